This is an optimization exercise on Yosys and OpenROAD, whose aim is small area, not a production implementation.
At most, simulation tests tie the RTL to the original design; equivalence was not proved.
Order is by start time. A run may have started before the one above it ended, and the first run may already hold edits.
Not every run is shown, and edits may drop behaviour that the tests do not exercise.
Function not checked in run 2: the RTL went through the layout flow alone.

**config.mk**
```make
export PLATFORM = sky130hd
export DESIGN_NAME = main
export DESIGN_NICKNAME = main
export VERILOG_FILES = /design/flow/design.v
export SDC_FILE = /design/flow/constraint.sdc
export NUM_CORES = 4
export LEC_CHECK = 0
export CAP_MARGIN = 20
export CORE_MARGIN = 2
export CORE_UTILIZATION = 45
export PLACE_DENSITY = 0.6
export SLEW_MARGIN = 20
```
**constraint.sdc**
```tcl
create_clock -name core_clock -period 5.0 [get_ports {clk}]
set_input_delay 1.0000 -clock core_clock [delete_from_list [all_inputs] [get_ports {clk}]]
set_output_delay 1.0000 -clock core_clock [all_outputs]
set_load 0.01 [all_outputs]
```
**design.v**
```verilog
`timescale 1ns/1ps
`default_nettype none
module adder_1(a, b, c_in, sum, c_out);
input wire a, b, c_in;
output logic sum, c_out;
logic sum0;
logic sum1;
logic carry0;
logic carry1;
always_comb begin
  sum0 = a ^ b;
  sum = sum0 ^ c_in;
  carry0 = a & b;
  carry1 = sum0 & c_in;
  c_out = carry1 | carry0; 
end
endmodule
`timescale 1ns/1ps
`default_nettype none
module eight_input_adder(neighbors, sum);
input  wire [7:0] neighbors;
output logic [3:0] sum;
logic s1, c1, s2, c2, s3, c3, c4, s4, c5, c6;
adder_1 FA1 (.a(neighbors[0]), .b(neighbors[1]), .c_in(neighbors[2]), .sum(s1), .c_out(c1));
adder_1 FA2 (.a(neighbors[3]), .b(neighbors[4]), .c_in(neighbors[5]), .sum(s2), .c_out(c2));
adder_1 FA3 (.a(s1), .b(s2), .c_in(neighbors[6]), .sum(s3), .c_out(c3));
adder_1 HA1 (.a(s3), .b(neighbors[7]), .c_in(1'b0), .sum(sum[0]), .c_out(c4));
adder_1 FA4 (.a(c1), .b(c2), .c_in(c3), .sum(s4), .c_out(c5));
adder_1 HA2 (.a(s4), .b(c4), .c_in(1'b0), .sum(sum[1]), .c_out(c6));
adder_1 HA3 (.a(c5), .b(c6), .c_in(1'b0), .sum(sum[2]), .c_out(sum[3]));
endmodule
module equality_comparator(a, b, out);
input wire [3:0] a;
input wire [3:0] b;
output logic out;
logic [3:0] xor_out;
always_comb begin
    xor_out = a ^ b;
    out = ~xor_out[0] & ~xor_out[1] & ~xor_out[2] & ~xor_out[3];
end
endmodule
`default_nettype none
`timescale 1ns/1ps
module conway_cell(clk, rst, ena, state_0, state_d, state_q, neighbors);
input wire clk;
input wire rst;
input wire ena;
input wire state_0;
output logic state_d;
output logic state_q;
input wire [7:0] neighbors;
logic [3:0] sum;
eight_input_adder eight_input_adder_inst (.neighbors(neighbors), .sum(sum));
logic three_neighbors;
logic two_neighbors;
logic two_or_three_neighbors;
equality_comparator two_neighbors_comparator (.a(sum), .b(4'b0010), .out(two_neighbors));
equality_comparator three_neighbors_comparator (.a(sum), .b(4'b0011), .out(three_neighbors));
always_comb begin
	two_or_three_neighbors = three_neighbors | two_neighbors;
	state_d = (~ state_q & three_neighbors) | (state_q & two_or_three_neighbors);
end
always_ff @(posedge clk) begin : delay
	state_q <= rst ? state_0 : (ena ? state_d : state_q);
end 
endmodule
`default_nettype none  
module main(clk, rst, ena, state_0, cells);
parameter N = 16;  
parameter M = N + 2;  
input wire clk;
input wire rst;
input wire ena;
input wire [N*N-1:0] state_0;
output logic [N*N-1:0] cells;
wire [M*M-1:0] bordered_cells_q;  
wire [M*M-1:0] bordered_cells_d;
logic [M*M-1:0] bordered_cells_0;  
function int cell_index(int i, int j);
  cell_index = M*j + i;
endfunction
generate
  genvar i;
  genvar j;
  for (i = 0; i < M; i = i + 1) begin : cells_x
    for (j = 0; j < M; j = j + 1) begin : cells_y
      if ( (i > 0) && (i < (M-1)) && (j > 0) && (j < (M-1)) ) begin
        assign bordered_cells_0[cell_index(i, j)] = state_0[N*(j-1) + (i-1)];
        conway_cell CELL(
          .clk(clk), .rst(rst), .ena(ena),
          .neighbors({
            bordered_cells_q[cell_index(i-1, j-1)],
            bordered_cells_q[cell_index(i-1, j  )],
            bordered_cells_q[cell_index(i-1, j+1)],
            bordered_cells_q[cell_index(i  , j+1)],
            bordered_cells_q[cell_index(i+1, j+1)],
            bordered_cells_q[cell_index(i+1, j  )],
            bordered_cells_q[cell_index(i+1, j-1)],
            bordered_cells_q[cell_index(i  , j-1)]
          }),
          .state_0(bordered_cells_0[cell_index(i, j)]),
          .state_d(bordered_cells_d[cell_index(i, j)]),
          .state_q(bordered_cells_q[cell_index(i, j)])
        );
      end else begin  
        assign bordered_cells_0[cell_index(i,j)] = 1'b0;
        assign bordered_cells_q[cell_index(i,j)] = bordered_cells_0[cell_index(i,j)];
        assign bordered_cells_d[cell_index(i,j)] = 0;
      end
    end
  end
  for (i = 0; i < N; i = i + 1) begin : unborder
    always_comb begin
        cells[N*(i+1)-1:N*i] = bordered_cells_q[M*(i+2)-2:M*(i+1)+1];
    end
  end
endgenerate
endmodule
`default_nettype wire  
```
**run.sh**
```bash
#!/bin/bash
# synth_recipe.tcl (not shown) runs the flow's synth.tcl, then flattens the netlist and writes it again
# the make line also repeats each setting of config.mk as NAME=value (left out here)
make -C /OpenROAD-flow-scripts/flow DESIGN_CONFIG=/design/flow/config.mk WORK_HOME=/design/flow/orfs CLKGATE_MAP_FILE= SYNTH_SCRIPT=/design/flow/synth_recipe.tcl finish
```
==> results.yml, run 1 <==
cells_and_area:
  final_layout_size_suffix_gt1_share_pct: 1.39
  largest_reg_flops: 256
  num-nets-final: 7174
  nFillCells: 10246
  reg.largest.list: "cells_x.cells_y.genblk1.CELL.state_q (256)"
  fin_area_um2: 56100
  syn2layout_area_growth_pct: 12.3
  largest-register: "cells_x.cells_y.genblk1.CELL.state_q"
setup_path:
  rr_worst_depth: 9
  crit_required_ns: 5.47
  path_class: "flip-flop to flip-flop"
  critPathLaunchType: "flip-flop"
  cp_slowest_stage_delay_ns: 0.64
  r2r_end: "cells_x[7].cells_y[10].genblk1.CELL.state_q"
  path_cells: "inv_1 > fa_1 > fa_1 > fa_1 > inv_1 > ha_1 > ha_1 > or4b_1 > o21ai_1"
  crit_path_frequent_cell: "fa_1"
  timing.rr.start: "cells_x[8].cells_y[10].genblk1.CELL.state_q"
  cp-end-kind: "flip-flop"
  r2r_slack_ns: 1.38
  arrival_ns: 4.09
  path_max_fanout: 8
  critPathSlowestCell: "edfxtp_1"
job:
  cap_viol_max_count: 0
clock_tree:
  clock_sinks: 256
  tritoncts: "done"
  clk_path_buf_depth: 3
  cts_htree_levels: 2
  cts-hold-fix-buffers: 0
  root_buffer: "clkbuf_16"
  cts_setup_buffers: 0
  ctsResizeCount: 0
  cts_buffers: 44
  clk_pin_slew_ns: 0.06
  clkLatencyLatePin_ns: 0.63
timing:
  max-slew-margin-rel_pct: 41.5
  grt_setup_unrepaired: "no"
  slew_violations: 0
  final-hold-violation-count: 0
  finClkSkew_ns: 0.0288
  tightestPinTransition_ns: 0.878
  period_minus_slack_ns: 3.62
  holdWs_ns: 0.714
  setup_violations: 0
  fin_ws_ns: 1.38
  period_share_pct: 72.4
  setup_tns_ns: 0
  fmax_mhz: 276
drt:
  dr.pass1.iters: 5
  wl_per_cell_um: 17.7
  vias: 32257
  drtIter0Drc: 1184
  vias_per_cell: 4.77
  antenna_left: 0
  wirelength_um: 120000
  drc: 0
synthesis:
  synth_top_cell_by_area: "fa_1"
  ys_ff_latch: 256
  netlist_top_cells_count: "inv_1, fa_1, ha_1, buf_4, edfxtp_1"
  syn_avg_cell_area_um2: 10.0
  async_flop_share_pct: 0
  seq_area_frac_synth_pct: 15.4
  syn_area_um2: 49900
  yosysMostFrequentCell: "inv_1"
  ys.flop_type: "edfxtp_1"
  synth_cells: 4978
  netlist.area_leader.share_pct: 36.1
  synth.area.top_cells: "fa_1, ha_1, edfxtp_1"
  yosysWarnings: 4
  synth_edf_count: 256
  synth_cell_type_count: 22
  synth_fp_nets: 6916
die:
  core_area_um2: 110000
  start_util_pct: 45.2
  die_h_um: 337
  rows: 122
  die_x_um: 337
  num_io_pins: 515
  die-area_um2: 114000
global_routing:
  grt_usage_pct: 22.1
  first_global_vias: 33991
  antenna_found_initial: 35
  grt_max_degree: 176
  grt_overflow: 0
  grt_pass1_wl_um: 192000
worst_hold_path:
  hold_end: "cells_x[16].cells_y[1].genblk1.CELL.state_q"
  hold_class: "flip-flop to flip-flop"
  min_path_cells: 2
  min_from: "cells_x[16].cells_y[1].genblk1.CELL.state_q"
placed_design:
  numPortBuffers: 514
  place_area_um2: 54800
  dp_hpwl_um: 94600
  gp_congestion: 0.845
  dp_slack_ns: 1.34
run_status:
  status: "timing/DRC/antenna clean"
stage by stage:
stage	utilization, %	cells
final	50.8	6763
after global routing	50.8	6757
after CTS	50.8	6752
after detailed placement	49.6	6678
after global placement	49.6	6678
after floorplan	-	4978
how the worst max path moves through the flow:
stage	slack [ns]	cells past startpoint	end	startpoint
final	1.38	9	cells_x[7].cells_y[10].genblk1.CELL.state_q	cells_x[8].cells_y[10].genblk1.CELL.state_q
after global routing	1.16	9	cells_x[10].cells_y[7].genblk1.CELL.state_q	cells_x[10].cells_y[6].genblk1.CELL.state_q
after CTS	1.33	9	cells_x[7].cells_y[10].genblk1.CELL.state_q	cells_x[8].cells_y[10].genblk1.CELL.state_q
after detailed placement	1.34	9	cells_x[7].cells_y[10].genblk1.CELL.state_q	cells_x[8].cells_y[10].genblk1.CELL.state_q
after global placement	1.37	9	cells_x[12].cells_y[12].genblk1.CELL.state_q	cells_x[13].cells_y[12].genblk1.CELL.state_q
after floorplan	1.23	4	cells_x[10].cells_y[10].genblk1.CELL.state_q	rst
kinds of logic (layout without fill, tap and decap cells):
| family | Yosys count | in the layout | synth area share, % |
|---|---|---|---|
| AO/OA/AOI/OAI | 260 | 260 | 2.90 |
| adder cells (fa/ha/maj) | 1679 | 1679 | 55.6 |
| buffers and inverters | 2050 | 2336 | 17.7 |
| flip-flops | 256 | 256 | 15.4 |
| other | 0 | 11 | 0 |
| AND/OR/NAND/NOR | 733 | 733 | 8.40 |
layout make-up:
class | count | area (um^2) | share of cell area, %
Inverter | 1738 | 6520 | 11.6
Timing Repair Buffer | 524 | 5310 | 9.47
Tap cell | 1488 | 1860 | 3.32
Clock buffer | 58 | 1170 | 2.10
Sequential cell | 256 | 7690 | 13.7
Clock inverter | 16 | 77.6 | 0.138
Multi-Input combinational cell | 2672 | 33400 | 59.6
Antenna cell | 11 | 27.5 | 0.0491
layout by cell type (no fill, tap or decap), drive strengths merged, types with 14 or more instances in the layout:
cell           count
inv             1740
ha               779
clkbuf            58
fa               900
clkdlybuf4s50    513
clkinv            14
or4b             224
edfxtp           256
o41ai             23
o21ai            226
nand2            248
nor2             251
worst max-delay path: cells and delay by family, from the launching register on:
kind                     cells  cell delay [ns]
AO/OA/AOI/OAI                1             0.12
buffers and inverters        2             0.28
AND/OR/NAND/NOR              1             0.51
flip-flops                   1             0.64
adder cells (fa/ha/maj)      5             1.93
routing by layer:
metal	track usage [%]	part of all wire, %
met5	0	0.23
met4	5.94	2.7
met3	5.50	6.6
met2	37.3	49
met1	28.3	42
Power of run 1 is left out: the tool's default activity adds up to more than one toggle a clock period on the data nets, which glitch-free logic cannot reach.
==> run 2, diff against run 1 <==
==> design.v (replaced) <==
`default_nettype none
module adder_1(a, b, c_in, sum, c_out);
input wire a, b, c_in;
output logic sum, c_out;
assign sum = a ^ b ^ c_in;
assign c_out = (a & b) | (a & c_in) | (b & c_in);
endmodule
`default_nettype wire
`default_nettype none
module conway_cell(rst, ena, state_0, state_q, s0, k, v0, v1, state_d);
input wire rst, ena, state_0, state_q;
input wire s0, k, v0, v1;
output logic state_d;
logic nxt;
assign nxt = s0 ? ((v0 ^ k) & ~v1) : (state_q & (v1 ? ~(v0 | k) : (v0 & k)));
assign state_d = rst ? state_0 : (ena ? nxt : state_q);
endmodule
`default_nettype wire
`default_nettype none
module main(clk, rst, ena, state_0, cells);
parameter N = 16;
input wire clk;
input wire rst;
input wire ena;
input wire [N*N-1:0] state_0;
output logic [N*N-1:0] cells;
logic [(N+2)*N-1:0] t0, t1;
logic [N*N-1:0] s0, k, v0, v1, nxt;
genvar x, y;
generate
  for (y = 0; y < N; y = y + 1) begin : g_row
    assign t0[(N+2)*y] = 1'b0;
    assign t1[(N+2)*y] = 1'b0;
    assign t0[(N+2)*y + N+1] = 1'b0;
    assign t1[(N+2)*y + N+1] = 1'b0;
    for (x = 0; x < N; x = x + 1) begin : g_col
      if (y == 0) begin : g_top
        assign t0[(N+2)*y + x+1] = cells[N*y + x] ^ cells[N*(y+1) + x];
        assign t1[(N+2)*y + x+1] = cells[N*y + x] & cells[N*(y+1) + x];
      end else if (y == N-1) begin : g_bot
        assign t0[(N+2)*y + x+1] = cells[N*(y-1) + x] ^ cells[N*y + x];
        assign t1[(N+2)*y + x+1] = cells[N*(y-1) + x] & cells[N*y + x];
      end else begin : g_mid
        adder_1 vsum (.a(cells[N*(y-1) + x]), .b(cells[N*y + x]), .c_in(cells[N*(y+1) + x]),
                      .sum(t0[(N+2)*y + x+1]), .c_out(t1[(N+2)*y + x+1]));
      end
    end
  end
  for (y = 0; y < N; y = y + 1) begin : g_cy
    for (x = 0; x < N; x = x + 1) begin : g_cx
      localparam int L = (N+2)*y + x;
      localparam int I = N*y + x;
      if (x == 0) begin : g_left
        assign s0[I] = t0[L+1] ^ t0[L+2];
        assign k[I] = t0[L+1] & t0[L+2];
        assign v0[I] = t1[L+1] ^ t1[L+2];
        assign v1[I] = t1[L+1] & t1[L+2];
      end else if (x == N-1) begin : g_right
        assign s0[I] = t0[L] ^ t0[L+1];
        assign k[I] = t0[L] & t0[L+1];
        assign v0[I] = t1[L] ^ t1[L+1];
        assign v1[I] = t1[L] & t1[L+1];
      end else begin : g_mid
        adder_1 hsum0 (.a(t0[L]), .b(t0[L+1]), .c_in(t0[L+2]), .sum(s0[I]), .c_out(k[I]));
        adder_1 hsum1 (.a(t1[L]), .b(t1[L+1]), .c_in(t1[L+2]), .sum(v0[I]), .c_out(v1[I]));
      end
      conway_cell rule (.rst(rst), .ena(ena), .state_0(state_0[I]), .state_q(cells[I]),
                        .s0(s0[I]), .k(k[I]), .v0(v0[I]), .v1(v1[I]), .state_d(nxt[I]));
    end
  end
endgenerate
always_ff @(posedge clk)
  cells <= nxt;
endmodule
`default_nettype wire
--- a/config.mk
+++ b/config.mk
@@ -10,3 +10,4 @@
 export CORE_UTILIZATION = 45
 export PLACE_DENSITY = 0.6
 export SLEW_MARGIN = 20
+export SYNTH_HIERARCHICAL = 1
==> results.yml, run 2 <==
timing:
  fmax_mhz: 337
  max-slew-margin-rel_pct: 37.5
  finClkSkew_ns: 0.0240
  slew_violations: 0
  tightestPinTransition_ns: 0.938
  period_minus_slack_ns: 2.97
  period_share_pct: 59.4
  setup_tns_ns: 0
  final-hold-violation-count: 0
  grt_setup_unrepaired: "no"
  setup_violations: 0
synthesis:
  synth_top_family_by_area: "adder cells"
  synth_simple_gate_area_share_pct: 10.3
  synth_fa_ha_area_share_pct: 51.9
  synth-compound-area-share_pct: 8.68
  netlist_top_cells_count: "inv_1, fa_1, ha_1"
  yosysMostFrequentCell: "inv_1"
  netlist.area_leader.share_pct: 33.1
  seq_area_frac_synth_pct: 12.6
  synth_xor_area_share_pct: 0
  synth_mux_area_share_pct: 7.10
  yosysWarnings: 7
  synth_edf_count: 0
  synth.area.top_cells: "fa_1, ha_1, dfxtp_1"
  async_flop_share_pct: 0
  ys_ff_latch: 256
  synth_cells: 3840
  synth_cell_type_count: 9
  syn_avg_cell_area_um2: 10.6
  synth_fp_nets: 5379
  ys.flop_type: "dfxtp_1"
  synth_top_cell_by_area: "fa_1"
  syn_area_um2: 40600
cells_and_area:
  final_cell_mix: "inv_1, fa_1, ha_1"
  largest_reg_flops: 256
  final_layout_size_suffix_gt1_share_pct: 1.58
  mostFrequentLayoutCell: "inv_1"
  reg.largest.list: "cells (256)"
  syn2layout_area_growth_pct: 19.9
  largest-register: "cells"
  num-nets-final: 5948
die:
  core_area_um2: 89700
  die_x_um: 304
  rows: 110
  die_h_um: 304
  num_io_pins: 515
  die-area_um2: 92600
  start_util_pct: 45.2
setup_path:
  critPathTopFamily: "buffers and inverters"
  cp_slowest_stage_delay_ns: 0.76
  rr_worst_depth: 6
  timing.rr.start: "cells[135]"
  path_class: "flip-flop to output port"
  path_max_fanout: 6
  timing.critical_path.buf_inv: 1
  path_cells: "clkdlybuf4s50_1"
  crit_required_ns: 4.00
  critPathLaunchType: "flip-flop"
  critPathSlowestCell: "clkdlybuf4s50_1"
  arrival_ns: 1.97
  r2r_end: "cells[120]"
  cp-end-kind: "output port"
  r2r_slack_ns: 2.41
global_routing:
  grt_pass1_wl_um: 179000
  grt_max_degree: 127
  grt_usage_pct: 24.6
  antenna_found_initial: 38
  first_global_vias: 31570
  grt_overflow: 0
drt:
  vias: 29800
  antenna_left: 0
  vias_per_cell: 5.30
  drc: 0
  wirelength_um: 111000
  drtIter0Drc: 1544
  wl_per_cell_um: 19.7
  dr.pass1.iters: 7
clock_tree:
  ctsResizeCount: 0
  cts_htree_levels: 2
  clkLatencyLatePin_ns: 0.58
  cts-hold-fix-buffers: 0
  tritoncts: "done"
  cts_setup_buffers: 0
  clock_sinks: 256
  root_buffer: "clkbuf_16"
  cts_buffers: 41
  clk_pin_slew_ns: 0.05
  clk_path_buf_depth: 3
placed_design:
  dp_hpwl_um: 91000
  numPortBuffers: 514
  gp_congestion: 0.845
worst_hold_path:
  min_path_cells: 2
  min_from: "cells[244]"
  hold_class: "flip-flop to flip-flop"
  hold_end: "cells[244]"
run_status:
  status: "timing/DRC/antenna clean"
job:
  cap_viol_max_count: 0
-- run 2: cell type report --
type	count	area, um^2
Tap cell	1176	1470
Clock inverter	4	27.5
Sequential cell	256	5120
Fill cell	7986	41000
Timing Repair Buffer	526	5330
Inverter	1024	3840
Antenna cell	14	35.0
Clock buffer	66	1230
Multi-Input combinational cell	2560	31600
-- run 2: kinds of logic after synthesis --
group	after synthesis
adder cells (fa/ha/maj)	1280
AO/OA/AOI/OAI	512
flip-flops	256
multiplexers	256
buffers and inverters	1024
AND/OR/NAND/NOR	512
-- run 2: worst max path at each step --
stage                     cells after the start  slack, ns          to        from
after floorplan                               7       2.75  cells[100]   cells[83]
after global placement                        4       2.37  cells[251]         rst
after detailed placement                      4       2.34  cells[205]         rst
after CTS                                     1       1.98  cells[164]  cells[164]
after global routing                          1       1.97  cells[165]  cells[165]
final                                         1       2.03  cells[164]  cells[164]
-- run 2: per-stage QoR --
step           worst slack, ns  instance area, um^2  utilization (%)  hold WS (ns)  std cells
3_3_place_gp              2.37                47400             52.8         0.571       5542
5_1_grt                   1.97                48700             54.2         0.617       5620
3_5_place_dp              2.34                47400             52.8         0.574       5542
2_1_floorplan             2.75                40600                -         0.577       3840
6_report                  2.03                48700             54.3         0.591       5626
4_1_cts                   1.98                48700             54.2         0.585       5612
-- run 2: modules after synthesis, one instance, submodules excluded --
module	cell area, um^2	flip-flops and latches
adder_1	20.0	0
conway_cell	81.3	0
main	6330	256
-- run 2: worst reg2reg max path, cell delays in order (launching register included) --
cell and delay [ns]:
dfxtp_1 0.65, fa_1 0.63, fa_1 0.49, ha_1 0.21
mux2_1 0.28, nand3b_1 0.08, a32oi_1 0.09
-- run 2: per-layer routing --
metal / share of wire, % / vias to the layer above / GRT usage [%]
met4: 2.3 / 48 / 6.16
met5: 0.27 / - / 0
met1: 43 / 14804 / 31.5
met3: 6.1 / 151 / 5.67
met2: 49 / 537 / 41.7
li1: - / 14260 / -
Power of run 2 is left out for the same reason.
==> run 3, diff against run 2 <==
--- a/design.v
+++ b/design.v
@@ -7,13 +7,13 @@
 endmodule
 `default_nettype wire
 `default_nettype none
-module conway_cell(rst, ena, state_0, state_q, s0, k, v0, v1, state_d);
-input wire rst, ena, state_0, state_q;
+module conway_cell(ld, st, hd, state_0, state_q, s0, k, v0, v1, state_d);
+input wire ld, st, hd, state_0, state_q;
 input wire s0, k, v0, v1;
 output logic state_d;
 logic nxt;
 assign nxt = s0 ? ((v0 ^ k) & ~v1) : (state_q & (v1 ? ~(v0 | k) : (v0 & k)));
-assign state_d = rst ? state_0 : (ena ? nxt : state_q);
+assign state_d = (ld & state_0) | (st & nxt) | (hd & state_q);
 endmodule
 `default_nettype wire
 `default_nettype none
@@ -26,6 +26,10 @@
 output logic [N*N-1:0] cells;
 logic [(N+2)*N-1:0] t0, t1;
 logic [N*N-1:0] s0, k, v0, v1, nxt;
+logic ld, st, hd;
+assign ld = rst;
+assign st = ~rst & ena;
+assign hd = ~rst & ~ena;
 genvar x, y;
 generate
   for (y = 0; y < N; y = y + 1) begin : g_row
@@ -64,7 +68,7 @@
         adder_1 hsum0 (.a(t0[L]), .b(t0[L+1]), .c_in(t0[L+2]), .sum(s0[I]), .c_out(k[I]));
         adder_1 hsum1 (.a(t1[L]), .b(t1[L+1]), .c_in(t1[L+2]), .sum(v0[I]), .c_out(v1[I]));
       end
-      conway_cell rule (.rst(rst), .ena(ena), .state_0(state_0[I]), .state_q(cells[I]),
+      conway_cell rule (.ld(ld), .st(st), .hd(hd), .state_0(state_0[I]), .state_q(cells[I]),
                         .s0(s0[I]), .k(k[I]), .v0(v0[I]), .v1(v1[I]), .state_d(nxt[I]));
     end
   end
==> results.yml, run 3 <==
setup_path:
  path_max_fanout: 6
  path_cells: "clkdlybuf4s50_1"
  rr_worst_depth: 7
  timing.rr.start: "cells[147]"
  r2r_slack_ns: 2.36
  crit_required_ns: 4.00
  cp-end-kind: "output port"
  timing.critical_path.buf_inv: 1
  critPathLaunchType: "flip-flop"
  critPathTopFamily: "buffers and inverters"
  path_class: "flip-flop to output port"
  arrival_ns: 2.03
  cp_slowest_stage_delay_ns: 0.76
  r2r_end: "cells[132]"
  critPathSlowestCell: "clkdlybuf4s50_1"
clock_tree:
  cts-hold-fix-buffers: 0
  cts_htree_levels: 2
  clkLatencyLatePin_ns: 0.59
  cts_buffers: 40
  clk_path_buf_depth: 3
  cts_setup_buffers: 0
  clock_sinks: 256
  tritoncts: "done"
  root_buffer: "clkbuf_16"
  clk_pin_slew_ns: 0.05
  ctsResizeCount: 0
placed_design:
  numPortBuffers: 514
  dp_hpwl_um: 89600
  gp_congestion: 0.851
timing:
  slew_violations: 0
  setup_violations: 0
  fmax_mhz: 330
  grt_setup_unrepaired: "no"
  period_minus_slack_ns: 3.03
  tightestPinTransition_ns: 1.08
  period_share_pct: 60.6
  finClkSkew_ns: 0.0362
  final-hold-violation-count: 0
  max-slew-margin-rel_pct: 27.9
  setup_tns_ns: 0
global_routing:
  grt_pass1_wl_um: 178000
  antenna_found_initial: 37
  grt_overflow: 0
  grt_usage_pct: 25.1
  first_global_vias: 31332
  grt_max_degree: 155
die:
  start_util_pct: 45.3
  die-area_um2: 91200
  core_area_um2: 88200
  num_io_pins: 515
  die_x_um: 302
  die_h_um: 302
  rows: 109
drt:
  wirelength_um: 111000
  dr.pass1.iters: 5
  drc: 0
  drtIter0Drc: 1045
  vias_per_cell: 5.31
  antenna_left: 0
  vias: 29809
  wl_per_cell_um: 19.8
cells_and_area:
  num-nets-final: 5944
  largest_reg_flops: 256
  final_layout_size_suffix_gt1_share_pct: 1.56
  syn2layout_area_growth_pct: 20.2
  largest-register: "cells"
  nFillCells: 7905
  reg.largest.list: "cells (256)"
  mostFrequentLayoutCell: "inv_1"
  final_cell_mix: "inv_1, fa_1, ha_1"
synthesis:
  yosysWarnings: 7
  synth_cells: 3842
  synth_edf_count: 0
  ys.flop_type: "dfxtp_1"
  seq_area_frac_synth_pct: 12.8
  synth.area.top_cells: "fa_1, ha_1, dfxtp_1"
  synth_cell_type_count: 12
  ys_ff_latch: 256
  yosysMostFrequentCell: "inv_1"
  syn_avg_cell_area_um2: 10.4
  synth_top_cell_by_area: "fa_1"
  netlist_top_cells_count: "inv_1, fa_1, ha_1"
  async_flop_share_pct: 0
  netlist.area_leader.share_pct: 33.7
  syn_area_um2: 40000
  synth_fp_nets: 5381
worst_hold_path:
  hold_class: "flip-flop to flip-flop"
  min_from: "cells[241]"
  min_path_cells: 2
  hold_end: "cells[241]"
job:
  cap_viol_max_count: 0
run_status:
  status: "timing/DRC/antenna clean"
run 3: worst max path at each step:
stage | from | cells past startpoint | end
finish | cells[147] | 1 | cells[147]
global route | cells[111] | 1 | cells[111]
CTS | cells[147] | 1 | cells[147]
detailed placement | ena | 4 | cells[98]
global placement | ena | 4 | cells[132]
floorplan | ena | 3 | cells[0]
run 3: kinds of logic after synthesis:
kind of cell | count (synthesis) | share of synthesized area, %
AO/OA/AOI/OAI | 1024 | 18.4
flip-flops | 256 | 12.8
buffers and inverters | 768 | 7.21
AND/OR/NAND/NOR | 514 | 8.86
adder cells (fa/ha/maj) | 1280 | 52.7
run 3: through the flow:
stage / instance area [um^2] / hold WS (ns) / cells / util [%] / worst slack (ns)
after floorplan: 40000 / 0.671 / 3842 / - / 0.777
after global placement: 46700 / 0.674 / 5528 / 52.9 / 2.21
after detailed placement: 46700 / 0.663 / 5528 / 52.9 / 2.18
after CTS: 48000 / 0.684 / 5599 / 54.4 / 1.96
after global routing: 48000 / 0.728 / 5613 / 54.4 / 1.91
final: 48000 / 0.695 / 5617 / 54.4 / 1.97
run 3: metal layers:
layer	track usage [%]	vias to the layer above	share of wire, %
met4	7.57	40	2.9
met3	6.02	179	6.0
met5	0	-	0.23
li1	-	14265	-
met1	31.6	14817	42
met2	42.9	508	49
run 3: area by class of cell:
cell class                 instances  area, um^2  area share, %
sequential                       256        5120           10.7
multi-input combinational       2818       32000           66.6
clock buffer                      64        1230           2.57
tap                             1165        1460           3.03
timing repair buffer             521        5270           11.0
inverter                         768        2880           6.00
clock inverter                     7        48.8          0.102
antenna                           18        45.0         0.0938
run 3: worst reg2reg max path, cell delays in order, from the launching register on:
cell and delay (ns):
dfxtp_1 0.69, fa_1 0.62, fa_1 0.48, inv_1 0.07, ha_1 0.22, and2b_1 0.18, o22ai_1 0.07, a31o_1 0.20
run 3: Yosys stat by module, one instance, submodules excluded:
module       cells  area (um^2)
main           354         6340
adder_1          1         20.0
conway_cell     11         78.8
Power of run 3 is left out for the same reason.
==> run 4, diff against run 3 <==
--- a/design.v
+++ b/design.v
@@ -7,13 +7,53 @@
 endmodule
 `default_nettype wire
 `default_nettype none
+module gate_a21oi(a1, a2, b1, y);
+input wire a1, a2, b1;
+output logic y;
+assign y = ~((a1 & a2) | b1);
+endmodule
+module gate_o21ai(a1, a2, b1, y);
+input wire a1, a2, b1;
+output logic y;
+assign y = ~((a1 | a2) & b1);
+endmodule
+module gate_nand4b(a_n, b, c, d, y);
+input wire a_n, b, c, d;
+output logic y;
+assign y = ~(~a_n & b & c & d);
+endmodule
+module gate_o2111ai(a1, a2, b1, c1, d1, y);
+input wire a1, a2, b1, c1, d1;
+output logic y;
+assign y = ~((a1 | a2) & b1 & c1 & d1);
+endmodule
+module gate_o211ai(a1, a2, b1, c1, y);
+input wire a1, a2, b1, c1;
+output logic y;
+assign y = ~((a1 | a2) & b1 & c1);
+endmodule
+module gate_a22oi(a1, a2, b1, b2, y);
+input wire a1, a2, b1, b2;
+output logic y;
+assign y = ~((a1 & a2) | (b1 & b2));
+endmodule
+`default_nettype wire
+`default_nettype none
 module conway_cell(ld, st, hd, state_0, state_q, s0, k, v0, v1, state_d);
 input wire ld, st, hd, state_0, state_q;
 input wire s0, k, v0, v1;
 output logic state_d;
-logic nxt;
-assign nxt = s0 ? ((v0 ^ k) & ~v1) : (state_q & (v1 ? ~(v0 | k) : (v0 & k)));
-assign state_d = (ld & state_0) | (st & nxt) | (hd & state_q);
+logic n_kv_or_v1;    
+logic n_kv_and_v1;   
+logic n_four;        
+logic n_three;       
+logic n_hold_load;   
+gate_a21oi  g1 (.a1(k), .a2(v0), .b1(v1), .y(n_kv_or_v1));
+gate_o21ai  g2 (.a1(k), .a2(v0), .b1(v1), .y(n_kv_and_v1));
+gate_nand4b g3 (.a_n(s0), .b(n_kv_and_v1), .c(state_q), .d(st), .y(n_four));
+gate_o2111ai g4 (.a1(k), .a2(v0), .b1(s0), .c1(n_kv_or_v1), .d1(st), .y(n_three));
+gate_a22oi  g5 (.a1(hd), .a2(state_q), .b1(ld), .b2(state_0), .y(n_hold_load));
+gate_o211ai g6 (.a1(n_kv_or_v1), .a2(n_four), .b1(n_three), .c1(n_hold_load), .y(state_d));
 endmodule
 `default_nettype wire
 `default_nettype none
==> results.yml, run 4 <==
die:
  start_util_pct: 45.4
  num_io_pins: 515
  rows: 103
  die_h_um: 286
  core_area_um2: 78900
  die_x_um: 286
  die-area_um2: 81900
drt:
  dr.pass1.iters: 5
  drc: 0
  drtIter0Drc: 1310
  wirelength_um: 115000
  vias: 27203
  antenna_left: 0
  vias_per_cell: 6.45
  wl_per_cell_um: 27.2
synthesis:
  synth_top_family_by_area: "adder cells"
  async_flop_share_pct: 0
  yosysMostFrequentCell: "fa_1"
  synth_simple_gate_area_share_pct: 6.31
  ys_ff_latch: 256
  synth.area.top_cells: "fa_1, dfxtp_1, o2111ai_2"
  synth_cells: 2562
  netlist.area_leader.share_pct: 37.6
  synth_edf_count: 0
  synth_top_cell_by_area: "fa_1"
  yosysWarnings: 7
  syn_area_um2: 35800
  synth_xor_area_share_pct: 0
  ys.flop_type: "dfxtp_1"
  synth_fp_nets: 3589
  seq_area_frac_synth_pct: 14.3
  synth_cell_type_count: 11
  synth_mux_area_share_pct: 0
  synth-compound-area-share_pct: 38.5
  syn_avg_cell_area_um2: 14.0
  synth_fa_ha_area_share_pct: 40.9
timing:
  period_share_pct: 59.9
  tightestPinTransition_ns: 1.04
  period_minus_slack_ns: 2.99
  setup_violations: 0
  slew_violations: 0
  grt_setup_unrepaired: "no"
  final-hold-violation-count: 0
  finClkSkew_ns: 0.0240
  fmax_mhz: 334
  max-slew-margin-rel_pct: 30.4
global_routing:
  first_global_vias: 30322
  grt_pass1_wl_um: 180000
  grt_usage_pct: 28.2
  grt_max_degree: 141
  antenna_found_initial: 26
  grt_overflow: 0
clock_tree:
  cts_htree_levels: 2
  cts_setup_buffers: 0
  clk_pin_slew_ns: 0.06
  tritoncts: "done"
  clk_path_buf_depth: 3
  root_buffer: "clkbuf_16"
  clock_sinks: 256
  clkLatencyLatePin_ns: 0.58
  ctsResizeCount: 0
  cts_buffers: 41
  cts-hold-fix-buffers: 0
run_status:
  status: "timing/DRC/antenna clean"
setup_path:
  path_max_fanout: 6
  critPathTopFamily: "flip-flops"
  critPathSlowestCell: "dfxtp_1"
  arrival_ns: 1.99
  path_class: "flip-flop to output port"
  timing.critical_path.buf_inv: 1
  path_cells: "clkdlybuf4s50_1"
  critPathLaunchType: "flip-flop"
  crit_required_ns: 4.00
  cp-end-kind: "output port"
  cp_slowest_stage_delay_ns: 0.73
placed_design:
  gp_congestion: 0.849
  numPortBuffers: 514
  dp_hpwl_um: 91000
cells_and_area:
  mostFrequentLayoutCell: "fa_1"
  fin_util_pct: 55.6
  reg.largest.list: "cells (256)"
  num-nets-final: 4161
  syn2layout_area_growth_pct: 22.4
  final_cell_mix: "fa_1, clkdlybuf4s50_1"
  nFillCells: 6475
  largest_reg_flops: 256
  final_layout_size_suffix_gt1_share_pct: 34.7
  largest-register: "cells"
job:
  cap_viol_max_count: 0
worst_hold_path:
  hold_class: "flip-flop to flip-flop"
-- run 4: per-layer routing --
| metal | wire (um) | global-route usage [%] | vias up |
|---|---|---|---|
| met3 | 6860 | 6.27 | 198 |
| met4 | 3730 | 9.16 | 40 |
| met2 | 56700 | 47.3 | 627 |
| li1 | - | - | 11957 |
| met1 | 46900 | 36.3 | 14381 |
| met5 | 245 | 0 | - |
-- run 4: per-module statistics from Yosys, one instance, submodules excluded, excerpt --
| module | flip-flops and latches | copies in the design | area, um^2 | cells |
|---|---|---|---|---|
| main | 256 | 1 | 6340 | 354 |
| gate_a21oi | 0 | 256 | 8.76 | 1 |
| gate_o21ai | 0 | 256 | 5.00 | 1 |
| gate_nand4b | 0 | 256 | 8.76 | 1 |
| gate_a22oi | 0 | 256 | 12.5 | 1 |
| gate_o211ai | 0 | 256 | 12.5 | 1 |
| adder_1 | 0 | 672 | 20.0 | 1 |
| gate_o2111ai | 0 | 256 | 15.0 | 1 |
-- run 4: worst register-to-register path, stage by stage, from the launching register on --
cell and delay (ns):
dfxtp_1 0.72, fa_1 0.63, fa_1 0.53, a21oi_2 0.24, o2111ai_2 0.16, o211ai_2 0.10
-- run 4: path summary, 6_finish.rpt --
| check | start | slack, ns | end | cells past startpoint |
|---|---|---|---|---|
| worst max-delay path | cells[144] | 2.01 | cells[144] | 1 |
| worst min-delay path | cells[3] | 0.64 | cells[3] | 2 |
| worst max register to register | cells[145] | 2.56 | cells[130] | 5 |
| worst min register to register | cells[3] | 0.64 | cells[3] | 2 |
-- run 4: per-stage QoR --
step | setup TNS [ns] | instance area [um^2] | hold WS [ns] | std cells | worst slack, ns
floorplan | -1093.07 | 35800 | 0.623 | 2562 | -4.27
global placement | 0 | 42500 | 0.614 | 4141 | 1.87
detailed placement | 0 | 42500 | 0.632 | 4141 | 1.78
CTS | 0 | 43800 | 0.639 | 4211 | 1.92
global route | 0 | 43800 | 0.660 | 4217 | 1.89
finish | 0 | 43800 | 0.638 | 4217 | 2.01
-- run 4: area by class of cell --
cell class	count	area (um^2)	area share, %
multi-input combinational	2306	30700	70.0
tap	1050	1310	3.00
timing repair buffer	529	5380	12.3
clock inverter	4	48.8	0.111
sequential	256	5120	11.7
antenna	6	15.0	0.0343
clock buffer	66	1250	2.86
-- run 4: cell families (layout without fill, tap and decap cells) --
group,Yosys count,in the layout
AOI/OAI and AO/OA,1280,1280
adders and majority gates,768,768
buffers and inverters,0,599
DFF,256,256
other,0,6
and+or+nand+nor,258,258
Power of run 4 is left out for the same reason.
==> run 5, diff against run 4 <==
==> flow/run.sh (new file) <==
#!/bin/bash
# Own flow: the standard layout, with three changes:
#  - after synthesis, every combinational cell gets its smallest drive strength
#    (flow/downsize.tcl); the resizer repairs slew, capacitance and timing later;
#  - the port buffers are sky130_fd_sc_hd__buf_1;
#  - clock tree synthesis without dummy loads.
set -euo pipefail
here=$(pwd)
bash standard.sh \
  "POST_SYNTH_TCL=$here/flow/downsize.tcl" \
  "BUFFER_PORTS_ARGS=-buffer_cell sky130_fd_sc_hd__buf_1" \
  "CTS_ARGS=-sink_clustering_enable -repair_clock_nets -dont_use_dummy_load" \
  finish > "$here/standard_flow.log" 2>&1
==> flow/downsize.tcl (new file) <==
# Post-synthesis hook: give every combinational cell the smallest drive
# strength of its function (the resizer repairs slew and timing later).
# Sequential cells keep the cell the standard synthesis gave them.
set db [ord::get_db]
set block [ord::get_db_block]
set n 0
foreach inst [$block getInsts] {
  set m [$inst getMaster]
  set name [$m getName]
  if { ![regexp {^(sky130_fd_sc_hd__[a-z0-9]+)_([0-9]+)$} $name -> base drive] } { continue }
  if { [regexp {^sky130_fd_sc_hd__(df|edf|sdf|sedf|dl|clkbuf|conb|tap|fill|decap)} $base] } { continue }
  set best $m
  set best_area [expr { [$m getWidth] * [$m getHeight] }]
  foreach d {0 1 2} {
    set cand [$db findMaster "${base}_$d"]
    if { $cand eq "NULL" || $cand eq "" } { continue }
    set a [expr { [$cand getWidth] * [$cand getHeight] }]
    if { $a < $best_area } { set best $cand; set best_area $a }
  }
  if { $best ne $m } {
    $inst swapMaster $best
    incr n
  }
}
puts "downsize: $n cells given a smaller drive strength"
==> standard.sh (new file) <==
#!/bin/bash
# synth_recipe.tcl (not shown) runs the flow's synth.tcl, then flattens the netlist and writes it again
# the make line also repeats each setting of config.mk as NAME=value (left out here)
make -C /OpenROAD-flow-scripts/flow DESIGN_CONFIG=/design/flow/config.mk WORK_HOME=/design/flow/orfs CLKGATE_MAP_FILE= SYNTH_SCRIPT=/design/flow/synth_recipe.tcl "${@:-finish}"
removed: run.sh
==> results.yml, run 5 <==
clock_tree:
  cts-hold-fix-buffers: 0
  tritoncts: "done"
  root_buffer: "clkbuf_16"
  cts_htree_levels: 2
  clock_sinks: 256
  clkLatencyLatePin_ns: 0.57
  clk_pin_slew_ns: 0.05
  cts_buffers: 38
  cts_setup_buffers: 0
  clk_path_buf_depth: 3
  ctsResizeCount: 0
timing:
  setup_violations: 0
  fin_ws_ns: 2.44
  final-hold-violation-count: 0
  tightestPinTransition_ns: 0.774
  max-slew-margin-rel_pct: 48.4
  period_share_pct: 51.2
  period_minus_slack_ns: 2.56
  finClkSkew_ns: 0.0397
  slew_violations: 0
  fmax_mhz: 391
  grt_setup_unrepaired: "no"
  holdWs_ns: 0.611
cells_and_area:
  syn2layout_area_growth_pct: 13.9
  largest_reg_flops: 256
  reg.largest.list: "cells (256)"
  num-nets-final: 4156
  mostFrequentLayoutCell: "fa_1"
  fin_area_um2: 34900
  final_layout_size_suffix_gt1_share_pct: 1.73
  largest-register: "cells"
  final_cell_mix: "fa_1, buf_1"
  nFillCells: 6059
drt:
  vias: 27240
  antenna_left: 0
  wirelength_um: 104000
  dr.pass1.iters: 5
  drtIter0Drc: 1980
  drc: 0
  vias_per_cell: 6.77
  wl_per_cell_um: 25.7
run_status:
  status: "timing/DRC/antenna clean"
synthesis:
  yosysWarnings: 7
  syn_area_um2: 30700
  synth_fp_nets: 3589
  syn_avg_cell_area_um2: 12.0
  synth_cells: 2562
placed_design:
  dp_slack_ns: 2.02
  dp_hpwl_um: 81800
  place_area_um2: 33900
  numPortBuffers: 514
  gp_congestion: 0.915
global_routing:
  grt_usage_pct: 29.8
  grt_pass1_wl_um: 165000
  grt_max_degree: 130
  antenna_found_initial: 40
  first_global_vias: 28871
  grt_overflow: 0
setup_path:
  path_cells: "buf_1"
  cp-startpoint: "cells[110]"
  critPathLaunchType: "flip-flop"
  critPathSlowestCell: "dfxtp_1"
  timing.critical_path.buf_inv: 1
  cp_slowest_stage_delay_ns: 0.73
  timing.rr.start: "cells[109]"
  critPathTopFamily: "flip-flops"
  path_class: "flip-flop to output port"
  arrival_ns: 1.56
  path_max_fanout: 6
  cp-end-kind: "output port"
  crit_required_ns: 4.00
die:
  rows: 95
  core_area_um2: 67300
  die_h_um: 265
  num_io_pins: 515
  die-area_um2: 70300
  die_x_um: 265
  start_util_pct: 45.6
job:
  cap_viol_max_count: 0
worst_hold_path:
  min_from: "cells[240]"
  hold_class: "flip-flop to flip-flop"
## run 5: changes by cell type in the layout (fill, tap and decap cells not counted), sizes merged, moves of 2 or more
cell	previous run	this run
diode	6	26
clkdlybuf4s50	513	0
clkinv	2	0
clkbuf	66	39
buf	16	526
## run 5: path summary, 6_finish.rpt
path,end,slack [ns],depth (start not counted)
worst max register to register,cells[94],2.63,5
worst max-delay path,cells[110],2.44,1
worst min register to register,cells[240],0.61,2
worst min-delay path,cells[240],0.61,2
## run 5: routing by layer
layer	track usage, %	up-vias	part of all wire [%]
met5	0	-	0.22
met4	12.7	36	4.4
met3	6.03	248	6.8
met2	47.6	978	47
met1	39.6	14007	41
li1	-	11971	-
## run 5: layout make-up
cell class                 instances  area (um^2)  share of cell area (%)
multi-input combinational       2306        25600                    73.2
sequential                       256         5120                    14.7
timing repair buffer             527         2140                    6.13
tap                              873         1090                    3.13
clock buffer                      38          951                    2.72
antenna                           26         65.1                   0.186
## run 5: per-stage QoR
step / cells / TNS [ns] / util [%]
final: 4026 / 0 / 51.9
after detailed placement: 3962 / 0 / 50.4
after global placement: 3962 / 0 / 50.4
after floorplan: 2562 / -532.57 / -
after global routing: 4022 / 0 / 51.9
after CTS: 4000 / 0 / 51.8
Power of run 5 is left out for the same reason.
==> run 6, diff against run 5 <==
==> design.v (replaced) <==
`default_nettype none
module adder_1(a, b, c_in, sum, c_out);
input wire a, b, c_in;
output logic sum, c_out;
assign sum = a ^ b ^ c_in;
assign c_out = (a & b) | (a & c_in) | (b & c_in);
endmodule
module half_adder(a, b, sum, c_out);
input wire a, b;
output logic sum, c_out;
assign sum = a ^ b;
assign c_out = a & b;
endmodule
module gate_xor2(a, b, y);
input wire a, b;
output logic y;
assign y = a ^ b;
endmodule
module gate_xnor2(a, b, y);
input wire a, b;
output logic y;
assign y = ~(a ^ b);
endmodule
module gate_a21o(a1, a2, b1, y);
input wire a1, a2, b1;
output logic y;
assign y = (a1 & a2) | b1;
endmodule
module gate_nor2(a, b, y);
input wire a, b;
output logic y;
assign y = ~(a | b);
endmodule
module gate_nor3(a, b, c, y);
input wire a, b, c;
output logic y;
assign y = ~(a | b | c);
endmodule
module gate_nand2(a, b, y);
input wire a, b;
output logic y;
assign y = ~(a & b);
endmodule
module gate_o21ai(a1, a2, b1, y);
input wire a1, a2, b1;
output logic y;
assign y = ~((a1 | a2) & b1);
endmodule
module gate_a22oi(a1, a2, b1, b2, y);
input wire a1, a2, b1, b2;
output logic y;
assign y = ~((a1 & a2) | (b1 & b2));
endmodule
`default_nettype wire
`default_nettype none
module conway_cell(ld, n_st, hd, state_0, state_q, n0, kk, w0, w1, state_d);
parameter bit has_w1 = 1'b1;
input wire ld, n_st, hd, state_0, state_q;
input wire n0, kk, w0, w1;
output logic state_d;
logic same;          
logic one_st;        
logic n_step;        
logic n_hold_load;   
gate_xnor2 g1 (.a(kk), .b(w0), .y(same));
if (has_w1) begin : g_w1
  gate_nor3 g2 (.a(same), .b(w1), .c(n_st), .y(one_st));
end else begin : g_no_w1
  gate_nor2 g2 (.a(same), .b(n_st), .y(one_st));
end
gate_o21ai g3 (.a1(n0), .a2(state_q), .b1(one_st), .y(n_step));
gate_a22oi g4 (.a1(hd), .a2(state_q), .b1(ld), .b2(state_0), .y(n_hold_load));
gate_nand2 g5 (.a(n_step), .b(n_hold_load), .y(state_d));
endmodule
`default_nettype wire
`default_nettype none
module main(clk, rst, ena, state_0, cells);
parameter N = 16;
input wire clk;
input wire rst;
input wire ena;
input wire [N*N-1:0] state_0;
output logic [N*N-1:0] cells;
logic [N*N-1:0] p0, p1, t0, t1;
logic [N*N-1:0] n0, kk, w0, w1;
logic [N*N-1:0] nxt;
logic ld, n_st, hd;
assign ld = rst;
assign n_st = rst | ~ena;
assign hd = ~rst & ~ena;
genvar x, y;
generate
  for (y = 0; y < N; y = y + 1) begin : g_row
    for (x = 0; x < N; x = x + 1) begin : g_col
      localparam int I = N*y + x;
      if (y == 0) begin : g_top
        assign p0[I] = cells[I+N];
        assign p1[I] = 1'b0;
        half_adder vt (.a(cells[I+N]), .b(cells[I]), .sum(t0[I]), .c_out(t1[I]));
      end else if (y == N-1) begin : g_bot
        assign p0[I] = cells[I-N];
        assign p1[I] = 1'b0;
        half_adder vt (.a(cells[I-N]), .b(cells[I]), .sum(t0[I]), .c_out(t1[I]));
      end else begin : g_mid
        half_adder vp (.a(cells[I-N]), .b(cells[I+N]), .sum(p0[I]), .c_out(p1[I]));
        gate_xor2 vt0 (.a(p0[I]), .b(cells[I]), .y(t0[I]));
        gate_a21o vt1 (.a1(p0[I]), .a2(cells[I]), .b1(p1[I]), .y(t1[I]));
      end
      if (x == 0) begin : g_left
        half_adder h0 (.a(t0[I+1]), .b(p0[I]), .sum(n0[I]), .c_out(kk[I]));
        if (y == 0 || y == N-1) begin : g_corner
          assign w0[I] = t1[I+1];
          assign w1[I] = 1'b0;
        end else begin : g_edge
          half_adder h1 (.a(t1[I+1]), .b(p1[I]), .sum(w0[I]), .c_out(w1[I]));
        end
      end else if (x == N-1) begin : g_right
        half_adder h0 (.a(t0[I-1]), .b(p0[I]), .sum(n0[I]), .c_out(kk[I]));
        if (y == 0 || y == N-1) begin : g_corner
          assign w0[I] = t1[I-1];
          assign w1[I] = 1'b0;
        end else begin : g_edge
          half_adder h1 (.a(t1[I-1]), .b(p1[I]), .sum(w0[I]), .c_out(w1[I]));
        end
      end else begin : g_inner
        adder_1 h0 (.a(t0[I-1]), .b(p0[I]), .c_in(t0[I+1]), .sum(n0[I]), .c_out(kk[I]));
        if (y == 0 || y == N-1) begin : g_edge
          half_adder h1 (.a(t1[I-1]), .b(t1[I+1]), .sum(w0[I]), .c_out(w1[I]));
        end else begin : g_mid
          adder_1 h1 (.a(t1[I-1]), .b(p1[I]), .c_in(t1[I+1]), .sum(w0[I]), .c_out(w1[I]));
        end
      end
      conway_cell #(.has_w1((x > 0 && x < N-1) || (y > 0 && y < N-1)))
        rule (.ld(ld), .n_st(n_st), .hd(hd), .state_0(state_0[I]), .state_q(cells[I]),
              .n0(n0[I]), .kk(kk[I]), .w0(w0[I]), .w1(w1[I]), .state_d(nxt[I]));
    end
  end
endgenerate
always_ff @(posedge clk)
  cells <= nxt;
endmodule
`default_nettype wire
==> results.yml, run 6 <==
synthesis:
  syn_avg_cell_area_um2: 10.5
  yosysWarnings: 7
  synth_fp_nets: 3805
  synth_cells: 2782
  syn_area_um2: 29300
setup_path:
  path_max_fanout: 56
  crit_required_ns: 5.42
  cp-end-kind: "flip-flop"
  timing.critical_path.buf_inv: 2
  path_cells: "clkbuf_4 > nand2b_4 > buf_4 > nor3_1 > o21ai_1 > nand2_1"
  r2r_slack_ns: 2.70
  rr_worst_depth: 7
  critPathSlowestCell: "nand2b_4"
  critPathLaunchType: "input port"
  cp-startpoint: "rst"
  critPathTopFamily: "simple AND/OR/NAND/NOR gates"
  path_class: "input port to flip-flop"
  r2r_end: "cells[35]"
  cp_slowest_stage_delay_ns: 0.78
  crit_cells: 6
  arrival_ns: 2.97
  timing.rr.start: "cells[18]"
  crit_end: "cells[189]"
clock_tree:
  cts_buffers: 38
  clkLatencyLatePin_ns: 0.56
  clk_path_buf_depth: 3
  cts-hold-fix-buffers: 0
  clock_sinks: 256
  cts_htree_levels: 2
  ctsResizeCount: 0
  clk_pin_slew_ns: 0.05
  cts_setup_buffers: 0
  root_buffer: "clkbuf_16"
  tritoncts: "done"
drt:
  dr.pass1.iters: 5
  vias_per_cell: 5.68
  drtIter0Drc: 1384
  wl_per_cell_um: 21.2
  antenna_left: 0
  vias: 23703
  routed.top_layer: "met5"
  wl_met3_um: 6250
  wl_met1_um: 33600
  drc: 0
  route.met2.wl_um: 45400
  wirelength_um: 88500
timing:
  fmax_mhz: 393
  finClkSkew_ns: 0.0277
  setup_violations: 0
  grt_setup_unrepaired: "no"
  slew_violations: 0
  period_share_pct: 50.9
  max-slew-margin-rel_pct: 24.9
  setup_tns_ns: 0
  period_minus_slack_ns: 2.55
  tightestPinTransition_ns: 1.13
  final-hold-violation-count: 0
die:
  die_x_um: 259
  core_area_um2: 64500
  num_io_pins: 515
  die-area_um2: 67200
  start_util_pct: 45.4
  rows: 93
  die_h_um: 259
worst_hold_path:
  hold_class: "flip-flop to flip-flop"
global_routing:
  grt_usage_pct: 26.2
  grt_overflow: 0
  grt_pass1_wl_um: 139000
  antenna_found_initial: 21
  first_global_vias: 25696
  grt_max_degree: 186
cells_and_area:
  reg.largest.list: "cells (256)"
  syn2layout_area_growth_pct: 13.6
  nFillCells: 5999
  largest-register: "cells"
  final_layout_size_suffix_gt1_share_pct: 1.54
  mostFrequentLayoutCell: "buf_1"
  final_cell_mix: "buf_1, fa_1, ha_1"
  num-nets-final: 4337
  largest_reg_flops: 256
job:
  cap_viol_max_count: 0
placed_design:
  dp_hpwl_um: 69200
  gp_congestion: 0.887
  numPortBuffers: 514
run_status:
  status: "timing/DRC/antenna clean"
-- run 6: worst min-delay path by stage --
stage	startpoint	to	slack [ns]	cells past startpoint
floorplan	cells[240]	cells[240]	0.57	2
global placement	cells[249]	cells[249]	0.54	2
detailed placement	cells[11]	cells[11]	0.56	2
CTS	cells[11]	cells[11]	0.57	2
global route	cells[240]	cells[240]	0.61	2
finish	cells[245]	cells[245]	0.57	2
-- run 6: worst min-delay path, cell delays in order, from the launching register on --
cell,delay (ns)
dfxtp_1,0.40
o21ai_1,0.09
nand2_1,0.05
-- run 6: cell type report --
class | instances | area (um^2) | area share (%)
multi-input cells | 2494 | 24100 | 72.3
flip-flops and latches | 256 | 5120 | 15.4
well taps | 855 | 1070 | 3.22
repair buffers | 524 | 2050 | 6.15
diodes | 7 | 17.5 | 0.0526
clock buffers | 38 | 951 | 2.86
-- run 6: layer usage --
layer	track usage, %	up-vias
met5	0	-
met3	6.80	181
li1	-	11131
met4	9.12	32
met1	29.8	11729
met2	47.2	630
-- run 6: stage by stage --
step | setup WS, ns | instances | hold slack (ns) | util, % | cell area [um^2]
floorplan | 0.765 | 2782 | 0.572 | - | 29300
global placement | 1.96 | 4129 | 0.540 | 50.1 | 32300
detailed placement | 1.90 | 4129 | 0.559 | 50.1 | 32300
CTS | 2.48 | 4167 | 0.570 | 51.6 | 33300
global route | 2.34 | 4169 | 0.606 | 51.6 | 33300
finish | 2.45 | 4174 | 0.568 | 51.6 | 33300
Power of run 6 is left out for the same reason.
==> run 7, diff against run 6 <==
--- a/flow/run.sh
+++ b/flow/run.sh
@@ -9,5 +9,5 @@
 bash standard.sh \
   "POST_SYNTH_TCL=$here/flow/downsize.tcl" \
   "BUFFER_PORTS_ARGS=-buffer_cell sky130_fd_sc_hd__buf_1" \
-  "CTS_ARGS=-sink_clustering_enable -repair_clock_nets -dont_use_dummy_load" \
+  "CTS_ARGS=-sink_clustering_enable -repair_clock_nets -dont_use_dummy_load -buf_list sky130_fd_sc_hd__clkbuf_8 -sink_clustering_size 12 -sink_clustering_max_diameter 50" \
   finish > "$here/standard_flow.log" 2>&1
==> results.yml, run 7 <==
run_status:
  status: "timing/DRC/antenna clean"
drt:
  vias: 23712
  antenna_left: 0
  wl_per_cell_um: 21.2
  wirelength_um: 88700
  drc: 0
  dr.pass1.iters: 5
  drtIter0Drc: 1420
  vias_per_cell: 5.66
setup_path:
  critPathTopFamily: "flip-flops"
  crit_required_ns: 4.00
  rr_worst_depth: 7
  critPathLaunchType: "flip-flop"
  r2r_slack_ns: 2.72
  cp-end-kind: "output port"
  timing.critical_path.buf_inv: 1
  r2r_end: "cells[108]"
  crit_cells: 1
  path_max_fanout: 7
  critPathSlowestCell: "dfxtp_1"
  path_cells: "buf_1"
  path_class: "flip-flop to output port"
  timing.rr.start: "cells[123]"
  arrival_ns: 1.48
  cp_slowest_stage_delay_ns: 0.52
clock_tree:
  clkLatencyLatePin_ns: 0.67
  cts_htree_levels: 2
  clk_pin_slew_ns: 0.07
  ctsResizeCount: 0
  root_buffer: "clkbuf_8"
  cts_buffers: 56
  clock_sinks: 256
  clk_path_buf_depth: 3
  cts_setup_buffers: 0
  cts-hold-fix-buffers: 0
  tritoncts: "done"
global_routing:
  grt_usage_pct: 26.2
  first_global_vias: 25795
  grt_pass1_wl_um: 139000
  grt_max_degree: 186
  grt_overflow: 0
  antenna_found_initial: 22
synthesis:
  synth_fp_nets: 3805
  synth_cells: 2782
  syn_area_um2: 29300
  syn_avg_cell_area_um2: 10.5
  yosysWarnings: 7
die:
  die_x_um: 259
  die-area_um2: 67200
  num_io_pins: 515
  core_area_um2: 64500
  rows: 93
  start_util_pct: 45.4
  die_h_um: 259
timing:
  fin_ws_ns: 2.52
  period_minus_slack_ns: 2.48
  setup_tns_ns: 0
  slew_violations: 0
  finClkSkew_ns: 0.0664
  tightestPinTransition_ns: 1.20
  max-slew-margin-rel_pct: 19.8
  fmax_mhz: 403
  setup_violations: 0
  final-hold-violation-count: 0
  period_share_pct: 49.6
  grt_setup_unrepaired: "no"
cells_and_area:
  syn2layout_area_growth_pct: 13.0
  final_cell_mix: "buf_1, fa_1, ha_1"
  num-nets-final: 4355
  largest_reg_flops: 256
  mostFrequentLayoutCell: "buf_1"
  largest-register: "cells"
  reg.largest.list: "cells (256)"
  final_layout_size_suffix_gt1_share_pct: 2.07
  final_cell_count_no_fill: 4191
  fin_area_um2: 33100
worst_hold_path:
  min_path_cells: 3
  min_from: "state_0[151]"
  hold_class: "input port to flip-flop"
  hold_end: "cells[151]"
placed_design:
  numPortBuffers: 514
  gp_congestion: 0.887
  dp_slack_ns: 1.90
  dp.cells: 4129
  place_area_um2: 32300
  dp_hpwl_um: 69200
job:
  cap_viol_max_count: 0
run 7: area by class of cell:
cell class | count | area, um^2
antenna | 6 | 15.0
clock buffer | 56 | 771
fill | 6005 | 31400
multi-input combinational | 2494 | 24100
sequential | 256 | 5120
tap | 855 | 1070
timing repair buffer | 524 | 2050
run 7: layer usage:
| layer | routed length, um | up-vias | part of all wire, % | global-route usage (%) |
|---|---|---|---|---|
| met5 | 226 | - | 0.25 | 0 |
| met2 | 45500 | 635 | 51 | 47.3 |
| met3 | 6250 | 200 | 7.0 | 7.11 |
| met1 | 33700 | 11700 | 38 | 29.6 |
| met4 | 3040 | 32 | 3.4 | 8.97 |
| li1 | - | 11145 | - | - |
run 7: through the flow:
step	util, %	hold slack (ns)
2_1_floorplan	-	0.572
3_3_place_gp	50.1	0.540
3_5_place_dp	50.1	0.559
4_1_cts	51.3	0.462
5_1_grt	51.3	0.500
6_report	51.3	0.531
run 7: how the worst max path moves through the flow:
stage,endpoint,slack [ns],start
after detailed placement,cells[147],1.90,rst
after global routing,cells[136],2.41,cells[136]
after global placement,cells[114],1.96,rst
final,cells[152],2.52,cells[152]
after floorplan,cells[0],0.76,ena
after CTS,cells[135],2.46,cells[135]
run 7: tightest hold or removal path, cell delays in order:
cell and delay [ns]:
buf_1 0.07, a22oi_1 0.06, nand2_1 0.05
Power of run 7 is left out for the same reason.
==> run 8, diff against run 7 <==
--- a/flow/run.sh
+++ b/flow/run.sh
@@ -9,5 +9,5 @@
 bash standard.sh \
   "POST_SYNTH_TCL=$here/flow/downsize.tcl" \
   "BUFFER_PORTS_ARGS=-buffer_cell sky130_fd_sc_hd__buf_1" \
-  "CTS_ARGS=-sink_clustering_enable -repair_clock_nets -dont_use_dummy_load -buf_list sky130_fd_sc_hd__clkbuf_8 -sink_clustering_size 12 -sink_clustering_max_diameter 50" \
+  "CTS_ARGS=-sink_clustering_enable -repair_clock_nets -dont_use_dummy_load -buf_list sky130_fd_sc_hd__clkbuf_8 -sink_clustering_size 16 -sink_clustering_max_diameter 50" \
   finish > "$here/standard_flow.log" 2>&1
==> results.yml, run 8 <==
timing:
  setup_tns_ns: 0
  fin_ws_ns: 2.52
  max-slew-margin-rel_pct: 19.8
  tightestPinTransition_ns: 1.20
  setup_violations: 0
  final-hold-violation-count: 0
  period_share_pct: 49.6
  grt_setup_unrepaired: "no"
  period_minus_slack_ns: 2.48
  fmax_mhz: 403
  slew_violations: 0
  finClkSkew_ns: 0.0664
placed_design:
  place_area_um2: 32300
  gp_congestion: 0.887
  dp_hpwl_um: 69200
  dp_slack_ns: 1.90
  numPortBuffers: 514
drt:
  vias_per_cell: 5.66
  dr.pass1.iters: 5
  drtIter0Drc: 1420
  wirelength_um: 88700
  antenna_left: 0
  vias: 23712
  wl_per_cell_um: 21.2
  drc: 0
cells_and_area:
  syn2layout_area_growth_pct: 13.0
  mostFrequentLayoutCell: "buf_1"
  final_layout_size_suffix_gt1_share_pct: 2.07
  fin_area_um2: 33100
  num-nets-final: 4355
  nFillCells: 6005
  largest_reg_flops: 256
  final_cell_mix: "buf_1, fa_1, ha_1"
  reg.largest.list: "cells (256)"
  largest-register: "cells"
setup_path:
  crit_required_ns: 4.00
  arrival_ns: 1.48
  cp_slowest_stage_delay_ns: 0.52
  critPathTopFamily: "flip-flops"
  path_class: "flip-flop to output port"
  critPathSlowestCell: "dfxtp_1"
  path_cells: "buf_1"
  path_max_fanout: 7
  critPathLaunchType: "flip-flop"
  timing.critical_path.buf_inv: 1
  cp-end-kind: "output port"
clock_tree:
  clock_sinks: 256
  cts_buffers: 56
  ctsResizeCount: 0
  tritoncts: "done"
  clkLatencyLatePin_ns: 0.67
  clk_pin_slew_ns: 0.07
  clk_path_buf_depth: 3
  cts_setup_buffers: 0
  cts_htree_levels: 2
  cts-hold-fix-buffers: 0
  root_buffer: "clkbuf_8"
die:
  die-area_um2: 67200
  start_util_pct: 45.4
  rows: 93
  die_h_um: 259
  num_io_pins: 515
  core_area_um2: 64500
  die_x_um: 259
synthesis:
  syn_area_um2: 29300
  synth_cells: 2782
  yosysWarnings: 7
  syn_avg_cell_area_um2: 10.5
  synth_fp_nets: 3805
job:
  cap_viol_max_count: 0
global_routing:
  grt_pass1_wl_um: 139000
  grt_usage_pct: 26.2
  grt_max_degree: 186
  grt_overflow: 0
  first_global_vias: 25795
  antenna_found_initial: 22
run_status:
  status: "timing/DRC/antenna clean"
worst_hold_path:
  hold_class: "input port to flip-flop"
run 8: cell counts in the layout (fill, tap and decap cells not counted):
No cell type changed its count.
run 8: worst paths after layout:
path / startpoint / endpoint / slack, ns / depth (start not counted)
setup / recovery: cells[152] / cells[152] / 2.52 / 1
hold / removal: state_0[151] / cells[151] / 0.53 / 3
setup reg to reg: cells[123] / cells[108] / 2.72 / 7
hold reg to reg: cells[11] / cells[11] / 0.56 / 2
run 8: metrics by stage:
| step | cells | utilization (%) | hold slack [ns] |
|---|---|---|---|
| after floorplan | 2782 | - | 0.572 |
| after global placement | 4129 | 50.1 | 0.540 |
| after detailed placement | 4129 | 50.1 | 0.559 |
| after CTS | 4185 | 51.3 | 0.462 |
| after global routing | 4188 | 51.3 | 0.500 |
| final | 4191 | 51.3 | 0.531 |
run 8: cell type report:
cell class / instances / area, um^2 / share of cell area, %
Tap cell: 855 / 1070 / 3.23
Multi-Input combinational cell: 2494 / 24100 / 72.7
Clock buffer: 56 / 771 / 2.33
Timing Repair Buffer: 524 / 2050 / 6.18
Sequential cell: 256 / 5120 / 15.5
Antenna cell: 6 / 15.0 / 0.0454
run 8: per-layer routing:
layer  up-vias  GRT usage (%)  wire (um)
li1      11145              -          -
met1     11700           29.6      33700
met2       635           47.3      45500
met3       200           7.11       6250
met4        32           8.97       3040
met5         -              0        226
Power of run 8 is left out for the same reason.
==> run 9, diff against run 8 <==
--- a/flow/run.sh
+++ b/flow/run.sh
@@ -9,5 +9,5 @@
 bash standard.sh \
   "POST_SYNTH_TCL=$here/flow/downsize.tcl" \
   "BUFFER_PORTS_ARGS=-buffer_cell sky130_fd_sc_hd__buf_1" \
-  "CTS_ARGS=-sink_clustering_enable -repair_clock_nets -dont_use_dummy_load -buf_list sky130_fd_sc_hd__clkbuf_8 -sink_clustering_size 16 -sink_clustering_max_diameter 50" \
+  "CTS_ARGS=-sink_clustering_enable -repair_clock_nets -dont_use_dummy_load -buf_list sky130_fd_sc_hd__clkbuf_4 -sink_clustering_size 10 -sink_clustering_max_diameter 50" \
   finish > "$here/standard_flow.log" 2>&1
==> results.yml, run 9 <==
run_status:
  status: "timing/DRC/antenna clean"
timing:
  setup_tns_ns: 0
  final-hold-violation-count: 0
  grt_setup_unrepaired: "no"
  finClkSkew_ns: 0.0727
  period_share_pct: 53.8
  slew_violations: 0
  period_minus_slack_ns: 2.69
  max-slew-margin-rel_pct: 21.9
  setup_violations: 0
  tightestPinTransition_ns: 1.17
  fmax_mhz: 372
cells_and_area:
  final_layout_size_suffix_gt1_share_pct: 2.07
  syn2layout_area_growth_pct: 11.8
  seq_area_um2: 5120
  reg.largest.list: "cells (256)"
  largest_reg_flops: 256
  nFillCells: 6050
  num-nets-final: 4355
  final_cell_mix: "buf_1, fa_1, ha_1"
  largest-register: "cells"
  mostFrequentLayoutCell: "buf_1"
  multiInputGateArea_um2: 24100
clock_tree:
  cts_setup_buffers: 0
  root_buffer: "clkbuf_4"
  cts_buffers: 56
  clkLatencyLatePin_ns: 0.85
  clk_path_buf_depth: 3
  tritoncts: "done"
  cts-hold-fix-buffers: 0
  clk_pin_slew_ns: 0.10
  cts_htree_levels: 2
  clock_sinks: 256
  ctsResizeCount: 0
global_routing:
  grt_max_degree: 186
  first_global_vias: 25765
  grt_busiest_layer: "met2"
  grt_pass1_wl_um: 139000
  grt_use_met1_pct: 29.6
  grt_overflow: 0
  grt_usage_pct: 26.1
  grtUsageMet2_pct: 47.1
  antenna_found_initial: 22
  grt_util_met3_pct: 7.04
placed_design:
  gp_congestion: 0.887
  numPortBuffers: 514
  dp_hpwl_um: 69200
synthesis:
  synth_fp_nets: 3805
  syn_area_um2: 29300
  synth_cells: 2782
  yosysWarnings: 7
  syn_avg_cell_area_um2: 10.5
setup_path:
  path_max_fanout: 7
  crit_required_ns: 4.00
  rr_worst_depth: 7
  cp-end-kind: "output port"
  timing.critical_path.buf_inv: 1
  critPathLaunchType: "flip-flop"
  critPathSlowestCell: "dfxtp_1"
  arrival_ns: 1.69
  crit_cells: 1
  cp_slowest_stage_delay_ns: 0.55
  critPathTopFamily: "flip-flops"
  path_class: "flip-flop to output port"
  path_cells: "buf_1"
die:
  die-area_um2: 67200
  die_h_um: 259
  die_x_um: 259
  core_area_um2: 64500
  rows: 93
  start_util_pct: 45.4
  num_io_pins: 515
worst_hold_path:
  hold_class: "input port to flip-flop"
  min_path_cells: 3
drt:
  dr.pass1.iters: 5
  drtIter0Drc: 1356
  vias: 23740
  drc: 0
  vias_per_cell: 5.66
  antenna_left: 0
  wirelength_um: 88500
  wl_per_cell_um: 21.1
job:
  cap_viol_max_count: 0
-- run 9: final cells by class --
cell class              instances  area share (%)
multi-input cells            2494            73.5
flip-flops and latches        256            15.7
repair buffers                524            6.25
well taps                     855            3.27
clock buffers                  56            1.28
diodes                          7          0.0535
-- run 9: final timing paths --
check	from	to	slack (ns)
setup / recovery	cells[135]	cells[135]	2.31
hold / removal	state_0[151]	cells[151]	0.35
setup reg to reg	cells[123]	cells[108]	2.71
hold reg to reg	cells[11]	cells[11]	0.57
-- run 9: worst min-delay path, stage by stage --
cell and delay, ns:
buf_1 0.07, a22oi_1 0.06, nand2_1 0.05
-- run 9: through the flow --
stage | hold WS, ns | area, um^2 | std cells | setup WS [ns] | utilization, %
2_1_floorplan | 0.572 | 29300 | 2782 | 0.765 | -
3_3_place_gp | 0.540 | 32300 | 4129 | 1.96 | 50.1
3_5_place_dp | 0.559 | 32300 | 4129 | 1.90 | 50.1
4_1_cts | 0.240 | 32700 | 4185 | 2.23 | 50.8
5_1_grt | 0.271 | 32700 | 4188 | 2.18 | 50.8
6_report | 0.348 | 32700 | 4192 | 2.31 | 50.8
-- run 9: layer usage --
metal / vias up / routed length [um]
met2: 633 / 45500
met1: 11720 / 33500
met5: - / 212
met3: 192 / 6360
met4: 30 / 2960
li1: 11165 / -
Power of run 9 is left out for the same reason.
==> run 10, diff against run 9 <==
--- a/flow/run.sh
+++ b/flow/run.sh
@@ -9,5 +9,5 @@
 bash standard.sh \
   "POST_SYNTH_TCL=$here/flow/downsize.tcl" \
   "BUFFER_PORTS_ARGS=-buffer_cell sky130_fd_sc_hd__buf_1" \
-  "CTS_ARGS=-sink_clustering_enable -repair_clock_nets -dont_use_dummy_load -buf_list sky130_fd_sc_hd__clkbuf_4 -sink_clustering_size 10 -sink_clustering_max_diameter 50" \
+  "CTS_ARGS=-sink_clustering_enable -repair_clock_nets -dont_use_dummy_load -buf_list sky130_fd_sc_hd__clkbuf_4 -sink_clustering_size 10 -sink_clustering_max_diameter 40" \
   finish > "$here/standard_flow.log" 2>&1
--- a/config.mk
+++ b/config.mk
@@ -7,7 +7,7 @@
 export LEC_CHECK = 0
 export CAP_MARGIN = 20
 export CORE_MARGIN = 2
-export CORE_UTILIZATION = 45
-export PLACE_DENSITY = 0.6
+export CORE_UTILIZATION = 60
+export PLACE_DENSITY = 0.7
 export SLEW_MARGIN = 20
 export SYNTH_HIERARCHICAL = 1
==> results.yml, run 10 <==
timing:
  setup_violations: 0
  period_share_pct: 55.5
  fmax_mhz: 360
  period_minus_slack_ns: 2.77
  grt_setup_unrepaired: "no"
  max-slew-margin-rel_pct: 30.2
  setup_tns_ns: 0
  slew_violations: 0
  finClkSkew_ns: 0.0895
  tightestPinTransition_ns: 1.05
  final-hold-violation-count: 0
worst_hold_path:
  hold_class: "input port to flip-flop"
  min_path_cells: 3
  min_from: "state_0[224]"
run_status:
  status: "timing/DRC/antenna clean"
setup_path:
  crit_required_ns: 4.00
  timing.critical_path.buf_inv: 1
  path_cells: "buf_1"
  cp-end-kind: "output port"
  path_max_fanout: 7
  crit_cells: 1
  timing.rr.start: "cells[98]"
  critPathTopFamily: "flip-flops"
  path_class: "flip-flop to output port"
  rr_worst_depth: 7
  critPathLaunchType: "flip-flop"
  cp-startpoint: "cells[136]"
  cp_slowest_stage_delay_ns: 0.52
  arrival_ns: 1.77
  critPathSlowestCell: "dfxtp_1"
cells_and_area:
  largest-register: "cells"
  num-nets-final: 4361
  reg.largest.list: "cells (256)"
  syn2layout_area_growth_pct: 10.9
  largest_reg_flops: 256
  multiInputGateArea_um2: 24100
  seq_area_um2: 5120
  mostFrequentLayoutCell: "buf_1"
  nFillCells: 3952
  final_layout_size_suffix_gt1_share_pct: 2.25
  final_cell_mix: "buf_1, fa_1, ha_1"
drt:
  wl_per_cell_um: 21.1
  vias: 23929
  wirelength_um: 83600
  dr.pass1.iters: 6
  vias_per_cell: 6.04
  antenna_left: 0
  drtIter0Drc: 1334
  drc: 0
synthesis:
  synth_cells: 2782
  yosysWarnings: 7
  syn_avg_cell_area_um2: 10.5
  synth_fp_nets: 3805
  syn_area_um2: 29300
clock_tree:
  tritoncts: "done"
  root_buffer: "clkbuf_4"
  clkLatencyLatePin_ns: 0.89
  cts_setup_buffers: 0
  clock_sinks: 256
  clk_path_buf_depth: 3
  ctsResizeCount: 0
  cts_buffers: 61
  cts_htree_levels: 2
  clk_pin_slew_ns: 0.09
  cts-hold-fix-buffers: 0
global_routing:
  antenna_found_initial: 24
  first_global_vias: 25303
  grt_overflow: 0
  grt_max_degree: 130
  grt_usage_pct: 33.1
  grt_pass1_wl_um: 132000
job:
  cap_viol_max_count: 0
placed_design:
  gp_congestion: 0.890
  dp_hpwl_um: 65900
  numPortBuffers: 514
die:
  die_h_um: 225
  start_util_pct: 61.1
  die_x_um: 225
  rows: 80
  die-area_um2: 50600
  core_area_um2: 47900
  num_io_pins: 515
run 10: layout make-up:
type                       count  share of cell area [%]
antenna                       12                  0.0924
clock buffer                  61                    1.41
multi-input combinational   2494                    74.0
sequential                   256                    15.8
tap                          615                    2.37
timing repair buffer         525                    6.32
run 10: routing by layer:
metal | global-route usage, % | wire [um]
met5 | 0 | 202
met1 | 38.2 | 31000
met2 | 58.5 | 42600
met4 | 12.0 | 3110
met3 | 9.20 | 6650
run 10: final timing paths:
| check | endpoint | slack (ns) |
|---|---|---|
| max | cells[136] | 2.23 |
| min | cells[224] | 0.29 |
| max reg2reg | cells[115] | 2.71 |
| min reg2reg | cells[249] | 0.57 |
run 10: through the flow:
| stage | area, um^2 | worst slack, ns | hold slack, ns | util, % | cells |
|---|---|---|---|---|---|
| 6_report | 32500 | 2.23 | 0.292 | 67.8 | 3963 |
| 5_1_grt | 32500 | 2.15 | 0.256 | 67.8 | 3958 |
| 4_1_cts | 32500 | 2.20 | 0.240 | 67.7 | 3951 |
| 3_5_place_dp | 32000 | 1.96 | 0.556 | 66.8 | 3890 |
| 3_3_place_gp | 32000 | 1.99 | 0.534 | 66.8 | 3890 |
| 2_1_floorplan | 29300 | 0.765 | 0.572 | - | 2782 |
Power of run 10 is left out for the same reason.
==> run 11, diff against run 10 <==
--- a/flow/run.sh
+++ b/flow/run.sh
@@ -9,5 +9,5 @@
 bash standard.sh \
   "POST_SYNTH_TCL=$here/flow/downsize.tcl" \
   "BUFFER_PORTS_ARGS=-buffer_cell sky130_fd_sc_hd__buf_1" \
-  "CTS_ARGS=-sink_clustering_enable -repair_clock_nets -dont_use_dummy_load -buf_list sky130_fd_sc_hd__clkbuf_4 -sink_clustering_size 10 -sink_clustering_max_diameter 40" \
+  "CTS_ARGS=-sink_clustering_enable -repair_clock_nets -dont_use_dummy_load -buf_list sky130_fd_sc_hd__clkbuf_4 -sink_clustering_size 8 -sink_clustering_max_diameter 40" \
   finish > "$here/standard_flow.log" 2>&1
--- a/config.mk
+++ b/config.mk
@@ -7,7 +7,7 @@
 export LEC_CHECK = 0
 export CAP_MARGIN = 20
 export CORE_MARGIN = 2
-export CORE_UTILIZATION = 60
-export PLACE_DENSITY = 0.7
+export CORE_UTILIZATION = 65
+export PLACE_DENSITY = 0.75
 export SLEW_MARGIN = 20
 export SYNTH_HIERARCHICAL = 1
==> results.yml, run 11 <==
die:
  rows: 77
  die_x_um: 216
  num_io_pins: 515
  die-area_um2: 46800
  die_h_um: 216
  start_util_pct: 66.1
  core_area_um2: 44300
setup_path:
  critPathLaunchType: "flip-flop"
  cp_slowest_stage_delay_ns: 0.49
  crit_required_ns: 4.00
  path_class: "flip-flop to output port"
  path_max_fanout: 7
  crit_cells: 1
  timing.critical_path.buf_inv: 1
  cp-startpoint: "cells[136]"
  cp-end-kind: "output port"
  rr_worst_depth: 7
  timing.rr.start: "cells[19]"
  r2r_end: "cells[36]"
  arrival_ns: 1.65
  crit_end: "cells[136]"
  critPathTopFamily: "flip-flops"
  path_cells: "buf_1"
  critPathSlowestCell: "dfxtp_1"
  r2r_slack_ns: 2.70
drt:
  dr.pass1.iters: 5
  drc: 0
  wirelength_um: 82900
  vias: 24260
  vias_per_cell: 6.16
  drtIter0Drc: 1627
  antenna_left: 0
  wl_per_cell_um: 21.1
synthesis:
  synth_cells: 2782
  syn_area_um2: 29300
  yosysWarnings: 7
  synth_fp_nets: 3805
  syn_avg_cell_area_um2: 10.5
timing:
  grt_setup_unrepaired: "no"
  finClkSkew_ns: 0.0687
  tightestPinTransition_ns: 0.854
  setup_tns_ns: 0
  setup_violations: 0
  final-hold-violation-count: 0
  fin_ws_ns: 2.35
  period_share_pct: 52.9
  fmax_mhz: 378
  slew_violations: 0
  max-slew-margin-rel_pct: 43.1
  period_minus_slack_ns: 2.65
global_routing:
  first_global_vias: 25777
  grt_max_degree: 154
  grt_usage_pct: 35.5
  grtUsageMet2_pct: 59.8
  grt_use_met1_pct: 41.2
  grt_busiest_layer: "met2"
  grt_overflow: 0
  grt_pass1_wl_um: 132000
  grt_util_met3_pct: 9.25
  antenna_found_initial: 19
clock_tree:
  clk_pin_slew_ns: 0.09
  ctsResizeCount: 0
  cts_setup_buffers: 0
  clk_path_buf_depth: 3
  cts-hold-fix-buffers: 0
  root_buffer: "clkbuf_4"
  cts_htree_levels: 3
  cts_buffers: 68
  clkLatencyLatePin_ns: 0.80
  tritoncts: "done"
  clock_sinks: 256
job:
  cap_viol_max_count: 0
cells_and_area:
  reg.largest.list: "cells (256)"
  final_layout_size_suffix_gt1_share_pct: 2.34
  mostFrequentLayoutCell: "buf_1"
  num-nets-final: 4364
  largest-register: "cells"
  nFillCells: 3338
  largest_reg_flops: 256
  final_cell_mix: "buf_1, fa_1, ha_1"
  syn2layout_area_growth_pct: 11.0
run_status:
  status: "timing/DRC/antenna clean"
worst_hold_path:
  hold_class: "input port to flip-flop"
placed_design:
  numPortBuffers: 514
  dp_hpwl_um: 64400
  gp_congestion: 0.903
  dp_slack_ns: 1.74
==> run 11: worst min-delay path, stage by stage <==
cell     delay [ns]
buf_1          0.07
a22oi_1        0.06
nand2_1        0.05
==> run 11: how the worst min path moves through the flow <==
stage	start	endpoint	slack (ns)	cells past startpoint
after floorplan	cells[240]	cells[240]	0.57	2
after global placement	cells[247]	cells[247]	0.53	2
after detailed placement	cells[246]	cells[246]	0.55	2
after CTS	state_0[223]	cells[223]	0.33	3
after global routing	state_0[144]	cells[144]	0.38	3
final	state_0[236]	cells[236]	0.40	3
==> run 11: per-layer routing <==
metal | share of wire, % | vias up
li1 | - | 11200
met1 | 37 | 11781
met2 | 49 | 962
met3 | 8.3 | 287
met4 | 5.7 | 30
met5 | 0.22 | -
==> run 11: through the flow <==
stage / hold slack, ns / cells / utilization (%) / cell area (um^2)
after floorplan: 0.572 / 2782 / - / 29300
after global placement: 0.534 / 3863 / 72.2 / 32000
after detailed placement: 0.550 / 3863 / 72.2 / 32000
after CTS: 0.328 / 3931 / 73.3 / 32500
after global routing: 0.377 / 3933 / 73.3 / 32500
final: 0.396 / 3936 / 73.4 / 32500
==> run 11: cell type report <==
cell class / count / area (um^2) / area share, %
Multi-Input combinational cell: 2494 / 24100 / 74.0
Sequential cell: 256 / 5120 / 15.8
Timing Repair Buffer: 521 / 2060 / 6.34
Tap cell: 592 / 741 / 2.28
Clock buffer: 68 / 510 / 1.57
Antenna cell: 5 / 12.5 / 0.0385
Power of run 11 is left out for the same reason.
==> run 12, diff against run 11 <==
--- a/config.mk
+++ b/config.mk
@@ -7,7 +7,7 @@
 export LEC_CHECK = 0
 export CAP_MARGIN = 20
 export CORE_MARGIN = 2
-export CORE_UTILIZATION = 65
-export PLACE_DENSITY = 0.75
+export CORE_UTILIZATION = 45
+export PLACE_DENSITY = 0.6
 export SLEW_MARGIN = 20
 export SYNTH_HIERARCHICAL = 1
==> results.yml, run 12 <==
run_status:
  status: "timing/DRC/antenna clean"
timing:
  final-hold-violation-count: 0
  grt_setup_unrepaired: "no"
  max-slew-margin-rel_pct: 22.4
  period_minus_slack_ns: 2.58
  holdWs_ns: 0.388
  setup_violations: 0
  tightestPinTransition_ns: 1.16
  finClkSkew_ns: 0.0598
  fmax_mhz: 388
  setup_tns_ns: 0
  period_share_pct: 51.6
  slew_violations: 0
placed_design:
  gp_congestion: 0.887
  dp_hpwl_um: 69200
  numPortBuffers: 514
setup_path:
  cp-end-kind: "output port"
  rr_worst_depth: 7
  r2r_slack_ns: 2.72
  arrival_ns: 1.58
  cp-startpoint: "cells[135]"
  r2r_end: "cells[104]"
  critPathSlowestCell: "dfxtp_1"
  timing.rr.start: "cells[119]"
  path_cells: "buf_1"
  path_class: "flip-flop to output port"
  cp_slowest_stage_delay_ns: 0.52
  crit_cells: 1
  path_max_fanout: 7
  crit_required_ns: 4.00
  crit_end: "cells[135]"
  timing.critical_path.buf_inv: 1
  critPathTopFamily: "flip-flops"
  critPathLaunchType: "flip-flop"
synthesis:
  syn_avg_cell_area_um2: 10.5
  synth_cells: 2782
  synth_fp_nets: 3805
  yosysWarnings: 7
  syn_area_um2: 29300
clock_tree:
  tritoncts: "done"
  ctsResizeCount: 0
  root_buffer: "clkbuf_4"
  clk_pin_slew_ns: 0.08
  cts_htree_levels: 3
  clkLatencyLatePin_ns: 0.80
  cts_setup_buffers: 0
  cts_buffers: 75
  clk_path_buf_depth: 3
  clock_sinks: 256
  cts-hold-fix-buffers: 0
global_routing:
  grt_max_degree: 186
  grt_usage_pct: 26.2
  grt_overflow: 0
  grt_pass1_wl_um: 139000
  antenna_found_initial: 23
  first_global_vias: 25941
worst_hold_path:
  hold_class: "input port to flip-flop"
cells_and_area:
  num-nets-final: 4374
  largest_reg_flops: 256
  final_cell_mix: "buf_1, fa_1, ha_1"
  nFillCells: 6056
  largest-register: "cells"
  reg.largest.list: "cells (256)"
  syn2layout_area_growth_pct: 12.3
  mostFrequentLayoutCell: "buf_1"
  final_layout_size_suffix_gt1_share_pct: 2.63
job:
  cap_viol_max_count: 0
die:
  die_h_um: 259
  die-area_um2: 67200
  core_area_um2: 64500
  num_io_pins: 515
  rows: 93
  start_util_pct: 45.4
  die_x_um: 259
drt:
  antenna_left: 0
  drtIter0Drc: 1302
  wl_per_cell_um: 21.0
  dr.pass1.iters: 6
  vias_per_cell: 5.65
  vias: 23774
  wirelength_um: 88500
  drc: 0
==> run 12: worst min-delay path by stage <==
stage,startpoint,end,depth (start not counted)
finish,state_0[0],cells[0],3
global route,state_0[0],cells[0],3
CTS,state_0[30],cells[30],3
detailed placement,cells[11],cells[11],2
global placement,cells[249],cells[249],2
floorplan,cells[240],cells[240],2
==> run 12: worst register-to-register path, cell delays in order, from the launching register on <==
cell     delay [ns]
dfxtp_1        0.57
ha_1           0.36
a21o_1         0.25
fa_1           0.51
xnor2_1        0.15
nor3_1         0.20
o21ai_1        0.10
nand2_1        0.07
==> run 12: final cells by class <==
| type | instances | area, um^2 | share of cell area, % |
|---|---|---|---|
| clock buffer | 75 | 563 | 1.71 |
| antenna | 6 | 15.0 | 0.0457 |
| tap | 855 | 1070 | 3.25 |
| sequential | 256 | 5120 | 15.6 |
| timing repair buffer | 524 | 2050 | 6.22 |
| multi-input combinational | 2494 | 24100 | 73.2 |
==> run 12: stage by stage <==
step                      cell area [um^2]  worst slack [ns]  utilization (%)  std cells
after floorplan                      29300             0.765                -       2782
after global placement               32300              1.96             50.1       4129
after detailed placement             32300              1.90             50.1       4129
after CTS                            32900              2.30             51.0       4204
after global routing                 32900              2.32             51.0       4208
final                                32900              2.42             51.0       4210
==> run 12: metal layers <==
layer	global-route usage, %	wire length, um	vias up
met5	0	248	-
met4	9.93	3100	34
met3	7.08	6410	207
met2	47.1	45300	654
met1	29.6	33500	11691
li1	-	-	11188
Power of run 12 is left out for the same reason.
==> run 13, diff against run 12 <==
--- a/flow/run.sh
+++ b/flow/run.sh
@@ -9,5 +9,5 @@
 bash standard.sh \
   "POST_SYNTH_TCL=$here/flow/downsize.tcl" \
   "BUFFER_PORTS_ARGS=-buffer_cell sky130_fd_sc_hd__buf_1" \
-  "CTS_ARGS=-sink_clustering_enable -repair_clock_nets -dont_use_dummy_load -buf_list sky130_fd_sc_hd__clkbuf_4 -sink_clustering_size 8 -sink_clustering_max_diameter 40" \
+  "CTS_ARGS=-sink_clustering_enable -repair_clock_nets -dont_use_dummy_load -buf_list sky130_fd_sc_hd__clkbuf_2 -sink_clustering_size 6 -sink_clustering_max_diameter 30" \
   finish > "$here/standard_flow.log" 2>&1
==> results.yml, run 13 <==
setup_path:
  r2r_slack_ns: 2.67
  path_cells: "buf_1"
  rr_worst_depth: 7
  critPathSlowestCell: "dfxtp_1"
  critPathLaunchType: "flip-flop"
  path_max_fanout: 7
  crit_required_ns: 4.00
  arrival_ns: 1.89
  cp_slowest_stage_delay_ns: 0.49
  r2r_end: "cells[104]"
  path_class: "flip-flop to output port"
  crit_cells: 1
  timing.rr.start: "cells[119]"
  critPathTopFamily: "flip-flops"
  timing.critical_path.buf_inv: 1
  cp-end-kind: "output port"
placed_design:
  numPortBuffers: 514
  gp_congestion: 0.887
  dp.cells: 4129
  dp_slack_ns: 1.90
  dp_hpwl_um: 69200
timing:
  tightestPinTransition_ns: 1.19
  period_minus_slack_ns: 2.89
  fin_ws_ns: 2.11
  slew_violations: 0
  max-slew-margin-rel_pct: 21.0
  grt_setup_unrepaired: "no"
  setup_violations: 0
  setup_tns_ns: 0
  fmax_mhz: 346
  finClkSkew_ns: 0.116
  period_share_pct: 57.7
  final-hold-violation-count: 0
die:
  num_io_pins: 515
  die_h_um: 259
  core_area_um2: 64500
  rows: 93
  die_x_um: 259
  start_util_pct: 45.4
  die-area_um2: 67200
worst_hold_path:
  min_from: "state_0[245]"
  hold_end: "cells[245]"
  min_path_cells: 3
  hold_class: "input port to flip-flop"
cells_and_area:
  num-nets-final: 4508
  largest_reg_flops: 256
  largest-register: "cells"
  mostFrequentLayoutCell: "buf_1"
  final_cell_mix: "buf_1, fa_1, ha_1"
  syn2layout_area_growth_pct: 15.7
  fin_util_pct: 52.6
  reg.largest.list: "cells (256)"
  final_cell_count_no_fill: 4345
  final_layout_size_suffix_gt1_share_pct: 3.33
clock_tree:
  root_buffer: "clkbuf_2"
  clkLatencyLatePin_ns: 1.12
  clk_pin_slew_ns: 0.09
  clk_path_buf_depth: 3
  cts_htree_levels: 3
  tritoncts: "done"
  clock_sinks: 256
  cts_buffers: 103
drt:
  wirelength_um: 89400
  drc: 0
  dr.pass1.iters: 5
  vias: 24369
  antenna_left: 0
  vias_per_cell: 5.61
  drtIter0Drc: 1326
  wl_per_cell_um: 20.6
global_routing:
  grt_max_degree: 186
  grt_usage_pct: 26.4
  grt_overflow: 0
  antenna_found_initial: 20
  first_global_vias: 26539
  grt_pass1_wl_um: 141000
synthesis:
  synth_fp_nets: 3805
  syn_area_um2: 29300
  synth_cells: 2782
  yosysWarnings: 7
  syn_avg_cell_area_um2: 10.5
job:
  cap_viol_max_count: 0
run_status:
  status: "timing/DRC/antenna clean"
[run 13: final cells by class]
type / count / area (um^2)
antenna: 7 / 17.5
clock buffer: 103 / 515
fill: 5996 / 30600
multi-input combinational: 2494 / 24100
sequential: 256 / 5120
tap: 855 / 1070
timing repair buffer: 630 / 3110
[run 13: what timing repair did]
item | 4_1_cts | 5_1_grt
setup endpoints to repair | 0 | 0
hold endpoints to repair | 106 | 0
setup buffers | 0 | 0
hold buffers | 106 | 0
gates resized for setup | 0 | 0
[run 13: worst max-delay path by stage]
stage,start,endpoint,slack [ns]
5_1_grt,cells[138],cells[138],1.94
4_1_cts,cells[138],cells[138],1.92
3_3_place_gp,rst,cells[114],1.96
2_1_floorplan,ena,cells[0],0.76
6_report,cells[138],cells[138],2.11
3_5_place_dp,rst,cells[147],1.90
[run 13: routing by layer]
metal  vias up  routed length, um  GRT usage (%)
met5         -                226              0
met3       203               6580           7.46
met2       702              45500           47.2
li1      11496                  -              -
met4        30               3160           10.6
met1     11938              34000           29.7
[run 13: through the flow]
step	area (um^2)	hold WS [ns]
floorplan	29300	0.572
global placement	32300	0.540
detailed placement	32300	0.559
CTS	33900	0.000457
global route	33900	0.0530
finish	33900	0.154
Power of run 13 is left out for the same reason.
==> run 14, diff against run 13 <==
--- a/flow/run.sh
+++ b/flow/run.sh
@@ -9,5 +9,5 @@
 bash standard.sh \
   "POST_SYNTH_TCL=$here/flow/downsize.tcl" \
   "BUFFER_PORTS_ARGS=-buffer_cell sky130_fd_sc_hd__buf_1" \
-  "CTS_ARGS=-sink_clustering_enable -repair_clock_nets -dont_use_dummy_load -buf_list sky130_fd_sc_hd__clkbuf_2 -sink_clustering_size 6 -sink_clustering_max_diameter 30" \
+  "CTS_ARGS=-sink_clustering_enable -repair_clock_nets -dont_use_dummy_load -buf_list sky130_fd_sc_hd__clkbuf_4 -sink_clustering_size 12 -sink_clustering_max_diameter 35" \
   finish > "$here/standard_flow.log" 2>&1
==> results.yml, run 14 <==
global_routing:
  grt_usage_pct: 26.2
  antenna_found_initial: 23
  grt_pass1_wl_um: 139000
  first_global_vias: 26046
  grt_max_degree: 186
  grt_overflow: 0
placed_design:
  dp_hpwl_um: 69200
  numPortBuffers: 514
  gp_congestion: 0.887
synthesis:
  yosysWarnings: 7
  syn_area_um2: 29300
  syn_avg_cell_area_um2: 10.5
  synth_fp_nets: 3805
  synth_cells: 2782
clock_tree:
  cts-hold-fix-buffers: 0
  tritoncts: "done"
  cts_htree_levels: 3
  clkLatencyLatePin_ns: 0.82
  clk_pin_slew_ns: 0.09
  clk_path_buf_depth: 3
  ctsResizeCount: 0
  cts_setup_buffers: 0
  clock_sinks: 256
  cts_buffers: 89
  root_buffer: "clkbuf_4"
die:
  core_area_um2: 64500
  die_h_um: 259
  rows: 93
  num_io_pins: 515
  die_x_um: 259
  die-area_um2: 67200
  start_util_pct: 45.4
drt:
  vias_per_cell: 5.66
  dr.pass1.iters: 5
  wl_per_cell_um: 20.9
  vias: 23920
  wirelength_um: 88500
  drc: 0
  drtIter0Drc: 1306
  antenna_left: 0
job:
  cap_viol_max_count: 0
timing:
  final-hold-violation-count: 0
  period_minus_slack_ns: 2.63
  tightestPinTransition_ns: 1.20
  fmax_mhz: 380
  finClkSkew_ns: 0.0398
  setup_violations: 0
  slew_violations: 0
  grt_setup_unrepaired: "no"
  max-slew-margin-rel_pct: 19.8
  period_share_pct: 52.7
  setup_tns_ns: 0
setup_path:
  path_max_fanout: 7
  critPathTopFamily: "flip-flops"
  path_class: "flip-flop to output port"
  critPathLaunchType: "flip-flop"
  cp_slowest_stage_delay_ns: 0.53
  timing.critical_path.buf_inv: 1
  arrival_ns: 1.63
  critPathSlowestCell: "dfxtp_1"
  cp-end-kind: "output port"
  path_cells: "buf_1"
  crit_required_ns: 4.00
cells_and_area:
  largest-register: "cells"
  largest_reg_flops: 256
  final_cell_mix: "buf_1, fa_1, ha_1"
  final_layout_size_suffix_gt1_share_pct: 3.03
  reg.largest.list: "cells (256)"
  num-nets-final: 4388
  syn2layout_area_growth_pct: 12.7
  mostFrequentLayoutCell: "buf_1"
  nFillCells: 6049
worst_hold_path:
  hold_class: "input port to flip-flop"
run_status:
  status: "timing/DRC/antenna clean"
==> run 14: area by class of cell <==
cell class	count	area (um^2)	area share, %
flip-flops and latches	256	5120	15.5
clock buffers	89	668	2.02
diodes	11	27.5	0.0834
well taps	855	1070	3.24
repair buffers	524	2050	6.20
multi-input cells	2494	24100	72.9
==> run 14: routing by layer <==
layer	up-vias	track usage (%)	routed length (um)	share of wire [%]
met5	-	0	165	0.19
met4	24	9.93	2940	3.3
met3	199	7.42	6630	7.5
met2	687	47.0	45200	51
met1	11777	29.5	33600	38
li1	11233	-	-	-
==> run 14: per-stage QoR <==
step           setup WS (ns)  hold WS (ns)  cell area, um^2  std cells  utilization, %
6_report                2.37         0.370            33000       4229            51.2
5_1_grt                 2.29         0.314            33000       4221            51.2
4_1_cts                 2.27         0.260            33000       4218            51.1
3_5_place_dp            1.90         0.559            32300       4129            50.1
3_3_place_gp            1.96         0.540            32300       4129            50.1
2_1_floorplan          0.765         0.572            29300       2782               -
==> run 14: final timing paths <==
path                from    endpoint  slack (ns)  cells past startpoint
max           cells[135]  cells[135]        2.37                      1
min          state_0[65]   cells[65]        0.37                      3
min reg2reg    cells[11]   cells[11]        0.56                      2
max reg2reg   cells[123]  cells[108]        2.70                      7
Power of run 14 is left out for the same reason.
==> run 15, diff against run 14 <==
--- a/flow/run.sh
+++ b/flow/run.sh
@@ -9,5 +9,5 @@
 bash standard.sh \
   "POST_SYNTH_TCL=$here/flow/downsize.tcl" \
   "BUFFER_PORTS_ARGS=-buffer_cell sky130_fd_sc_hd__buf_1" \
-  "CTS_ARGS=-sink_clustering_enable -repair_clock_nets -dont_use_dummy_load -buf_list sky130_fd_sc_hd__clkbuf_4 -sink_clustering_size 12 -sink_clustering_max_diameter 35" \
+  "CTS_ARGS=-sink_clustering_enable -repair_clock_nets -dont_use_dummy_load -buf_list sky130_fd_sc_hd__clkbuf_4 -sink_clustering_size 8 -sink_clustering_max_diameter 40" \
   finish > "$here/standard_flow.log" 2>&1
==> config.mk (replaced) <==
export PLATFORM = sky130hd
export DESIGN_NAME = main
export DESIGN_NICKNAME = main
export VERILOG_FILES = /design/flow/design.v
export SDC_FILE = /design/flow/constraint.sdc
export NUM_CORES = 4
export LEC_CHECK = 0
export CAP_MARGIN = 0
export CORE_MARGIN = 2
export CORE_UTILIZATION = 60
export PLACE_DENSITY = 0.7
export SLEW_MARGIN = 0
export SYNTH_HIERARCHICAL = 1
==> results.yml, run 15 <==
run_status:
  status: "timing/DRC/antenna clean"
cells_and_area:
  syn2layout_area_growth_pct: 10.9
  mostFrequentLayoutCell: "buf_1"
  nFillCells: 3952
  num-nets-final: 4361
  largest_reg_flops: 256
  final_layout_size_suffix_gt1_share_pct: 2.25
  final_cell_mix: "buf_1, fa_1, ha_1"
  reg.largest.list: "cells (256)"
  largest-register: "cells"
clock_tree:
  clk_pin_slew_ns: 0.09
  cts_setup_buffers: 0
  cts_buffers: 61
  tritoncts: "done"
  ctsResizeCount: 0
  clk_path_buf_depth: 3
  clock_sinks: 256
  cts-hold-fix-buffers: 0
  clkLatencyLatePin_ns: 0.89
  root_buffer: "clkbuf_4"
  cts_htree_levels: 2
setup_path:
  critPathLaunchType: "flip-flop"
  cp_slowest_stage_delay_ns: 0.52
  path_class: "flip-flop to output port"
  path_cells: "buf_1"
  cp-end-kind: "output port"
  critPathSlowestCell: "dfxtp_1"
  critPathTopFamily: "flip-flops"
  crit_required_ns: 4.00
  timing.rr.start: "cells[98]"
  cp-startpoint: "cells[136]"
  arrival_ns: 1.77
  timing.critical_path.buf_inv: 1
  path_max_fanout: 7
drt:
  route.met2.wl_um: 42600
  wl_met3_um: 6650
  routed.top_layer: "met5"
  drtIter0Drc: 1334
  wl_met1_um: 31000
  vias: 23929
  dr.pass1.iters: 6
  wirelength_um: 83600
  wl_per_cell_um: 21.1
  antenna_left: 0
  drc: 0
  vias_per_cell: 6.04
synthesis:
  yosysWarnings: 7
  synth_fp_nets: 3805
  syn_area_um2: 29300
  synth_cells: 2782
  syn_avg_cell_area_um2: 10.5
job:
  cap_viol_max_count: 0
die:
  core_area_um2: 47900
  die_h_um: 225
  die_x_um: 225
  num_io_pins: 515
  rows: 80
  die-area_um2: 50600
  start_util_pct: 61.1
global_routing:
  grt_usage_pct: 33.1
  grt_overflow: 0
  grt_pass1_wl_um: 132000
  antenna_found_initial: 24
  first_global_vias: 25303
  grt_max_degree: 130
worst_hold_path:
  hold_class: "input port to flip-flop"
  min_from: "state_0[224]"
timing:
  max-slew-margin-rel_pct: 30.2
  slew_violations: 0
  grt_setup_unrepaired: "no"
  fmax_mhz: 360
  final-hold-violation-count: 0
  setup_violations: 0
  finClkSkew_ns: 0.0895
  tightestPinTransition_ns: 1.05
  period_minus_slack_ns: 2.77
  setup_tns_ns: 0
  period_share_pct: 55.5
placed_design:
  dp_hpwl_um: 65900
  numPortBuffers: 514
  gp_congestion: 0.890
run 15: area by class of cell:
type	instances	area (um^2)	area share (%)
diodes	12	30.0	0.0924
clock buffers	61	458	1.41
multi-input cells	2494	24100	74.0
flip-flops and latches	256	5120	15.8
well taps	615	769	2.37
repair buffers	525	2050	6.32
run 15: worst paths after layout:
path / slack, ns / endpoint / cells past startpoint
setup / recovery: 2.23 / cells[136] / 1
hold / removal: 0.29 / cells[224] / 3
setup reg to reg: 2.71 / cells[115] / 7
hold reg to reg: 0.57 / cells[249] / 2
run 15: metrics by stage:
step / instance area [um^2] / hold WS, ns / instances / util (%) / setup slack [ns]
floorplan: 29300 / 0.572 / 2782 / - / 0.765
global placement: 32000 / 0.534 / 3890 / 66.8 / 1.99
detailed placement: 32000 / 0.556 / 3890 / 66.8 / 1.96
CTS: 32500 / 0.240 / 3951 / 67.7 / 2.20
global route: 32500 / 0.256 / 3958 / 67.8 / 2.15
finish: 32500 / 0.292 / 3963 / 67.8 / 2.23
run 15: metal layers:
metal | up-vias | global-route usage, %
met5 | - | 0
met4 | 32 | 12.0
met3 | 221 | 9.20
met2 | 791 | 58.5
met1 | 11698 | 38.2
li1 | 11187 | -
Power of run 15 is left out for the same reason.
==> run 16, diff against run 15 <==
--- a/config.mk
+++ b/config.mk
@@ -8,6 +8,7 @@
 export CAP_MARGIN = 0
 export CORE_MARGIN = 2
 export CORE_UTILIZATION = 60
+export GPL_TIMING_DRIVEN = 0
 export PLACE_DENSITY = 0.7
 export SLEW_MARGIN = 0
 export SYNTH_HIERARCHICAL = 1
==> results.yml, run 16 <==
setup_path:
  crit_path_frequent_cell: "buf_16"
  r2r_end: "cells[93]"
  critPathLaunchType: "input port"
  timing.rr.start: "cells[108]"
  r2r_slack_ns: 2.74
  critPathSlowestCell: "nand2b_4"
  cp_slowest_stage_delay_ns: 0.77
  crit_required_ns: 5.63
  arrival_ns: 3.83
  path_max_fanout: 65
  cp-end-kind: "flip-flop"
  path_class: "input port to flip-flop"
  rr_worst_depth: 7
  path_cells: "buf_2 > buf_12 > nand2b_4 > buf_16 > buf_16 > nor3_1 > o21ai_1 > nand2_1"
worst_hold_path:
  hold_end: "cells[9]"
  min_from: "state_0[9]"
  min_path_cells: 3
  hold_class: "input port to flip-flop"
run_status:
  status: "timing/DRC/antenna clean"
timing:
  period_minus_slack_ns: 3.20
  tightestPinTransition_ns: 0.900
  period_share_pct: 63.9
  max-slew-margin-rel_pct: 40.0
  setup_violations: 0
  final-hold-violation-count: 0
  fmax_mhz: 313
  finClkSkew_ns: 0.0656
  holdWs_ns: 0.381
  slew_violations: 0
  grt_setup_unrepaired: "no"
clock_tree:
  cts_buffers: 68
  clk_pin_slew_ns: 0.07
  clkLatencyLatePin_ns: 0.82
  ctsResizeCount: 0
  cts_setup_buffers: 0
  root_buffer: "clkbuf_4"
  cts_htree_levels: 3
  tritoncts: "done"
  cts-hold-fix-buffers: 0
  clock_sinks: 256
  clk_path_buf_depth: 3
die:
  rows: 80
  num_io_pins: 515
  start_util_pct: 61.1
  die_h_um: 225
  die-area_um2: 50600
  core_area_um2: 47900
  die_x_um: 225
global_routing:
  grt_max_degree: 74
  grt_pass1_wl_um: 132000
  grt_overflow: 0
  grt_usage_pct: 33.2
  first_global_vias: 25609
  antenna_found_initial: 19
cells_and_area:
  num-nets-final: 4404
  final_cell_mix: "buf_1, fa_1, ha_1"
  final_layout_size_suffix_gt1_share_pct: 2.55
  fin_util_pct: 68.6
  fin_area_um2: 32900
  syn2layout_area_growth_pct: 12.2
  mostFrequentLayoutCell: "buf_1"
  reg.largest.list: "cells (256)"
  largest_reg_flops: 256
  largest-register: "cells"
  final_cell_count_no_fill: 4003
drt:
  drc: 0
  vias: 23992
  wl_per_cell_um: 20.7
  dr.pass1.iters: 5
  drtIter0Drc: 1242
  vias_per_cell: 5.99
  antenna_left: 0
  wirelength_um: 82800
placed_design:
  dp_hpwl_um: 65900
  numPortBuffers: 514
  place_area_um2: 32300
  dp.cells: 3926
  gp_congestion: 0.910
job:
  cap_viol_max_count: 0
synthesis:
  syn_area_um2: 29300
  synth_fp_nets: 3805
  syn_avg_cell_area_um2: 10.5
  synth_cells: 2782
  yosysWarnings: 7
## run 16: cell type report
cell class / count / area, um^2
sequential: 256 / 5120
clock buffer: 68 / 510
timing repair buffer: 529 / 2270
tap: 615 / 769
antenna: 9 / 22.5
buffer: 32 / 120
multi-input combinational: 2494 / 24100
fill: 3992 / 15100
## run 16: worst max-delay path, delay by kind of cell
kind | cells | cell delay (ns)
and+or+nand+nor | 3 | 0.92
AOI/OAI and AO/OA | 1 | 0.09
buffers and inverters | 4 | 1.66
## run 16: worst max path at each step
| stage | start | end | slack (ns) | cells after the start |
|---|---|---|---|---|
| 2_1_floorplan | ena | cells[0] | 0.76 | 3 |
| 3_3_place_gp | rst | cells[91] | -18.57 | 4 |
| 3_5_place_dp | rst | cells[194] | 1.04 | 8 |
| 4_1_cts | rst | cells[245] | 1.91 | 8 |
| 5_1_grt | rst | cells[245] | 1.70 | 8 |
| 6_report | rst | cells[245] | 1.80 | 8 |
## run 16: layer usage
layer  up-vias  global-route usage [%]  share of wire (%)
li1      11270                       -                  -
met1     11714                    38.6                 37
met2       774                    57.0                 50
met3       206                    8.70                8.0
met4        28                    16.1                4.6
met5         -                       0               0.22
## run 16: stage by stage
step	setup slack [ns]	setup TNS, ns
floorplan	0.765	0
global placement	-18.57	-4563.26
detailed placement	1.04	0
CTS	1.91	0
global route	1.70	0
finish	1.80	0
Power of run 16 is left out for the same reason.
==> run 17, diff against run 16 <==
--- a/design.v
+++ b/design.v
@@ -16,35 +16,30 @@
 output logic y;
 assign y = a ^ b;
 endmodule
-module gate_xnor2(a, b, y);
-input wire a, b;
-output logic y;
-assign y = ~(a ^ b);
-endmodule
 module gate_a21o(a1, a2, b1, y);
 input wire a1, a2, b1;
 output logic y;
 assign y = (a1 & a2) | b1;
 endmodule
-module gate_nor2(a, b, y);
-input wire a, b;
+module gate_a21oi(a1, a2, b1, y);
+input wire a1, a2, b1;
 output logic y;
-assign y = ~(a | b);
+assign y = ~((a1 & a2) | b1);
 endmodule
-module gate_nor3(a, b, c, y);
-input wire a, b, c;
+module gate_a211oi(a1, a2, b1, c1, y);
+input wire a1, a2, b1, c1;
 output logic y;
-assign y = ~(a | b | c);
+assign y = ~((a1 & a2) | b1 | c1);
+endmodule
+module gate_o221ai(a1, a2, b1, b2, c1, y);
+input wire a1, a2, b1, b2, c1;
+output logic y;
+assign y = ~((a1 | a2) & (b1 | b2) & c1);
 endmodule
 module gate_nand2(a, b, y);
 input wire a, b;
 output logic y;
 assign y = ~(a & b);
-endmodule
-module gate_o21ai(a1, a2, b1, y);
-input wire a1, a2, b1;
-output logic y;
-assign y = ~((a1 | a2) & b1);
 endmodule
 module gate_a22oi(a1, a2, b1, b2, y);
 input wire a1, a2, b1, b2;
@@ -58,19 +53,17 @@
 input wire ld, n_st, hd, state_0, state_q;
 input wire n0, kk, w0, w1;
 output logic state_d;
-logic same;          
-logic one_st;        
+logic not_two_st;    
 logic n_step;        
 logic n_hold_load;   
-gate_xnor2 g1 (.a(kk), .b(w0), .y(same));
 if (has_w1) begin : g_w1
-  gate_nor3 g2 (.a(same), .b(w1), .c(n_st), .y(one_st));
+  gate_a211oi g1 (.a1(kk), .a2(w0), .b1(w1), .c1(n_st), .y(not_two_st));
 end else begin : g_no_w1
-  gate_nor2 g2 (.a(same), .b(n_st), .y(one_st));
+  gate_a21oi g1 (.a1(kk), .a2(w0), .b1(n_st), .y(not_two_st));
 end
-gate_o21ai g3 (.a1(n0), .a2(state_q), .b1(one_st), .y(n_step));
-gate_a22oi g4 (.a1(hd), .a2(state_q), .b1(ld), .b2(state_0), .y(n_hold_load));
-gate_nand2 g5 (.a(n_step), .b(n_hold_load), .y(state_d));
+gate_o221ai g2 (.a1(kk), .a2(w0), .b1(n0), .b2(state_q), .c1(not_two_st), .y(n_step));
+gate_a22oi g3 (.a1(hd), .a2(state_q), .b1(ld), .b2(state_0), .y(n_hold_load));
+gate_nand2 g4 (.a(n_step), .b(n_hold_load), .y(state_d));
 endmodule
 `default_nettype wire
 `default_nettype none
==> config.mk (replaced) <==
export PLATFORM = sky130hd
export DESIGN_NAME = main
export DESIGN_NICKNAME = main
export VERILOG_FILES = /design/flow/design.v
export SDC_FILE = /design/flow/constraint.sdc
export NUM_CORES = 4
export LEC_CHECK = 0
export CAP_MARGIN = 20
export CORE_MARGIN = 2
export CORE_UTILIZATION = 45
export PLACE_DENSITY = 0.6
export SLEW_MARGIN = 20
export SYNTH_HIERARCHICAL = 1
==> results.yml, run 17 <==
timing:
  tightestPinTransition_ns: 0.923
  finClkSkew_ns: 0.0812
  max-slew-margin-rel_pct: 38.5
  final-hold-violation-count: 0
  period_minus_slack_ns: 2.61
  grt_setup_unrepaired: "no"
  fmax_mhz: 384
  period_share_pct: 52.1
  setup_tns_ns: 0
  holdWs_ns: 0.369
  slew_violations: 0
  setup_violations: 0
die:
  rows: 92
  core_area_um2: 63000
  start_util_pct: 45.5
  num_io_pins: 515
  die_x_um: 256
  die-area_um2: 65700
  die_h_um: 256
setup_path:
  critPathTopFamily: "flip-flops"
  path_max_fanout: 8
  path_class: "flip-flop to output port"
  cp-end-kind: "output port"
  timing.critical_path.buf_inv: 1
  r2r_slack_ns: 2.74
  arrival_ns: 1.61
  cp_slowest_stage_delay_ns: 0.53
  critPathLaunchType: "flip-flop"
  path_cells: "buf_1"
  critPathSlowestCell: "dfxtp_1"
  crit_required_ns: 4.00
cells_and_area:
  reg.largest.list: "cells (256)"
  largest-register: "cells"
  final_layout_size_suffix_gt1_share_pct: 2.88
  largest_reg_flops: 256
  syn2layout_area_growth_pct: 12.6
  num-nets-final: 4119
  mostFrequentLayoutCell: "buf_1"
  final_cell_mix: "buf_1, fa_1, ha_1"
run_status:
  status: "timing/DRC/antenna clean"
drt:
  vias_per_cell: 6.19
  drc: 0
  vias: 24437
  drtIter0Drc: 1673
  wirelength_um: 91000
  wl_per_cell_um: 23.1
  antenna_left: 0
  dr.pass1.iters: 7
worst_hold_path:
  hold_class: "input port to flip-flop"
clock_tree:
  cts-hold-fix-buffers: 0
  cts_buffers: 77
  clk_pin_slew_ns: 0.08
  clock_sinks: 256
  clkLatencyLatePin_ns: 0.83
  clk_path_buf_depth: 3
  cts_htree_levels: 3
  ctsResizeCount: 0
  root_buffer: "clkbuf_4"
  tritoncts: "done"
  cts_setup_buffers: 0
placed_design:
  dp_hpwl_um: 71100
  numPortBuffers: 514
  gp_congestion: 0.891
global_routing:
  grt_pass1_wl_um: 144000
  grt_usage_pct: 27.4
  antenna_found_initial: 19
  grt_max_degree: 156
  first_global_vias: 26389
  grt_overflow: 0
synthesis:
  syn_avg_cell_area_um2: 11.3
  yosysWarnings: 7
  synth_cells: 2526
  synth_fp_nets: 3549
  syn_area_um2: 28600
job:
  cap_viol_max_count: 0
==> run 17: cell types whose count changed in the layout (fill, tap and decap cells not counted), sizes merged <==
cell,before,now
a21oi,0,4
clkbuf,68,78
a211oi,0,252
buf,561,522
nor2,5,1
o221ai,0,256
nor3,252,0
diode,9,5
xnor2,256,0
o21ai,256,0
==> run 17: layer usage <==
| layer | GRT usage [%] | share of wire (%) | wire [um] |
|---|---|---|---|
| met2 | 49.3 | 52 | 47200 |
| met4 | 9.08 | 2.7 | 2490 |
| met3 | 6.88 | 7.1 | 6480 |
| met5 | 0 | 0.20 | 178 |
| met1 | 31.6 | 38 | 34600 |
==> run 17: through the flow <==
stage	instances	area (um^2)	setup WS (ns)	utilization (%)
6_report	3945	32300	2.39	51.2
5_1_grt	3944	32300	2.27	51.2
4_1_cts	3940	32200	2.30	51.2
3_5_place_dp	3863	31700	1.92	50.3
3_3_place_gp	3863	31700	1.99	50.3
2_1_floorplan	2526	28700	0.765	-
==> run 17: area by class of cell <==
cell class              count  area, um^2
fillers                  5864       30700
multi-input cells        2238       23400
flip-flops and latches    256        5120
repair buffers            523        2060
well taps                 846        1060
clock buffers              77         578
diodes                      5        12.5
==> run 17: final timing paths <==
check,cells past startpoint,start,to
max,1,cells[28],cells[28]
min,3,state_0[62],cells[62]
max reg2reg,6,cells[148],cells[133]
min reg2reg,2,cells[7],cells[7]
Power of run 17 is left out for the same reason.
==> run 18, diff against run 17 <==
==> config.mk (replaced) <==
export PLATFORM = sky130hd
export DESIGN_NAME = main
export DESIGN_NICKNAME = main
export VERILOG_FILES = /design/flow/design.v
export SDC_FILE = /design/flow/constraint.sdc
export NUM_CORES = 4
export LEC_CHECK = 0
export CAP_MARGIN = 0
export CORE_MARGIN = 2
export CORE_UTILIZATION = 60
export PLACE_DENSITY = 0.7
export SLEW_MARGIN = 0
export SYNTH_HIERARCHICAL = 1
==> results.yml, run 18 <==
clock_tree:
  clk_pin_slew_ns: 0.10
  cts_htree_levels: 3
  tritoncts: "done"
  clkLatencyLatePin_ns: 0.84
  cts-hold-fix-buffers: 0
  clock_sinks: 256
  ctsResizeCount: 0
  root_buffer: "clkbuf_4"
  cts_buffers: 70
  cts_setup_buffers: 0
  clk_path_buf_depth: 3
synthesis:
  yosysWarnings: 7
  syn_area_um2: 28600
  synth_cells: 2526
  syn_avg_cell_area_um2: 11.3
  synth_fp_nets: 3549
setup_path:
  rr_worst_depth: 6
  critPathSlowestCell: "nand2b_4"
  critPathLaunchType: "input port"
  cp-startpoint: "rst"
  crit_end: "cells[60]"
  r2r_slack_ns: 2.70
  crit_required_ns: 5.63
  path_max_fanout: 76
  timing.rr.start: "cells[162]"
  cp-end-kind: "flip-flop"
  crit_cells: 6
  arrival_ns: 3.55
  timing.critical_path.buf_inv: 2
  path_cells: "clkbuf_4 > nand2b_4 > buf_4 > a211oi_1 > o221ai_1 > nand2_1"
  r2r_end: "cells[179]"
  cp_slowest_stage_delay_ns: 1.01
  path_class: "input port to flip-flop"
  critPathTopFamily: "buffers and inverters"
die:
  die_x_um: 223
  core_area_um2: 47400
  die_h_um: 223
  start_util_pct: 60.4
  num_io_pins: 515
  die-area_um2: 49500
  rows: 80
timing:
  period_minus_slack_ns: 2.93
  fmax_mhz: 342
  tightestPinTransition_ns: 1.13
  max-slew-margin-rel_pct: 24.9
  finClkSkew_ns: 0.0737
  setup_tns_ns: 0
  slew_violations: 0
  setup_violations: 0
  period_share_pct: 58.5
  grt_setup_unrepaired: "no"
  final-hold-violation-count: 0
  fin_ws_ns: 2.07
  holdWs_ns: 0.354
drt:
  antenna_left: 0
  vias: 24334
  drc: 0
  dr.pass1.iters: 5
  wirelength_um: 84200
  vias_per_cell: 6.56
  wl_per_cell_um: 22.7
  drtIter0Drc: 1428
cells_and_area:
  largest-register: "cells"
  reg.largest.list: "cells (256)"
  final_layout_size_suffix_gt1_share_pct: 2.66
  final_cell_mix: "buf_1, fa_1, ha_1"
  syn2layout_area_growth_pct: 11.4
  mostFrequentLayoutCell: "buf_1"
  largest_reg_flops: 256
  num-nets-final: 4112
  final_cell_count_no_fill: 3711
global_routing:
  antenna_found_initial: 24
  grt_pass1_wl_um: 134000
  grt_usage_pct: 33.9
  grt_overflow: 0
  first_global_vias: 25254
  grt_max_degree: 186
placed_design:
  numPortBuffers: 514
  dp_slack_ns: 1.37
  dp.cells: 3632
  gp_congestion: 0.905
  dp_hpwl_um: 66000
run_status:
  status: "timing/DRC/antenna clean"
job:
  cap_viol_max_count: 0
worst_hold_path:
  hold_class: "input port to flip-flop"
run 18: metrics by stage:
step	area, um^2	util, %
floorplan	28700	-
global placement	31400	66.1
detailed placement	31400	66.1
CTS	31900	67.2
global route	31900	67.2
finish	31900	67.3
run 18: routing by layer:
metal  vias up  share of wire, %  GRT usage (%)
met3       212               7.6           9.20
met5         -              0.23              0
met2       767                50           58.1
met4        30               3.9           14.2
li1      11266                 -              -
met1     12059                38           40.3
run 18: layout make-up:
class | count | area (um^2)
Fill cell | 3840 | 15500
Multi-Input combinational cell | 2238 | 23400
Clock buffer | 70 | 526
Antenna cell | 9 | 22.5
Timing Repair Buffer | 523 | 2050
Tap cell | 615 | 769
Sequential cell | 256 | 5120
run 18: worst min-delay path by stage:
stage	startpoint	to	cells past startpoint
floorplan	cells[240]	cells[240]	2
global placement	cells[251]	cells[251]	2
detailed placement	cells[13]	cells[13]	2
CTS	state_0[128]	cells[128]	3
global route	state_0[234]	cells[234]	3
finish	state_0[128]	cells[128]	3
run 18: tightest hold or removal path, stage by stage:
cell and delay, ns:
buf_1 0.07, a22oi_1 0.06, nand2_1 0.05
Power of run 18 is left out for the same reason.
==> run 19, diff against run 18 <==
--- a/flow/run.sh
+++ b/flow/run.sh
@@ -9,5 +9,5 @@
 bash standard.sh \
   "POST_SYNTH_TCL=$here/flow/downsize.tcl" \
   "BUFFER_PORTS_ARGS=-buffer_cell sky130_fd_sc_hd__buf_1" \
-  "CTS_ARGS=-sink_clustering_enable -repair_clock_nets -dont_use_dummy_load -buf_list sky130_fd_sc_hd__clkbuf_4 -sink_clustering_size 8 -sink_clustering_max_diameter 40" \
+  "CTS_ARGS=-sink_clustering_enable -repair_clock_nets -dont_use_dummy_load -buf_list sky130_fd_sc_hd__clkbuf_4 -sink_clustering_size 10 -sink_clustering_max_diameter 50" \
   finish > "$here/standard_flow.log" 2>&1
==> results.yml, run 19 <==
timing:
  setup_tns_ns: 0
  max-slew-margin-rel_pct: 27.0
  final-hold-violation-count: 0
  period_minus_slack_ns: 2.86
  slew_violations: 0
  tightestPinTransition_ns: 1.09
  period_share_pct: 57.1
  setup_violations: 0
  finClkSkew_ns: 0.0784
  fmax_mhz: 350
  grt_setup_unrepaired: "no"
synthesis:
  yosysWarnings: 7
  syn_area_um2: 28600
  synth_fp_nets: 3549
  synth_cells: 2526
  syn_avg_cell_area_um2: 11.3
cells_and_area:
  num-nets-final: 4090
  final_layout_size_suffix_gt1_share_pct: 1.96
  final_cell_mix: "buf_1, fa_1, ha_1"
  largest-register: "cells"
  reg.largest.list: "cells (256)"
  mostFrequentLayoutCell: "buf_1"
  largest_reg_flops: 256
  syn2layout_area_growth_pct: 10.8
job:
  cap_viol_max_count: 0
global_routing:
  antenna_found_initial: 26
  grt_pass1_wl_um: 133000
  grt_usage_pct: 33.7
  first_global_vias: 25045
  grt_overflow: 0
  grt_max_degree: 186
clock_tree:
  cts-hold-fix-buffers: 0
  cts_htree_levels: 2
  clk_path_buf_depth: 3
  root_buffer: "clkbuf_4"
  clock_sinks: 256
  tritoncts: "done"
  clk_pin_slew_ns: 0.10
  cts_buffers: 48
  cts_setup_buffers: 0
  clkLatencyLatePin_ns: 0.86
  ctsResizeCount: 0
setup_path:
  path_class: "input port to flip-flop"
  critPathLaunchType: "input port"
  cp-end-kind: "flip-flop"
  path_max_fanout: 76
  crit_required_ns: 5.67
  arrival_ns: 3.53
drt:
  wirelength_um: 84000
  dr.pass1.iters: 8
  vias_per_cell: 6.57
  drc: 0
  drtIter0Drc: 1552
  antenna_left: 0
  wl_per_cell_um: 22.8
  vias: 24256
run_status:
  status: "timing/DRC/antenna clean"
die:
  rows: 80
  die_h_um: 223
  die_x_um: 223
  die-area_um2: 49500
  core_area_um2: 47400
  start_util_pct: 60.4
  num_io_pins: 515
placed_design:
  dp_hpwl_um: 66000
  numPortBuffers: 514
  gp_congestion: 0.905
worst_hold_path:
  hold_class: "input port to flip-flop"
[run 19: cell types whose count changed in the layout (fill, tap and decap cells not counted)]
cell      change
diode_2       +2
clkbuf_4     -22
[run 19: cell type report]
class                   instances  area, um^2
multi-input cells            2238       23400
flip-flops and latches        256        5120
diodes                         11        27.5
fillers                      3856       15700
clock buffers                  48         360
repair buffers                523        2050
well taps                     615         769
[run 19: stage by stage]
step / hold WS [ns] / setup slack, ns / util, % / cells / area [um^2]
3_3_place_gp: 0.550 / 1.44 / 66.1 / 3632 / 31400
6_report: 0.333 / 2.14 / 66.9 / 3691 / 31800
4_1_cts: 0.275 / 2.26 / 66.9 / 3680 / 31700
3_5_place_dp: 0.572 / 1.37 / 66.1 / 3632 / 31400
2_1_floorplan: 0.593 / 0.765 / - / 2526 / 28700
5_1_grt: 0.288 / 2.09 / 66.9 / 3684 / 31700
[run 19: path summary, 6_finish.rpt]
| kind | to | slack [ns] | startpoint | cells after the start |
|---|---|---|---|---|
| max | cells[61] | 2.14 | rst | 6 |
| max reg2reg | cells[132] | 2.67 | cells[147] | 6 |
| min | cells[168] | 0.33 | state_0[168] | 3 |
| min reg2reg | cells[240] | 0.59 | cells[240] | 2 |
[run 19: critical path, stage by stage]
cell      delay (ns)
clkbuf_4        0.58
nand2b_4        1.00
buf_4           0.54
a211oi_1        0.09
o221ai_1        0.09
nand2_1         0.08
[run 19: metal layers]
metal  vias up  share of wire (%)  GRT usage, %
met2       813                 50          57.7
met1     12005                 38          40.6
met4        30                4.0          12.7
met3       203                7.9          9.28
met5         -               0.23             0
li1      11205                  -             -
Power of run 19 is left out for the same reason.
==> run 20, diff against run 19 <==
--- a/flow/run.sh
+++ b/flow/run.sh
@@ -9,5 +9,5 @@
 bash standard.sh \
   "POST_SYNTH_TCL=$here/flow/downsize.tcl" \
   "BUFFER_PORTS_ARGS=-buffer_cell sky130_fd_sc_hd__buf_1" \
-  "CTS_ARGS=-sink_clustering_enable -repair_clock_nets -dont_use_dummy_load -buf_list sky130_fd_sc_hd__clkbuf_4 -sink_clustering_size 10 -sink_clustering_max_diameter 50" \
+  "CTS_ARGS=-sink_clustering_enable -repair_clock_nets -dont_use_dummy_load -buf_list sky130_fd_sc_hd__clkbuf_4 -sink_clustering_size 8 -sink_clustering_max_diameter 45" \
   finish > "$here/standard_flow.log" 2>&1
--- a/config.mk
+++ b/config.mk
@@ -7,7 +7,7 @@
 export LEC_CHECK = 0
 export CAP_MARGIN = 0
 export CORE_MARGIN = 2
-export CORE_UTILIZATION = 60
-export PLACE_DENSITY = 0.7
+export CORE_UTILIZATION = 70
+export PLACE_DENSITY = 0.8
 export SLEW_MARGIN = 0
 export SYNTH_HIERARCHICAL = 1
==> results.yml, run 20 <==
cells_and_area:
  syn2layout_area_growth_pct: 10.5
  largest_reg_flops: 256
  largest-register: "cells"
  num-nets-final: 4090
  mostFrequentLayoutCell: "buf_1"
  final_layout_size_suffix_gt1_share_pct: 1.96
  reg.largest.list: "cells (256)"
  final_cell_count_no_fill: 3617
  nFillCells: 2812
  final_cell_mix: "buf_1, fa_1, ha_1"
worst_hold_path:
  hold_end: "cells[224]"
  hold_class: "input port to flip-flop"
  min_path_cells: 3
  min_from: "state_0[224]"
synthesis:
  syn_area_um2: 28600
  yosysWarnings: 7
  syn_avg_cell_area_um2: 11.3
  synth_cells: 2526
  synth_fp_nets: 3549
timing:
  max-slew-margin-rel_pct: 16.6
  period_minus_slack_ns: 2.71
  tightestPinTransition_ns: 1.25
  fin_ws_ns: 2.29
  holdWs_ns: 0.363
  period_share_pct: 54.2
  fmax_mhz: 369
  setup_violations: 0
  slew_violations: 0
  grt_setup_unrepaired: "no"
  final-hold-violation-count: 0
  finClkSkew_ns: 0.0536
  setup_tns_ns: 0
setup_path:
  r2r_end: "cells[217]"
  critPathSlowestCell: "dfxtp_1"
  critPathLaunchType: "flip-flop"
  path_cells: "buf_1"
  rr_worst_depth: 6
  cp_slowest_stage_delay_ns: 0.54
  timing.critical_path.buf_inv: 1
  path_max_fanout: 8
  timing.rr.start: "cells[232]"
  crit_required_ns: 4.00
  critPathTopFamily: "flip-flops"
  arrival_ns: 1.71
  r2r_slack_ns: 2.64
  cp-end-kind: "output port"
  crit_cells: 1
  path_class: "flip-flop to output port"
die:
  num_io_pins: 515
  start_util_pct: 70.5
  rows: 74
  core_area_um2: 40600
  die_h_um: 206
  die_x_um: 206
  die-area_um2: 42600
clock_tree:
  cts_buffers: 50
  clock_sinks: 256
  clk_path_buf_depth: 3
  clk_pin_slew_ns: 0.10
  cts_setup_buffers: 0
  ctsResizeCount: 0
  cts_htree_levels: 2
  tritoncts: "done"
  root_buffer: "clkbuf_4"
  clkLatencyLatePin_ns: 0.82
  cts-hold-fix-buffers: 0
drt:
  vias_per_cell: 6.87
  wirelength_um: 83800
  dr.pass1.iters: 8
  drc: 0
  antenna_left: 0
  drtIter0Drc: 2213
  vias: 24847
  wl_per_cell_um: 23.2
placed_design:
  dp_slack_ns: 1.81
  numPortBuffers: 514
  dp.cells: 3547
  dp_hpwl_um: 64300
  gp_congestion: 0.913
global_routing:
  first_global_vias: 25921
  grt_max_degree: 225
  grt_overflow: 0
  grt_pass1_wl_um: 131000
  grt_usage_pct: 39.0
  antenna_found_initial: 21
job:
  cap_viol_max_count: 0
run_status:
  status: "timing/DRC/antenna clean"
run 20: area by class of cell:
class	count	area (um^2)	share of cell area [%]
clock buffers	50	375	1.19
multi-input cells	2238	23400	74.0
repair buffers	521	2020	6.39
flip-flops and latches	256	5120	16.2
diodes	20	50.0	0.158
well taps	532	666	2.10
run 20: worst max-delay path by stage:
stage / start / endpoint
2_1_floorplan: ena / cells[0]
3_3_place_gp: rst / cells[77]
3_5_place_dp: rst / cells[217]
4_1_cts: cells[232] / cells[232]
5_1_grt: cells[24] / cells[24]
6_report: cells[24] / cells[24]
run 20: metal layers:
layer / vias to the layer above / track usage (%) / wire length, um
met5: - / 0 / 105
met4: 16 / 23.9 / 4910
met3: 305 / 10.0 / 7540
met2: 1113 / 65.3 / 40500
met1: 12183 / 44.8 / 30700
li1: 11230 / - / -
run 20: stage by stage:
step                      utilization, %  instance area, um^2
final                               77.9                31700
after global routing                77.8                31600
after CTS                           77.8                31600
after detailed placement            76.8                31200
after global placement              76.8                31200
after floorplan                        -                28700
Power of run 20 is left out for the same reason.
==> run 21, diff against run 20 <==
--- a/flow/run.sh
+++ b/flow/run.sh
@@ -9,5 +9,5 @@
 bash standard.sh \
   "POST_SYNTH_TCL=$here/flow/downsize.tcl" \
   "BUFFER_PORTS_ARGS=-buffer_cell sky130_fd_sc_hd__buf_1" \
-  "CTS_ARGS=-sink_clustering_enable -repair_clock_nets -dont_use_dummy_load -buf_list sky130_fd_sc_hd__clkbuf_4 -sink_clustering_size 8 -sink_clustering_max_diameter 45" \
+  "CTS_ARGS=-sink_clustering_enable -repair_clock_nets -dont_use_dummy_load -buf_list sky130_fd_sc_hd__clkbuf_4 -sink_clustering_size 12 -sink_clustering_max_diameter 40" \
   finish > "$here/standard_flow.log" 2>&1
==> results.yml, run 21 <==
timing:
  period_minus_slack_ns: 2.74
  fin_ws_ns: 2.26
  max-slew-margin-rel_pct: 15.8
  holdWs_ns: 0.330
  tightestPinTransition_ns: 1.26
  period_share_pct: 54.8
  final-hold-violation-count: 0
  slew_violations: 0
  setup_violations: 0
  fmax_mhz: 365
  setup_tns_ns: 0
  grt_setup_unrepaired: "no"
  finClkSkew_ns: 0.0672
clock_tree:
  clk_pin_slew_ns: 0.09
  clock_sinks: 256
  tritoncts: "done"
  clk_path_buf_depth: 3
  root_buffer: "clkbuf_4"
  clkLatencyLatePin_ns: 0.88
  cts_buffers: 58
  cts_htree_levels: 2
  cts-hold-fix-buffers: 0
  ctsResizeCount: 0
  cts_setup_buffers: 0
setup_path:
  path_max_fanout: 8
  path_class: "flip-flop to output port"
  rr_worst_depth: 6
  cp-end-kind: "output port"
  cp_slowest_stage_delay_ns: 0.54
  critPathLaunchType: "flip-flop"
  crit_required_ns: 4.00
  timing.critical_path.buf_inv: 1
  path_cells: "buf_1"
  critPathSlowestCell: "dfxtp_1"
  arrival_ns: 1.74
  crit_cells: 1
  critPathTopFamily: "flip-flops"
cells_and_area:
  mostFrequentLayoutCell: "buf_1"
  reg.largest.list: "cells (256)"
  largest-register: "cells"
  largest_reg_flops: 256
  syn2layout_area_growth_pct: 10.7
  final_layout_size_suffix_gt1_share_pct: 2.21
  final_cell_count_no_fill: 3625
  final_cell_mix: "buf_1, fa_1, ha_1"
  num-nets-final: 4098
placed_design:
  numPortBuffers: 514
  dp_hpwl_um: 64300
  dp.cells: 3547
  dp_slack_ns: 1.81
  gp_congestion: 0.913
die:
  start_util_pct: 70.5
  num_io_pins: 515
  die_x_um: 206
  die_h_um: 206
  rows: 74
  core_area_um2: 40600
  die-area_um2: 42600
drt:
  wl_per_cell_um: 23.2
  vias_per_cell: 6.89
  routed.top_layer: "met5"
  route.met2.wl_um: 40800
  dr.pass1.iters: 6
  vias: 24964
  drc: 0
  wl_met1_um: 30600
  wirelength_um: 84100
  antenna_left: 0
  drtIter0Drc: 2213
  wl_met3_um: 7640
global_routing:
  grt_pass1_wl_um: 132000
  antenna_found_initial: 23
  grt_max_degree: 225
  grt_usage_pct: 39.2
  grt_overflow: 0
  first_global_vias: 26055
worst_hold_path:
  min_path_cells: 3
  hold_class: "input port to flip-flop"
job:
  cap_viol_max_count: 0
synthesis:
  syn_area_um2: 28600
  yosysWarnings: 7
  syn_avg_cell_area_um2: 11.3
  synth_fp_nets: 3549
  synth_cells: 2526
run_status:
  status: "timing/DRC/antenna clean"
[run 21: worst paths after layout]
| kind | to | slack, ns | start |
|---|---|---|---|
| worst min register to register | cells[249] | 0.58 | cells[249] |
| worst max-delay path | cells[24] | 2.26 | cells[24] |
| worst max register to register | cells[217] | 2.62 | cells[232] |
| worst min-delay path | cells[196] | 0.33 | state_0[196] |
[run 21: metrics by stage]
step / area (um^2) / util [%]
floorplan: 28700 / -
global placement: 31200 / 76.8
detailed placement: 31200 / 76.8
CTS: 31700 / 77.9
global route: 31700 / 78.0
finish: 31700 / 78.0
[run 21: layout make-up]
class                           instances  area (um^2)
Sequential cell                       256         5120
Fill cell                            2799         8930
Multi-Input combinational cell       2238        23400
Clock buffer                           58          435
Antenna cell                           20         50.0
Tap cell                              532          666
Timing Repair Buffer                  521         2020
[run 21: layer usage]
layer	up-vias	GRT usage, %
met5	-	0
met1	12160	45.0
li1	11253	-
met2	1215	65.4
met3	316	10.8
met4	20	23.4
Power of run 21 is left out for the same reason.
==> run 22, diff against run 21 <==
--- a/flow/run.sh
+++ b/flow/run.sh
@@ -9,5 +9,5 @@
 bash standard.sh \
   "POST_SYNTH_TCL=$here/flow/downsize.tcl" \
   "BUFFER_PORTS_ARGS=-buffer_cell sky130_fd_sc_hd__buf_1" \
-  "CTS_ARGS=-sink_clustering_enable -repair_clock_nets -dont_use_dummy_load -buf_list sky130_fd_sc_hd__clkbuf_4 -sink_clustering_size 12 -sink_clustering_max_diameter 40" \
+  "CTS_ARGS=-sink_clustering_enable -repair_clock_nets -dont_use_dummy_load -buf_list sky130_fd_sc_hd__clkbuf_4 -sink_clustering_size 8 -sink_clustering_max_diameter 40" \
   finish > "$here/standard_flow.log" 2>&1
==> results.yml, run 22 <==
clock_tree:
  tritoncts: "done"
  cts-hold-fix-buffers: 0
  cts_buffers: 58
  clk_pin_slew_ns: 0.09
  clkLatencyLatePin_ns: 0.88
  ctsResizeCount: 0
  root_buffer: "clkbuf_4"
  clock_sinks: 256
  clk_path_buf_depth: 3
  cts_setup_buffers: 0
  cts_htree_levels: 2
cells_and_area:
  final_layout_size_suffix_gt1_share_pct: 2.21
  reg.largest.list: "cells (256)"
  largest-register: "cells"
  final_cell_mix: "buf_1, fa_1, ha_1"
  largest_reg_flops: 256
  nFillCells: 2799
  mostFrequentLayoutCell: "buf_1"
  num-nets-final: 4098
  syn2layout_area_growth_pct: 10.7
timing:
  fmax_mhz: 365
  period_share_pct: 54.8
  slew_violations: 0
  fin_ws_ns: 2.26
  final-hold-violation-count: 0
  finClkSkew_ns: 0.0672
  setup_tns_ns: 0
  period_minus_slack_ns: 2.74
  tightestPinTransition_ns: 1.26
  max-slew-margin-rel_pct: 15.8
  setup_violations: 0
  grt_setup_unrepaired: "no"
synthesis:
  synth_cells: 2526
  syn_area_um2: 28600
  syn_avg_cell_area_um2: 11.3
  synth_fp_nets: 3549
  yosysWarnings: 7
die:
  core_area_um2: 40600
  num_io_pins: 515
  die_h_um: 206
  die-area_um2: 42600
  die_x_um: 206
  rows: 74
  start_util_pct: 70.5
drt:
  drtIter0Drc: 2213
  dr.pass1.iters: 6
  wirelength_um: 84100
  vias_per_cell: 6.89
  drc: 0
  wl_per_cell_um: 23.2
  vias: 24964
  antenna_left: 0
setup_path:
  cp-end-kind: "output port"
  timing.critical_path.buf_inv: 1
  path_cells: "buf_1"
  arrival_ns: 1.74
  critPathTopFamily: "flip-flops"
  cp_slowest_stage_delay_ns: 0.54
  path_class: "flip-flop to output port"
  crit_required_ns: 4.00
  critPathLaunchType: "flip-flop"
  critPathSlowestCell: "dfxtp_1"
  path_max_fanout: 8
global_routing:
  grt_pass1_wl_um: 132000
  first_global_vias: 26055
  grt_max_degree: 225
  grt_usage_pct: 39.2
  grt_overflow: 0
  antenna_found_initial: 23
placed_design:
  dp_hpwl_um: 64300
  dp_slack_ns: 1.81
  numPortBuffers: 514
  gp_congestion: 0.913
run_status:
  status: "timing/DRC/antenna clean"
job:
  cap_viol_max_count: 0
worst_hold_path:
  hold_class: "input port to flip-flop"
[run 22: cell counts in the layout (fill, tap and decap cells not counted)]
Identical to the previous run, type by type.
[run 22: per-layer routing]
layer | up-vias | GRT usage (%) | share of wire [%] | wire [um]
li1 | 11253 | - | - | -
met1 | 12160 | 45.0 | 36 | 30600
met2 | 1215 | 65.4 | 48 | 40800
met3 | 316 | 10.8 | 9.1 | 7640
met4 | 20 | 23.4 | 5.9 | 4940
met5 | - | 0 | 0.16 | 136
[run 22: area by class of cell]
cell class	instances	area, um^2	area share [%]
Antenna cell	20	50.0	0.158
Clock buffer	58	435	1.37
Multi-Input combinational cell	2238	23400	73.8
Sequential cell	256	5120	16.2
Tap cell	532	666	2.10
Timing Repair Buffer	521	2020	6.38
[run 22: path summary, 6_finish.rpt]
check | start | end | slack, ns | depth (start not counted)
max | cells[24] | cells[24] | 2.26 | 1
min | state_0[196] | cells[196] | 0.33 | 3
max reg2reg | cells[232] | cells[217] | 2.62 | 6
min reg2reg | cells[249] | cells[249] | 0.58 | 2
[run 22: stage by stage]
stage | hold WS, ns | util [%] | cell area [um^2] | std cells
floorplan | 0.593 | - | 28700 | 2526
global placement | 0.548 | 76.8 | 31200 | 3547
detailed placement | 0.560 | 76.8 | 31200 | 3547
CTS | 0.273 | 77.9 | 31700 | 3605
global route | 0.302 | 78.0 | 31700 | 3616
finish | 0.330 | 78.0 | 31700 | 3625
Power of run 22 is left out for the same reason.
==> run 23, diff against run 22 <==
--- a/design.v
+++ b/design.v
@@ -15,6 +15,16 @@
 input wire a, b;
 output logic y;
 assign y = a ^ b;
+endmodule
+module gate_or3(a, b, c, y);
+input wire a, b, c;
+output logic y;
+assign y = a | b | c;
+endmodule
+module gate_maj3(a, b, c, y);
+input wire a, b, c;
+output logic y;
+assign y = (a & b) | (a & c) | (b & c);
 endmodule
 module gate_a21o(a1, a2, b1, y);
 input wire a1, a2, b1;
@@ -120,7 +130,8 @@
         if (y == 0 || y == N-1) begin : g_edge
           half_adder h1 (.a(t1[I-1]), .b(t1[I+1]), .sum(w0[I]), .c_out(w1[I]));
         end else begin : g_mid
-          adder_1 h1 (.a(t1[I-1]), .b(p1[I]), .c_in(t1[I+1]), .sum(w0[I]), .c_out(w1[I]));
+          gate_or3 h1o (.a(t1[I-1]), .b(p1[I]), .c(t1[I+1]), .y(w0[I]));
+          gate_maj3 h1m (.a(t1[I-1]), .b(p1[I]), .c(t1[I+1]), .y(w1[I]));
         end
       end
       conway_cell #(.has_w1((x > 0 && x < N-1) || (y > 0 && y < N-1)))
==> results.yml, run 23 <==
clock_tree:
  cts-hold-fix-buffers: 0
  clock_sinks: 256
  cts_htree_levels: 2
  cts_setup_buffers: 0
  ctsResizeCount: 0
  clkLatencyLatePin_ns: 0.87
  clk_pin_slew_ns: 0.09
  clk_path_buf_depth: 3
  cts_buffers: 55
  root_buffer: "clkbuf_4"
  tritoncts: "done"
global_routing:
  first_global_vias: 26919
  grt_pass1_wl_um: 135000
  grt_max_degree: 194
  grt_usage_pct: 39.9
  grt_overflow: 0
  antenna_found_initial: 13
die:
  start_util_pct: 70.6
  die_h_um: 204
  die_x_um: 204
  core_area_um2: 39500
  die-area_um2: 41500
  num_io_pins: 515
  rows: 73
timing:
  slew_violations: 0
  holdWs_ns: 0.311
  max-slew-margin-rel_pct: 24.7
  tightestPinTransition_ns: 1.13
  fmax_mhz: 369
  grt_setup_unrepaired: "no"
  setup_violations: 0
  period_minus_slack_ns: 2.71
  period_share_pct: 54.3
  finClkSkew_ns: 0.0487
  setup_tns_ns: 0
  final-hold-violation-count: 0
cells_and_area:
  nFillCells: 2695
  final_layout_size_suffix_gt1_share_pct: 2.05
  mostFrequentLayoutCell: "buf_1"
  final_cell_mix: "buf_1, ha_1"
  largest-register: "cells"
  num-nets-final: 4097
  reg.largest.list: "cells (256)"
  syn2layout_area_growth_pct: 10.8
  largest_reg_flops: 256
setup_path:
  timing.rr.start: "cells[169]"
  crit_required_ns: 4.00
  cp_slowest_stage_delay_ns: 0.52
  cp-startpoint: "cells[150]"
  timing.critical_path.buf_inv: 1
  r2r_end: "cells[154]"
  path_max_fanout: 7
  cp-end-kind: "output port"
  path_cells: "buf_1"
  critPathTopFamily: "flip-flops"
  critPathLaunchType: "flip-flop"
  path_class: "flip-flop to output port"
  crit_end: "cells[150]"
  r2r_slack_ns: 2.73
  arrival_ns: 1.71
  rr_worst_depth: 6
  crit_cells: 1
  critPathSlowestCell: "dfxtp_1"
synthesis:
  synth_cells: 2722
  syn_avg_cell_area_um2: 10.3
  synth_fp_nets: 3549
  yosysWarnings: 7
  syn_area_um2: 27900
job:
  cap_viol_max_count: 0
drt:
  dr.pass1.iters: 6
  antenna_left: 0
  wl_per_cell_um: 22.5
  vias_per_cell: 6.96
  drc: 0
  drtIter0Drc: 2271
  wirelength_um: 85600
  vias: 26489
placed_design:
  gp_congestion: 0.927
  numPortBuffers: 514
  dp_hpwl_um: 66200
worst_hold_path:
  hold_class: "input port to flip-flop"
run_status:
  status: "timing/DRC/antenna clean"
run 23: cell types whose count changed in the layout (fill, tap and decap cells not counted), sizes merged:
cell,previous run,this run
fa,420,224
or3,0,196
clkbuf,59,56
buf,520,522
diode,20,15
maj3,0,196
run 23: final cells by class:
cell class	count	area (um^2)	share of cell area, %
tap	525	657	2.12
sequential	256	5120	16.6
clock buffer	55	413	1.33
multi-input combinational	2434	22700	73.3
antenna	15	37.5	0.121
timing repair buffer	523	2030	6.55
run 23: how the worst min path moves through the flow:
| stage | cells after the start | start | slack, ns | to |
|---|---|---|---|---|
| after CTS | 3 | state_0[49] | 0.28 | cells[49] |
| after detailed placement | 2 | cells[250] | 0.57 | cells[250] |
| after global routing | 3 | state_0[80] | 0.31 | cells[80] |
| after floorplan | 2 | cells[240] | 0.59 | cells[240] |
| final | 3 | state_0[17] | 0.31 | cells[17] |
| after global placement | 2 | cells[250] | 0.55 | cells[250] |
run 23: metal layers:
metal / global-route usage (%) / wire, um
met5: 0 / 71
met2: 69.6 / 42300
met1: 45.1 / 31300
met3: 9.46 / 7350
met4: 21.2 / 4640
run 23: through the flow:
stage | utilization, % | cell area, um^2 | setup WS [ns] | std cells
final | 78.2 | 30900 | 2.29 | 3808
after global routing | 78.2 | 30900 | 2.25 | 3801
after CTS | 78.1 | 30900 | 2.26 | 3793
after detailed placement | 77.1 | 30500 | 1.82 | 3738
after global placement | 77.1 | 30500 | 1.90 | 3738
after floorplan | - | 27900 | 0.765 | 2722
Power of run 23 is left out for the same reason.
==> run 24, diff against run 23 <==
--- a/config.mk
+++ b/config.mk
@@ -7,7 +7,7 @@
 export LEC_CHECK = 0
 export CAP_MARGIN = 0
 export CORE_MARGIN = 2
-export CORE_UTILIZATION = 70
-export PLACE_DENSITY = 0.8
+export CORE_UTILIZATION = 78
+export PLACE_DENSITY = 0.85
 export SLEW_MARGIN = 0
 export SYNTH_HIERARCHICAL = 1
==> results.yml, run 24 <==
clock_tree:
  tritoncts: "done"
  cts_htree_levels: 2
  root_buffer: "clkbuf_4"
  cts_buffers: 52
  clk_pin_slew_ns: 0.12
  ctsResizeCount: 0
  cts-hold-fix-buffers: 0
  clk_path_buf_depth: 3
  clkLatencyLatePin_ns: 0.85
  clock_sinks: 256
  cts_setup_buffers: 0
job:
  cap_viol_max_count: 0
die:
  die_x_um: 193
  start_util_pct: 78.9
  core_area_um2: 35400
  die_h_um: 193
  die-area_um2: 37300
  rows: 69
  num_io_pins: 515
run_status:
  status: "timing/DRC/antenna clean"
cells_and_area:
  final_cell_mix: "buf_1, ha_1"
  syn2layout_area_growth_pct: 10.7
  final_layout_size_suffix_gt1_share_pct: 1.90
  largest_reg_flops: 256
  num-nets-final: 4092
  mostFrequentLayoutCell: "buf_1"
  largest-register: "cells"
  reg.largest.list: "cells (256)"
synthesis:
  yosysWarnings: 7
  syn_avg_cell_area_um2: 10.3
  synth_cells: 2722
  syn_area_um2: 27900
  synth_fp_nets: 3549
placed_design:
  gp_congestion: 0.951
  numPortBuffers: 514
  dp_hpwl_um: 67300
global_routing:
  grt_usage_pct: 46.8
  grt_max_degree: 194
  grt_pass1_wl_um: 140000
  first_global_vias: 27878
  grt_overflow: 0
  antenna_found_initial: 22
timing:
  finClkSkew_ns: 0.0506
  grt_setup_unrepaired: "no"
  tightestPinTransition_ns: 1.12
  setup_tns_ns: 0
  slew_violations: 0
  final-hold-violation-count: 0
  period_minus_slack_ns: 2.77
  setup_violations: 0
  max-slew-margin-rel_pct: 25.5
  fmax_mhz: 361
  period_share_pct: 55.4
setup_path:
  critPathLaunchType: "flip-flop"
  cp_slowest_stage_delay_ns: 0.52
  cp-end-kind: "output port"
  path_max_fanout: 7
  critPathSlowestCell: "dfxtp_1"
  path_cells: "buf_1"
  path_class: "flip-flop to output port"
  crit_required_ns: 4.00
  arrival_ns: 1.77
  timing.critical_path.buf_inv: 1
  critPathTopFamily: "flip-flops"
drt:
  wirelength_um: 90500
  vias: 27760
  drtIter0Drc: 2469
  vias_per_cell: 7.41
  wl_per_cell_um: 24.1
  drc: 0
  dr.pass1.iters: 13
  antenna_left: 0
worst_hold_path:
  hold_class: "input port to flip-flop"
-- run 24: worst min-delay path, delay by kind of cell --
| kind | cells | cell delay, ns |
|---|---|---|
| and+or+nand+nor | 1 | 0.05 |
| buffers and inverters | 1 | 0.07 |
| AOI/OAI and AO/OA | 1 | 0.06 |
-- run 24: stage by stage --
step | cell area [um^2] | util (%) | setup slack [ns] | hold WS [ns] | std cells
5_1_grt | 30900 | 87.2 | 2.19 | 0.338 | 3733
3_3_place_gp | 30500 | 86.0 | 1.77 | 0.549 | 3672
4_1_cts | 30800 | 87.1 | 2.28 | 0.301 | 3724
6_report | 30900 | 87.3 | 2.23 | 0.323 | 3748
2_1_floorplan | 27900 | - | 0.765 | 0.593 | 2722
3_5_place_dp | 30500 | 86.0 | 1.67 | 0.568 | 3672
-- run 24: final cells by class --
cell class | instances | area [um^2]
fill | 1857 | 4490
timing repair buffer | 521 | 2070
multi-input combinational | 2434 | 22700
clock buffer | 52 | 390
tap | 461 | 577
sequential | 256 | 5120
antenna | 24 | 60.1
-- run 24: final timing paths --
kind                 from    endpoint  slack, ns  cells after the start
min reg2reg    cells[253]  cells[253]       0.59                      2
max reg2reg      cells[8]   cells[25]       2.64                      6
min          state_0[199]  cells[199]       0.32                      3
max             cells[40]   cells[40]       2.23                      1
-- run 24: layer usage --
layer	global-route usage, %	up-vias	share of wire (%)
met5	0	-	0.11
met2	77.1	1743	48
met4	33.2	16	7.1
met3	15.7	509	11
li1	-	12197	-
met1	50.7	13295	34
Power of run 24 is left out for the same reason.
==> run 25, diff against run 24 <==
--- a/flow/run.sh
+++ b/flow/run.sh
@@ -9,5 +9,5 @@
 bash standard.sh \
   "POST_SYNTH_TCL=$here/flow/downsize.tcl" \
   "BUFFER_PORTS_ARGS=-buffer_cell sky130_fd_sc_hd__buf_1" \
-  "CTS_ARGS=-sink_clustering_enable -repair_clock_nets -dont_use_dummy_load -buf_list sky130_fd_sc_hd__clkbuf_4 -sink_clustering_size 8 -sink_clustering_max_diameter 40" \
+  "CTS_ARGS=-sink_clustering_enable -repair_clock_nets -dont_use_dummy_load -buf_list sky130_fd_sc_hd__clkbuf_4 -sink_clustering_size 8 -sink_clustering_max_diameter 45" \
   finish > "$here/standard_flow.log" 2>&1
--- a/config.mk
+++ b/config.mk
@@ -7,7 +7,7 @@
 export LEC_CHECK = 0
 export CAP_MARGIN = 0
 export CORE_MARGIN = 2
-export CORE_UTILIZATION = 78
-export PLACE_DENSITY = 0.85
+export CORE_UTILIZATION = 70
+export PLACE_DENSITY = 0.8
 export SLEW_MARGIN = 0
 export SYNTH_HIERARCHICAL = 1
==> results.yml, run 25 <==
die:
  die-area_um2: 41500
  die_h_um: 204
  die_x_um: 204
  rows: 73
  start_util_pct: 70.6
  num_io_pins: 515
  core_area_um2: 39500
synthesis:
  synth_fp_nets: 3549
  syn_avg_cell_area_um2: 10.3
  syn_area_um2: 27900
  yosysWarnings: 7
  synth_cells: 2722
drt:
  vias_per_cell: 6.97
  dr.pass1.iters: 6
  wirelength_um: 85500
  vias: 26484
  antenna_left: 0
  drc: 0
  drtIter0Drc: 2327
  wl_per_cell_um: 22.5
setup_path:
  r2r_end: "cells[153]"
  path_class: "flip-flop to output port"
  critPathTopFamily: "flip-flops"
  cp-end-kind: "output port"
  timing.rr.start: "cells[170]"
  arrival_ns: 1.66
  rr_worst_depth: 6
  crit_required_ns: 4.00
  critPathLaunchType: "flip-flop"
  path_cells: "buf_1"
  r2r_slack_ns: 2.67
  critPathSlowestCell: "dfxtp_1"
  path_max_fanout: 7
  timing.critical_path.buf_inv: 1
  cp_slowest_stage_delay_ns: 0.52
clock_tree:
  tritoncts: "done"
  cts_buffers: 49
  clkLatencyLatePin_ns: 0.82
  cts_htree_levels: 2
  clock_sinks: 256
  root_buffer: "clkbuf_4"
  cts-hold-fix-buffers: 0
  cts_setup_buffers: 0
  clk_path_buf_depth: 3
  clk_pin_slew_ns: 0.09
  ctsResizeCount: 0
cells_and_area:
  largest-register: "cells"
  mostFrequentLayoutCell: "buf_1"
  largest_reg_flops: 256
  final_layout_size_suffix_gt1_share_pct: 1.87
  syn2layout_area_growth_pct: 10.7
  final_cell_mix: "buf_1, ha_1"
  reg.largest.list: "cells (256)"
  num-nets-final: 4091
worst_hold_path:
  hold_class: "input port to flip-flop"
  min_from: "state_0[178]"
  hold_end: "cells[178]"
  min_path_cells: 3
global_routing:
  first_global_vias: 26846
  antenna_found_initial: 14
  grt_max_degree: 194
  grt_usage_pct: 39.8
  grt_overflow: 0
  grt_pass1_wl_um: 134000
timing:
  fmax_mhz: 375
  period_minus_slack_ns: 2.66
  grt_setup_unrepaired: "no"
  max-slew-margin-rel_pct: 26.0
  fin_ws_ns: 2.34
  slew_violations: 0
  setup_violations: 0
  setup_tns_ns: 0
  final-hold-violation-count: 0
  period_share_pct: 53.3
  finClkSkew_ns: 0.0647
  tightestPinTransition_ns: 1.11
placed_design:
  gp_congestion: 0.927
  dp_slack_ns: 1.82
  numPortBuffers: 514
  dp_hpwl_um: 66200
job:
  cap_viol_max_count: 0
run_status:
  status: "timing/DRC/antenna clean"
==> run 25: worst max-delay path by stage <==
| stage | startpoint | endpoint | slack, ns | cells after the start |
|---|---|---|---|---|
| final | cells[150] | cells[150] | 2.34 | 1 |
| after global routing | cells[150] | cells[150] | 2.29 | 1 |
| after CTS | cells[150] | cells[150] | 2.31 | 1 |
| after detailed placement | ena | cells[96] | 1.82 | 6 |
| after global placement | ena | cells[175] | 1.90 | 6 |
| after floorplan | ena | cells[0] | 0.76 | 3 |
==> run 25: per-stage QoR <==
stage	hold slack [ns]	util [%]	cells	instance area, um^2
final	0.381	78.1	3798	30900
after global routing	0.361	78.1	3792	30900
after CTS	0.328	78.0	3787	30900
after detailed placement	0.569	77.1	3738	30500
after global placement	0.546	77.1	3738	30500
after floorplan	0.593	-	2722	27900
==> run 25: cell type report <==
class | count | area (um^2)
diodes | 11 | 27.5
fillers | 2702 | 8660
well taps | 525 | 657
multi-input cells | 2434 | 22700
flip-flops and latches | 256 | 5120
repair buffers | 523 | 2030
clock buffers | 49 | 368
==> run 25: metal layers <==
metal | track usage [%] | share of wire [%] | wire [um]
met5 | 0 | 0.12 | 99
met3 | 8.93 | 8.4 | 7150
met1 | 45.1 | 37 | 31400
met4 | 21.4 | 5.3 | 4520
met2 | 69.7 | 49 | 42300
Power of run 25 is left out for the same reason.
==> run 26, diff against run 25 <==
--- a/design.v
+++ b/design.v
@@ -26,10 +26,10 @@
 output logic y;
 assign y = (a & b) | (a & c) | (b & c);
 endmodule
-module gate_a21o(a1, a2, b1, y);
-input wire a1, a2, b1;
+module gate_a211o(a1, a2, b1, c1, y);
+input wire a1, a2, b1, c1;
 output logic y;
-assign y = (a1 & a2) | b1;
+assign y = (a1 & a2) | b1 | c1;
 endmodule
 module gate_a21oi(a1, a2, b1, y);
 input wire a1, a2, b1;
@@ -60,13 +60,16 @@
 `default_nettype none
 module conway_cell(ld, n_st, hd, state_0, state_q, n0, kk, w0, w1, state_d);
 parameter bit has_w1 = 1'b1;
+parameter bit has_st = 1'b1;
 input wire ld, n_st, hd, state_0, state_q;
 input wire n0, kk, w0, w1;
 output logic state_d;
 logic not_two_st;    
 logic n_step;        
 logic n_hold_load;   
-if (has_w1) begin : g_w1
+if (!has_st) begin : g_no_st
+  gate_a21oi g1 (.a1(kk), .a2(w0), .b1(w1), .y(not_two_st));
+end else if (has_w1) begin : g_w1
   gate_a211oi g1 (.a1(kk), .a2(w0), .b1(w1), .c1(n_st), .y(not_two_st));
 end else begin : g_no_w1
   gate_a21oi g1 (.a1(kk), .a2(w0), .b1(n_st), .y(not_two_st));
@@ -107,7 +110,7 @@
       end else begin : g_mid
         half_adder vp (.a(cells[I-N]), .b(cells[I+N]), .sum(p0[I]), .c_out(p1[I]));
         gate_xor2 vt0 (.a(p0[I]), .b(cells[I]), .y(t0[I]));
-        gate_a21o vt1 (.a1(p0[I]), .a2(cells[I]), .b1(p1[I]), .y(t1[I]));
+        gate_a211o vt1 (.a1(p0[I]), .a2(cells[I]), .b1(p1[I]), .c1(n_st), .y(t1[I]));
       end
       if (x == 0) begin : g_left
         half_adder h0 (.a(t0[I+1]), .b(p0[I]), .sum(n0[I]), .c_out(kk[I]));
@@ -134,7 +137,8 @@
           gate_maj3 h1m (.a(t1[I-1]), .b(p1[I]), .c(t1[I+1]), .y(w1[I]));
         end
       end
-      conway_cell #(.has_w1((x > 0 && x < N-1) || (y > 0 && y < N-1)))
+      conway_cell #(.has_w1((x > 0 && x < N-1) || (y > 0 && y < N-1)),
+                    .has_st(!(x > 0 && x < N-1 && y > 0 && y < N-1)))
         rule (.ld(ld), .n_st(n_st), .hd(hd), .state_0(state_0[I]), .state_q(cells[I]),
               .n0(n0[I]), .kk(kk[I]), .w0(w0[I]), .w1(w1[I]), .state_d(nxt[I]));
     end
--- a/flow/run.sh
+++ b/flow/run.sh
@@ -9,5 +9,5 @@
 bash standard.sh \
   "POST_SYNTH_TCL=$here/flow/downsize.tcl" \
   "BUFFER_PORTS_ARGS=-buffer_cell sky130_fd_sc_hd__buf_1" \
-  "CTS_ARGS=-sink_clustering_enable -repair_clock_nets -dont_use_dummy_load -buf_list sky130_fd_sc_hd__clkbuf_4 -sink_clustering_size 8 -sink_clustering_max_diameter 45" \
+  "CTS_ARGS=-sink_clustering_enable -repair_clock_nets -dont_use_dummy_load -buf_list sky130_fd_sc_hd__clkbuf_4 -sink_clustering_size 8 -sink_clustering_max_diameter 40" \
   finish > "$here/standard_flow.log" 2>&1
==> results.yml, run 26 <==
run_status:
  status: "timing/DRC/antenna clean"
die:
  die_x_um: 203
  num_io_pins: 515
  die_h_um: 203
  rows: 72
  start_util_pct: 71.3
  core_area_um2: 38800
  die-area_um2: 41200
synthesis:
  yosysWarnings: 7
  syn_avg_cell_area_um2: 10.2
  synth_cells: 2722
  synth_fp_nets: 3549
  syn_area_um2: 27700
cells_and_area:
  mostFrequentLayoutCell: "buf_1"
  final_cell_mix: "buf_1, ha_1"
  nFillCells: 2700
  reg.largest.list: "cells (256)"
  largest-register: "cells"
  largest_reg_flops: 256
  final_layout_size_suffix_gt1_share_pct: 2.23
  syn2layout_area_growth_pct: 11.3
  num-nets-final: 4103
  fin_util_pct: 79.4
setup_path:
  rr_worst_depth: 5
  critPathLaunchType: "input port"
  cp-end-kind: "flip-flop"
  timing.rr.start: "cells[133]"
  cp-startpoint: "rst"
  path_class: "input port to flip-flop"
  r2r_end: "cells[118]"
  path_max_fanout: 62
  crit_end: "cells[32]"
  arrival_ns: 3.60
  r2r_slack_ns: 2.71
  crit_required_ns: 5.75
placed_design:
  numPortBuffers: 514
  gp_congestion: 0.943
  dp_hpwl_um: 66500
global_routing:
  grt_pass1_wl_um: 138000
  antenna_found_initial: 25
  grt_overflow: 0
  grt_max_degree: 112
  grt_usage_pct: 41.3
  first_global_vias: 26570
drt:
  antenna_left: 0
  wl_per_cell_um: 22.7
  drtIter0Drc: 2963
  vias: 27288
  wirelength_um: 86500
  drc: 0
  dr.pass1.iters: 8
  vias_per_cell: 7.15
timing:
  setup_tns_ns: 0
  final-hold-violation-count: 0
  max-slew-margin-rel_pct: 33.1
  period_share_pct: 57.0
  slew_violations: 0
  setup_violations: 0
  holdWs_ns: 0.340
  tightestPinTransition_ns: 1.00
  period_minus_slack_ns: 2.85
  finClkSkew_ns: 0.0647
  grt_setup_unrepaired: "no"
  fmax_mhz: 351
clock_tree:
  cts_htree_levels: 2
  tritoncts: "done"
  clk_pin_slew_ns: 0.09
  cts-hold-fix-buffers: 0
  cts_buffers: 58
  clk_path_buf_depth: 3
  ctsResizeCount: 0
  clock_sinks: 256
  clkLatencyLatePin_ns: 0.85
  root_buffer: "clkbuf_4"
  cts_setup_buffers: 0
worst_hold_path:
  hold_class: "input port to flip-flop"
job:
  cap_viol_max_count: 0
-- run 26: final cells by class --
cell class                 count  area (um^2)  area share, %
multi-input combinational   2434        22500           72.9
sequential                   256         5120           16.6
timing repair buffer         526         2090           6.77
tap                          518          648           2.10
clock buffer                  58          435           1.41
antenna                       25         62.6          0.203
-- run 26: how the worst min path moves through the flow --
| stage | to | from | slack (ns) | cells past startpoint |
|---|---|---|---|---|
| after floorplan | cells[240] | cells[240] | 0.59 | 2 |
| after global placement | cells[9] | cells[9] | 0.56 | 2 |
| after detailed placement | cells[11] | cells[11] | 0.57 | 2 |
| after CTS | cells[111] | state_0[111] | 0.29 | 3 |
| after global routing | cells[145] | state_0[145] | 0.31 | 3 |
| final | cells[111] | state_0[111] | 0.34 | 3 |
-- run 26: critical path, cell delays in order --
cell and delay (ns):
clkbuf_4 0.22, nand2b_4 0.61, buf_12 0.41, a211o_1 0.34
ha_1 0.33, a211oi_1 0.30, o221ai_1 0.22, nand2_1 0.10
-- run 26: stage by stage --
step,cell area (um^2),setup slack [ns],instances
floorplan,27700,0.240,2722
detailed placement,30300,1.46,3734
finish,30800,2.15,3817
global placement,30300,1.56,3734
CTS,30800,2.29,3792
global route,30800,2.14,3811
-- run 26: routing by layer --
layer	global-route usage [%]	wire length (um)	vias to the layer above	share of wire, %
met3	9.20	9150	255	11
met5	0	51	-	0.059
li1	-	-	12267	-
met2	62.0	38300	1585	44
met1	57.0	35500	13173	41
met4	18.5	3570	8	4.1
Power of run 26 is left out for the same reason.
==> run 27, diff against run 26 <==
--- a/flow/run.sh
+++ b/flow/run.sh
@@ -9,5 +9,5 @@
 bash standard.sh \
   "POST_SYNTH_TCL=$here/flow/downsize.tcl" \
   "BUFFER_PORTS_ARGS=-buffer_cell sky130_fd_sc_hd__buf_1" \
-  "CTS_ARGS=-sink_clustering_enable -repair_clock_nets -dont_use_dummy_load -buf_list sky130_fd_sc_hd__clkbuf_4 -sink_clustering_size 8 -sink_clustering_max_diameter 40" \
+  "CTS_ARGS=-sink_clustering_enable -repair_clock_nets -dont_use_dummy_load -buf_list sky130_fd_sc_hd__clkbuf_4 -sink_clustering_size 8 -sink_clustering_max_diameter 45" \
   finish > "$here/standard_flow.log" 2>&1
==> results.yml, run 27 <==
setup_path:
  cp-end-kind: "flip-flop"
  timing.critical_path.buf_inv: 2
  critPathSlowestCell: "nand2b_4"
  critPathTopFamily: "compound AO/OA/AOI/OAI gates"
  path_class: "input port to flip-flop"
  critPathLaunchType: "input port"
  path_cells: "clkbuf_4 > nand2b_4 > buf_12 > a211o_1 > ha_1 > a211oi_1 > o221ai_1 > nand2_1"
  path_max_fanout: 62
  arrival_ns: 3.57
  rr_worst_depth: 6
  crit_required_ns: 5.73
  cp_slowest_stage_delay_ns: 0.57
  crit_cells: 8
synthesis:
  syn_avg_cell_area_um2: 10.2
  yosysWarnings: 7
  syn_area_um2: 27700
  synth_fp_nets: 3549
  synth_cells: 2722
die:
  die_x_um: 203
  num_io_pins: 515
  core_area_um2: 38800
  start_util_pct: 71.3
  die_h_um: 203
  rows: 72
  die-area_um2: 41200
clock_tree:
  root_buffer: "clkbuf_4"
  ctsResizeCount: 0
  cts-hold-fix-buffers: 0
  clk_pin_slew_ns: 0.11
  cts_htree_levels: 2
  cts_buffers: 47
  clk_path_buf_depth: 3
  tritoncts: "done"
  cts_setup_buffers: 0
  clkLatencyLatePin_ns: 0.83
  clock_sinks: 256
job:
  cap_viol_max_count: 0
timing:
  period_minus_slack_ns: 2.85
  grt_setup_unrepaired: "no"
  max-slew-margin-rel_pct: 31.7
  period_share_pct: 56.9
  final-hold-violation-count: 0
  finClkSkew_ns: 0.0438
  slew_violations: 0
  tightestPinTransition_ns: 1.02
  setup_violations: 0
  fmax_mhz: 351
  holdWs_ns: 0.376
  setup_tns_ns: 0
global_routing:
  grt_util_met3_pct: 7.64
  antenna_found_initial: 25
  grt_pass1_wl_um: 138000
  grt_use_met1_pct: 57.3
  grt_usage_pct: 41.2
  grt_max_degree: 112
  first_global_vias: 26354
  grt_overflow: 0
  grt_busiest_layer: "met2"
  grtUsageMet2_pct: 61.8
drt:
  drc: 0
  drtIter0Drc: 2878
  wl_per_cell_um: 22.6
  vias_per_cell: 7.14
  vias: 27154
  antenna_left: 0
  wirelength_um: 86000
  dr.pass1.iters: 6
worst_hold_path:
  min_path_cells: 3
  hold_class: "input port to flip-flop"
placed_design:
  numPortBuffers: 514
  gp_congestion: 0.943
  dp_hpwl_um: 66500
run_status:
  status: "timing/DRC/antenna clean"
cells_and_area:
  final_layout_size_suffix_gt1_share_pct: 1.90
  final_cell_mix: "buf_1, ha_1"
  largest-register: "cells"
  largest_reg_flops: 256
  num-nets-final: 4092
  syn2layout_area_growth_pct: 11.0
  mostFrequentLayoutCell: "buf_1"
  reg.largest.list: "cells (256)"
## run 27: cell types whose count changed in the layout (fill, tap and decap cells not counted)
cell      previous run  this run
diode_2             25        24
clkbuf_4            59        48
## run 27: metal layers
metal	part of all wire [%]	up-vias
li1	-	12247
met1	42	13201
met2	44	1452
met3	9.5	246
met4	4.7	8
met5	0.066	-
## run 27: path summary, 6_finish.rpt
kind           startpoint         end  slack [ns]
max                   rst   cells[32]        2.15
min          state_0[152]  cells[152]        0.38
max reg2reg     cells[17]   cells[32]        2.74
min reg2reg    cells[245]  cells[245]        0.59
## run 27: layout make-up
cell class / instances / area, um^2
Multi-Input combinational cell: 2434 / 22500
Fill cell: 2712 / 8080
Sequential cell: 256 / 5120
Timing Repair Buffer: 526 / 2090
Tap cell: 518 / 648
Clock buffer: 47 / 353
Antenna cell: 24 / 60.1
## run 27: per-stage QoR
| step | cell area, um^2 | instances | worst slack (ns) | utilization (%) |
|---|---|---|---|---|
| final | 30700 | 3805 | 2.15 | 79.2 |
| after global routing | 30700 | 3800 | 2.08 | 79.1 |
| after CTS | 30700 | 3781 | 2.27 | 79.0 |
| after detailed placement | 30300 | 3734 | 1.46 | 78.1 |
| after global placement | 30300 | 3734 | 1.56 | 78.1 |
| after floorplan | 27700 | 2722 | 0.240 | - |
## run 27: worst reg2reg max path, delay by kind of cell (launching register included)
family / cells / cell delay (ns)
flip-flops: 1 / 0.55
adder cells (fa/ha/maj): 2 / 0.69
AO/OA/AOI/OAI: 3 / 0.87
AND/OR/NAND/NOR: 1 / 0.10
Power of run 27 is left out for the same reason.

afterwards: timing with drivers on the ports:
Ports are ideal in the flow. The routed layouts listed here were re-timed in OpenROAD. Step 1 assumes that a clkbuf_16 drives the clock port and a buf_2 every other input. Step 2 also shifts input and output timing later by t, the mid clock arrival at the registers, as if the neighbouring blocks saw the same clock. a / b / c = ideal ports / drivers / drivers and shift; a / b = the first two.
run | t (ns) | setup slack, ns | worst slew at a driven data input, ns
run 1 | 0.684 | 1.382 / 1.382 / 1.382 | 0.18
run 2 | 0.633 | 2.032 / 1.963 / 2.265 | 0.15
run 3 | 0.639 | 1.969 / 1.900 / 2.002 | 0.14
run 4 | 0.641 | 2.007 / 1.936 / 1.702 | 0.14
run 5 | 0.619 | 2.439 / 2.373 / 1.984 | 0.12
run 6 | 0.613 | 2.453 / 2.494 / 1.881 | 0.12
run 7 | 0.693 | 2.518 / 2.458 / 1.887 | 0.12
run 8 | 0.693 | 2.518 / 2.458 / 1.887 | 0.12
run 9 | 0.864 | 2.309 / 2.249 / 1.886 | 0.12
run 10 | 0.907 | 2.226 / 2.167 / 1.848 | 0.12
run 11 | 0.823 | 2.354 / 2.296 / 1.632 | 0.15
run 12 | 0.825 | 2.420 / 2.363 / 1.878 | 0.12
run 13 | 1.115 | 2.113 / 2.057 / 1.836 | 0.12
run 14 | 0.855 | 2.367 / 2.309 / 1.860 | 0.12
run 15 | 0.907 | 2.226 / 2.167 / 1.848 | 0.12
run 16 | 0.844 | 1.803 / 1.842 / 0.999 | 0.12
run 17 | 0.850 | 2.394 / 2.335 / 1.875 | 0.12
run 18 | 0.847 | 2.073 / 2.106 / 1.259 | 0.12
run 19 | 0.875 | 2.144 / 2.180 / 1.305 | 0.11
run 20 | 0.855 | 2.291 / 2.236 / 1.664 | 0.14
run 21 | 0.893 | 2.259 / 2.204 / 1.679 | 0.14
run 22 | 0.893 | 2.259 / 2.204 / 1.679 | 0.14
run 23 | 0.910 | 2.287 / 2.228 / 1.658 | 0.14
run 24 | 0.890 | 2.231 / 2.177 / 1.510 | 0.13
run 25 | 0.837 | 2.336 / 2.280 / 1.701 | 0.13
run 26 | 0.877 | 2.149 / 2.154 / 1.277 | 0.16
run 27 | 0.852 | 2.154 / 2.157 / 1.305 | 0.15
After both steps every run listed still meets setup and hold. The setup slack of run 26, which loses most, moves by +0.005 ns with the drivers and by -0.872 ns with both steps.
